This is an optimization exercise on Yosys and OpenROAD, whose aim is small area, a short achievable clock period and few clock cycles, not a production implementation.
At most, simulation tests tie the RTL to the original design; equivalence was not proved.
The runs stand in the order in which they began. Some may have run side by side, so a run need not build on the results above it, and the first need not be the original design.
Some runs may be left out. An edit can pass the tests and still lose a function that they never use.
No functional check of the RTL was part of runs 4, 12 to 14, 16, 17, 19 and 20.

==> flow/run.sh <==
#!/bin/bash
# synth_recipe.tcl (not shown) runs the flow's synth.tcl, then flattens the netlist and writes it again
# the make line also repeats each setting of config.mk as NAME=value (left out here)
make -C /OpenROAD-flow-scripts/flow DESIGN_CONFIG=/design/flow/config.mk WORK_HOME=/design/flow/orfs CLKGATE_MAP_FILE= SYNTH_SCRIPT=/design/flow/synth_recipe.tcl finish
==> flow/config.mk <==
export PLATFORM = sky130hd
export DESIGN_NAME = accelerator_interface
export DESIGN_NICKNAME = accelerator_interface
export VERILOG_FILES = /design/flow/design.v
export SDC_FILE = /design/flow/constraint.sdc
export NUM_CORES = 4
export LEC_CHECK = 0
export CAP_MARGIN = 20
export CORE_MARGIN = 2
export CORE_UTILIZATION = 40
export SLEW_MARGIN = 20
==> flow/constraint.sdc <==
create_clock -name core_clock -period 120.0 [get_ports {clk}]
set_input_delay 24.0000 -clock core_clock [delete_from_list [all_inputs] [get_ports {clk}]]
set_output_delay 24.0000 -clock core_clock [all_outputs]
set_load 0.01 [all_outputs]
==> flow/design.v <==
module modulo #(parameter DATA_WIDTH = 8)(
  input  logic [DATA_WIDTH-1:0] hi,
  input  logic [DATA_WIDTH-1:0] lo,
  input  logic [DATA_WIDTH-1:0] modulant,
  output logic [DATA_WIDTH-1:0] out
);
logic [DATA_WIDTH-1:0] r [0:DATA_WIDTH];
assign r[0] = hi;
genvar i;
generate
  for (i = 0; i < DATA_WIDTH; i++) begin : g_step
    logic [DATA_WIDTH:0]   d;
    logic [DATA_WIDTH+1:0] t;
    assign d = {r[i], lo[DATA_WIDTH-1-i]};
    assign t = {1'b0, d} - {2'b00, modulant};
    assign r[i+1] = t[DATA_WIDTH+1] ? d[DATA_WIDTH-1:0] : t[DATA_WIDTH-1:0];
  end
endgenerate
assign out = r[DATA_WIDTH];
endmodule
module multiplicator #(parameter DATA_WIDTH = 8)(
  input  logic [DATA_WIDTH-1:0]   a,
  input  logic [DATA_WIDTH-1:0]   b,
  output logic [2*DATA_WIDTH-1:0] out
);
assign out = a * b;
endmodule
module accelerator_interface #(parameter DATA_WIDTH = 8)(
  input  logic [DATA_WIDTH-1:0] a,
  input  logic [DATA_WIDTH-1:0] b,
  input  logic [DATA_WIDTH-1:0] modulant,
  input  logic                  start,
  input  logic [2:0]            control,
  input  logic                  clk,
  output logic [DATA_WIDTH-1:0] result,
  output logic                  finished
);
typedef enum logic [2:0] {
  S_IDLE = 3'd0, S_ADD = 3'd1, S_SUB = 3'd2, S_DIV1 = 3'd3,
  S_DIV2 = 3'd4, S_MUL = 3'd5, S_EXP0 = 3'd6, S_EXP = 3'd7
} state_t;
state_t state;
logic [7:0] r;       
logic [7:0] a_r;     
logic [7:0] e_r;     
logic [7:0] m_r;     
logic [2:0] cnt;     
logic       pm;      
logic       fin;
logic [2:0] lead;
logic       e_zero, e_one;
always_comb begin
  lead = 3'd0;
  for (int k = 0; k < 8; k++)
    if (e_r[k]) lead = k[2:0];
end
assign e_zero = (e_r == 8'd0);
assign e_one  = (e_r == 8'd1);
logic [7:0]  y_op;
logic [15:0] prod;
logic [8:0]  t;
logic [7:0]  hi, lo;
logic [7:0]  red;
always_comb begin
  case (state)
    S_MUL:   y_op = e_r;
    S_EXP:   y_op = pm ? a_r : r;
    default: y_op = r;
  endcase
end
multiplicator #(.DATA_WIDTH(8)) u_mul (.a(r), .b(y_op), .out(prod));
always_comb begin
  case (state)
    S_ADD:   t = {1'b0, r} + {1'b0, e_r};
    S_SUB:   t = {1'b0, r} - {1'b0, e_r};
    default: t = {1'b0, r};
  endcase
end
always_comb begin
  case (state)
    S_ADD:   begin hi = {7'd0, t[8]};                    lo = t[7:0]; end
    S_SUB:   begin hi = t[8] ? {m_r[7:1], 1'b0} : 8'd0;   lo = t[7:0]; end
    S_DIV1:  begin hi = 8'd0;                            lo = t[7:0]; end
    S_DIV2:  begin hi = r;                               lo = e_r;    end
    default: begin hi = prod[15:8];                      lo = prod[7:0]; end
  endcase
end
modulo #(.DATA_WIDTH(8)) u_red (.hi(hi), .lo(lo), .modulant(m_r), .out(red));
always_ff @(posedge clk) begin
  if (start) begin
    a_r <= a;
    e_r <= b;
    m_r <= modulant;
    pm  <= 1'b0;
    cnt <= 3'd0;
    r   <= (control == 3'b011) ? 8'd1 : a;
    fin <= (control == 3'b011);
    case (control)
      3'b000:  state <= S_ADD;
      3'b001:  state <= S_SUB;
      3'b010:  state <= S_DIV1;
      3'b100:  state <= S_MUL;
      3'b101:  state <= S_EXP0;
      default: state <= S_IDLE;
    endcase
  end else begin
    case (state)
      S_ADD, S_SUB, S_MUL, S_DIV2: begin
        r     <= red;
        fin   <= 1'b1;
        state <= S_IDLE;
      end
      S_DIV1: begin
        r     <= red;
        state <= S_DIV2;
      end
      S_EXP0: begin
        if (e_zero) begin
          r     <= 8'd1;
          fin   <= 1'b1;
          state <= S_IDLE;
        end else if (e_one) begin
          fin   <= 1'b1;
          state <= S_IDLE;
        end else begin
          r   <= red;
          pm  <= e_r[lead - 3'd1];
          cnt <= lead - 3'd1;
          e_r <= e_r << (4'd9 - {1'b0, lead});
          if (!e_r[lead - 3'd1] && lead == 3'd1) begin
            fin   <= 1'b1;
            state <= S_IDLE;
          end else
            state <= S_EXP;
        end
      end
      S_EXP: begin
        r <= red;
        if (pm) begin
          pm <= 1'b0;
          if (cnt == 3'd0) begin
            fin   <= 1'b1;
            state <= S_IDLE;
          end
        end else begin
          pm  <= e_r[7];
          e_r <= e_r << 1;
          cnt <= cnt - 3'd1;
          if (!e_r[7] && cnt == 3'd1) begin
            fin   <= 1'b1;
            state <= S_IDLE;
          end
        end
      end
      default: ;
    endcase
  end
end
assign result   = r;
assign finished = fin;
endmodule
==> metrics.cfg, run 1 <==
[sta]
setup_tns_ns = 0
rsz0062_at_grt = false
slew_headroom = 0.310
finalCritPeriodShare = 0.217
finalWorstSetupSlack_ns = 93.97
fin_worst_skew_ns = 0.0106
period_needed_ns = 26.03
tightest_slew_ns = 1.03
drv_slew = 0
hold_violations = 0
setup_viol = 0
fmax_ghz = 0.0384

[clocking]
clk_pin_slew_ns = 0.07
clock-root-buffer = clkbuf_16
cts_made_buffers = 5
clock_sinks = 40
post_cts_resized = 0
cts-htree-levels = 2
post_cts_buffers = 0
cts_tree = yes
hold_buffers = 0
clk_path_buf_depth = 2
clock_latency_ns = 0.29

[synth]
synthCells = 1112
synth_top_family_by_area = adder cells
synth_top_cells_by_count = 120 x nand2_1, 116 x ha_1, 104 x inv_1
synth.avg_cell_area_um2 = 8.16
synth_top_area_frac = 0.160
synth.most_common_cell = nand2_1
muxShareOfSynthArea = 0.0625
synth_xor_area_frac = 0.0512
yosysTopAreaCell = ha_1
netlist_area_um2 = 9070
synth_seq_cells = 40
ys_types = 99
syn_nets = 1302
synth_edf_count = 36
ys_seq_area_frac = 0.128
synth_compound_area_frac = 0.235
synth.area.top_cells = ha_1 16%, edfxtp_1 12%, fa_1 9.9%, nand2_1 5.0%, inv_1 4.3%
async_reset_ff_frac = 0
synth_ff_type = edfxtp_1
synthAdderAreaFrac = 0.259
synth_simple_gate_area_share = 0.202
ys_warn_count = 3

[detailed_routing]
routed_via_density = 5.75
firstDrtPassIters = 9
drc = 0
first_iter_violations = 676
vias = 8121
wl_per_cell_um = 17.8
ant_nets = 0
routed_wl_um = 25200

[floorplanning]
start_util = 0.405
die_w_um = 155
io_pins = 38
core-area_um2 = 22400
design.die.area_um2 = 23900
num_rows = 55
die_h_um = 155

[placed_design]
place_congestion = 0.894
portBuffers = 37
placed_cells = 1404
pre_cts_ws_ns = 93.66
placed_area_um2 = 9680
dpl.hpwl_um = 20100

[setup_path]
start_kind = register
cp_data_arrival_time_ns = 26.06
cpMaxStageDelayCell = o41ai_1
endpoint_kind = register
cp.required_ns = 120.03
crit_top_cell = o21ai_0
crit_type = register to register
cp_max_fo = 25
cpPeakStageDelay_ns = 0.70

[min_path]
hp-class = register to register

[final_layout]
seq_area_um2 = 1160
nFillCells = 2309
flow.area_growth_from_synthesis_pct = 8.62
diodes = 0
multi_input_area_um2 = 7350
final_cell_count_no_fill = 1412
final_area_um2 = 9860
final_layout_size_suffix_gt1_frac = 0.0665
nets = 1316

[global_route]
gr-total-overflow = 0
grt_usage = 0.215
grt_pass1_vias = 8064
grt_pass1_wl_um = 41600
grt_max_degree = 44
antenna_found_initial = 0

[run_status]
status = no timing/DRC/antenna violations

[job]
cap_violations = 0

==> final cells by class <==
type	count	area share
clock buffer	5	0.0127
clock inverter	3	0.00482
inverter	105	0.0400
multi-input combinational	930	0.746
sequential	40	0.118
tap	285	0.0362
timing repair buffer	44	0.0429
==> state kept, by name, indices dropped and copies added (netlist names) <==
signal	cells
a_r	8
cnt	3
e_r	8
fin	1
m_r	8
pm	1
r	8
state	3
==> placed cells by master, fill, tap and decap left out, types with 6 or more instances in the layout <==
cell,instances
a21boi_0,8
o211ai_1,9
o21ai_0,58
edfxtp_1,36
xnor2_1,32
o31ai_1,6
fa_1,45
inv_1,104
nor2b_1,19
a21o_1,27
clkdlybuf4s50_1,37
nor2_1,84
a211oi_1,11
nor3_1,15
nand2b_1,12
a21oi_1,67
a31oi_1,11
mux2i_1,26
nand2_1,120
xor2_1,21
o21ai_1,10
and2_1,51
or3_1,6
ha_1,116
buf_4,7
mux2_2,18
a2111oi_0,6
nand3_1,14
o21a_1,15
a22oi_1,10
==> final timing paths <==
check             cells past startpoint  endpoint  startpoint  slack, ns
setup / recovery                    109      r[0]    state[0]      93.97
hold / removal                        2    cnt[2]      cnt[2]       0.47
setup reg to reg                    109      r[0]    state[0]      93.97
hold reg to reg                       2    cnt[2]      cnt[2]       0.47
==> metal layers <==
metal	global-route usage	part of all wire	vias to the layer above
li1	-	-	3998
met5	0	0	-
met1	0.302	0.48	3862
met4	0.0340	0.0088	0
met3	0.0294	0.056	19
met2	0.360	0.46	242
==> through the flow <==
stage | hold slack, ns | utilization
2_1_floorplan | 0.445 | -
3_3_place_gp | 0.462 | 0.432
3_5_place_dp | 0.471 | 0.432
4_1_cts | 0.480 | 0.439
5_1_grt | 0.516 | 0.439
6_report | 0.473 | 0.439
==> critical path, delay by kind of cell, from the launching register on <==
family	cells	cell delay [ns]
compound gates	59	12.94
fa+ha+maj	13	4.77
simple gates	24	4.64
mux	6	2.05
buf+inv	6	0.78
flops	1	0.32
xor+xnor	1	0.19
==> logic make-up (layout without fill, tap and decap cells) <==
logic type / count (synthesis) / in the layout
fa+ha+maj: 161 / 161
simple gates: 367 / 367
xor+xnor: 53 / 53
flops: 40 / 40
mux: 50 / 50
compound gates: 299 / 299
buf+inv: 142 / 157
Testbench counts, summed over its fixed seeds: cycles 8,036.
Power of run 1 is left out: the tool's default activity adds up to more than one toggle a clock period on the data nets, which glitch-free logic cannot reach.
==> run 2, diff against run 1 <==
==> flow/design.v (replaced) <==
module modulo #(parameter DATA_WIDTH = 8)(
  input  logic [DATA_WIDTH-1:0] hi,
  input  logic [DATA_WIDTH-1:0] lo,
  input  logic [DATA_WIDTH-1:0] modulant,
  output logic [DATA_WIDTH-1:0] out
);
logic [DATA_WIDTH-1:0] r [0:DATA_WIDTH];
assign r[0] = hi;
genvar i;
generate
  for (i = 0; i < DATA_WIDTH; i++) begin : g_step
    logic [DATA_WIDTH:0]   d;
    logic [DATA_WIDTH+1:0] t;
    assign d = {r[i], lo[DATA_WIDTH-1-i]};
    assign t = {1'b0, d} - {2'b00, modulant};
    assign r[i+1] = t[DATA_WIDTH+1] ? d[DATA_WIDTH-1:0] : t[DATA_WIDTH-1:0];
  end
endgenerate
assign out = r[DATA_WIDTH];
endmodule
module multiplicator #(parameter DATA_WIDTH = 8)(
  input  logic [DATA_WIDTH-1:0]   x,
  input  logic [DATA_WIDTH-1:0]   y,
  input  logic [DATA_WIDTH-1:0]   z,
  input  logic                    cin,
  output logic [2*DATA_WIDTH-1:0] out
);
localparam int W = DATA_WIDTH;
logic [W-1:0] s [0:W-1];    
logic [W-1:0] c [0:W-1];    
genvar k, j;
generate
  for (k = 0; k < W; k++) begin : g_row
    for (j = 0; j < W; j++) begin : g_col
      logic p, u, v;
      assign p = x[j] & y[k];
      if (k == 0) begin : g_first
        assign u = z[j];
        assign v = (j == 0) ? cin : 1'b0;
      end else begin : g_next
        assign u = (j == W-1) ? 1'b0 : s[k-1][j+1];
        assign v = c[k-1][j];
      end
      assign s[k][j] = p ^ u ^ v;
      assign c[k][j] = (p & u) | (v & (p ^ u));
    end
    assign out[k] = s[k][0];
  end
endgenerate
assign out[2*W-1:W] = {1'b0, s[W-1][W-1:1]} + c[W-1];
endmodule
module accelerator_interface #(parameter DATA_WIDTH = 8)(
  input  logic [DATA_WIDTH-1:0] a,
  input  logic [DATA_WIDTH-1:0] b,
  input  logic [DATA_WIDTH-1:0] modulant,
  input  logic                  start,
  input  logic [2:0]            control,
  input  logic                  clk,
  output logic [DATA_WIDTH-1:0] result,
  output logic                  finished
);
typedef enum logic [2:0] {
  S_IDLE = 3'd0, S_ADD = 3'd1, S_SUB = 3'd2, S_DIV1 = 3'd3,
  S_DIV2 = 3'd4, S_MUL = 3'd5, S_EXP0 = 3'd6, S_EXP = 3'd7
} state_t;
state_t state;
logic [7:0] r;       
logic [7:0] a_r;     
logic [7:0] e_r;     
logic [7:0] m_r;     
logic [2:0] j;       
logic       pm;      
logic       fin;
logic [2:0] lead;    
always_comb begin
  lead = 3'd0;
  for (int k = 0; k < 8; k++)
    if (e_r[k]) lead = k[2:0];
end
logic [2:0] nidx;    
logic       nbit;
assign nidx = ((state == S_EXP0) ? lead : j) - 3'd1;
assign nbit = e_r[nidx];
logic [7:0]  y_op, z_op;
logic        cin;
logic [15:0] prod;
logic [7:0]  hi, lo;
logic [7:0]  red;
always_comb begin
  y_op = 8'd1;
  z_op = 8'd0;
  cin  = 1'b0;
  case (state)
    S_ADD:  z_op = e_r;
    S_SUB:  begin z_op = ~e_r; cin = 1'b1; end
    S_MUL:  y_op = e_r;
    S_EXP0: y_op = r;
    S_EXP:  y_op = pm ? a_r : r;
    default: ;
  endcase
end
multiplicator #(.DATA_WIDTH(8)) u_mul (.x(r), .y(y_op), .z(z_op), .cin(cin), .out(prod));
always_comb begin
  hi = prod[15:8];
  lo = prod[7:0];
  case (state)
    S_SUB:  hi = prod[8] ? 8'd0 : {m_r[7:1], 1'b0};
    S_DIV2: begin hi = r; lo = e_r; end
    default: ;
  endcase
end
modulo #(.DATA_WIDTH(8)) u_red (.hi(hi), .lo(lo), .modulant(m_r), .out(red));
always_ff @(posedge clk) begin
  if (start) begin
    a_r <= a;
    e_r <= b;
    m_r <= modulant;
    pm  <= 1'b0;
    j   <= 3'd0;
    r   <= (control == 3'b011) ? 8'd1 : a;
    fin <= (control == 3'b011);
    case (control)
      3'b000:  state <= S_ADD;
      3'b001:  state <= S_SUB;
      3'b010:  state <= S_DIV1;
      3'b100:  state <= S_MUL;
      3'b101:  state <= S_EXP0;
      default: state <= S_IDLE;
    endcase
  end else begin
    case (state)
      S_ADD, S_SUB, S_MUL, S_DIV2: begin
        r     <= red;
        fin   <= 1'b1;
        state <= S_IDLE;
      end
      S_DIV1: begin
        r     <= red;
        state <= S_DIV2;
      end
      S_EXP0: begin
        if (lead == 3'd0) begin
          if (!e_r[0]) r <= 8'd1;
          fin   <= 1'b1;
          state <= S_IDLE;
        end else begin
          r   <= red;               
          j   <= nidx;
          pm  <= nbit;
          if (nidx == 3'd0 && !nbit) begin
            fin   <= 1'b1;
            state <= S_IDLE;
          end else
            state <= S_EXP;
        end
      end
      S_EXP: begin
        r <= red;
        if (pm) begin
          pm <= 1'b0;
          if (j == 3'd0) begin
            fin   <= 1'b1;
            state <= S_IDLE;
          end
        end else begin
          j  <= nidx;
          pm <= nbit;
          if (nidx == 3'd0 && !nbit) begin
            fin   <= 1'b1;
            state <= S_IDLE;
          end
        end
      end
      default: ;
    endcase
  end
end
assign result   = r;
assign finished = fin;
endmodule
==> run 2 against run 1 <==
- final area decreased by 12%
- global-route usage shrank 1.1 points
- still clean on timing, DRC and antenna
- maximum frequency shrank 0.53%
- final cell count is 16% lower
- count of clock-buffer cells in the layout is the same
- largest cell class unchanged
- die area shrank 13%
- synthesized cell count down 19%
==> metrics.cfg, run 2 <==
[run_status]
status = no timing/DRC/antenna violations

[setup_path]
cpMaxStageDelayCell = edfxtp_1
worstSetupStartpoint = state[0]
cpPeakStageDelay_ns = 0.72
endpoint = r[2]
cp_max_fo = 21
cp_data_arrival_time_ns = 26.18
cp.required_ns = 120.01
worstRegToRegCells = 93
worstReg2RegEnd = r[2]
crit_top_cell = a21o_1
endpoint_kind = register
crit_type = register to register
critical_path_buf_inv_count = 3
start_kind = register
cp_num_cells = 93
cpLargestDelayFamily = compound AO/OA/AOI/OAI gates
rrSetupSlack_ns = 93.83
r2r-start = state[0]

[synth]
synth_top_area_frac = 0.149
async_reset_ff_frac = 0
ys_types = 79
netlist_area_um2 = 7910
ys_warn_count = 6
synth_top_cells_by_count = 87 x ha_1, 81 x inv_1, 72 x nand2_1
synth_ff_type = edfxtp_1
synth.area.top_cells = fa_1 15%, ha_1 14%, edfxtp_1 14%, inv_1 3.8%, xnor2_1 3.5%
synth_edf_count = 36
synth.avg_cell_area_um2 = 8.81
synth.most_common_cell = ha_1
syn_nets = 1073
synthCells = 898
synth_seq_cells = 40
ys_seq_area_frac = 0.147
yosysTopAreaCell = fa_1

[detailed_routing]
routed_via_density = 5.54
routed_wl_um = 20900
ant_nets = 0
drc = 0
vias = 6576
first_iter_violations = 467
firstDrtPassIters = 6
wl_per_cell_um = 17.6

[final_layout]
flow.area_growth_from_synthesis_pct = 10.0
diodes = 0
layout_common_cells = 87 x ha_1, 81 x inv_1, 72 x nand2_1
nets = 1096
final_layout_size_suffix_gt1_frac = 0.0629
final_common_cell = ha_1

[floorplanning]
io_pins = 38
core-area_um2 = 19500
die_w_um = 145
start_util = 0.406
die_h_um = 145
design.die.area_um2 = 20900
num_rows = 51

[clocking]
post_cts_buffers = 0
cts-htree-levels = 2
clk_path_buf_depth = 2
cts_tree = yes
cts_made_buffers = 5
hold_buffers = 0
clock_sinks = 40
clock_latency_ns = 0.28
post_cts_resized = 0
clk_pin_slew_ns = 0.06
clock-root-buffer = clkbuf_16

[sta]
setup_tns_ns = 0
slew_headroom = 0.487
tightest_slew_ns = 0.766
fmax_ghz = 0.0382
hold_violations = 0
drv_slew = 0
period_needed_ns = 26.17
setup_viol = 0
finalCritPeriodShare = 0.218
rsz0062_at_grt = false
fin_worst_skew_ns = 0.00660

[global_route]
grt_max_degree = 33
gr-total-overflow = 0
grt_usage = 0.204
antenna_found_initial = 0
grt_pass1_vias = 6384
grt_pass1_wl_um = 33600

[placed_design]
portBuffers = 37
place_congestion = 0.878
dpl.hpwl_um = 17000

[job]
cap_violations = 0

[min_path]
hp-class = register to register

## run 2: cell type report
type / instances / area (um2)
multi-input combinational: 752 / 6330
tap: 265 / 332
sequential: 40 / 1160
inverter: 81 / 304
fill: 1910 / 10800
clock inverter: 3 / 47.5
clock buffer: 5 / 125
timing repair buffer: 41 / 400
## run 2: worst min path at each step
stage	startpoint	to	slack (ns)	depth (start not counted)
global placement	j[0]	j[0]	0.51	2
detailed placement	j[0]	j[0]	0.52	2
finish	j[0]	j[0]	0.53	2
floorplan	j[2]	j[2]	0.48	2
global route	j[0]	j[0]	0.56	2
CTS	j[0]	j[0]	0.53	2
## run 2: kinds of logic (layout without fill, tap and decap cells)
| kind of cell | count (synthesis) | after routing | share of synthesized area |
|---|---|---|---|
| buffers and inverters | 106 | 130 | 0.0528 |
| DFF | 40 | 40 | 0.147 |
| AOI/OAI and AO/OA | 227 | 227 | 0.203 |
| and+or+nand+nor | 282 | 282 | 0.184 |
| xor gates and xnor gates | 45 | 45 | 0.0508 |
| adders and majority gates | 146 | 146 | 0.287 |
| muxes | 52 | 52 | 0.0756 |
## run 2: metal layers
metal | vias up | global-route usage | wire length [um] | share of wire
met5 | - | 0 | 0 | 0
met4 | 0 | 0.0327 | 280 | 0.013
met3 | 20 | 0.0142 | 872 | 0.042
met2 | 160 | 0.333 | 9670 | 0.46
met1 | 3133 | 0.302 | 10100 | 0.48
li1 | 3263 | - | - | -
## run 2: worst register-to-register path: cells and delay by family, from the launching register on
kind	cells	cell delay [ns]
AO/OA/AOI/OAI	46	11.61
XOR/XNOR	1	0.21
adder cells (fa/ha/maj)	18	6.61
buffers and inverters	3	0.28
flip-flops	1	0.72
multiplexers	7	2.72
AND/OR/NAND/NOR	18	3.77
## run 2: through the flow
stage               hold WS (ns)  utilization  worst slack, ns  std cells  cell area, um2
floorplan                  0.483            -            94.72        898            7910
global placement           0.506        0.438            93.72       1179            8530
detailed placement         0.519        0.438            93.70       1179            8530
CTS                        0.528        0.447            93.97       1187            8700
global route               0.565        0.447            91.75       1187            8700
finish                     0.533        0.447            93.83       1187            8700
Testbench counts for the RTL of run 2, summed over its fixed seeds: cycles 8,036.
Power of run 2 is left out for the same reason.
==> run 3, diff against run 2 <==
==> flow/design.v (replaced) <==
module modulo #(parameter DATA_WIDTH = 8)(
  input  logic [DATA_WIDTH-1:0] hi,
  input  logic [DATA_WIDTH-1:0] lo,
  input  logic [DATA_WIDTH-1:0] modulant,
  output logic [DATA_WIDTH-1:0] out
);
logic [DATA_WIDTH-1:0] r [0:DATA_WIDTH];
assign r[0] = hi;
genvar i;
generate
  for (i = 0; i < DATA_WIDTH; i++) begin : g_step
    logic [DATA_WIDTH:0]   d;
    logic [DATA_WIDTH+1:0] t;
    assign d = {r[i], lo[DATA_WIDTH-1-i]};
    assign t = {1'b0, d} - {2'b00, modulant};
    assign r[i+1] = t[DATA_WIDTH+1] ? d[DATA_WIDTH-1:0] : t[DATA_WIDTH-1:0];
  end
endgenerate
assign out = r[DATA_WIDTH];
endmodule
module multiplicator #(parameter DATA_WIDTH = 8)(
  input  logic [DATA_WIDTH-1:0]   x,
  input  logic [DATA_WIDTH-1:0]   y,
  input  logic [DATA_WIDTH-1:0]   z,
  input  logic                    cin,
  output logic [2*DATA_WIDTH-1:0] out
);
localparam int W = DATA_WIDTH;
logic [W-1:0] s [0:W-1];    
logic [W-1:0] c [0:W-1];    
genvar k, j;
generate
  for (k = 0; k < W; k++) begin : g_row
    for (j = 0; j < W; j++) begin : g_col
      logic p, u, v;
      assign p = x[j] & y[k];
      if (k == 0) begin : g_first
        assign u = z[j];
        assign v = (j == 0) ? cin : 1'b0;
      end else begin : g_next
        assign u = (j == W-1) ? 1'b0 : s[k-1][j+1];
        assign v = c[k-1][j];
      end
      assign s[k][j] = p ^ u ^ v;
      assign c[k][j] = (p & u) | (v & (p ^ u));
    end
    assign out[k] = s[k][0];
  end
endgenerate
assign out[2*W-1:W] = {1'b0, s[W-1][W-1:1]} + c[W-1];
endmodule
module accelerator_interface #(parameter DATA_WIDTH = 8)(
  input  logic [DATA_WIDTH-1:0] a,
  input  logic [DATA_WIDTH-1:0] b,
  input  logic [DATA_WIDTH-1:0] modulant,
  input  logic                  start,
  input  logic [2:0]            control,
  input  logic                  clk,
  output logic [DATA_WIDTH-1:0] result,
  output logic                  finished
);
logic [7:0] a_r;     
logic [7:0] e_r;     
logic [7:0] m_r;     
logic [7:0] r;       
logic [2:0] j;       
logic       pm;      
logic       fin;
logic s_add, s_sub, s_div1, s_div2, s_mul, s_exp0, s_exp;
always_ff @(posedge clk) begin
  a_r <= a;
  e_r <= b;
  m_r <= modulant;
end
logic [2:0] lead;    
always_comb begin
  lead = 3'd0;
  for (int k = 0; k < 8; k++)
    if (e_r[k]) lead = k[2:0];
end
logic [2:0] nidx;    
logic       nbit;
assign nidx = (s_exp0 ? lead : j) - 3'd1;
assign nbit = e_r[nidx];
logic [7:0]  y_op, z_op;
logic [15:0] prod;
logic [7:0]  hi, lo;
logic [7:0]  red;
assign y_op = ({8{s_exp & pm}} & a_r)
            | ({8{s_mul}} & e_r)
            | ({8{s_exp0 | (s_exp & ~pm)}} & r)
            | {7'd0, s_add | s_sub | s_div1};
assign z_op = ({8{s_add}} & e_r) | ({8{s_sub}} & ~e_r);
multiplicator #(.DATA_WIDTH(8)) u_mul (.x(r), .y(y_op), .z(z_op), .cin(s_sub), .out(prod));
assign hi = s_div2 ? r
          : s_sub  ? (prod[8] ? 8'd0 : {m_r[7:1], 1'b0})
          :          prod[15:8];
assign lo = s_div2 ? e_r : prod[7:0];
modulo #(.DATA_WIDTH(8)) u_red (.hi(hi), .lo(lo), .modulant(m_r), .out(red));
logic last;          
always_comb begin
  last = s_add | s_sub | s_mul | s_div2;
  if (s_exp0) last = (lead == 3'd0) | (nidx == 3'd0 && !nbit);
  if (s_exp)  last = pm ? (j == 3'd0) : (nidx == 3'd0 && !nbit);
end
always_ff @(posedge clk) begin
  if (start) begin
    r      <= (control == 3'b011) ? 8'd1 : a;
    fin    <= (control == 3'b011);
    pm     <= 1'b0;
    j      <= 3'd0;
    s_add  <= (control == 3'b000);
    s_sub  <= (control == 3'b001);
    s_div1 <= (control == 3'b010);
    s_div2 <= 1'b0;
    s_mul  <= (control == 3'b100);
    s_exp0 <= (control == 3'b101);
    s_exp  <= 1'b0;
  end else begin
    if (s_exp0 && lead == 3'd0) begin
      if (!e_r[0]) r <= 8'd1;         
    end else if (s_add | s_sub | s_mul | s_div1 | s_div2 | s_exp0 | s_exp)
      r <= red;
    if (s_exp0 | (s_exp & ~pm)) begin
      j  <= nidx;
      pm <= nbit;
    end else if (s_exp)
      pm <= 1'b0;
    if (last) fin <= 1'b1;
    s_add  <= 1'b0;
    s_sub  <= 1'b0;
    s_mul  <= 1'b0;
    s_div1 <= 1'b0;
    s_div2 <= s_div1;
    s_exp0 <= 1'b0;
    s_exp  <= (s_exp0 | s_exp) & ~last;
  end
end
assign result   = r;
assign finished = fin;
endmodule
--- a/flow/config.mk
+++ b/flow/config.mk
@@ -5,6 +5,7 @@
 export SDC_FILE = /design/flow/constraint.sdc
 export NUM_CORES = 4
 export LEC_CHECK = 0
+export ABC_AREA = 1
 export CAP_MARGIN = 20
 export CORE_MARGIN = 2
 export CORE_UTILIZATION = 40
==> run 3 against run 2 <==
- via count down 1.7%
- largest cell class unchanged
- global-route usage down 2.2 points
- die area down 7.2%
- area after synthesis down 7.4%
- setup slack better by 0.49 ns
==> metrics.cfg, run 3 <==
[run_status]
status = no timing/DRC/antenna violations

[detailed_routing]
firstDrtPassIters = 5
drc = 0
first_iter_violations = 318
ant_nets = 0
vias = 6462
routed_via_density = 4.95
wl_per_cell_um = 13.1
routed_wl_um = 17100

[sta]
drv_slew = 0
fin_worst_skew_ns = 0.00959
period_needed_ns = 25.68
hold-worst-slack_ns = 0.483
rsz0062_at_grt = false
setup_tns_ns = 0
slew_headroom = 0.506
fmax_ghz = 0.0389
setup_viol = 0
tightest_slew_ns = 0.742
hold_violations = 0
finalCritPeriodShare = 0.214

[global_route]
grt_max_degree = 28
grt_usage = 0.182
gr-total-overflow = 0
grt_pass1_wl_um = 29500
grt_pass1_vias = 6141
antenna_found_initial = 0

[clocking]
post_cts_buffers = 0
clock-root-buffer = clkbuf_16
cts_tree = yes
cts_made_buffers = 5
hold_buffers = 0
clock_latency_ns = 0.30
clk_pin_slew_ns = 0.07
clk_path_buf_depth = 2
clock_sinks = 44
cts-htree-levels = 2
post_cts_resized = 0

[final_layout]
flow.area_growth_from_synthesis_pct = 10.3
final_cell_count_no_fill = 1305
final_common_cell = nand2_1
layout_common_cells = 229 x nand2_1, 202 x inv_1, 87 x nor2_1, 87 x ha_1, 66 x a21oi_1
final_layout_size_suffix_gt1_frac = 0.0548
nets = 1250
nFillCells = 1893
diodes = 0

[floorplanning]
core-area_um2 = 18000
io_pins = 38
design.die.area_um2 = 19400
die_w_um = 139
die_h_um = 139
start_util = 0.408
num_rows = 49

[setup_path]
r2r-start = s_exp0
rrSetupSlack_ns = 98.43
start_kind = input port
cp_max_fo = 8
crit_type = input port to register
worstReg2RegEnd = r[7]
cp_data_arrival_time_ns = 25.73
endpoint_kind = register
worstRegToRegCells = 124
cp.required_ns = 120.05
worstSetupStartpoint = start

[synth]
ys_seq_area_frac = 0.133
yosysTopAreaCell = fa_1
synth_top_cells_by_count = 229 x nand2_1, 202 x inv_1, 87 x ha_1, 87 x nor2_1, 66 x a21oi_1
synth.most_common_cell = nand2_1
synth.area.top_cells = fa_1 16%, ha_1 15%, nand2_1 12%, inv_1 10%, dfxtp_1 9.6%
async_reset_ff_frac = 0
synth_seq_cells = 44
syn_nets = 1217
synth_ff_type = dfxtp_1
synthCells = 1042
synth_top_area_frac = 0.161
synth_edf_count = 9
ys_types = 41
ys_warn_count = 6
synth.avg_cell_area_um2 = 7.03
netlist_area_um2 = 7320

[placed_design]
dpl.hpwl_um = 14400
place_congestion = 0.868
placed_cells = 1297
portBuffers = 37

[min_path]
holdPathStages = 2
hold_path.startpoint = s_div1
hp-class = register to register
min_to = s_div2

[job]
cap_violations = 0

run 3: cell count changes after synthesis, sizes merged, moves of 27 or more:
cell,change
o21ai,+37
and2,-44
nand2,+167
nor2,+33
dfxtp,+31
inv,+122
nand3,+55
nor2b,-31
edfxtp,-27
run 3: stage by stage:
| stage | worst slack, ns | area, um2 | util |
|---|---|---|---|
| CTS | 94.33 | 8070 | 0.449 |
| global route | 94.18 | 8070 | 0.449 |
| finish | 94.32 | 8070 | 0.449 |
| floorplan | 94.92 | 7320 | - |
| detailed placement | 94.03 | 7900 | 0.440 |
| global placement | 94.04 | 7900 | 0.440 |
run 3: worst max-delay path by stage:
| stage | endpoint | slack (ns) | cells after the start |
|---|---|---|---|
| 6_report | r[0] | 94.32 | 7 |
| 5_1_grt | r[0] | 94.18 | 7 |
| 4_1_cts | r[0] | 94.33 | 7 |
| 3_5_place_dp | r[0] | 94.03 | 7 |
| 3_3_place_gp | r[0] | 94.04 | 7 |
| 2_1_floorplan | r[0] | 94.92 | 7 |
run 3: worst max-delay path, cell delays in order:
cell             delay (ns)
clkdlybuf4s50_1        0.60
inv_1                  0.15
nor2_1                 0.48
inv_1                  0.11
or2_2                  0.29
nand2_1                0.06
inv_1                  0.04
run 3: final cells by class:
type / instances / area [um2] / area share
clock buffers: 5 / 125 / 0.0155
well taps: 229 / 287 / 0.0355
multi-input cells: 779 / 5480 / 0.679
clock inverters: 3 / 45.0 / 0.00558
inverters: 204 / 766 / 0.0949
flip-flops and latches: 44 / 971 / 0.120
repair buffers: 41 / 400 / 0.0496
run 3: metal layers:
metal	track usage	vias to the layer above	part of all wire	wire length (um)
li1	-	3378	-	-
met1	0.254	2940	0.49	8380
met2	0.305	122	0.46	7890
met3	0.0169	22	0.028	481
met4	0.0463	0	0.021	365
met5	0	-	0	0
run 3: cells by family after synthesis:
family,after synthesis,share of synthesized area
AO/OA/AOI/OAI,170,0.130
AND/OR/NAND/NOR,419,0.256
XOR/XNOR,44,0.0526
buffers and inverters,219,0.119
flip-flops,44,0.133
adder cells (fa/ha/maj),146,0.310
Testbench counts for the RTL of run 3, summed over its fixed seeds: cycles 8,036.
Power of run 3 is left out for the same reason.
==> run 4, diff against run 3 <==
--- a/flow/design.v
+++ b/flow/design.v
@@ -1,4 +1,4 @@
-module modulo #(parameter DATA_WIDTH = 8)(
+module modulo #(parameter DATA_WIDTH = 8, parameter NRIP = 0)(
   input  logic [DATA_WIDTH-1:0] hi,
   input  logic [DATA_WIDTH-1:0] lo,
   input  logic [DATA_WIDTH-1:0] modulant,
@@ -10,10 +10,22 @@
 generate
   for (i = 0; i < DATA_WIDTH; i++) begin : g_step
     logic [DATA_WIDTH:0]   d;
-    logic [DATA_WIDTH+1:0] t;
     assign d = {r[i], lo[DATA_WIDTH-1-i]};
-    assign t = {1'b0, d} - {2'b00, modulant};
-    assign r[i+1] = t[DATA_WIDTH+1] ? d[DATA_WIDTH-1:0] : t[DATA_WIDTH-1:0];
+    if (i < DATA_WIDTH - NRIP) begin : g_fast
+      logic [DATA_WIDTH+1:0] t;
+      assign t = {1'b0, d} - {2'b00, modulant};
+      assign r[i+1] = t[DATA_WIDTH+1] ? d[DATA_WIDTH-1:0] : t[DATA_WIDTH-1:0];
+    end else begin : g_ripple
+      logic [DATA_WIDTH+1:0] bw;
+      logic [DATA_WIDTH:0]   df, mm;
+      assign mm = {1'b0, modulant};
+      assign bw[0] = 1'b0;
+      for (genvar k = 0; k <= DATA_WIDTH; k++) begin : g_bit
+        assign df[k]   = d[k] ^ mm[k] ^ bw[k];
+        assign bw[k+1] = (~d[k] & mm[k]) | (~(d[k] ^ mm[k]) & bw[k]);
+      end
+      assign r[i+1] = bw[DATA_WIDTH+1] ? d[DATA_WIDTH-1:0] : df[DATA_WIDTH-1:0];
+    end
   end
 endgenerate
 assign out = r[DATA_WIDTH];
@@ -47,7 +59,14 @@
     assign out[k] = s[k][0];
   end
 endgenerate
-assign out[2*W-1:W] = {1'b0, s[W-1][W-1:1]} + c[W-1];
+logic [W:0]   fc;
+logic [W-1:0] fa;
+assign fa = {1'b0, s[W-1][W-1:1]};
+assign fc[0] = 1'b0;
+for (genvar q = 0; q < W; q++) begin : g_fin
+  assign out[W+q] = fa[q] ^ c[W-1][q] ^ fc[q];
+  assign fc[q+1]  = (fa[q] & c[W-1][q]) | (fc[q] & (fa[q] ^ c[W-1][q]));
+end
 endmodule
 module accelerator_interface #(parameter DATA_WIDTH = 8)(
   input  logic [DATA_WIDTH-1:0] a,
==> flow/flow/run.sh (new file) <==
#!/bin/bash
# Own layout flow: the standard layout (standard.sh) with two changes.
#  1. Synthesis runs the standard flow's synthesis script with ABC mapping for area
#     (flow/synth.tcl, flow/area.abc); registers come out as in the standard
#     synthesis, only the logic between them is mapped differently.
#  2. Port buffers are sky130_fd_sc_hd__buf_2 cells (buffer_ports -buffer_cell).
# Every step's full log is in orfs/logs/; make's own output is in flow_make.log.
set -euo pipefail
W=$(pwd)
export OWN_ABC_SCRIPT=$W/flow/area.abc
export OWN_ABC_D=22000
export BUFFER_PORTS_ARGS="-buffer_cell sky130_fd_sc_hd__buf_2"
sed "s#SYNTH_SCRIPT=[^ ]*#SYNTH_SCRIPT=$W/flow/synth.tcl#" standard.sh > own_standard.sh
grep -q "SYNTH_SCRIPT=$W/flow/synth.tcl" own_standard.sh
bash own_standard.sh > flow_make.log 2>&1
test -s out/final.def
==> flow/flow/area.abc (new file) <==
strash
dch
map -a
strash
dch
map -a
topo
stime -c
buffer -c
upsize -c
dnsize -c
==> flow/flow/synth.tcl (new file) <==
# The standard flow's synthesis script (synth_recipe.tcl) unchanged, except that ABC maps
# the logic with the script in $OWN_ABC_SCRIPT (delay target $OWN_ABC_D ps)
# in place of ORFS's abc_speed / abc_area script.
proc synth {args} { yosys synth -nofsm -noshare {*}$args }
proc abc {args} {
  set i [lsearch -exact $args -script]
  if {$i >= 0} { lset args [expr {$i + 1}] $::env(OWN_ABC_SCRIPT) }
  set i [lsearch -exact $args -D]
  if {$i >= 0} { set args [lreplace $args $i [expr {$i + 1}]] }
  if {[info exists ::env(OWN_ABC_D)]} { lappend args -D $::env(OWN_ABC_D) }
  yosys abc {*}$args
}
source $::env(SCRIPTS_DIR)/synth.tcl
# left out here: clear keep_hierarchy, flatten, clean up, hide names made inside functions, write 1_2_yosys.v
==> flow/standard.sh (new file) <==
#!/bin/bash
# synth_recipe.tcl (not shown) runs the flow's synth.tcl, then flattens the netlist and writes it again
# the make line also repeats each setting of config.mk as NAME=value (left out here)
make -C /OpenROAD-flow-scripts/flow DESIGN_CONFIG=/design/flow/config.mk WORK_HOME=/design/flow/orfs CLKGATE_MAP_FILE= SYNTH_SCRIPT=/design/flow/synth_recipe.tcl "${@:-finish}"
--- a/flow/config.mk
+++ b/flow/config.mk
@@ -5,7 +5,6 @@
 export SDC_FILE = /design/flow/constraint.sdc
 export NUM_CORES = 4
 export LEC_CHECK = 0
-export ABC_AREA = 1
 export CAP_MARGIN = 20
 export CORE_MARGIN = 2
 export CORE_UTILIZATION = 40
removed: flow/run.sh
==> run 4 against run 3 <==
- final cell count down 16%
- register-to-register slack worse by 3.7 ns
- area after synthesis down 9.6%
==> metrics.cfg, run 4 <==
[run_status]
status = no timing/DRC/antenna violations

[clocking]
clock_sinks = 44
clock-root-buffer = clkbuf_16
cts-htree-levels = 2
post_cts_buffers = 0
clk_pin_slew_ns = 0.08
post_cts_resized = 0
cts_tree = yes
clk_path_buf_depth = 2
hold_buffers = 0
clock_latency_ns = 0.30
cts_made_buffers = 5

[final_layout]
seq_area_um2 = 971
final_common_cell = nor2_1
flow.area_growth_from_synthesis_pct = 8.31
nets = 1052
final_layout_size_suffix_gt1_frac = 0.106
nFillCells = 1655
layout_common_cells = 129 x nor2_1, 119 x inv_1, 102 x nand2_1
multi_input_area_um2 = 5060
final_core_util = 0.437
diodes = 0

[global_route]
gr-total-overflow = 0
antenna_found_initial = 0
grt_pass1_wl_um = 27400
grt_pass1_vias = 5428
grt_usage = 0.193
grt_max_degree = 32

[sta]
finalCritPeriodShare = 0.211
setup_tns_ns = 0
drv_slew = 0
fmax_ghz = 0.0396
slew_headroom = 0.540
tightest_slew_ns = 0.686
finalWorstSetupSlack_ns = 94.74
rsz0062_at_grt = false
hold_violations = 0
setup_viol = 0
fin_worst_skew_ns = 0.00769
period_needed_ns = 25.26

[setup_path]
cp_max_fo = 15
cpPeakStageDelay_ns = 0.60
cpMaxStageDelayCell = a21oi_1
endpoint_kind = register
start_kind = register
crit_top_cell = nor2_1
crit_type = register to register
cp.required_ns = 120.05
cp_data_arrival_time_ns = 25.31

[synth]
synth_top_cells_by_count = 129 x nor2_1, 119 x inv_1, 102 x nand2_1
yosysTopAreaCell = fa_1
synthCells = 846
synth_seq_cells = 44
synth_top_area_frac = 0.193
synth.most_common_cell = nor2_1
ys_warn_count = 6
async_reset_ff_frac = 0
syn_nets = 1020
ys_seq_area_frac = 0.147
ys_types = 51
synth.avg_cell_area_um2 = 7.83
synth_edf_count = 9
netlist_area_um2 = 6620
synth.area.top_cells = fa_1 19%, ha_1 15%, dfxtp_1 11%, nor2_1 7.3%, inv_1 6.7%
synth_ff_type = dfxtp_1

[detailed_routing]
routed_via_density = 5.07
firstDrtPassIters = 6
drc = 0
wl_per_cell_um = 14.9
ant_nets = 0
vias = 5574
routed_wl_um = 16400
first_iter_violations = 300

[floorplanning]
design.die.area_um2 = 17600
core-area_um2 = 16400
io_pins = 38
die_w_um = 133
die_h_um = 133
start_util = 0.404
num_rows = 47

[placed_design]
place_congestion = 0.862
pre_cts_ws_ns = 94.59
portBuffers = 37
dpl.hpwl_um = 13600

[job]
cap_violations = 0

[min_path]
hp-class = register to register

run 4: cell count changes in the layout (fill, tap and decap cells not counted), moves of 36 or more:
cell             previous run  this run
buf_2                       0        37
clkdlybuf4s50_1            37         0
inv_1                     202       119
nand2_1                   229       102
nand3_1                    46        10
nor2_1                     87       129
run 4: stage by stage:
stage                     cells  cell area, um2  hold WS (ns)
after detailed placement   1091            7000         0.431
after global routing       1099            7170         0.454
after floorplan             846            6620         0.403
after global placement     1091            7000         0.423
after CTS                  1099            7170         0.440
final                      1099            7170         0.438
run 4: worst paths after layout:
check	startpoint	slack (ns)	endpoint	cells past startpoint
worst max-delay path	pm	94.74	r[0]	129
worst min-delay path	s_div1	0.44	s_div2	2
worst max register to register	pm	94.74	r[0]	129
worst min register to register	s_div1	0.44	s_div2	2
run 4: cells by family (layout without fill, tap and decap cells):
kind of cell    after synthesis  in the layout  synth area share
buf+inv                     144            177            0.0892
fa+ha+maj                   145            145             0.347
flops                        44             44             0.147
xor+xnor                     43             43            0.0569
compound gates              197            197             0.182
mux                           3              3           0.00454
simple gates                270            270             0.174
run 4: final cells by class:
cell class	count	share of cell area
well taps	220	0.0384
clock buffers	5	0.0174
multi-input cells	658	0.706
clock inverters	3	0.00628
inverters	130	0.0691
flip-flops and latches	44	0.135
repair buffers	39	0.0279
run 4: routing by layer:
metal  vias to the layer above  track usage  part of all wire
li1                       2852            -                 -
met1                      2573        0.283              0.49
met2                       127        0.308              0.45
met3                        22       0.0234             0.044
met4                         0       0.0382             0.013
met5                         -            0                 0
run 4: critical path, delay by kind of cell, from the launching register on:
kind / cells / cell delay (ns)
buffers and inverters: 19 / 2.13
AOI/OAI and AO/OA: 45 / 8.53
muxes: 3 / 1.13
adders and majority gates: 22 / 8.36
DFF: 1 / 0.53
and+or+nand+nor: 40 / 4.24
Power of run 4 is left out for the same reason.
==> run 5, diff against run 4 <==
--- a/flow/design.v
+++ b/flow/design.v
@@ -83,9 +83,11 @@
 logic [7:0] m_r;     
 logic [7:0] r;       
 logic [2:0] j;       
-logic       pm;      
 logic       fin;
-logic s_add, s_sub, s_div1, s_div2, s_mul, s_exp0, s_exp;
+logic f_add, f_sub, f_div1, f_div2, f_mul;
+logic f_sq;          
+logic f_mula;        
+logic f_e0;          
 always_ff @(posedge clk) begin
   a_r <= a;
   e_r <= b;
@@ -99,60 +101,55 @@
 end
 logic [2:0] nidx;    
 logic       nbit;
-assign nidx = (s_exp0 ? lead : j) - 3'd1;
+assign nidx = (f_e0 ? lead : j) - 3'd1;
 assign nbit = e_r[nidx];
 logic [7:0]  y_op, z_op;
 logic [15:0] prod;
-logic [7:0]  hi, lo;
+logic [7:0]  hi;
 logic [7:0]  red;
-assign y_op = ({8{s_exp & pm}} & a_r)
-            | ({8{s_mul}} & e_r)
-            | ({8{s_exp0 | (s_exp & ~pm)}} & r)
-            | {7'd0, s_add | s_sub | s_div1};
-assign z_op = ({8{s_add}} & e_r) | ({8{s_sub}} & ~e_r);
-multiplicator #(.DATA_WIDTH(8)) u_mul (.x(r), .y(y_op), .z(z_op), .cin(s_sub), .out(prod));
-assign hi = s_div2 ? r
-          : s_sub  ? (prod[8] ? 8'd0 : {m_r[7:1], 1'b0})
+assign y_op = ({8{f_mula}} & a_r)
+            | ({8{f_mul}}  & e_r)
+            | ({8{f_sq}}   & r)
+            | {7'd0, f_add | f_sub | f_div1};
+assign z_op = ({8{f_add | f_div2}} & e_r) | ({8{f_sub}} & ~e_r);
+multiplicator #(.DATA_WIDTH(8)) u_mul (.x(r), .y(y_op), .z(z_op), .cin(f_sub), .out(prod));
+assign hi = f_div2 ? r
+          : f_sub  ? (prod[8] ? 8'd0 : {m_r[7:1], 1'b0})
           :          prod[15:8];
-assign lo = s_div2 ? e_r : prod[7:0];
-modulo #(.DATA_WIDTH(8)) u_red (.hi(hi), .lo(lo), .modulant(m_r), .out(red));
-logic last;          
-always_comb begin
-  last = s_add | s_sub | s_mul | s_div2;
-  if (s_exp0) last = (lead == 3'd0) | (nidx == 3'd0 && !nbit);
-  if (s_exp)  last = pm ? (j == 3'd0) : (nidx == 3'd0 && !nbit);
-end
+modulo #(.DATA_WIDTH(8)) u_red (.hi(hi), .lo(prod[7:0]), .modulant(m_r), .out(red));
+logic e_small;       
+logic sq_last;       
+assign e_small = f_e0 & (lead == 3'd0);
+assign sq_last = (nidx == 3'd0) & ~nbit;
 always_ff @(posedge clk) begin
   if (start) begin
     r      <= (control == 3'b011) ? 8'd1 : a;
     fin    <= (control == 3'b011);
-    pm     <= 1'b0;
-    j      <= 3'd0;
-    s_add  <= (control == 3'b000);
-    s_sub  <= (control == 3'b001);
-    s_div1 <= (control == 3'b010);
-    s_div2 <= 1'b0;
-    s_mul  <= (control == 3'b100);
-    s_exp0 <= (control == 3'b101);
-    s_exp  <= 1'b0;
+    f_add  <= (control == 3'b000);
+    f_sub  <= (control == 3'b001);
+    f_div1 <= (control == 3'b010);
+    f_div2 <= 1'b0;
+    f_mul  <= (control == 3'b100);
+    f_sq   <= (control == 3'b101);
+    f_e0   <= (control == 3'b101);
+    f_mula <= 1'b0;
   end else begin
-    if (s_exp0 && lead == 3'd0) begin
+    if (e_small) begin
       if (!e_r[0]) r <= 8'd1;         
-    end else if (s_add | s_sub | s_mul | s_div1 | s_div2 | s_exp0 | s_exp)
+    end else if (f_add | f_sub | f_div1 | f_div2 | f_mul | f_sq | f_mula)
       r <= red;
-    if (s_exp0 | (s_exp & ~pm)) begin
-      j  <= nidx;
-      pm <= nbit;
-    end else if (s_exp)
-      pm <= 1'b0;
-    if (last) fin <= 1'b1;
-    s_add  <= 1'b0;
-    s_sub  <= 1'b0;
-    s_mul  <= 1'b0;
-    s_div1 <= 1'b0;
-    s_div2 <= s_div1;
-    s_exp0 <= 1'b0;
-    s_exp  <= (s_exp0 | s_exp) & ~last;
+    if (f_add | f_sub | f_div2 | f_mul | e_small
+        | (f_sq & sq_last) | (f_mula & (j == 3'd0)))
+      fin <= 1'b1;
+    if (f_sq) j <= nidx;
+    f_add  <= 1'b0;
+    f_sub  <= 1'b0;
+    f_mul  <= 1'b0;
+    f_div1 <= 1'b0;
+    f_div2 <= f_div1;
+    f_e0   <= 1'b0;
+    f_sq   <= (f_sq & ~e_small & ~nbit & ~sq_last) | (f_mula & (j != 3'd0));
+    f_mula <= f_sq & ~e_small & nbit;
   end
 end
 assign result   = r;
==> run 5 against run 4 <==
- critical path type is now input port to register
- maximum frequency fell by 0.65%
- final area fell by 2.9%
- clock skew rose by 0.0060 ns
- synthesized cell count fell by 2.5%
- first-iteration DRC count fell by 1.7%
==> metrics.cfg, run 5 <==
[run_status]
status = no timing/DRC/antenna violations

[clocking]
cts_tree = yes
clk_pin_slew_ns = 0.07
cts-htree-levels = 2
clock_sinks = 44
clock-root-buffer = clkbuf_16
clk_path_buf_depth = 2
post_cts_buffers = 0
hold_buffers = 0
post_cts_resized = 0
cts_made_buffers = 5
clock_latency_ns = 0.31

[final_layout]
final_common_cell = nor2_1
layout_common_cells = 129 x nor2_1, 123 x nand2_1, 122 x inv_1
nets = 1033
final_layout_size_suffix_gt1_frac = 0.0814
final_area_um2 = 6960
seq_area_um2 = 1000
flow.area_growth_from_synthesis_pct = 9.01
diodes = 0
multi_input_area_um2 = 4840
nFillCells = 1637

[floorplanning]
design.die.area_um2 = 17000
start_util = 0.405
num_rows = 46
die_w_um = 130
core-area_um2 = 15800
io_pins = 38
die_h_um = 130

[sta]
finalWorstSetupSlack_ns = 94.57
hold-worst-slack_ns = 0.471
drv_slew = 0
hold_violations = 0
rsz0062_at_grt = false
tightest_slew_ns = 0.948
setup_tns_ns = 0
setup_viol = 0
period_needed_ns = 25.43
finalCritPeriodShare = 0.212
fmax_ghz = 0.0393
fin_worst_skew_ns = 0.0137
slew_headroom = 0.365

[detailed_routing]
first_iter_violations = 295
routed_wl_um = 14900
wl_per_cell_um = 13.8
routed_via_density = 5.00
drc = 0
vias = 5382
ant_nets = 0
firstDrtPassIters = 5

[placed_design]
pre_cts_ws_ns = 94.28
dpl.hpwl_um = 12500
place_congestion = 0.817
portBuffers = 37
placed_area_um2 = 6790

[synth]
synth_ff_type = dfxtp_1
synth_seq_cells = 44
synth_top_cells_by_count = 129 x nor2_1, 123 x nand2_1, 122 x inv_1
yosysTopAreaCell = fa_1
synth.area.top_cells = fa_1 20%, ha_1 16%, dfxtp_1 10%, nor2_1 7.6%, nand2_1 7.2%
synth_top_area_frac = 0.201
async_reset_ff_frac = 0
ys_types = 49
syn_nets = 999
netlist_area_um2 = 6390
synthCells = 825
synth.most_common_cell = nor2_1
synth_edf_count = 12
ys_seq_area_frac = 0.157
synth.avg_cell_area_um2 = 7.74
ys_warn_count = 6

[setup_path]
worstRegToRegCells = 129
endpoint_kind = register
cp.required_ns = 119.92
cp_max_fo = 8
start_kind = input port
cp_data_arrival_time_ns = 25.35
rrSetupSlack_ns = 95.19
crit_type = input port to register
r2r-start = f_mula
worstReg2RegEnd = r[2]

[min_path]
hold_path.startpoint = f_div1
min_to = f_div2
hp-class = register to register
holdPathStages = 2

[global_route]
gr-total-overflow = 0
grt_usage = 0.185
grt_max_degree = 17
grt_pass1_wl_um = 24900
grt_pass1_vias = 5047
antenna_found_initial = 0

[job]
cap_violations = 0

[run 5: cell count changes after synthesis, moves of 4 or more]
cell     change
xor2_1       -4
nand2_2      -6
nand2_1     +21
a21oi_2      -5
a22oi_1      +7
nand3_1      -7
a21oi_1      -4
o21ai_0     -11
[run 5: kinds of logic after synthesis]
| kind of cell | after synthesis | synth area share |
|---|---|---|
| AOI/OAI and AO/OA | 177 | 0.167 |
| xor gates and xnor gates | 39 | 0.0535 |
| adders and majority gates | 145 | 0.359 |
| buffers and inverters | 141 | 0.0860 |
| DFF | 44 | 0.157 |
| muxes | 1 | 0.00157 |
| and+or+nand+nor | 278 | 0.176 |
[run 5: critical path, stage by stage]
cell,delay (ns)
buf_2,0.15
nor2_1,0.09
inv_1,0.18
nor4_1,0.07
inv_1,0.09
nor4_1,0.05
a31oi_1,0.72
[run 5: metrics by stage]
step / instances / utilization
2_1_floorplan: 825 / -
3_3_place_gp: 1068 / 0.431
3_5_place_dp: 1068 / 0.431
4_1_cts: 1076 / 0.442
5_1_grt: 1076 / 0.442
6_report: 1076 / 0.442
[run 5: how the worst max path moves through the flow]
stage / start / endpoint / cells after the start
final: start / r[0] / 7
after global routing: f_mula / r[2] / 129
after CTS: start / r[0] / 7
after detailed placement: start / r[6] / 7
after global placement: start / r[0] / 7
after floorplan: start / r[0] / 6
[run 5: layout make-up]
type / count / area share
clock buffer: 5 / 0.0180
sequential: 44 / 0.144
tap: 216 / 0.0388
multi-input combinational: 640 / 0.695
clock inverter: 3 / 0.00665
timing repair buffer: 38 / 0.0277
inverter: 130 / 0.0704
[run 5: layer usage]
layer	wire length (um)	global-route usage
met1	7020	0.253
met2	7040	0.317
met3	585	0.0234
met4	241	0.0382
met5	0	0
Testbench counts for the RTL of run 5, summed over its fixed seeds: cycles 8,036.
Power of run 5 is left out for the same reason.
==> run 6, diff against run 5 <==
--- a/flow/config.mk
+++ b/flow/config.mk
@@ -7,5 +7,6 @@
 export LEC_CHECK = 0
 export CAP_MARGIN = 20
 export CORE_MARGIN = 2
-export CORE_UTILIZATION = 40
+export CORE_UTILIZATION = 65
+export PLACE_DENSITY = 0.75
 export SLEW_MARGIN = 20
==> run 6 against run 5 <==
- non-clock buffer count unchanged
- first-iteration DRC count down 5.4%
- final cell count down 7.7%
- sequential share of layout area up 0.34 points
- final area down 2.3%
- via count up 4.1%
- largest cell class unchanged
- die area down 37%
- still clean
- register-to-register slack worse by 0.19 ns
==> metrics.cfg, run 6 <==
[run_status]
status = no timing/DRC/antenna violations

[min_path]
hp-class = register to register

[clocking]
post_cts_buffers = 0
hold_buffers = 0
clock_latency_ns = 0.31
cts_tree = yes
cts_made_buffers = 5
clock_sinks = 44
clk_pin_slew_ns = 0.09
clk_path_buf_depth = 2
cts-htree-levels = 2
clock-root-buffer = clkbuf_8
post_cts_resized = 0

[floorplanning]
die_h_um = 103
die_w_um = 103
num_rows = 36
start_util = 0.663
core-area_um2 = 9640
io_pins = 38
design.die.area_um2 = 10600

[synth]
synth.most_common_cell = nor2_1
synth_top_cells_by_count = 129 x nor2_1, 123 x nand2_1, 122 x inv_1
synthCells = 825
ys_warn_count = 6
synth.avg_cell_area_um2 = 7.74
synth_ff_type = dfxtp_1
ys_types = 49
ys_seq_area_frac = 0.157
synth_top_area_frac = 0.201
async_reset_ff_frac = 0
synth_seq_cells = 44
synth_edf_count = 12
netlist_area_um2 = 6390
synth.area.top_cells = fa_1 20%, ha_1 16%, dfxtp_1 10%, nor2_1 7.6%, nand2_1 7.2%
syn_nets = 999
yosysTopAreaCell = fa_1

[global_route]
grt_pass1_wl_um = 24400
grt_max_degree = 17
use_met2 = 0.516
grt-busiest-layer = met2
grt_pass1_vias = 5456
grt_use_met1 = 0.373
grt_usage = 0.295
antenna_found_initial = 0
met3_usage = 0.0400
gr-total-overflow = 0

[detailed_routing]
drc = 0
routed_wl_um = 14800
vias = 5605
wl_per_cell_um = 14.9
ant_nets = 0
routed_via_density = 5.64
firstDrtPassIters = 5
first_iter_violations = 279

[sta]
setup_viol = 0
tightest_slew_ns = 0.895
fmax_ghz = 0.0395
finalCritPeriodShare = 0.211
drv_slew = 0
slew_headroom = 0.401
hold_violations = 0
setup_tns_ns = 0
fin_worst_skew_ns = 0.0132
finalWorstSetupSlack_ns = 94.68
rsz0062_at_grt = false
period_needed_ns = 25.32

[setup_path]
worstRegToRegCells = 129
start_kind = input port
crit_type = input port to register
worstReg2RegEnd = r[2]
r2r-start = f_mula
endpoint_kind = register
cp_data_arrival_time_ns = 25.27
rrSetupSlack_ns = 95.00
cp_max_fo = 8
cp.required_ns = 119.94
endpoint = r[0]
worstSetupStartpoint = start

[final_layout]
diodes = 0
final_layout_size_suffix_gt1_frac = 0.0814
final_common_cell = nor2_1
nets = 1033
seq_area_um2 = 1000
multi_input_area_um2 = 4840
flow.area_growth_from_synthesis_pct = 6.50
final_core_util = 0.706
layout_common_cells = 129 x nor2_1, 123 x nand2_1, 122 x inv_1
nFillCells = 833

[job]
cap_violations = 0

[placed_design]
portBuffers = 37
pre_cts_ws_ns = 94.35
dpl.hpwl_um = 12400
place_congestion = 0.923

run 6: stage by stage:
stage / cell area, um2 / instances / hold slack, ns
6_report: 6800 / 993 / 0.475
5_1_grt: 6800 / 993 / 0.512
2_1_floorplan: 6390 / 825 / 0.416
3_3_place_gp: 6690 / 985 / 0.466
3_5_place_dp: 6690 / 985 / 0.460
4_1_cts: 6800 / 993 / 0.474
run 6: final cells by class:
cell class              count  share of cell area
flip-flops and latches     44               0.147
multi-input cells         640               0.711
well taps                 133              0.0245
clock buffers               5              0.0101
repair buffers             38              0.0283
clock inverters             3             0.00681
inverters                 130              0.0721
run 6: worst max-delay path, stage by stage:
cell	delay, ns
buf_2	0.13
nor2_1	0.09
inv_1	0.17
nor4_1	0.07
inv_1	0.09
nor4_1	0.05
a31oi_1	0.68
run 6: kinds of logic (layout without fill, tap and decap cells):
logic type               Yosys count  in the layout  synth area share
multiplexers                       1              1           0.00157
adder cells (fa/ha/maj)          145            145             0.359
AO/OA/AOI/OAI                    177            177             0.167
XOR/XNOR                          39             39            0.0535
buffers and inverters            141            176            0.0860
flip-flops                        44             44             0.157
AND/OR/NAND/NOR                  278            278             0.176
run 6: how the worst min path moves through the flow:
stage               startpoint      to  slack, ns  cells after the start
global route            f_div1  f_div2       0.51                      2
floorplan               f_div1  f_div2       0.42                      2
detailed placement      f_div1  f_div2       0.46                      2
global placement        f_div1  f_div2       0.47                      2
finish                  f_div1  f_div2       0.48                      2
CTS                     f_div1  f_div2       0.47                      2
run 6: per-layer routing:
metal	share of wire	routed length (um)	vias up
li1	-	-	2766
met1	0.42	6200	2619
met2	0.49	7260	186
met3	0.063	933	34
met4	0.027	393	0
met5	0	0	-
Power of run 6 is left out for the same reason.
==> run 7, diff against run 6 <==
--- a/flow/config.mk
+++ b/flow/config.mk
@@ -7,6 +7,6 @@
 export LEC_CHECK = 0
 export CAP_MARGIN = 20
 export CORE_MARGIN = 2
-export CORE_UTILIZATION = 65
-export PLACE_DENSITY = 0.75
+export CORE_UTILIZATION = 40
+export CTS_BUF_LIST = sky130_fd_sc_hd__clkbuf_8
 export SLEW_MARGIN = 20
==> run 7 against run 6 <==
- count of clock-buffer cells in the layout is the same
- critical path depth is the same
- clock skew rose by 0.012 ns
- maximum frequency decreased by 0.24%
- utilization down 27 points
- flip-flop and latch count unchanged
- final cell count rose by 8.4%
==> metrics.cfg, run 7 <==
[run_status]
status = no timing/DRC/antenna violations

[sta]
slew_headroom = 0.382
tightest_slew_ns = 0.922
fmax_ghz = 0.0394
fin_worst_skew_ns = 0.0249
drv_slew = 0
hold_violations = 0
setup_tns_ns = 0
period_needed_ns = 25.39
rsz0062_at_grt = false
finalCritPeriodShare = 0.212
finalWorstSetupSlack_ns = 94.61
hold-worst-slack_ns = 0.477
setup_viol = 0

[synth]
syn_nets = 999
ys_seq_area_frac = 0.157
synth.area.top_cells = fa_1 20%, ha_1 16%, dfxtp_1 10%, nor2_1 7.6%, nand2_1 7.2%
synth_ff_type = dfxtp_1
yosysTopAreaCell = fa_1
netlist_area_um2 = 6390
synth_top_cells_by_count = 129 x nor2_1, 123 x nand2_1, 122 x inv_1
synth_seq_cells = 44
synth_edf_count = 12
synth.most_common_cell = nor2_1
ys_warn_count = 6
synth_top_area_frac = 0.201
synthCells = 825
synth.avg_cell_area_um2 = 7.74
async_reset_ff_frac = 0
synthAdderAreaFrac = 0.359
synth_top_family_by_area = adder cells
synth_simple_gate_area_share = 0.176
synth_compound_area_frac = 0.167
muxShareOfSynthArea = 0.00157
synth_xor_area_frac = 0.0535
ys_types = 49

[floorplanning]
die_w_um = 130
die_h_um = 130
start_util = 0.405
core-area_um2 = 15800
design.die.area_um2 = 17000
num_rows = 46
io_pins = 38

[final_layout]
seq_area_um2 = 1000
multi_input_area_um2 = 4840
nets = 1033
final_common_cell = nor2_1
diodes = 0
flow.area_growth_from_synthesis_pct = 8.13
final_core_util = 0.438
layout_common_cells = 129 x nor2_1, 123 x nand2_1, 122 x inv_1
final_layout_size_suffix_gt1_frac = 0.0814
nFillCells = 1642

[setup_path]
crit_type = input port to register
worstSetupStartpoint = start
worstReg2RegEnd = r[2]
endpoint = r[0]
cp_max_fo = 8
cp.required_ns = 119.95
cp_data_arrival_time_ns = 25.33
rrSetupSlack_ns = 95.18
endpoint_kind = register
start_kind = input port
r2r-start = f_mula
worstRegToRegCells = 129

[clocking]
clock_sinks = 44
clock-root-buffer = clkbuf_8
cts_made_buffers = 5
cts-htree-levels = 2
hold_buffers = 0
post_cts_resized = 0
clk_pin_slew_ns = 0.10
clock_latency_ns = 0.34
cts_tree = yes
clk_path_buf_depth = 2
post_cts_buffers = 0

[detailed_routing]
vias = 5372
first_iter_violations = 313
ant_nets = 0
firstDrtPassIters = 5
wl_per_cell_um = 13.8
routed_via_density = 4.99
drc = 0
routed_wl_um = 14900

[global_route]
grt_usage = 0.185
grt_pass1_vias = 5057
antenna_found_initial = 0
grt_pass1_wl_um = 24800
gr-total-overflow = 0
grt_max_degree = 17

[placed_design]
dpl.hpwl_um = 12500
pre_cts_ws_ns = 94.28
portBuffers = 37
place_congestion = 0.817

[job]
cap_violations = 0

[min_path]
hp-class = register to register

run 7: final cells by class:
class,count,share of cell area
multi-input combinational,640,0.700
sequential,44,0.145
inverter,130,0.0710
tap,216,0.0391
timing repair buffer,38,0.0279
clock buffer,5,0.00996
clock inverter,3,0.00670
run 7: logic make-up after synthesis:
logic type      count (synthesis)
compound gates                177
xor+xnor                       39
fa+ha+maj                     145
buf+inv                       141
flops                          44
mux                             1
simple gates                  278
run 7: how the worst min path moves through the flow:
stage / start / slack (ns) / depth (start not counted) / to
after floorplan: f_div1 / 0.42 / 2 / f_div2
after global placement: f_div1 / 0.46 / 2 / f_div2
after global routing: f_div1 / 0.53 / 2 / f_div2
after detailed placement: f_div1 / 0.45 / 2 / f_div2
final: f_div1 / 0.48 / 2 / f_div2
after CTS: f_div1 / 0.47 / 2 / f_div2
run 7: stage by stage:
step / std cells / area, um2
finish: 1076 / 6910
CTS: 1076 / 6910
floorplan: 825 / 6390
detailed placement: 1068 / 6790
global placement: 1068 / 6790
global route: 1076 / 6910
run 7: routing by layer:
metal / up-vias / GRT usage / wire, um
met3: 21 / 0.0234 / 603
met5: - / 0 / 0
met4: 0 / 0.0451 / 298
li1: 2766 / - / -
met1: 2485 / 0.253 / 7090
met2: 100 / 0.312 / 6910
run 7: critical path, cell delays in order:
cell and delay [ns]:
buf_2 0.15, nor2_1 0.09, inv_1 0.19, nor4_1 0.07, inv_1 0.09, nor4_1 0.05
a31oi_1 0.70
Power of run 7 is left out for the same reason.
==> run 8, diff against run 7 <==
==> flow/flow/area.abc (replaced) <==
strash
dc2
dch
map -a
strash
dc2
dch
map -a
strash
dc2
dch
map -a
topo
stime -c
buffer -c
upsize -c
dnsize -c
--- a/flow/config.mk
+++ b/flow/config.mk
@@ -7,6 +7,6 @@
 export LEC_CHECK = 0
 export CAP_MARGIN = 20
 export CORE_MARGIN = 2
-export CORE_UTILIZATION = 40
-export CTS_BUF_LIST = sky130_fd_sc_hd__clkbuf_8
+export CORE_UTILIZATION = 55
+export PLACE_DENSITY = 0.7
 export SLEW_MARGIN = 20
==> run 8 against run 7 <==
- first-iteration DRC count increased by 7.7%
- via count increased by 1.6%
- critical path depth decreased by 2
- clock skew decreased by 0.018 ns
- highest routed layer unchanged
- synthesized cell count increased by 0.36%
- count of clock-buffer cells in the layout increased by 1
- register-to-register slack improved by 0.29 ns
==> metrics.cfg, run 8 <==
[min_path]
holdPathStages = 2
hold_path.startpoint = f_div1
min_to = f_div2
hp-class = register to register

[floorplanning]
die_h_um = 112
design.die.area_um2 = 12500
num_rows = 39
core-area_um2 = 11400
die_w_um = 112
io_pins = 38
start_util = 0.562

[setup_path]
crit_top_cell = inv_1
cpMaxStageDelayCell = a31oi_1
worstReg2RegEnd = r[0]
cp_cell_sequence = buf_2 > inv_1 > a31oi_1 > inv_1 > o22a_1
cp_data_arrival_time_ns = 25.17
worstRegToRegCells = 111
crit_type = input port to register
start_kind = input port
cpLargestDelayFamily = compound AO/OA/AOI/OAI gates
cp_max_fo = 8
cpPeakStageDelay_ns = 0.57
critical_path_buf_inv_count = 3
endpoint_kind = register
cp.required_ns = 120.05
r2r-start = f_sub
worstSetupStartpoint = start
rrSetupSlack_ns = 95.47

[detailed_routing]
wl_per_cell_um = 15.0
first_iter_violations = 337
ant_nets = 0
routed_wl_um = 15100
firstDrtPassIters = 6
drc = 0
routed_via_density = 5.42
vias = 5457

[synth]
synth.area.top_cells = fa_1 20%, ha_1 16%, dfxtp_1 10%, nand2_1 8.5%, inv_1 7.7%
synth.avg_cell_area_um2 = 7.74
ys_types = 50
ys_seq_area_frac = 0.156
synth_top_cells_by_count = 146 x nand2_1, 132 x inv_1, 90 x nor2_1
synth_seq_cells = 44
synthCells = 828
ys_warn_count = 6
synth_ff_type = dfxtp_1
async_reset_ff_frac = 0
yosysTopAreaCell = fa_1
netlist_area_um2 = 6410
synth_edf_count = 12
syn_nets = 1002
synth.most_common_cell = nand2_1
synth_top_area_frac = 0.200

[sta]
rsz0062_at_grt = false
period_needed_ns = 25.12
fmax_ghz = 0.0398
finalWorstSetupSlack_ns = 94.88
setup_tns_ns = 0
tightest_slew_ns = 0.749
fin_worst_skew_ns = 0.00652
finalCritPeriodShare = 0.209
hold_violations = 0
slew_headroom = 0.499
drv_slew = 0
setup_viol = 0

[final_layout]
flow.area_growth_from_synthesis_pct = 7.14
final_cell_count_no_fill = 1006
layout_common_cells = 146 x nand2_1, 132 x inv_1, 90 x nor2_1
diodes = 0
nets = 1036
final_layout_size_suffix_gt1_frac = 0.0823
final_common_cell = nand2_1
final_area_um2 = 6870
nFillCells = 1050

[global_route]
grt_pass1_vias = 5572
grt_pass1_wl_um = 25700
gr-total-overflow = 0
grt_max_degree = 15
grt_usage = 0.252
antenna_found_initial = 0

[clocking]
cts-htree-levels = 2
clock-root-buffer = clkbuf_16
clk_pin_slew_ns = 0.06
clock_sinks = 44
cts_tree = yes
clock_latency_ns = 0.29
post_cts_resized = 0
hold_buffers = 0
cts_made_buffers = 5
post_cts_buffers = 0
clk_path_buf_depth = 2

[run_status]
status = no timing/DRC/antenna violations

[placed_design]
placed_cells = 998
pre_cts_ws_ns = 94.55
dpl.hpwl_um = 12900
portBuffers = 37
place_congestion = 0.884
placed_area_um2 = 6730

[job]
cap_violations = 0

==> run 8: cell families (layout without fill, tap and decap cells) <==
group,count (synthesis),count (layout),share of synthesized area
adder cells (fa/ha/maj),145,145,0.358
XOR/XNOR,38,38,0.0519
AND/OR/NAND/NOR,270,270,0.172
multiplexers,3,3,0.00566
AO/OA/AOI/OAI,181,181,0.169
flip-flops,44,44,0.156
buffers and inverters,147,182,0.0882
==> run 8: layer usage <==
metal	vias up	track usage	part of all wire
met5	-	0	0
met4	0	0.0667	0.018
met3	17	0.0261	0.035
met2	112	0.467	0.51
met1	2576	0.312	0.43
li1	2752	-	-
==> run 8: layout make-up <==
type	instances	area, um2	share of cell area
Clock inverter	2	12.5	0.00182
Tap cell	143	179	0.0260
Multi-Input combinational cell	637	4850	0.705
Sequential cell	44	1000	0.146
Clock buffer	6	129	0.0188
Timing Repair Buffer	38	193	0.0280
Inverter	136	510	0.0743
==> run 8: tightest hold or removal path: stages (launching register included) <==
cell and delay, ns:
dfxtp_1 0.30, inv_1 0.07, nor2_1 0.08
==> run 8: stage by stage <==
| step | util | hold slack (ns) |
|---|---|---|
| floorplan | - | 0.428 |
| global placement | 0.589 | 0.483 |
| detailed placement | 0.589 | 0.478 |
| CTS | 0.602 | 0.492 |
| global route | 0.602 | 0.528 |
| finish | 0.602 | 0.492 |
==> run 8: how the worst max path moves through the flow <==
stage / to / slack, ns / cells after the start
after CTS: r[0] / 94.88 / 5
after floorplan: r[0] / 95.05 / 4
after global placement: r[0] / 94.59 / 5
after detailed placement: r[0] / 94.55 / 5
after global routing: r[0] / 93.02 / 111
final: r[0] / 94.88 / 5
Power of run 8 is left out for the same reason.
==> run 9, diff against run 8 <==
--- a/flow/config.mk
+++ b/flow/config.mk
@@ -7,6 +7,5 @@
 export LEC_CHECK = 0
 export CAP_MARGIN = 20
 export CORE_MARGIN = 2
-export CORE_UTILIZATION = 55
-export PLACE_DENSITY = 0.7
+export CORE_UTILIZATION = 40
 export SLEW_MARGIN = 20
==> run 9 against run 8 <==
- first-iteration DRC count rose by 8.0%
- synthesized cell count unchanged
- still clean
- largest cell class unchanged
- global-route usage down 7.1 points
- routed wire length down 3.5%
- area after synthesis stayed put
==> metrics.cfg, run 9 <==
[setup_path]
crit_top_cell = inv_1
worstRegToRegCells = 111
cp.required_ns = 120.05
rrSetupSlack_ns = 96.01
worstReg2RegEnd = r[0]
cpMaxStageDelayCell = a31oi_1
cp_max_fo = 8
r2r-start = f_sub
endpoint_kind = register
cp_cell_sequence = buf_2 > inv_1 > a31oi_1 > inv_1 > o22a_1
cpPeakStageDelay_ns = 0.54
crit_type = input port to register
critical_path_buf_inv_count = 3
cpLargestDelayFamily = compound AO/OA/AOI/OAI gates
cp_data_arrival_time_ns = 25.13
start_kind = input port

[sta]
setup_tns_ns = 0
tightest_slew_ns = 0.797
slew_headroom = 0.469
setup_viol = 0
fin_worst_skew_ns = 0.00771
finalCritPeriodShare = 0.209
fmax_ghz = 0.0399
rsz0062_at_grt = false
period_needed_ns = 25.08
finalWorstSetupSlack_ns = 94.92
hold-worst-slack_ns = 0.514
hold_violations = 0
drv_slew = 0

[clocking]
cts-htree-levels = 2
clk_path_buf_depth = 2
post_cts_resized = 0
clk_pin_slew_ns = 0.07
cts_made_buffers = 5
clock_latency_ns = 0.30
cts_tree = yes
clock-root-buffer = clkbuf_16
clock_sinks = 44
hold_buffers = 0
post_cts_buffers = 0

[floorplanning]
io_pins = 38
core-area_um2 = 15800
start_util = 0.407
num_rows = 46
die_h_um = 131
design.die.area_um2 = 17100
die_w_um = 131

[final_layout]
flow.area_growth_from_synthesis_pct = 9.03
final_core_util = 0.443
final_common_cell = nand2_1
diodes = 0
final_layout_size_suffix_gt1_frac = 0.0834
nets = 1036
layout_common_cells = 146 x nand2_1, 132 x inv_1, 90 x nor2_1

[synth]
synth_top_area_frac = 0.200
ys_seq_area_frac = 0.156
synthCells = 828
async_reset_ff_frac = 0
synth_top_cells_by_count = 146 x nand2_1, 132 x inv_1, 90 x nor2_1
syn_nets = 1002
synth_seq_cells = 44
netlist_area_um2 = 6410
synth.avg_cell_area_um2 = 7.74
synth_ff_type = dfxtp_1
synth.area.top_cells = fa_1 20%, ha_1 16%, dfxtp_1 10%, nand2_1 8.5%, inv_1 7.7%
yosysTopAreaCell = fa_1
synth_edf_count = 12
ys_types = 50
synth.most_common_cell = nand2_1
ys_warn_count = 6

[min_path]
hp-class = register to register
hold_path.startpoint = f_div1
min_to = f_div2
holdPathStages = 2

[global_route]
grt_usage = 0.181
grt_max_degree = 16
gr-total-overflow = 0
antenna_found_initial = 0
grt_pass1_vias = 5090
grt_pass1_wl_um = 24600

[detailed_routing]
routed_via_density = 4.93
routed_wl_um = 14500
ant_nets = 0
vias = 5324
wl_met2_um = 7020
first_iter_violations = 364
wl_per_cell_um = 13.5
drc = 0
firstDrtPassIters = 4
routed-wl-met3_um = 393
wirelength_met1_um = 6940
routed.top_layer = met4

[placed_design]
dpl.hpwl_um = 12300
portBuffers = 37
place_congestion = 0.845
pre_cts_ws_ns = 94.59

[run_status]
status = no timing/DRC/antenna violations

[job]
cap_violations = 0

run 9: cell counts after synthesis:
No cell type changed its count.
run 9: worst reg2reg max path: cells and delay by family (launching register included):
kind            cells  cell delay (ns)
compound gates     55            10.81
fa+ha+maj          23             8.47
buf+inv            19             2.00
flops               1             0.41
mux                 1             0.39
simple gates       13             1.66
run 9: worst max-delay path by stage:
| stage | from | to | slack [ns] | cells after the start |
|---|---|---|---|---|
| after detailed placement | start | r[0] | 94.59 | 5 |
| after CTS | start | r[0] | 94.89 | 5 |
| after global routing | f_sub | r[0] | 93.56 | 111 |
| final | start | r[0] | 94.92 | 5 |
| after global placement | start | r[0] | 94.59 | 5 |
| after floorplan | start | r[0] | 95.05 | 4 |
run 9: area by class of cell:
cell class                      instances  area, um2
Clock buffer                            5        125
Multi-Input combinational cell        637       4850
Inverter                              136        510
Tap cell                              216        270
Sequential cell                        44       1000
Clock inverter                          3       46.3
Timing Repair Buffer                   38        193
Fill cell                            1675       8780
run 9: through the flow:
stage	area, um2	instances
after CTS	6990	1079
after detailed placement	6820	1071
final	6990	1079
after floorplan	6410	828
after global routing	6990	1079
after global placement	6820	1071
run 9: metal layers:
metal / global-route usage / vias to the layer above
met5: 0 / -
met2: 0.316 / 70
met1: 0.244 / 2488
li1: - / 2753
met4: 0.0432 / 0
met3: 0.0167 / 13
run 9: cells by family after synthesis:
group / after synthesis / share of synthesized area
flip-flops: 44 / 0.156
buffers and inverters: 147 / 0.0882
AND/OR/NAND/NOR: 270 / 0.172
adder cells (fa/ha/maj): 145 / 0.358
AO/OA/AOI/OAI: 181 / 0.169
XOR/XNOR: 38 / 0.0519
multiplexers: 3 / 0.00566
Power of run 9 is left out for the same reason.
==> run 10, diff against run 9 <==
--- a/flow/flow/run.sh
+++ b/flow/flow/run.sh
@@ -9,6 +9,7 @@
 W=$(pwd)
 export OWN_ABC_SCRIPT=$W/flow/area.abc
 export OWN_ABC_D=22000
+export SETUP_SLACK_MARGIN=95.3
 export BUFFER_PORTS_ARGS="-buffer_cell sky130_fd_sc_hd__buf_2"
 sed "s#SYNTH_SCRIPT=[^ ]*#SYNTH_SCRIPT=$W/flow/synth.tcl#" standard.sh > own_standard.sh
 grep -q "SYNTH_SCRIPT=$W/flow/synth.tcl" own_standard.sh
==> run 10 against run 9 <==
- first-iteration DRC count fell by 2.5%
- worst hold slack lost 0.013 ns
- die area is the same
- setup slack improved by 0.17 ns
- register-to-register slack gained 1.1 ns
- critical endpoint is now result[3]
==> metrics.cfg, run 10 <==
[setup_path]
cp_data_arrival_time_ns = 0.91
endpoint_kind = primary output
critical_path_buf_inv_count = 1
rrSetupSlack_ns = 97.11
cpLargestDelayFamily = flip-flops
start_kind = register
cpPeakStageDelay_ns = 0.45
cpMaxStageDelayCell = edfxtp_1
cp_max_fo = 2
crit_type = register to primary output
cp.required_ns = 96.00
cp_cell_sequence = buf_6

[detailed_routing]
routed_via_density = 4.90
firstDrtPassIters = 5
ant_nets = 0
vias = 5387
routed_wl_um = 14900
wl_per_cell_um = 13.6
first_iter_violations = 355
drc = 0

[sta]
rsz0062_at_grt = true
hold_violations = 0
slew_headroom = 0.528
finalCritPeriodShare = 0.208
setup_viol = 0
tightest_slew_ns = 0.702
period_needed_ns = 24.91
fmax_ghz = 0.0401
drv_slew = 0
setup_tns_ns = 0
fin_worst_skew_ns = 0.00841

[min_path]
hp-class = register to register

[synth]
synth.most_common_cell = nand2_1
synth_ff_type = dfxtp_1
synth_top_cells_by_count = 146 x nand2_1, 132 x inv_1, 90 x nor2_1
ys_types = 50
yosysTopAreaCell = fa_1
ys_seq_area_frac = 0.156
synth_top_area_frac = 0.200
synth_edf_count = 12
syn_nets = 1002
async_reset_ff_frac = 0
synth.area.top_cells = fa_1 20%, ha_1 16%, dfxtp_1 10%, nand2_1 8.5%, inv_1 7.7%
synth_seq_cells = 44
netlist_area_um2 = 6410
synth.avg_cell_area_um2 = 7.74
ys_warn_count = 6
synthCells = 828

[clocking]
cts_tree = yes
cts_made_buffers = 5
clk_pin_slew_ns = 0.07
clk_path_buf_depth = 2
cts-htree-levels = 2
clock_latency_ns = 0.29
clock-root-buffer = clkbuf_16
clock_sinks = 44

[global_route]
grt_max_degree = 15
grt_pass1_vias = 5100
grt_usage = 0.182
antenna_found_initial = 0
grt_pass1_wl_um = 24400
gr-total-overflow = 0

[floorplanning]
num_rows = 46
design.die.area_um2 = 17100
core-area_um2 = 15800
die_w_um = 131
die_h_um = 131
start_util = 0.407
io_pins = 38

[final_layout]
final_core_util = 0.457
nets = 1056
layout_common_cells = 146 x nand2_1, 130 x inv_1, 89 x nor2_1
diodes = 0
flow.area_growth_from_synthesis_pct = 12.4
final_common_cell = nand2_1
final_area_um2 = 7210
final_layout_size_suffix_gt1_frac = 0.111

[job]
cap_violations = 0

[placed_design]
place_congestion = 0.928
portBuffers = 37
dpl.hpwl_um = 12400
placed_area_um2 = 6850

[run_status]
status = no timing/DRC/antenna violations

[run 10: cell counts after synthesis]
Identical to the previous run, type by type.
[run 10: area by class of cell]
class,instances,area (um2)
clock inverter,2,12.5
sequential,44,1000
inverter,136,520
tap,216,270
fill,1657,8560
multi-input combinational,637,4920
clock buffer,6,129
timing repair buffer,58,349
[run 10: worst paths after layout]
| path | startpoint | endpoint | cells after the start |
|---|---|---|---|
| worst max-delay path | r[3] | result[3] | 1 |
| worst min-delay path | f_div1 | f_div2 | 2 |
| worst max register to register | r[0] | r[0] | 111 |
| worst min register to register | f_div1 | f_div2 | 2 |
[run 10: logic make-up after synthesis]
group / share of synthesized area
muxes: 0.00566
AOI/OAI and AO/OA: 0.169
buffers and inverters: 0.0882
and+or+nand+nor: 0.172
adders and majority gates: 0.358
DFF: 0.156
xor gates and xnor gates: 0.0519
[run 10: what timing repair did]
action | in CTS | in global routing
hold buffers | 0 | 0
buffers inserted | 10 | 10
gates resized for setup | 1 | 11
pin swaps | 0 | 2
endpoints found under the setup margin | 10 | 18
[run 10: metrics by stage]
step	setup WS (ns)	cells	hold WS, ns
2_1_floorplan	95.25	828	0.428
3_3_place_gp	94.92	1071	0.495
3_5_place_dp	94.92	1071	0.493
4_1_cts	95.07	1089	0.509
5_1_grt	95.07	1099	0.533
6_report	95.09	1099	0.501
[run 10: routing by layer]
metal  GRT usage  routed length [um]
met2       0.322                7320
met5           0                   0
met1       0.238                6950
met3      0.0212                 452
met4      0.0457                 220
Power of run 10 is left out for the same reason.
==> run 11, diff against run 10 <==
--- a/flow/flow/run.sh
+++ b/flow/flow/run.sh
@@ -9,7 +9,6 @@
 W=$(pwd)
 export OWN_ABC_SCRIPT=$W/flow/area.abc
 export OWN_ABC_D=22000
-export SETUP_SLACK_MARGIN=95.3
 export BUFFER_PORTS_ARGS="-buffer_cell sky130_fd_sc_hd__buf_2"
 sed "s#SYNTH_SCRIPT=[^ ]*#SYNTH_SCRIPT=$W/flow/synth.tcl#" standard.sh > own_standard.sh
 grep -q "SYNTH_SCRIPT=$W/flow/synth.tcl" own_standard.sh
--- a/flow/config.mk
+++ b/flow/config.mk
@@ -8,4 +8,5 @@
 export CAP_MARGIN = 20
 export CORE_MARGIN = 2
 export CORE_UTILIZATION = 40
+export CTS_BUF_LIST = sky130_fd_sc_hd__clkbuf_8 sky130_fd_sc_hd__clkbuf_16
 export SLEW_MARGIN = 20
==> run 11 against run 10 <==
- clock skew decreased by 0.00070 ns
- die area is the same
- area after synthesis unchanged
- sequential share of layout area increased by 0.43 points
- global-route usage is 0.10 points lower
- synthesized cell count is the same
- routed wire length down 2.6%
- setup slack lost 0.17 ns
- utilization decreased by 1.4 points
- worst hold slack gained 0.013 ns
- largest cell class unchanged
==> metrics.cfg, run 11 <==
[synth]
async_reset_ff_frac = 0
synthCells = 828
synthAdderAreaFrac = 0.358
synth_xor_area_frac = 0.0519
synth.most_common_cell = nand2_1
ys_types = 50
ys_warn_count = 6
synth.avg_cell_area_um2 = 7.74
netlist_area_um2 = 6410
synth_edf_count = 12
synth_ff_type = dfxtp_1
synth_seq_cells = 44
syn_nets = 1002
synth_top_cells_by_count = 146 x nand2_1, 132 x inv_1, 90 x nor2_1
synth_top_family_by_area = adder cells
synth_top_area_frac = 0.200
yosysTopAreaCell = fa_1
muxShareOfSynthArea = 0.00566
synth_compound_area_frac = 0.169
synth.area.top_cells = fa_1 20%, ha_1 16%, dfxtp_1 10%, nand2_1 8.5%, inv_1 7.7%
synth_simple_gate_area_share = 0.172
ys_seq_area_frac = 0.156

[final_layout]
layout_common_cells = 146 x nand2_1, 132 x inv_1, 90 x nor2_1
flow.area_growth_from_synthesis_pct = 9.03
final_common_cell = nand2_1
final_layout_size_suffix_gt1_frac = 0.0834
nets = 1036
diodes = 0

[sta]
finalCritPeriodShare = 0.209
setup_tns_ns = 0
slew_headroom = 0.469
fmax_ghz = 0.0399
hold_violations = 0
setup_viol = 0
drv_slew = 0
fin_worst_skew_ns = 0.00771
tightest_slew_ns = 0.797
rsz0062_at_grt = false
period_needed_ns = 25.08
finalWorstSetupSlack_ns = 94.92

[global_route]
grt_pass1_vias = 5090
antenna_found_initial = 0
grt_max_degree = 16
grt_pass1_wl_um = 24600
gr-total-overflow = 0
grt_usage = 0.181

[setup_path]
cp.required_ns = 120.05
endpoint_kind = register
cp_data_arrival_time_ns = 25.13
start_kind = input port
cp_max_fo = 8
rrSetupSlack_ns = 96.01
crit_type = input port to register

[clocking]
clock_latency_ns = 0.30
clock-root-buffer = clkbuf_16
post_cts_resized = 0
clock_sinks = 44
clk_path_buf_depth = 2
hold_buffers = 0
cts_tree = yes
post_cts_buffers = 0
clk_pin_slew_ns = 0.07
cts-htree-levels = 2
cts_made_buffers = 5

[detailed_routing]
vias = 5324
routed_via_density = 4.93
first_iter_violations = 364
wl_per_cell_um = 13.5
ant_nets = 0
routed_wl_um = 14500
drc = 0
firstDrtPassIters = 4

[floorplanning]
start_util = 0.407
design.die.area_um2 = 17100
num_rows = 46
die_w_um = 131
io_pins = 38
core-area_um2 = 15800
die_h_um = 131

[min_path]
hp-class = register to register

[run_status]
status = no timing/DRC/antenna violations

[placed_design]
dpl.hpwl_um = 12300
portBuffers = 37
place_congestion = 0.845
pre_cts_ws_ns = 94.59

[job]
cap_violations = 0

-- run 11: cell counts after synthesis --
Identical to the previous run, type by type.
-- run 11: final timing paths --
path | start | end | cells past startpoint
worst max register to register | f_sub | r[0] | 111
worst min-delay path | f_div1 | f_div2 | 2
worst min register to register | f_div1 | f_div2 | 2
worst max-delay path | start | r[0] | 5
-- run 11: cell type report --
type                            instances  area [um2]
Clock buffer                            5         125
Clock inverter                          3        46.3
Fill cell                            1675        8780
Inverter                              136         510
Multi-Input combinational cell        637        4850
Sequential cell                        44        1000
Tap cell                              216         270
Timing Repair Buffer                   38         193
-- run 11: critical path, cell delays in order --
cell and delay, ns:
buf_2 0.15, inv_1 0.09, a31oi_1 0.54, inv_1 0.13, o22a_1 0.22
-- run 11: per-layer routing --
layer  track usage  vias up  wire [um]
li1              -     2753          -
met1         0.244     2488       6940
met2         0.316       70       7020
met3        0.0167       13        393
met4        0.0432        0        188
met5             0        -          0
-- run 11: cells by family after synthesis --
| kind of cell | Yosys count |
|---|---|
| flip-flops | 44 |
| multiplexers | 3 |
| AND/OR/NAND/NOR | 270 |
| adder cells (fa/ha/maj) | 145 |
| buffers and inverters | 147 |
| XOR/XNOR | 38 |
| AO/OA/AOI/OAI | 181 |
-- run 11: per-stage QoR --
| step | cells | hold slack (ns) | utilization | instance area [um2] |
|---|---|---|---|---|
| 2_1_floorplan | 828 | 0.428 | - | 6410 |
| 3_3_place_gp | 1071 | 0.504 | 0.432 | 6820 |
| 3_5_place_dp | 1071 | 0.496 | 0.432 | 6820 |
| 4_1_cts | 1079 | 0.513 | 0.443 | 6990 |
| 5_1_grt | 1079 | 0.537 | 0.443 | 6990 |
| 6_report | 1079 | 0.514 | 0.443 | 6990 |
Power of run 11 is left out for the same reason.
==> run 12, diff against run 11 <==
--- a/flow/design.v
+++ b/flow/design.v
@@ -1,4 +1,4 @@
-module modulo #(parameter DATA_WIDTH = 8, parameter NRIP = 0)(
+module modulo #(parameter DATA_WIDTH = 8, parameter NRIP = 1)(
   input  logic [DATA_WIDTH-1:0] hi,
   input  logic [DATA_WIDTH-1:0] lo,
   input  logic [DATA_WIDTH-1:0] modulant,
--- a/flow/config.mk
+++ b/flow/config.mk
@@ -8,5 +8,4 @@
 export CAP_MARGIN = 20
 export CORE_MARGIN = 2
 export CORE_UTILIZATION = 40
-export CTS_BUF_LIST = sky130_fd_sc_hd__clkbuf_8 sky130_fd_sc_hd__clkbuf_16
 export SLEW_MARGIN = 20
==> run 12 against run 11 <==
- register-to-register slack worse by 1.3 ns
- routed wire length down 1.2%
- first-iteration DRC count down 44%
- area after synthesis down 2.2%
- flip-flop and latch count unchanged
- via count down 3.6%
- die area down 2.1%
- maximum frequency down 0.90%
- utilization up 0.43 points
==> metrics.cfg, run 12 <==
[clocking]
cts_made_buffers = 5
clock_latency_ns = 0.29
hold_buffers = 0
clk_pin_slew_ns = 0.06
cts-htree-levels = 2
clock-root-buffer = clkbuf_16
post_cts_buffers = 0
post_cts_resized = 0
cts_tree = yes
clk_path_buf_depth = 2
clock_sinks = 44

[final_layout]
final_common_cell = nand2_1
layout_common_cells = 132 x nand2_1, 118 x inv_1, 89 x nor2_1
final_core_util = 0.448
nets = 992
flow.area_growth_from_synthesis_pct = 8.90
nFillCells = 1568
diodes = 0
final_layout_size_suffix_gt1_frac = 0.0927

[setup_path]
worstReg2RegEnd = r[6]
crit_top_cell = fa_1
r2r-start = r[0]
worstSetupStartpoint = r[0]
cp.required_ns = 120.04
cpMaxStageDelayCell = a21oi_1
crit_type = register to register
cp_num_cells = 103
rrSetupSlack_ns = 94.69
cp_data_arrival_time_ns = 25.35
cp_max_fo = 14
endpoint_kind = register
cpPeakStageDelay_ns = 0.60
endpoint = r[6]
cpLargestDelayFamily = adder cells
worstRegToRegCells = 103
start_kind = register
critical_path_buf_inv_count = 12

[placed_design]
place_congestion = 0.818
portBuffers = 37
dpl.hpwl_um = 12300

[sta]
period_needed_ns = 25.31
hold_violations = 0
setup_viol = 0
drv_slew = 0
tightest_slew_ns = 0.794
fmax_ghz = 0.0395
finalCritPeriodShare = 0.211
setup_tns_ns = 0
slew_headroom = 0.468
rsz0062_at_grt = false
fin_worst_skew_ns = 0.00540

[global_route]
grt-busiest-layer = met2
grt_max_degree = 16
met3_usage = 0.0194
grt_use_met1 = 0.258
grt_pass1_wl_um = 24400
grt_usage = 0.181
antenna_found_initial = 0
use_met2 = 0.302
gr-total-overflow = 0
grt_pass1_vias = 5112

[detailed_routing]
first_iter_violations = 204
wl_per_cell_um = 13.9
routed_via_density = 4.98
ant_nets = 0
vias = 5133
firstDrtPassIters = 5
drc = 0
routed_wl_um = 14400

[min_path]
hp-class = register to register

[synth]
synth_ff_type = dfxtp_1
synth_top_cells_by_count = 132 x nand2_1, 118 x inv_1, 89 x nor2_1
ys_types = 51
syn_nets = 960
synth.area.top_cells = fa_1 22%, ha_1 15%, dfxtp_1 10%, nand2_1 7.9%, inv_1 7.1%
netlist_area_um2 = 6270
synth.most_common_cell = nand2_1
async_reset_ff_frac = 0
yosysTopAreaCell = fa_1
ys_warn_count = 6
synth.avg_cell_area_um2 = 7.97
synth_seq_cells = 44
ys_seq_area_frac = 0.160
synthCells = 787
synth_top_area_frac = 0.223
synth_edf_count = 12

[run_status]
status = no timing/DRC/antenna violations

[floorplanning]
start_util = 0.411
die_h_um = 129
design.die.area_um2 = 16700
io_pins = 38
die_w_um = 129
num_rows = 45
core-area_um2 = 15300

[job]
cap_violations = 0

==> run 12: cell count changes after synthesis, moves of 3 or more <==
cell and delta:
o21ai_0 -15, inv_1 -14, nand2_1 -14, xor2_1 -8, ha_1 -7, o21ai_1 -7, a32o_1 +6, fa_1 +6
a21oi_2 +4, xnor2_1 +4, nand4_1 -3, o211ai_1 -3, o21bai_1 -3
==> run 12: cells by family after synthesis <==
kind of cell             after synthesis  synth area share
buffers and inverters                136            0.0840
XOR/XNOR                              34            0.0475
multiplexers                           4           0.00738
AND/OR/NAND/NOR                      256             0.165
AO/OA/AOI/OAI                        169             0.166
adder cells (fa/ha/maj)              144             0.371
flip-flops                            44             0.160
==> run 12: metrics by stage <==
stage,instance area [um2],setup slack (ns),cells,hold WS (ns)
finish,6830,94.69,1031,0.460
global route,6830,92.41,1031,0.489
CTS,6830,94.51,1031,0.462
detailed placement,6660,94.58,1023,0.449
global placement,6660,94.68,1023,0.476
floorplan,6270,95.04,787,0.424
==> run 12: worst min-delay path by stage <==
stage	start	endpoint	slack [ns]	cells after the start
floorplan	f_div1	f_div2	0.42	2
global placement	f_div1	f_div2	0.48	2
detailed placement	f_div1	f_div2	0.45	2
CTS	f_div1	f_div2	0.46	2
global route	f_div1	f_div2	0.49	2
finish	f_div1	f_div2	0.46	2
==> run 12: area by class of cell <==
cell class / count / area, um2 / share of cell area
Multi-Input combinational cell: 607 / 4740 / 0.695
Sequential cell: 44 / 1000 / 0.147
Inverter: 123 / 462 / 0.0676
Tap cell: 211 / 264 / 0.0387
Timing Repair Buffer: 38 / 193 / 0.0282
Clock buffer: 6 / 150 / 0.0220
Clock inverter: 2 / 16.3 / 0.00238
==> run 12: worst reg2reg max path, delay by kind of cell, from the launching register on <==
kind,cells,cell delay (ns)
muxes,2,0.78
and+or+nand+nor,14,1.80
adders and majority gates,29,11.00
AOI/OAI and AO/OA,46,9.64
DFF,1,0.47
buffers and inverters,12,1.36
==> run 12: routing by layer <==
| layer | share of wire | routed length [um] | up-vias |
|---|---|---|---|
| met5 | 0 | 0 | - |
| met4 | 0.011 | 153 | 0 |
| met3 | 0.040 | 574 | 13 |
| met2 | 0.47 | 6810 | 86 |
| met1 | 0.48 | 6840 | 2404 |
| li1 | - | - | 2630 |
Power of run 12 is left out for the same reason.
==> run 13, diff against run 12 <==
--- a/flow/design.v
+++ b/flow/design.v
@@ -1,4 +1,4 @@
-module modulo #(parameter DATA_WIDTH = 8, parameter NRIP = 1)(
+module modulo #(parameter DATA_WIDTH = 8, parameter NRIP = 2)(
   input  logic [DATA_WIDTH-1:0] hi,
   input  logic [DATA_WIDTH-1:0] lo,
   input  logic [DATA_WIDTH-1:0] modulant,
--- a/flow/flow/run.sh
+++ b/flow/flow/run.sh
@@ -9,6 +9,7 @@
 W=$(pwd)
 export OWN_ABC_SCRIPT=$W/flow/area.abc
 export OWN_ABC_D=22000
+export SETUP_SLACK_MARGIN=94.9
 export BUFFER_PORTS_ARGS="-buffer_cell sky130_fd_sc_hd__buf_2"
 sed "s#SYNTH_SCRIPT=[^ ]*#SYNTH_SCRIPT=$W/flow/synth.tcl#" standard.sh > own_standard.sh
 grep -q "SYNTH_SCRIPT=$W/flow/synth.tcl" own_standard.sh
==> run 13 against run 12 <==
- die area increased by 1.1%
- utilization increased by 0.78 points
- synthesized cell count decreased by 2.0%
- global-route usage increased by 0.83 points
- first-iteration DRC count decreased by 4.9%
- worst hold slack improved by 0.027 ns
- routed wire length increased by 6.1%
- clock skew increased by 0.0047 ns
- count of clock-buffer cells in the layout unchanged
- highest routed layer unchanged
- setup slack improved by 0.24 ns
- maximum frequency increased by 0.97%
- final area increased by 4.8%
==> metrics.cfg, run 13 <==
[clocking]
clk_path_buf_depth = 2
hold_buffers = 0
cts_made_buffers = 5
clk_pin_slew_ns = 0.07
clock_sinks = 44
clock_latency_ns = 0.29
cts-htree-levels = 2
cts_tree = yes
clock-root-buffer = clkbuf_16

[detailed_routing]
routed.top_layer = met4
ant_nets = 0
drc = 0
first_iter_violations = 194
firstDrtPassIters = 5
wl_per_cell_um = 14.7
wirelength_met1_um = 7150
vias = 5179
routed_wl_um = 15200
routed-wl-met3_um = 580
wl_met2_um = 7300
routed_via_density = 4.98

[final_layout]
diodes = 0
nets = 995
layout_common_cells = 123 x nand2_1, 118 x inv_1, 85 x nor2_1
final_layout_size_suffix_gt1_frac = 0.161
flow.area_growth_from_synthesis_pct = 12.8
final_common_cell = nand2_1

[run_status]
status = no timing/DRC/antenna violations

[floorplanning]
die_h_um = 130
start_util = 0.404
core-area_um2 = 15700
io_pins = 38
die_w_um = 130
num_rows = 46
design.die.area_um2 = 16900

[setup_path]
cp_max_fo = 6
start_kind = register
endpoint_kind = primary output
cp.required_ns = 96.00
cp_cell_sequence = buf_2
cp_data_arrival_time_ns = 1.07
critical_path_buf_inv_count = 1
crit_type = register to primary output
cpLargestDelayFamily = flip-flops
cpPeakStageDelay_ns = 0.57
cpMaxStageDelayCell = edfxtp_1

[sta]
fin_worst_skew_ns = 0.0101
hold_violations = 0
fmax_ghz = 0.0399
setup_tns_ns = 0
hold-worst-slack_ns = 0.487
setup_viol = 0
finalCritPeriodShare = 0.209
drv_slew = 0
tightest_slew_ns = 0.941
period_needed_ns = 25.07
rsz0062_at_grt = false
slew_headroom = 0.367

[synth]
ys_seq_area_frac = 0.158
synth_ff_type = dfxtp_1
synth.avg_cell_area_um2 = 8.23
netlist_area_um2 = 6340
synth_top_cells_by_count = 126 x nand2_1, 119 x inv_1, 86 x nor2_1
synthCells = 771
ys_types = 54
synth_edf_count = 12
yosysTopAreaCell = fa_1
synth.area.top_cells = fa_1 24%, ha_1 13%, dfxtp_1 10%, nand2_1 7.5%, inv_1 7.0%
synth_seq_cells = 44
syn_nets = 943
synth.most_common_cell = nand2_1
async_reset_ff_frac = 0
synth_top_area_frac = 0.240
ys_warn_count = 6

[global_route]
grt_max_degree = 16
gr-total-overflow = 0
grt_pass1_vias = 5049
antenna_found_initial = 0
grt_pass1_wl_um = 25100
grt_usage = 0.189

[placed_design]
dpl.hpwl_um = 12600
place_congestion = 0.860
portBuffers = 37

[job]
cap_violations = 0

[min_path]
hp-class = register to register

[run 13: worst paths after layout]
| kind | startpoint | endpoint | slack [ns] | cells after the start |
|---|---|---|---|---|
| max | r[1] | result[1] | 94.93 | 1 |
| min | f_div1 | f_div2 | 0.49 | 2 |
| max reg2reg | r[0] | r[3] | 96.40 | 109 |
| min reg2reg | f_div1 | f_div2 | 0.49 | 2 |
[run 13: timing repair]
action,CTS,global route
setup endpoints to repair,16,17
endpoints found under the hold margin,0,0
pin swaps,1,6
gates resized for setup,8,30
setup buffers,3,14
[run 13: cell families after synthesis]
| family | share of synthesized area |
|---|---|
| flip-flops | 0.158 |
| AO/OA/AOI/OAI | 0.154 |
| adder cells (fa/ha/maj) | 0.372 |
| multiplexers | 0.00473 |
| buffers and inverters | 0.0876 |
| AND/OR/NAND/NOR | 0.182 |
| XOR/XNOR | 0.0414 |
[run 13: through the flow]
step                      setup slack [ns]  cells  cell area [um2]  utilization
after floorplan                      94.91    771             6340            -
after global placement               94.53   1015             6740        0.429
after detailed placement             94.24   1015             6740        0.429
after CTS                            94.93   1026             6940        0.442
after global routing                 94.87   1040             7160        0.455
final                                94.93   1040             7160        0.455
[run 13: metal layers]
metal / vias to the layer above / GRT usage
met5: - / 0
met1: 2464 / 0.266
li1: 2596 / -
met3: 15 / 0.0193
met4: 0 / 0.0436
met2: 104 / 0.317
[run 13: layout make-up]
| class | instances | area, um2 |
|---|---|---|
| multi-input combinational | 590 | 4930 |
| timing repair buffer | 55 | 320 |
| sequential | 44 | 1000 |
| clock inverter | 2 | 11.3 |
| clock buffer | 6 | 129 |
| fill | 1550 | 8560 |
| tap | 216 | 270 |
| inverter | 127 | 492 |
Power of run 13 is left out for the same reason.
==> run 14, diff against run 13 <==
--- a/flow/design.v
+++ b/flow/design.v
@@ -1,4 +1,4 @@
-module modulo #(parameter DATA_WIDTH = 8, parameter NRIP = 2)(
+module modulo #(parameter DATA_WIDTH = 8, parameter NRIP = 1)(
   input  logic [DATA_WIDTH-1:0] hi,
   input  logic [DATA_WIDTH-1:0] lo,
   input  logic [DATA_WIDTH-1:0] modulant,
==> run 14 against run 13 <==
- still clean on timing, DRC and antenna
- register-to-register slack better by 0.25 ns
- non-clock buffer count up 3
- first-iteration DRC count up 7.7%
- worst hold slack worse by 0.027 ns
- area after synthesis down 1.1%
- setup slack better by 0.031 ns
- count of clock-buffer cells in the layout unchanged
- utilization up 0.58 points
- die area down 1.1%
- critical path type unchanged
- critical endpoint is now result[4]
==> metrics.cfg, run 14 <==
[detailed_routing]
ant_nets = 0
firstDrtPassIters = 5
routed_wl_um = 14700
drc = 0
wl_per_cell_um = 14.0
routed_via_density = 4.97
first_iter_violations = 209
vias = 5228

[sta]
hold_violations = 0
setup_tns_ns = 0
setup_viol = 0
slew_headroom = 0.473
drv_slew = 0
period_needed_ns = 25.03
tightest_slew_ns = 0.788
finalCritPeriodShare = 0.209
rsz0062_at_grt = false
fmax_ghz = 0.0399
fin_worst_skew_ns = 0.00540

[global_route]
grt_pass1_vias = 5121
grt_usage = 0.181
grt_max_degree = 16
gr-total-overflow = 0
grt_pass1_wl_um = 24400
antenna_found_initial = 0

[synth]
synth_xor_area_frac = 0.0475
synth.avg_cell_area_um2 = 7.97
synth_top_family_by_area = adder cells
synthCells = 787
async_reset_ff_frac = 0
synth_seq_cells = 44
ys_types = 51
synth_top_area_frac = 0.223
synth.most_common_cell = nand2_1
synthAdderAreaFrac = 0.371
netlist_area_um2 = 6270
syn_nets = 960
synth.area.top_cells = fa_1 22%, ha_1 15%, dfxtp_1 10%, nand2_1 7.9%, inv_1 7.1%
synth_edf_count = 12
synth_top_cells_by_count = 132 x nand2_1, 118 x inv_1, 89 x nor2_1
synth_ff_type = dfxtp_1
synth_compound_area_frac = 0.166
ys_warn_count = 6
muxShareOfSynthArea = 0.00738
synth_simple_gate_area_share = 0.165
ys_seq_area_frac = 0.160
yosysTopAreaCell = fa_1

[floorplanning]
num_rows = 45
core-area_um2 = 15300
die_w_um = 129
die_h_um = 129
design.die.area_um2 = 16700
io_pins = 38
start_util = 0.411

[clocking]
cts_made_buffers = 5
clock_sinks = 44
clk_path_buf_depth = 2
cts_tree = yes
hold_buffers = 0
clk_pin_slew_ns = 0.06
cts-htree-levels = 2
clock-root-buffer = clkbuf_16
clock_latency_ns = 0.29

[placed_design]
place_congestion = 0.818
dpl.hpwl_um = 12300
portBuffers = 37

[setup_path]
critical_path_buf_inv_count = 1
worstRegToRegCells = 106
cpLargestDelayFamily = flip-flops
crit_type = register to primary output
endpoint_kind = primary output
cp_max_fo = 6
r2r-start = r[0]
cp_data_arrival_time_ns = 1.03
cp.required_ns = 96.00
cpMaxStageDelayCell = edfxtp_1
start_kind = register
cp_num_cells = 1
cpPeakStageDelay_ns = 0.54
worstSetupStartpoint = r[4]
cp_cell_sequence = buf_2

[final_layout]
diodes = 0
final_layout_size_suffix_gt1_frac = 0.119
final_common_cell = nand2_1
nets = 1012
layout_common_cells = 132 x nand2_1, 117 x inv_1, 89 x nor2_1
flow.area_growth_from_synthesis_pct = 12.2

[job]
cap_violations = 0

[min_path]
hp-class = register to register
holdPathStages = 2
hold_path.startpoint = f_div1

[run_status]
status = no timing/DRC/antenna violations

run 14: cells by family after synthesis:
group	after synthesis
fa+ha+maj	144
compound gates	169
simple gates	256
xor+xnor	34
mux	4
buf+inv	136
flops	44
run 14: tightest hold or removal path, delay by kind of cell (launching register included):
kind                   cells  cell delay [ns]
buffers and inverters      1             0.07
DFF                        1             0.31
and+or+nand+nor            1             0.04
run 14: final timing paths:
path | endpoint | slack (ns)
min | f_div2 | 0.46
min reg2reg | f_div2 | 0.46
max reg2reg | r[3] | 96.65
max | result[4] | 94.97
run 14: what timing repair did:
action                                  CTS  global route
buffers inserted                          0            20
endpoints found under the setup margin    8             9
gates resized for setup                   2            12
pin swaps                                 0             6
run 14: per-stage QoR:
stage / cells / setup slack (ns) / cell area, um2 / util / hold slack, ns
6_report: 1051 / 94.97 / 7040 / 0.461 / 0.460
5_1_grt: 1051 / 94.89 / 7040 / 0.461 / 0.489
3_3_place_gp: 1023 / 94.68 / 6660 / 0.437 / 0.476
4_1_cts: 1031 / 94.92 / 6840 / 0.448 / 0.462
3_5_place_dp: 1023 / 94.58 / 6660 / 0.437 / 0.449
2_1_floorplan: 787 / 95.04 / 6270 / - / 0.424
run 14: layer usage:
metal  global-route usage  wire length (um)
met3               0.0194               506
met2                0.302              7050
met4               0.0307               110
met1                0.258              7000
met5                    0                 0
run 14: layout make-up:
type / count / area (um2)
inverters: 123 / 462
repair buffers: 58 / 343
fillers: 1557 / 8220
well taps: 211 / 264
clock inverters: 2 / 16.3
clock buffers: 6 / 150
multi-input cells: 607 / 4800
flip-flops and latches: 44 / 1000
Power of run 14 is left out for the same reason.
==> run 15, diff against run 14 <==
--- a/flow/design.v
+++ b/flow/design.v
@@ -1,4 +1,4 @@
-module modulo #(parameter DATA_WIDTH = 8, parameter NRIP = 1)(
+module modulo #(parameter DATA_WIDTH = 8, parameter NRIP = 0)(
   input  logic [DATA_WIDTH-1:0] hi,
   input  logic [DATA_WIDTH-1:0] lo,
   input  logic [DATA_WIDTH-1:0] modulant,
--- a/flow/flow/run.sh
+++ b/flow/flow/run.sh
@@ -9,7 +9,6 @@
 W=$(pwd)
 export OWN_ABC_SCRIPT=$W/flow/area.abc
 export OWN_ABC_D=22000
-export SETUP_SLACK_MARGIN=94.9
 export BUFFER_PORTS_ARGS="-buffer_cell sky130_fd_sc_hd__buf_2"
 sed "s#SYNTH_SCRIPT=[^ ]*#SYNTH_SCRIPT=$W/flow/synth.tcl#" standard.sh > own_standard.sh
 grep -q "SYNTH_SCRIPT=$W/flow/synth.tcl" own_standard.sh
--- a/flow/config.mk
+++ b/flow/config.mk
@@ -8,4 +8,6 @@
 export CAP_MARGIN = 20
 export CORE_MARGIN = 2
 export CORE_UTILIZATION = 40
+export CTS_CLUSTER_DIAMETER = 300
+export CTS_CLUSTER_SIZE = 50
 export SLEW_MARGIN = 20
==> run 15 against run 14 <==
- still clean on timing, DRC and antenna
- clock skew increased by 0.0023 ns
- flip-flop and latch count is the same
- final cell count increased by 2.7%
- final area is 0.66% lower
- global-route usage barely moved
- critical path type is now input port to register
==> metrics.cfg, run 15 <==
[clocking]
post_cts_buffers = 0
clock-root-buffer = clkbuf_16
hold_buffers = 0
clock_sinks = 44
clock_latency_ns = 0.30
clk_path_buf_depth = 2
clk_pin_slew_ns = 0.07
cts_tree = yes
cts-htree-levels = 2
cts_made_buffers = 5
post_cts_resized = 0

[setup_path]
crit_top_cell = inv_1
start_kind = input port
critical_path_buf_inv_count = 3
cp_max_fo = 8
cpPeakStageDelay_ns = 0.54
crit_type = input port to register
endpoint_kind = register
cp_data_arrival_time_ns = 25.13
cpLargestDelayFamily = compound AO/OA/AOI/OAI gates
cp_cell_sequence = buf_2 > inv_1 > a31oi_1 > inv_1 > o22a_1
cpMaxStageDelayCell = a31oi_1
cp.required_ns = 120.05

[sta]
setup_tns_ns = 0
finalCritPeriodShare = 0.209
fmax_ghz = 0.0399
drv_slew = 0
period_needed_ns = 25.08
fin_worst_skew_ns = 0.00771
slew_headroom = 0.469
setup_viol = 0
finalWorstSetupSlack_ns = 94.92
tightest_slew_ns = 0.797
hold_violations = 0
rsz0062_at_grt = false

[synth]
synth_ff_type = dfxtp_1
synth_edf_count = 12
ys_seq_area_frac = 0.156
ys_types = 50
synthCells = 828
netlist_area_um2 = 6410
async_reset_ff_frac = 0
yosysTopAreaCell = fa_1
synthAdderAreaFrac = 0.358
synth.avg_cell_area_um2 = 7.74
syn_nets = 1002
synth_top_area_frac = 0.200
ys_warn_count = 6
synth_top_cells_by_count = 146 x nand2_1, 132 x inv_1, 90 x nor2_1
synth.area.top_cells = fa_1 20%, ha_1 16%, dfxtp_1 10%, nand2_1 8.5%, inv_1 7.7%
synth_xor_area_frac = 0.0519
synth_simple_gate_area_share = 0.172
synth_top_family_by_area = adder cells
synth.most_common_cell = nand2_1
synth_seq_cells = 44
muxShareOfSynthArea = 0.00566
synth_compound_area_frac = 0.169

[run_status]
status = no timing/DRC/antenna violations

[detailed_routing]
drc = 0
firstDrtPassIters = 4
wl_per_cell_um = 13.5
vias = 5324
routed_via_density = 4.93
routed_wl_um = 14500
ant_nets = 0
first_iter_violations = 364

[placed_design]
placed_cells = 1071
portBuffers = 37
place_congestion = 0.845
pre_cts_ws_ns = 94.59
dpl.hpwl_um = 12300

[final_layout]
final_cell_count_no_fill = 1079
diodes = 0
nets = 1036
layout_common_cells = 146 x nand2_1, 132 x inv_1, 90 x nor2_1
flow.area_growth_from_synthesis_pct = 9.03
final_common_cell = nand2_1
final_layout_size_suffix_gt1_frac = 0.0834

[job]
cap_violations = 0

[floorplanning]
die_w_um = 131
die_h_um = 131
io_pins = 38
core-area_um2 = 15800
design.die.area_um2 = 17100
num_rows = 46
start_util = 0.407

[global_route]
grt_pass1_vias = 5090
antenna_found_initial = 0
grt_usage = 0.181
grt_pass1_wl_um = 24600
gr-total-overflow = 0
grt_max_degree = 16

[min_path]
hp-class = register to register

-- run 15: cells by family (layout without fill, tap and decap cells) --
| logic type | Yosys count | after routing |
|---|---|---|
| AOI/OAI and AO/OA | 181 | 181 |
| xor gates and xnor gates | 38 | 38 |
| adders and majority gates | 145 | 145 |
| buffers and inverters | 147 | 182 |
| DFF | 44 | 44 |
| muxes | 3 | 3 |
| and+or+nand+nor | 270 | 270 |
-- run 15: through the flow --
stage / util / cell area [um2] / hold slack (ns)
floorplan: - / 6410 / 0.428
global placement: 0.432 / 6820 / 0.504
detailed placement: 0.432 / 6820 / 0.496
CTS: 0.443 / 6990 / 0.513
global route: 0.443 / 6990 / 0.537
finish: 0.443 / 6990 / 0.514
-- run 15: cell type report --
| type | count | area, um2 |
|---|---|---|
| flip-flops and latches | 44 | 1000 |
| clock buffers | 5 | 125 |
| multi-input cells | 637 | 4850 |
| inverters | 136 | 510 |
| clock inverters | 3 | 46.3 |
| well taps | 216 | 270 |
| repair buffers | 38 | 193 |
| fillers | 1675 | 8780 |
-- run 15: final timing paths --
check	startpoint	endpoint	slack, ns	depth (start not counted)
setup / recovery	start	r[0]	94.92	5
hold / removal	f_div1	f_div2	0.51	2
setup reg to reg	f_sub	r[0]	96.01	111
hold reg to reg	f_div1	f_div2	0.51	2
-- run 15: routing by layer --
layer  GRT usage  vias to the layer above  wire, um
li1            -                     2753         -
met1       0.244                     2488      6940
met2       0.316                       70      7020
met3      0.0167                       13       393
met4      0.0432                        0       188
met5           0                        -         0
-- run 15: worst reg2reg max path: cells and delay by family, from the launching register on --
family | cells | cell delay (ns)
buffers and inverters | 19 | 2.00
adders and majority gates | 23 | 8.47
and+or+nand+nor | 13 | 1.66
DFF | 1 | 0.41
muxes | 1 | 0.39
AOI/OAI and AO/OA | 55 | 10.81
Testbench counts for the RTL of run 15, summed over its fixed seeds: cycles 8,036.
Power of run 15 is left out for the same reason.
==> run 16, diff against run 15 <==
--- a/flow/design.v
+++ b/flow/design.v
@@ -1,4 +1,4 @@
-module modulo #(parameter DATA_WIDTH = 8, parameter NRIP = 0)(
+module modulo #(parameter DATA_WIDTH = 8, parameter NRIP = 1)(
   input  logic [DATA_WIDTH-1:0] hi,
   input  logic [DATA_WIDTH-1:0] lo,
   input  logic [DATA_WIDTH-1:0] modulant,
--- a/flow/flow/run.sh
+++ b/flow/flow/run.sh
@@ -9,6 +9,8 @@
 W=$(pwd)
 export OWN_ABC_SCRIPT=$W/flow/area.abc
 export OWN_ABC_D=22000
+export SETUP_SLACK_MARGIN=94.9
+export SETUP_MOVE_SEQUENCE=sizeup,swap
 export BUFFER_PORTS_ARGS="-buffer_cell sky130_fd_sc_hd__buf_2"
 sed "s#SYNTH_SCRIPT=[^ ]*#SYNTH_SCRIPT=$W/flow/synth.tcl#" standard.sh > own_standard.sh
 grep -q "SYNTH_SCRIPT=$W/flow/synth.tcl" own_standard.sh
--- a/flow/config.mk
+++ b/flow/config.mk
@@ -8,6 +8,4 @@
 export CAP_MARGIN = 20
 export CORE_MARGIN = 2
 export CORE_UTILIZATION = 40
-export CTS_CLUSTER_DIAMETER = 300
-export CTS_CLUSTER_SIZE = 50
 export SLEW_MARGIN = 20
==> run 16 against run 15 <==
- non-clock buffer count unchanged
- die area is 2.1% lower
- global-route usage about the same
- first-iteration DRC count is 37% lower
- count of clock-buffer cells in the layout increased by 1
- largest cell class unchanged
- final area fell by 0.86%
- worst hold slack lost 0.054 ns
- utilization increased by 1.1 points
- critical path type is now register to primary output
==> metrics.cfg, run 16 <==
[clocking]
clock-root-buffer = clkbuf_16
clk_pin_slew_ns = 0.06
cts_made_buffers = 5
cts_tree = yes
clk_path_buf_depth = 2
clock_sinks = 44
hold_buffers = 0
post_cts_buffers = 0
clock_latency_ns = 0.29
cts-htree-levels = 2

[setup_path]
cp_max_fo = 5
cpLargestDelayFamily = flip-flops
cp_data_arrival_time_ns = 1.09
cp.required_ns = 96.00
crit_type = register to primary output
critical_path_buf_inv_count = 1
cpPeakStageDelay_ns = 0.59
cp_cell_sequence = buf_2
endpoint_kind = primary output
cpMaxStageDelayCell = edfxtp_1
start_kind = register

[run_status]
status = no timing/DRC/antenna violations

[placed_design]
placed_cells = 1023
place_congestion = 0.818
pre_cts_ws_ns = 94.58
dpl.hpwl_um = 12300
portBuffers = 37

[floorplanning]
num_rows = 45
die_w_um = 129
core-area_um2 = 15300
design.die.area_um2 = 16700
start_util = 0.411
io_pins = 38
die_h_um = 129

[sta]
finalCritPeriodShare = 0.209
hold-worst-slack_ns = 0.460
finalWorstSetupSlack_ns = 94.91
fin_worst_skew_ns = 0.00515
rsz0062_at_grt = true
tightest_slew_ns = 0.803
fmax_ghz = 0.0399
setup_tns_ns = 0
setup_viol = 0
drv_slew = 0
slew_headroom = 0.462
period_needed_ns = 25.09
hold_violations = 0

[synth]
netlist_area_um2 = 6270
synth.avg_cell_area_um2 = 7.97
ys_warn_count = 6
synth.area.top_cells = fa_1 22%, ha_1 15%, dfxtp_1 10%, nand2_1 7.9%, inv_1 7.1%
synth.most_common_cell = nand2_1
async_reset_ff_frac = 0
synth_top_cells_by_count = 132 x nand2_1, 118 x inv_1, 89 x nor2_1
synth_seq_cells = 44
ys_seq_area_frac = 0.160
synth_ff_type = dfxtp_1
synthCells = 787
syn_nets = 960
ys_types = 51
yosysTopAreaCell = fa_1
synth_edf_count = 12
synth_top_area_frac = 0.223

[final_layout]
final_cell_count_no_fill = 1031
multi_input_area_um2 = 4850
final_layout_size_suffix_gt1_frac = 0.106
final_common_cell = nand2_1
nets = 992
nFillCells = 1559
layout_common_cells = 132 x nand2_1, 117 x inv_1, 89 x nor2_1
diodes = 0
seq_area_um2 = 1000
flow.area_growth_from_synthesis_pct = 10.5

[global_route]
grt_max_degree = 16
grt-busiest-layer = met2
grt_use_met1 = 0.258
use_met2 = 0.302
gr-total-overflow = 0
grt_pass1_wl_um = 24400
grt_pass1_vias = 5121
met3_usage = 0.0194
grt_usage = 0.181
antenna_found_initial = 0

[detailed_routing]
drc = 0
routed_via_density = 4.98
ant_nets = 0
first_iter_violations = 229
vias = 5130
routed_wl_um = 14500
firstDrtPassIters = 5
wl_per_cell_um = 14.0

[min_path]
hp-class = register to register

[job]
cap_violations = 0

run 16: cell types whose count changed in the layout (fill, tap and decap cells not counted), moves of 6 or more:
| cell | delta |
|---|---|
| inv_1 | -15 |
| o21ai_0 | -19 |
| o21ai_1 | -6 |
| fa_1 | +6 |
| xor2_1 | -8 |
| a32o_1 | +6 |
| nand2_1 | -14 |
| ha_1 | -7 |
run 16: cells by family after synthesis:
group / after synthesis / synth area share
simple gates: 256 / 0.165
mux: 4 / 0.00738
flops: 44 / 0.160
buf+inv: 136 / 0.0840
fa+ha+maj: 144 / 0.371
xor+xnor: 34 / 0.0475
compound gates: 169 / 0.166
run 16: final timing paths:
check                                  to  slack (ns)  depth (start not counted)   start
worst min register to register     f_div2        0.46                          2  f_div1
worst min-delay path               f_div2        0.46                          2  f_div1
worst max register to register       r[6]       96.66                        108    r[0]
worst max-delay path            result[5]       94.91                          1    r[5]
run 16: worst min-delay path, delay by kind of cell, from the launching register on:
family        cells  cell delay (ns)
flops             1             0.31
buf+inv           1             0.07
simple gates      1             0.04
run 16: per-layer routing:
layer  share of wire  wire length (um)
met2            0.48              6910
met3           0.044               639
met4           0.010               146
met5               0                 0
met1            0.47              6780
run 16: final cells by class:
| cell class | instances | area share |
|---|---|---|
| flip-flops and latches | 44 | 0.144 |
| clock inverters | 2 | 0.00235 |
| clock buffers | 6 | 0.0217 |
| repair buffers | 38 | 0.0278 |
| multi-input cells | 607 | 0.699 |
| well taps | 211 | 0.0381 |
| inverters | 123 | 0.0666 |
run 16: repair_timing:
item	4_1_cts	5_1_grt
endpoints found under the hold margin	0	0
pin swaps	0	6
endpoints found under the setup margin	8	9
resized for setup	2	22
run 16: stage by stage:
step,instance area (um2),util
5_1_grt,6930,0.454
6_report,6930,0.454
2_1_floorplan,6270,-
4_1_cts,6840,0.448
3_5_place_dp,6660,0.437
3_3_place_gp,6660,0.437
Power of run 16 is left out for the same reason.
==> run 17, diff against run 16 <==
--- a/flow/design.v
+++ b/flow/design.v
@@ -1,4 +1,4 @@
-module modulo #(parameter DATA_WIDTH = 8, parameter NRIP = 1)(
+module modulo #(parameter DATA_WIDTH = 8, parameter NRIP = 2)(
   input  logic [DATA_WIDTH-1:0] hi,
   input  logic [DATA_WIDTH-1:0] lo,
   input  logic [DATA_WIDTH-1:0] modulant,
==> run 17 against run 16 <==
- critical endpoint is now result[1]
- die area is 1.1% higher
- setup slack better by 0.027 ns
- final cell count is 0.78% lower
- highest routed layer unchanged
- still clean
==> metrics.cfg, run 17 <==
[final_layout]
final_area_um2 = 7090
nFillCells = 1550
nets = 978
final_layout_size_suffix_gt1_frac = 0.154
flow.area_growth_from_synthesis_pct = 11.7
final_cell_count_no_fill = 1023
diodes = 0
final_common_cell = nand2_1
layout_common_cells = 121 x nand2_1, 118 x inv_1, 85 x nor2_1

[synth]
synth_edf_count = 12
netlist_area_um2 = 6340
syn_nets = 943
yosysTopAreaCell = fa_1
ys_types = 54
synth.avg_cell_area_um2 = 8.23
async_reset_ff_frac = 0
synth_seq_cells = 44
synthCells = 771
synth_top_area_frac = 0.240
synth_ff_type = dfxtp_1
synth.area.top_cells = fa_1 24%, ha_1 13%, dfxtp_1 10%, nand2_1 7.5%, inv_1 7.0%
ys_warn_count = 6
synth.most_common_cell = nand2_1
ys_seq_area_frac = 0.158
synth_top_cells_by_count = 126 x nand2_1, 119 x inv_1, 86 x nor2_1

[placed_design]
dpl.hpwl_um = 12600
portBuffers = 37
placed_area_um2 = 6740
place_congestion = 0.860
placed_cells = 1015

[detailed_routing]
first_iter_violations = 201
vias = 5103
routed_via_density = 4.99
ant_nets = 0
firstDrtPassIters = 5
wl_per_cell_um = 14.8
drc = 0
routed_wl_um = 15100

[floorplanning]
die_w_um = 130
io_pins = 38
num_rows = 46
design.die.area_um2 = 16900
die_h_um = 130
core-area_um2 = 15700
start_util = 0.404

[sta]
setup_tns_ns = 0
fin_worst_skew_ns = 0.00977
tightest_slew_ns = 0.958
fmax_ghz = 0.0399
hold_violations = 0
period_needed_ns = 25.06
rsz0062_at_grt = false
drv_slew = 0
finalCritPeriodShare = 0.209
slew_headroom = 0.356
setup_viol = 0

[setup_path]
cpMaxStageDelayCell = edfxtp_1
cp_data_arrival_time_ns = 1.06
cp_num_cells = 1
worstRegToRegCells = 109
cp_cell_sequence = buf_2
start_kind = register
worstReg2RegEnd = r[3]
cpPeakStageDelay_ns = 0.57
cp_max_fo = 6
r2r-start = r[0]
endpoint_kind = primary output
critical_path_buf_inv_count = 1
rrSetupSlack_ns = 96.32
cp.required_ns = 96.00
crit_type = register to primary output
cpLargestDelayFamily = flip-flops

[clocking]
clk_path_buf_depth = 2
clk_pin_slew_ns = 0.07
cts-htree-levels = 2
cts_made_buffers = 5
clock-root-buffer = clkbuf_16
cts_tree = yes
clock_sinks = 44
post_cts_buffers = 0
clock_latency_ns = 0.29

[global_route]
antenna_found_initial = 0
gr-total-overflow = 0
grt_max_degree = 16
grt_usage = 0.189
grt_pass1_vias = 5034
grt_pass1_wl_um = 25000

[run_status]
status = no timing/DRC/antenna violations

[min_path]
min_to = f_div2
hold_path.startpoint = f_div1
hp-class = register to register
holdPathStages = 2

[job]
cap_violations = 0

[run 17: kinds of logic (layout without fill, tap and decap cells)]
group,count (synthesis),count (layout),share of synthesized area
compound gates,150,150,0.154
buf+inv,137,173,0.0876
simple gates,264,264,0.182
xor+xnor,30,30,0.0414
flops,44,44,0.158
mux,3,3,0.00473
fa+ha+maj,143,143,0.372
[run 17: final cells by class]
type | instances | area (um2) | share of cell area
Multi-Input combinational cell | 590 | 4990 | 0.704
Sequential cell | 44 | 1000 | 0.141
Inverter | 127 | 492 | 0.0694
Tap cell | 216 | 270 | 0.0381
Timing Repair Buffer | 38 | 193 | 0.0272
Clock buffer | 6 | 129 | 0.0182
Clock inverter | 2 | 11.3 | 0.00159
[run 17: per-layer routing]
metal	share of wire	track usage	up-vias
met5	0	0	-
met4	0.014	0.0436	0
met3	0.041	0.0185	14
met2	0.48	0.315	92
met1	0.47	0.265	2431
li1	-	-	2566
[run 17: timing repair]
| item | in CTS | in global routing |
|---|---|---|
| pin swaps | 2 | 17 |
| endpoints found under the hold margin | 0 | 0 |
| hold buffers | 0 | 0 |
| endpoints found under the setup margin | 16 | 17 |
| gates resized for setup | 10 | 41 |
[run 17: per-stage QoR]
step / hold WS (ns) / setup WS (ns) / utilization
2_1_floorplan: 0.423 / 94.91 / -
3_3_place_gp: 0.511 / 94.53 / 0.429
3_5_place_dp: 0.482 / 94.24 / 0.429
4_1_cts: 0.491 / 94.93 / 0.441
5_1_grt: 0.512 / 94.90 / 0.451
6_report: 0.489 / 94.94 / 0.451
[run 17: how the worst max path moves through the flow]
stage	startpoint	to
after global placement	start	r[1]
after floorplan	start	r[0]
after CTS	r[1]	result[1]
final	r[1]	result[1]
after detailed placement	r[0]	r[3]
after global routing	start	r[0]
[run 17: worst register-to-register path: cells and delay by family, from the launching register on]
family,cells,cell delay (ns)
compound gates,42,6.51
fa+ha+maj,35,12.94
buf+inv,14,1.22
flops,1,0.54
mux,1,0.29
simple gates,17,1.98
Power of run 17 is left out for the same reason.
==> run 18, diff against run 17 <==
--- a/flow/design.v
+++ b/flow/design.v
@@ -1,4 +1,4 @@
-module modulo #(parameter DATA_WIDTH = 8, parameter NRIP = 2)(
+module modulo #(parameter DATA_WIDTH = 8, parameter NRIP = 0)(
   input  logic [DATA_WIDTH-1:0] hi,
   input  logic [DATA_WIDTH-1:0] lo,
   input  logic [DATA_WIDTH-1:0] modulant,
==> flow/run.sh (new file) <==
#!/bin/bash
# synth_recipe.tcl (not shown) runs the flow's synth.tcl, then flattens the netlist and writes it again
# the make line also repeats each setting of config.mk as NAME=value (left out here)
make -C /OpenROAD-flow-scripts/flow DESIGN_CONFIG=/design/flow/config.mk WORK_HOME=/design/flow/orfs CLKGATE_MAP_FILE= SYNTH_SCRIPT=/design/flow/synth_recipe.tcl finish
--- a/flow/config.mk
+++ b/flow/config.mk
@@ -5,6 +5,7 @@
 export SDC_FILE = /design/flow/constraint.sdc
 export NUM_CORES = 4
 export LEC_CHECK = 0
+export ABC_AREA = 1
 export CAP_MARGIN = 20
 export CORE_MARGIN = 2
 export CORE_UTILIZATION = 40
removed: flow/flow/run.sh
removed: flow/flow/area.abc
removed: flow/flow/synth.tcl
removed: flow/standard.sh
==> run 18 against run 17 <==
- synthesized cell count increased by 33%
- first-iteration DRC count is 51% higher
- setup slack lost 0.61 ns
- count of clock-buffer cells in the layout decreased by 1
- utilization decreased by 0.48 points
- routed wire length up 10%
- final area increased by 13%
- still clean
- global-route usage shrank 1.2 points
- largest cell class unchanged
- area after synthesis up 15%
- via count rose by 21%
- critical path type is now input port to register
==> metrics.cfg, run 18 <==
[detailed_routing]
wl_per_cell_um = 13.0
drc = 0
firstDrtPassIters = 5
first_iter_violations = 304
routed_wl_um = 16600
routed_via_density = 4.83
ant_nets = 0
vias = 6169

[clocking]
post_cts_resized = 0
clk_path_buf_depth = 2
hold_buffers = 0
cts-htree-levels = 2
cts_made_buffers = 5
clk_pin_slew_ns = 0.07
post_cts_buffers = 0
clock_sinks = 44
cts_tree = yes
clock-root-buffer = clkbuf_16
clock_latency_ns = 0.31

[placed_design]
portBuffers = 37
place_congestion = 0.858
dpl.hpwl_um = 13900

[synth]
synth_top_area_frac = 0.176
synth.most_common_cell = nand2_1
synthCells = 1027
yosysTopAreaCell = fa_1
ys_types = 42
syn_nets = 1201
synth_ff_type = dfxtp_1
synth_top_cells_by_count = 264 x nand2_1, 212 x inv_1, 81 x ha_1
netlist_area_um2 = 7290
async_reset_ff_frac = 0
synth_edf_count = 12
synth.avg_cell_area_um2 = 7.10
ys_seq_area_frac = 0.137
ys_warn_count = 6
synth.area.top_cells = fa_1 18%, ha_1 14%, nand2_1 14%, inv_1 11%, dfxtp_1 8.8%
synth_seq_cells = 44

[setup_path]
cp_data_arrival_time_ns = 25.74
cpMaxStageDelayCell = clkdlybuf4s50_1
cpLargestDelayFamily = buffers and inverters
cp_cell_sequence = clkdlybuf4s50_1 > inv_1 > nor2_1 > inv_1 > or2_2 > nand2_1 > inv_1
start_kind = input port
endpoint_kind = register
cp_max_fo = 8
crit_top_cell = inv_1
cp.required_ns = 120.06
cpPeakStageDelay_ns = 0.62
critical_path_buf_inv_count = 4
crit_type = input port to register
rrSetupSlack_ns = 97.24

[global_route]
gr-total-overflow = 0
antenna_found_initial = 0
grt_usage = 0.177
grt_pass1_wl_um = 28200
grt_pass1_vias = 5883
grt_max_degree = 17

[floorplanning]
start_util = 0.407
core-area_um2 = 17900
die_w_um = 139
die_h_um = 139
num_rows = 49
design.die.area_um2 = 19300
io_pins = 38

[sta]
tightest_slew_ns = 0.858
fin_worst_skew_ns = 0.0166
finalCritPeriodShare = 0.214
fmax_ghz = 0.0390
drv_slew = 0
setup_viol = 0
hold_violations = 0
rsz0062_at_grt = false
setup_tns_ns = 0
slew_headroom = 0.423
period_needed_ns = 25.67

[final_layout]
layout_common_cells = 264 x nand2_1, 212 x inv_1, 81 x ha_1
final_layout_size_suffix_gt1_frac = 0.0543
diodes = 0
final_common_cell = nand2_1
nets = 1222
nFillCells = 1872
final_core_util = 0.446
flow.area_growth_from_synthesis_pct = 9.52

[run_status]
status = no timing/DRC/antenna violations

[job]
cap_violations = 0

[min_path]
hp-class = register to register

==> run 18: changes by cell type after synthesis, moves of 8 or more <==
cell / change
inv_1: +93
nand3_2: +8
nor2_1: -39
nand3_1: +36
xnor2_1: +14
clkbuf_1: +11
o21ai_0: -9
fa_1: -12
nand2_1: +138
a21oi_1: +12
ha_1: +14
==> run 18: cell type report <==
class	instances	area, um2	share of cell area
Sequential cell	44	1000	0.125
Clock inverter	3	46.3	0.00580
Tap cell	229	287	0.0359
Timing Repair Buffer	37	370	0.0464
Multi-Input combinational cell	743	5340	0.669
Inverter	217	815	0.102
Clock buffer	5	125	0.0157
==> run 18: worst register-to-register path, delay by kind of cell (launching register included) <==
kind / cells / cell delay [ns]
flip-flops: 1 / 0.56
AO/OA/AOI/OAI: 35 / 6.32
AND/OR/NAND/NOR: 45 / 5.51
buffers and inverters: 16 / 1.42
adder cells (fa/ha/maj): 23 / 8.71
==> run 18: through the flow <==
| stage | area (um2) | std cells | setup WS (ns) | hold WS (ns) |
|---|---|---|---|---|
| floorplan | 7290 | 1027 | 94.70 | 0.425 |
| detailed placement | 7820 | 1270 | 94.03 | 0.467 |
| global placement | 7820 | 1270 | 94.04 | 0.483 |
| finish | 7990 | 1278 | 94.33 | 0.471 |
| CTS | 7990 | 1278 | 94.34 | 0.471 |
| global route | 7990 | 1278 | 94.20 | 0.487 |
==> run 18: kinds of logic (layout without fill, tap and decap cells) <==
kind of cell	count (synthesis)	count (layout)	synth area share
simple gates	421	421	0.262
xor+xnor	42	42	0.0504
buf+inv	240	262	0.130
fa+ha+maj	145	145	0.315
compound gates	135	135	0.106
flops	44	44	0.137
==> run 18: worst paths after layout <==
kind / start / to / depth (start not counted)
worst min-delay path: f_div1 / f_div2 / 2
worst min register to register: f_div1 / f_div2 / 2
worst max-delay path: start / r[0] / 7
worst max register to register: r[0] / r[6] / 119
==> run 18: per-layer routing <==
| metal | global-route usage | vias to the layer above | share of wire |
|---|---|---|---|
| met5 | 0 | - | 0 |
| met4 | 0.0260 | 0 | 0.0075 |
| met3 | 0.0197 | 11 | 0.027 |
| met2 | 0.316 | 61 | 0.49 |
| met1 | 0.236 | 2842 | 0.48 |
| li1 | - | 3255 | - |
Testbench counts for the RTL of run 18, summed over its fixed seeds: cycles 8,036.
Power of run 18 is left out for the same reason.
==> run 19, diff against run 18 <==
--- a/flow/design.v
+++ b/flow/design.v
@@ -1,4 +1,4 @@
-module modulo #(parameter DATA_WIDTH = 8, parameter NRIP = 0)(
+module modulo #(parameter DATA_WIDTH = 8, parameter NRIP = 4)(
   input  logic [DATA_WIDTH-1:0] hi,
   input  logic [DATA_WIDTH-1:0] lo,
   input  logic [DATA_WIDTH-1:0] modulant,
==> flow/flow/run.sh (new file) <==
#!/bin/bash
# Own layout flow: the standard layout (standard.sh) with two changes.
#  1. Synthesis runs the standard flow's synthesis script with ABC mapping for area
#     (flow/synth.tcl, flow/area.abc); registers come out as in the standard
#     synthesis, only the logic between them is mapped differently.
#  2. Port buffers are sky130_fd_sc_hd__buf_2 cells (buffer_ports -buffer_cell).
# Every step's full log is in orfs/logs/; make's own output is in flow_make.log.
set -euo pipefail
W=$(pwd)
export OWN_ABC_SCRIPT=$W/flow/area.abc
export OWN_ABC_D=22000
export SETUP_SLACK_MARGIN=94.9
export SETUP_MOVE_SEQUENCE=sizeup,swap
export BUFFER_PORTS_ARGS="-buffer_cell sky130_fd_sc_hd__buf_2"
sed "s#SYNTH_SCRIPT=[^ ]*#SYNTH_SCRIPT=$W/flow/synth.tcl#" standard.sh > own_standard.sh
grep -q "SYNTH_SCRIPT=$W/flow/synth.tcl" own_standard.sh
bash own_standard.sh > flow_make.log 2>&1
test -s out/final.def
==> flow/flow/area.abc (new file) <==
strash
dc2
dch
map -a
strash
dc2
dch
map -a
strash
dc2
dch
map -a
topo
stime -c
buffer -c
upsize -c
dnsize -c
==> flow/flow/synth.tcl (new file) <==
# The standard flow's synthesis script (synth_recipe.tcl) unchanged, except that ABC maps
# the logic with the script in $OWN_ABC_SCRIPT (delay target $OWN_ABC_D ps)
# in place of ORFS's abc_speed / abc_area script.
proc synth {args} { yosys synth -nofsm -noshare {*}$args }
proc abc {args} {
  set i [lsearch -exact $args -script]
  if {$i >= 0} { lset args [expr {$i + 1}] $::env(OWN_ABC_SCRIPT) }
  set i [lsearch -exact $args -D]
  if {$i >= 0} { set args [lreplace $args $i [expr {$i + 1}]] }
  if {[info exists ::env(OWN_ABC_D)]} { lappend args -D $::env(OWN_ABC_D) }
  yosys abc {*}$args
}
source $::env(SCRIPTS_DIR)/synth.tcl
# left out here: clear keep_hierarchy, flatten, clean up, hide names made inside functions, write 1_2_yosys.v
==> flow/standard.sh (new file) <==
#!/bin/bash
# synth_recipe.tcl (not shown) runs the flow's synth.tcl, then flattens the netlist and writes it again
# the make line also repeats each setting of config.mk as NAME=value (left out here)
make -C /OpenROAD-flow-scripts/flow DESIGN_CONFIG=/design/flow/config.mk WORK_HOME=/design/flow/orfs CLKGATE_MAP_FILE= SYNTH_SCRIPT=/design/flow/synth_recipe.tcl "${@:-finish}"
--- a/flow/config.mk
+++ b/flow/config.mk
@@ -5,7 +5,6 @@
 export SDC_FILE = /design/flow/constraint.sdc
 export NUM_CORES = 4
 export LEC_CHECK = 0
-export ABC_AREA = 1
 export CAP_MARGIN = 20
 export CORE_MARGIN = 2
 export CORE_UTILIZATION = 40
removed: flow/run.sh
==> run 19 against run 18 <==
- first-iteration DRC count down 30%
- flip-flop and latch count stayed put
- synthesized cell count shrank 30%
- count of clock-buffer cells in the layout unchanged
- die area is 16% lower
- global-route usage increased by 1.9 points
- clock skew is 0.0074 ns lower
==> metrics.cfg, run 19 <==
[run_status]
status = no timing/DRC/antenna violations

[global_route]
grt_pass1_vias = 5233
grt-busiest-layer = met2
grt_max_degree = 17
grt_use_met1 = 0.256
grt_usage = 0.195
antenna_found_initial = 0
met3_usage = 0.0310
grt_pass1_wl_um = 25300
gr-total-overflow = 0
use_met2 = 0.343

[final_layout]
diodes = 0
flow.area_growth_from_synthesis_pct = 14.4
nets = 929
final_common_cell = nand2_1
nFillCells = 1464
final_layout_size_suffix_gt1_frac = 0.213
layout_common_cells = 136 x nand2_1, 97 x inv_1, 81 x nor2_1

[setup_path]
cpMaxStageDelayCell = fa_2
cp_max_fo = 14
crit_top_cell = fa_2
cpPeakStageDelay_ns = 0.56
start_kind = register
crit_type = register to register
endpoint_kind = register
cp_data_arrival_time_ns = 25.61
cp.required_ns = 120.04

[job]
cap_violations = 0

[synth]
synth_ff_type = dfxtp_1
ys_types = 49
async_reset_ff_frac = 0
ys_warn_count = 6
synth_top_area_frac = 0.291
syn_nets = 894
synthCells = 724
yosysTopAreaCell = fa_1
synth_seq_cells = 44
synth.most_common_cell = nand2_1
ys_seq_area_frac = 0.165
netlist_area_um2 = 6060
synth_top_cells_by_count = 138 x nand2_1, 109 x inv_1, 88 x fa_1
synth.area.top_cells = fa_1 29%, ha_1 11%, dfxtp_1 11%, nand2_1 8.5%, inv_1 6.8%
synth_edf_count = 12
synth.avg_cell_area_um2 = 8.37

[min_path]
hp-class = register to register

[floorplanning]
num_rows = 44
start_util = 0.414
die_w_um = 127
io_pins = 38
die_h_um = 127
design.die.area_um2 = 16100
core-area_um2 = 14600

[sta]
slew_headroom = 0.449
setup_tns_ns = 0
period_needed_ns = 25.57
fin_worst_skew_ns = 0.00923
setup_viol = 0
finalCritPeriodShare = 0.213
tightest_slew_ns = 0.823
hold_violations = 0
drv_slew = 0
rsz0062_at_grt = true
fmax_ghz = 0.0391

[detailed_routing]
drc = 0
routed_wl_um = 15200
ant_nets = 0
first_iter_violations = 214
firstDrtPassIters = 5
wl_per_cell_um = 16.1
routed_via_density = 5.25
vias = 4958

[clocking]
cts_made_buffers = 5
clock-root-buffer = clkbuf_16
clock_latency_ns = 0.29
cts-htree-levels = 2
hold_buffers = 0
clk_pin_slew_ns = 0.07
post_cts_buffers = 0
cts_tree = yes
clk_path_buf_depth = 2
clock_sinks = 44

[placed_design]
portBuffers = 37
dpl.hpwl_um = 12600
place_congestion = 0.912

==> run 19: cell count changes in the layout (fill, tap and decap cells not counted), moves of 12 or more <==
cell and change:
nand2_1 -128, buf_2 +37, xnor2_1 -12, fa_2 +41
clkdlybuf4s50_1 -37, inv_1 -115, a21oi_1 -21, nor2_1 +34
fa_1 -17, nand3_1 -37, ha_1 -31
==> run 19: metal layers <==
| layer | vias to the layer above | routed length (um) |
|---|---|---|
| met4 | 0 | 182 |
| met2 | 104 | 7510 |
| met3 | 16 | 700 |
| met1 | 2445 | 6830 |
| met5 | - | 0 |
| li1 | 2393 | - |
==> run 19: critical path, delay by kind of cell (launching register included) <==
family                     cells  cell delay, ns
DFF                            1            0.54
and+or+nand+nor               14            1.65
AOI/OAI and AO/OA             35            5.97
buffers and inverters          8            0.43
adders and majority gates     46           16.07
muxes                          2            0.62
==> run 19: per-stage QoR <==
stage / hold slack (ns) / setup slack (ns) / utilization / cells / instance area, um2
2_1_floorplan: 0.427 / 94.90 / - / 724 / 6190
3_3_place_gp: 0.496 / 93.44 / 0.447 / 936 / 6540
3_5_place_dp: 0.497 / 92.88 / 0.447 / 936 / 6540
4_1_cts: 0.507 / 94.19 / 0.467 / 944 / 6830
5_1_grt: 0.538 / 93.37 / 0.473 / 944 / 6930
6_report: 0.498 / 94.43 / 0.473 / 944 / 6930
==> run 19: cell type report <==
class	count	area, um2	area share
clock buffers	5	125	0.0181
clock inverters	3	46.3	0.00668
inverters	117	459	0.0663
multi-input cells	554	4880	0.704
flip-flops and latches	44	1010	0.145
well taps	184	230	0.0332
repair buffers	37	185	0.0267
==> run 19: final timing paths <==
check | start | end | slack, ns | cells past startpoint
max reg2reg | r[0] | r[6] | 94.43 | 105
max | r[0] | r[6] | 94.43 | 105
min | f_div1 | f_div2 | 0.50 | 2
min reg2reg | f_div1 | f_div2 | 0.50 | 2
==> run 19: what timing repair did <==
item	CTS	global route
pin swaps	41	58
setup endpoints to repair	8	8
resized for setup	47	31
==> run 19: kinds of logic after synthesis <==
family                     after synthesis  share of synthesized area
and+or+nand+nor                        256                      0.170
adders and majority gates              141                      0.400
AOI/OAI and AO/OA                      130                      0.143
buffers and inverters                  126                     0.0803
DFF                                     44                      0.165
xor gates and xnor gates                21                     0.0304
muxes                                    6                     0.0107
Power of run 19 is left out for the same reason.
==> run 20, diff against run 19 <==
--- a/flow/design.v
+++ b/flow/design.v
@@ -1,4 +1,4 @@
-module modulo #(parameter DATA_WIDTH = 8, parameter NRIP = 4)(
+module modulo #(parameter DATA_WIDTH = 8, parameter NRIP = 8)(
   input  logic [DATA_WIDTH-1:0] hi,
   input  logic [DATA_WIDTH-1:0] lo,
   input  logic [DATA_WIDTH-1:0] modulant,
==> run 20 against run 19 <==
- first-iteration DRC count is 12% lower
- flip-flop and latch count unchanged
- final area shrank 7.0%
- critical endpoint is now r[2]
- still clean
- sequential share of layout area up 1.0 points
- global-route usage is 0.76 points higher
- die area down 7.5%
- clock skew up 0.0011 ns
==> metrics.cfg, run 20 <==
[synth]
synth_edf_count = 12
ys_types = 42
syn_nets = 775
netlist_area_um2 = 5590
synth_top_cells_by_count = 124 x nand2_1, 111 x fa_1, 90 x nor2_1
synth_top_area_frac = 0.397
ys_warn_count = 6
synth.most_common_cell = nand2_1
synth.avg_cell_area_um2 = 9.18
ys_seq_area_frac = 0.179
synth.area.top_cells = fa_1 40%, dfxtp_1 11%, nand2_1 8.3%, edfxtp_1 6.4%, nor2_1 6.0%
yosysTopAreaCell = fa_1
synth_ff_type = dfxtp_1
synth_seq_cells = 44
synthCells = 609
async_reset_ff_frac = 0

[final_layout]
nets = 813
flow.area_growth_from_synthesis_pct = 15.3
final_common_cell = nand2_1
final_cell_count_no_fill = 828
final_layout_size_suffix_gt1_frac = 0.245
layout_common_cells = 123 x nand2_1, 83 x nor2_1, 68 x inv_1
nFillCells = 1348
diodes = 0

[detailed_routing]
drc = 0
ant_nets = 0
wl_per_cell_um = 16.5
routed_via_density = 5.17
routed_wl_um = 13700
vias = 4278
first_iter_violations = 188
firstDrtPassIters = 4

[floorplanning]
design.die.area_um2 = 14900
core-area_um2 = 13800
start_util = 0.406
num_rows = 43
io_pins = 38
die_h_um = 122
die_w_um = 122

[sta]
slew_headroom = 0.406
fin_worst_skew_ns = 0.0103
finalCritPeriodShare = 0.244
setup_viol = 0
drv_slew = 0
fmax_ghz = 0.0342
setup_tns_ns = 0
tightest_slew_ns = 0.890
hold_violations = 0
rsz0062_at_grt = true
period_needed_ns = 29.24

[clocking]
clock_latency_ns = 0.30
clock_sinks = 44
clock-root-buffer = clkbuf_16
clk_pin_slew_ns = 0.07
cts_tree = yes
cts_made_buffers = 5
cts-htree-levels = 2
post_cts_buffers = 0
clk_path_buf_depth = 2

[placed_design]
dpl.hpwl_um = 11500
place_congestion = 0.849
portBuffers = 37
placed_cells = 820

[setup_path]
crit_top_cell = fa_2
start_kind = register
cp_data_arrival_time_ns = 29.28
r2r-start = f_sub
endpoint_kind = register
cpMaxStageDelayCell = fa_2
cpPeakStageDelay_ns = 0.54
worstReg2RegEnd = r[2]
worstRegToRegCells = 113
cp.required_ns = 120.04
crit_type = register to register
cp_max_fo = 13
rrSetupSlack_ns = 90.76

[global_route]
grt_pass1_wl_um = 23400
grt_pass1_vias = 4704
grt_usage = 0.203
gr-total-overflow = 0
grt_max_degree = 16
antenna_found_initial = 0

[min_path]
hp-class = register to register
min_to = f_div2
holdPathStages = 2
hold_path.startpoint = f_div1

[job]
cap_violations = 0

[run_status]
status = no timing/DRC/antenna violations

run 20: cell count changes after synthesis, sizes merged, moves of 5 or more:
cell and change:
a221o +5, ha -27, a31oi +12, a21oi -24, inv -34, fa +23
o21ai -21, nand2 -17, xor2 -12, xnor2 -6
run 20: worst max-delay path by stage:
stage               start   end  slack [ns]
floorplan            r[0]  r[3]       91.81
global placement    f_sub  r[7]       90.33
detailed placement  f_sub  r[7]       89.89
CTS                  r[0]  r[2]       90.61
global route         r[0]  r[2]       89.63
finish              f_sub  r[2]       90.76
run 20: layout make-up:
class | count | area [um2] | share of cell area
clock inverters | 3 | 45.0 | 0.00699
inverters | 83 | 327 | 0.0507
flip-flops and latches | 44 | 1000 | 0.155
clock buffers | 5 | 125 | 0.0194
well taps | 180 | 225 | 0.0349
repair buffers | 38 | 193 | 0.0299
multi-input cells | 475 | 4530 | 0.703
run 20: worst max-delay path: cells and delay by family, from the launching register on:
kind / cells / cell delay [ns]
adders and majority gates: 65 / 22.39
AOI/OAI and AO/OA: 25 / 4.02
and+or+nand+nor: 10 / 0.88
muxes: 2 / 0.59
buffers and inverters: 10 / 0.52
DFF: 1 / 0.43
xor gates and xnor gates: 1 / 0.10
run 20: repair_timing:
action,4_1_cts,5_1_grt
gates resized for setup,15,6
setup endpoints to repair,8,11
hold buffers,0,0
pin swaps,10,2
run 20: layer usage:
| metal | vias up | track usage | routed length, um |
|---|---|---|---|
| met5 | - | 0 | 0 |
| met4 | 0 | 0.0481 | 211 |
| met3 | 16 | 0.0311 | 630 |
| met2 | 84 | 0.325 | 6400 |
| met1 | 2139 | 0.292 | 6430 |
| li1 | 2039 | - | - |
run 20: per-stage QoR:
| stage | util | instance area (um2) | hold WS (ns) | setup WS [ns] |
|---|---|---|---|---|
| 2_1_floorplan | - | 5840 | 0.456 | 91.81 |
| 3_3_place_gp | 0.451 | 6210 | 0.480 | 90.33 |
| 3_5_place_dp | 0.451 | 6210 | 0.481 | 89.89 |
| 4_1_cts | 0.467 | 6430 | 0.492 | 90.61 |
| 5_1_grt | 0.468 | 6450 | 0.517 | 89.63 |
| 6_report | 0.468 | 6450 | 0.488 | 90.76 |
run 20: logic make-up after synthesis:
| logic type | share of synthesized area |
|---|---|
| xor gates and xnor gates | 0.00470 |
| and+or+nand+nor | 0.170 |
| buffers and inverters | 0.0653 |
| adders and majority gates | 0.456 |
| AOI/OAI and AO/OA | 0.113 |
| muxes | 0.0125 |
| DFF | 0.179 |
Power of run 20 is left out for the same reason.

afterwards: timing with drivers on the ports:
In the flow no input, the clock included, has a driving cell. The finished layouts below were timed again as built, in two steps.
Step 1 sets driving cells, clkbuf_16 on the clock port and buf_2 on the other inputs (assumed; they add their load-dependent delay and slew).
Step 2 times the ports against the registers' clock, not the clock port: input delays grow and output delays shrink by t, the midpoint of the rising clock arrivals with the driver on.
a / b / c = no drivers / after step 1 / after step 2; a / b = the first two.
| run | t (ns) | setup WS [ns] | worst setup path after step 2 | latest minus earliest clock arrival (ns) | slew at the worst register clock pin (ns) |
|---|---|---|---|---|---|
| run 1 | 0.320 | 93.968 / 93.968 / 93.671 | input to register | 0.011 / 0.010 | 0.07 / 0.07 |
| run 2 | 0.314 | 93.830 / 93.830 / 93.740 | input to register | 0.006 / 0.007 | 0.06 / 0.06 |
| run 3 | 0.331 | 94.324 / 94.340 / 94.009 | input to register | 0.011 / 0.010 | 0.07 / 0.07 |
| run 4 | 0.336 | 94.737 / 94.737 / 94.576 | input to register | 0.008 / 0.008 | 0.08 / 0.08 |
| run 5 | 0.337 | 94.572 / 94.590 / 94.253 | input to register | 0.014 / 0.014 | 0.08 / 0.08 |
| run 6 | 0.340 | 94.676 / 94.690 / 94.350 | input to register | 0.015 / 0.015 | 0.10 / 0.10 |
| run 7 | 0.356 | 94.614 / 94.628 / 94.272 | input to register | 0.026 / 0.025 | 0.12 / 0.12 |
| run 8 | 0.329 | 94.877 / 94.895 / 94.566 | input to register | 0.007 / 0.006 | 0.06 / 0.06 |
| run 9 | 0.332 | 94.919 / 94.938 / 94.608 | input to register | 0.011 / 0.012 | 0.07 / 0.07 |
| run 10 | 0.327 | 95.091 / 95.054 / 95.018 | input to register | 0.008 / 0.008 | 0.07 / 0.07 |
| run 11 | 0.332 | 94.919 / 94.938 / 94.608 | input to register | 0.011 / 0.012 | 0.07 / 0.07 |
| run 12 | 0.315 | 94.690 / 94.690 / 94.670 | input to register | 0.005 / 0.006 | 0.06 / 0.06 |
| run 13 | 0.324 | 94.934 / 94.896 / 94.702 | input to register | 0.010 / 0.010 | 0.07 / 0.07 |
| run 14 | 0.315 | 94.966 / 94.934 / 94.708 | input to register | 0.006 / 0.006 | 0.06 / 0.06 |
| run 15 | 0.332 | 94.919 / 94.938 / 94.608 | input to register | 0.011 / 0.012 | 0.07 / 0.07 |
| run 16 | 0.315 | 94.911 / 94.879 / 94.698 | input to register | 0.005 / 0.005 | 0.06 / 0.06 |
| run 17 | 0.324 | 94.938 / 94.900 / 94.702 | input to register | 0.010 / 0.010 | 0.07 / 0.07 |
| run 18 | 0.340 | 94.326 / 94.339 / 93.999 | input to register | 0.017 / 0.016 | 0.08 / 0.08 |
| run 19 | 0.324 | 94.432 / 94.432 / 94.432 | register to register | 0.011 / 0.011 | 0.07 / 0.07 |
| run 20 | 0.329 | 90.763 / 90.763 / 90.763 | register to register | 0.010 / 0.010 | 0.07 / 0.07 |
After both steps every run listed still meets setup and hold. The setup slack of run 7, which loses most, moves by +0.014 ns with the drivers and by -0.342 ns with both steps.
